Source: an optimization exercise on an open RTL-to-GDS flow (aim: small area, a short achievable clock period and few clock cycles per item). Production flows keep margins and buffers that such runs may drop. Where RTL was checked, it was by simulation tests only, not by an equivalence proof against the original. Runs are listed by start time; runs that overlapped did not see each other's results, and the first one shown may already differ from the original design. Not every run is shown, and edits may drop behaviour that the tests do not exercise. For runs 3 to 6, only the layout was checked, not whether the RTL still works. Power figures rest on the tool's default switching activity, not on a simulated workload.

--- run.sh ---
#!/bin/bash
# synth_recipe.tcl (not shown) runs the flow's synth.tcl, then flattens the netlist and writes it again
# the make line also repeats each setting of config.mk as NAME=value (left out here)
make -C /OpenROAD-flow-scripts/flow DESIGN_CONFIG=/design/flow/config.mk WORK_HOME=/design/flow/orfs CLKGATE_MAP_FILE= SYNTH_SCRIPT=/design/flow/synth_recipe.tcl finish
--- config.mk ---
export PLATFORM = sky130hd
export DESIGN_NAME = led_serial
export DESIGN_NICKNAME = led_serial
export VERILOG_FILES = /design/flow/design.v
export SDC_FILE = /design/flow/constraint.sdc
export NUM_CORES = 4
export LEC_CHECK = 0
export CAP_MARGIN = 20
export CORE_MARGIN = 2
export CORE_UTILIZATION = 40
export PLACE_DENSITY = 0.6
export SLEW_MARGIN = 20
--- constraint.sdc ---
create_clock -name core_clock -period 6.0 [get_ports {clk}]
set_input_delay 1.2000 -clock core_clock [delete_from_list [all_inputs] [get_ports {clk}]]
set_output_delay 1.2000 -clock core_clock [all_outputs]
set_load 0.01 [all_outputs]
--- design.v ---
module tff(q,t,c,r);
    output q;
    input t,c,r;
    reg q;
    always @ (posedge c, posedge r)
    begin
        if (r) q <= 1'b1;
        else if (t==1'b1) q <= ~q;
    end
endmodule
module tff1(q,t,c,r);
    output q;
    input t,c,r;
    reg q;
    always @ (posedge c, posedge r)
    begin
        if (r) q <= 1'b0;
        else if (t==1'b1) q <= ~q;
    end
endmodule
module random(o,clk,reset);
    output [3:0]o;      input clk; input reset;
    wire t0,t1,t2,t3;
    xor (t0,o[3],o[2]);
    assign t1=o[0];
    assign t2=o[1];
    assign t3=o[2];
    tff u1(o[0],t0,clk,reset);
    tff1 u2(o[1],t1,clk,reset);
    tff1 u3(o[2],t2,clk,reset);
    tff1 u4(o[3],t3,clk,reset);
endmodule
module sbox
	(
    clk,
    reset,
    nibblesi_8,
	mask,
	start,
    nibblesq_8,
	done
	);
   input clk;
   input reset;
   input [7:0] nibblesi_8;
   input [7:0] mask;
   input 	  start;
   output [7:0]  nibblesq_8;
   output done;
   reg [ 11:0] nibblesq_12;
   reg [ 11:0] nibblesq_12_next;
   reg [3:0] y1;
   reg [3:0] y2;
   reg [3:0] y3;
   reg [3:0] y1_next;
   reg [3:0] y2_next;
   reg [3:0] y3_next;
   wire [3:0] n1;
   wire [3:0] n2;
   wire [3:0] n3;
   assign n1[3:0] = mask[3:0] ^ mask[7:4];  
   assign n2[3:0] = nibblesi_8[7:4] ^ mask[7:4];
   assign n3[3:0] = nibblesi_8[3:0] ^ mask[3:0];
   assign done = (ctlstate == STATE_FINISH);
   assign nibblesq_8[7:4] = nibblesq_12[11:8];
   assign nibblesq_8[3:0] = nibblesq_12[7:4] ^ nibblesq_12[3:0];
	parameter STATE_IDLE = 4'h0;
	parameter STATE_SBOXG = 4'h1;
	parameter STATE_SBOXF = 4'h2;
	parameter STATE_FINISH = 4'h3;
	reg [3:0] 	 ctlstate, ctlstate_next;
	function [3:0] G1;  
	input [7:0] G1input;
	begin
		G1[3] = G1input[6]^G1input[5]^G1input[4];  
		G1[2] = 1'b1^G1input[6]^G1input[5];  
		G1[1] = 1'b1^G1input[7]^G1input[5]^(G1input[6]&G1input[4])^(G1input[6]&G1input[0])^(G1input[2]&G1input[4])^(G1input[5]&G1input[4])^(G1input[5]&G1input[0])^(G1input[1]&G1input[4]);  
		G1[0] = 1'b1^G1input[4]^(G1input[7]&G1input[6])^(G1input[7]&G1input[2])^(G1input[3]&G1input[6])^(G1input[7]&G1input[5])^(G1input[7]&G1input[1])^(G1input[3]&G1input[5])^(G1input[6]&G1input[5])^(G1input[6]&G1input[1])^(G1input[2]&G1input[5]);  
	end
	endfunction
	function [3:0] G2;   
	input [7:0] G2input;
	begin
		G2[3] = G2input[2]^G2input[1]^G2input[0];  
		G2[2] = G2input[2]^G2input[1];  
		G2[1] = G2input[3]^G2input[1]^(G2input[2]&G2input[0])^(G2input[2]&G2input[4])^(G2input[6]&G2input[0])^(G2input[1]&G2input[0])^(G2input[1]&G2input[4])^(G2input[5]&G2input[0]);  
		G2[0] = G2input[0]^(G2input[3]&G2input[2])^(G2input[3]&G2input[6])^(G2input[7]&G2input[2])^(G2input[3]&G2input[1])^(G2input[3]&G2input[5])^(G2input[7]&G2input[1])^(G2input[2]&G2input[1])^(G2input[2]&G2input[5])^(G2input[6]&G2input[1]);  
	end
	endfunction
	function [3:0] G3;   
	input [7:0] G3input;
	begin
		G3[3] = G3input[6]^G3input[5]^G3input[4];  
		G3[2] = G3input[6]^G3input[5];  
		G3[1] = G3input[7]^G3input[5]^(G3input[6]&G3input[4])^(G3input[6]&G3input[0])^(G3input[2]&G3input[4])^(G3input[5]&G3input[4])^(G3input[5]&G3input[0])^(G3input[1]&G3input[4]);  
		G3[0] = G3input[4]^(G3input[7]&G3input[6])^(G3input[7]&G3input[2])^(G3input[3]&G3input[6])^(G3input[7]&G3input[5])^(G3input[7]&G3input[1])^(G3input[3]&G3input[5])^(G3input[6]&G3input[5])^(G3input[6]&G3input[1])^(G3input[2]&G3input[5]);  
	end
	endfunction
	function [3:0] F1;   
	input [7:0] F1input;
	begin
		F1[3] = F1input[6]^F1input[5]^F1input[4]^(F1input[7]&F1input[4])^(F1input[7]&F1input[0])^(F1input[3]&F1input[4]);	 
		F1[2] = F1input[7]^(F1input[5]&F1input[4])^(F1input[5]&F1input[0])^(F1input[1]&F1input[4]);	 
		F1[1] = F1input[6]^F1input[5]^(F1input[7]&F1input[4])^(F1input[7]&F1input[0])^(F1input[3]&F1input[4]);	 
		F1[0] = F1input[5]^(F1input[6]&F1input[4])^(F1input[6]&F1input[0])^(F1input[2]&F1input[4]);	 
	end
	endfunction
	function [3:0] F2;   
	input [7:0] F2input;
	begin
		F2[3] = F2input[2]^F2input[1]^F2input[0]^(F2input[3]&F2input[0])^(F2input[3]&F2input[4])^(F2input[7]&F2input[0]);	 
		F2[2] = F2input[3]^(F2input[1]&F2input[0])^(F2input[1]&F2input[4])^(F2input[5]&F2input[0]);	 
		F2[1] = F2input[2]^F2input[1]^(F2input[3]&F2input[0])^(F2input[3]&F2input[4])^(F2input[7]&F2input[0]);	 
		F2[0] = F2input[1]^(F2input[2]&F2input[0])^(F2input[6]&F2input[0])^(F2input[2]&F2input[4]);	 
	end
	endfunction
	function [3:0] F3;   
	input [7:0] F3input;
	begin	
		F3[3] = F3input[6]^F3input[5]^F3input[4]^(F3input[7]&F3input[4])^(F3input[7]&F3input[0])^(F3input[3]&F3input[4]);	 
		F3[2] = F3input[7]^(F3input[5]&F3input[4])^(F3input[5]&F3input[0])^(F3input[1]&F3input[4]);	 
		F3[1] = F3input[6]^F3input[5]^(F3input[7]&F3input[4])^(F3input[7]&F3input[0])^(F3input[3]&F3input[4]);	 
		F3[0] = F3input[5]^(F3input[6]&F3input[4])^(F3input[6]&F3input[0])^(F3input[2]&F3input[4]);	 
	end
	endfunction
	always @(posedge clk, posedge reset)
	if (reset)
	begin
		ctlstate <= STATE_IDLE;
		nibblesq_12 <= 12'h0;
		y1 <= 4'h0;
		y2 <= 4'h0;
		y3 <= 4'h0;
	end
	else
	begin
		ctlstate <= ctlstate_next;
		nibblesq_12 <= nibblesq_12_next;
		y1 <= y1_next;
		y2 <= y2_next;
		y3 <= y3_next; 
	end
	always @(*)
	begin
	y1_next   = y1;
	y2_next   = y2;
	y3_next   = y3;
	ctlstate_next = ctlstate;
	nibblesq_12_next = nibblesq_12;
	case (ctlstate)
		STATE_IDLE:
		begin
			ctlstate_next = start ? STATE_SBOXG : STATE_IDLE;
		end
		STATE_SBOXG:
		begin
			y1_next = G1({n2[3:0],n3[3:0]});
			y2_next = G2({n1[3:0],n3[3:0]});
			y3_next = G3({n1[3:0],n2[3:0]});
			ctlstate_next = STATE_SBOXF;
		end
		STATE_SBOXF:
		begin
			nibblesq_12_next[3:0] = F1({y2[3:0],y1[3:0]});	 
			nibblesq_12_next[7:4] = F2({y3[3:0],y1[3:0]});  
			nibblesq_12_next[11:8] = F3({y3[3:0],y2[3:0]});  
			ctlstate_next = STATE_FINISH;
		end
		STATE_FINISH:
		begin
			ctlstate_next = STATE_IDLE;
		end
	endcase
	end
endmodule
module led_serial
   (
    clk,
    reset,
    keyi,  
    datai,  
    dataq,  
    start,
    done);
   input clk;
   input reset;
   input  [127:0] keyi;
   input  [ 63:0] datai;
   output [ 63:0] dataq;
   input 	  start;
   output 	  done;
   reg  [7:0]  mask;
   wire [7:0]  mask_wire;
    random core_0 (.clk (clk),.reset (reset),.o (mask_wire[3:0]));
    random core_1 (.clk (clk),.reset (reset),.o (mask_wire[7:4]));
	always @(posedge clk)
	begin
		mask <= mask_wire;
	end
   reg [ 63:0] 	 state, state_next;
   reg [127:0] 	 key, key_next;
   reg [  5:0] 	 rc, rc_next;
   reg [127:0]   state_shared, state_shared_next;
   reg [255:0] 	 key_shared, key_shared_next;
   reg [7:0] 	temp_reg1;
   reg [7:0] 	temp_reg2;
   reg [7:0] 	temp_reg3;
   reg [7:0] 	temp_reg4;
   reg [7:0] 	temp_reg5;
   parameter CMD_IDLE = 4'h0;
   parameter CMD_LOAD = 4'h1;
   parameter CMD_ADDSHARE_NIBBLE = 4'h2;
   parameter CMD_ADDSHARE_KEY = 4'h3;
   parameter CMD_ADDCONSTANT = 4'h4;
   parameter CMD_SBOX_CAL = 4'h5;
   parameter CMD_SBOX_SHIFT = 4'h6;
   parameter CMD_SHIFTROW = 4'h7;
   parameter CMD_MIXCOLCOMPUTE = 4'h8;
   parameter CMD_MIXCOLROTATE = 4'h9;
   parameter CMD_ADDKEY = 4'hA;
    parameter CMD_BACK_SHARE = 4'hb;
   reg [3:0] 	 cmd;
   parameter STATE_IDLE = 4'h0;
   parameter STATE_LOAD = 4'h1;
   parameter STATE_ADDSHARE_NIBBLE = 4'h2;
   parameter STATE_ADDSHARE_KEY = 4'h3;
   parameter STATE_INIT = 4'h4;
   parameter STATE_ADDCONSTANT= 4'h5;
   parameter STATE_SBOX_CAL= 4'h6;
   parameter STATE_SBOX_SHIFT= 4'h7;
   parameter STATE_SHIFTROW = 5'h8;
   parameter STATE_MIXCOL0 = 5'h9;
   parameter STATE_MIXCOL1 = 5'hA;
   parameter STATE_MIXCOL2 = 5'hB;
   parameter STATE_MIXCOL3 = 5'hC;
   parameter STATE_MIXCOL4 = 5'hD;
   parameter STATE_NEXTROUND = 5'hE;
   parameter STATE_ADDKEY = 5'hF;
   parameter STATE_NEXTSTEP = 5'h10;
   parameter STATE_BACK_SHARE = 5'h11;
   reg [4:0] 	 ctlstate, ctlstate_next;
   reg [3:0] 	 bcount, bcount_next;   
   reg [3:0] 	 rcount, rcount_next;   
   reg [3:0] 	 scount, scount_next;   
   reg [4:0] 	 keycount, keycount_next;  
   wire sbox_start;
   assign sbox_start = (ctlstate == STATE_SBOX_CAL);
   wire sbox_done;
   wire [7:0] sbox_out;
   sbox s( .clk(clk), .reset(reset), .nibblesi_8(state_shared[(15-(0 + 4*0))*8+7:(15-(0 + 4*0))*8]), .mask(mask), .start(sbox_start), .nibblesq_8(sbox_out), .done(sbox_done));   
   function [7:0] logic_round;
      input [7:0] d;
      input [7:0] k;
	  begin
	  logic_round = d ^ k;
	  end
   endfunction  
   function [7:0] logic_addconst_decode; 
      input [3:0] d;
      case (d)	
    	4'h0: logic_addconst_decode = {4'h8 ^ mask[3:0],mask[3:0]};
	4'h1: logic_addconst_decode = {{1'b0,rc[5:3]}^mask[3:0],mask[3:0]};
	4'h2: logic_addconst_decode = {4'h0 ^ mask[3:0],mask[3:0]};
	4'h3: logic_addconst_decode = {4'h0 ^ mask[3:0],mask[3:0]};
	4'h4: logic_addconst_decode = {4'h9 ^ mask[3:0],mask[3:0]};
	4'h5: logic_addconst_decode = {{1'b0,rc[2:0]}^mask[3:0],mask[3:0]};
	4'h6: logic_addconst_decode = {4'h0 ^ mask[3:0],mask[3:0]};
	4'h7: logic_addconst_decode = {4'h0 ^ mask[3:0],mask[3:0]};
	4'h8: logic_addconst_decode = {4'h2 ^ mask[3:0],mask[3:0]};
	4'h9: logic_addconst_decode = {{1'b0,rc[5:3]}^mask[3:0],mask[3:0]};
	4'ha: logic_addconst_decode = {4'h0 ^ mask[3:0],mask[3:0]};
	4'hb: logic_addconst_decode = {4'h0 ^ mask[3:0],mask[3:0]};
	4'hc: logic_addconst_decode = {4'h3 ^ mask[3:0],mask[3:0]};
	4'hd: logic_addconst_decode = {{1'b0,rc[2:0]}^mask[3:0],mask[3:0]};
	4'he: logic_addconst_decode = {4'h0 ^ mask[3:0],mask[3:0]};
	4'hf: logic_addconst_decode = {4'h0 ^ mask[3:0],mask[3:0]};
      endcase  
   endfunction
   function automatic [3:0] logic_fmul2;
      input [3:0] d;
      logic_fmul2 = {d[2],d[1],d[3]^d[0],d[3]};
   endfunction  
   function [3:0] logic_fmul4;
      input [3:0] d;
      logic_fmul4 = logic_fmul2(logic_fmul2(d));
   endfunction  
   always @(posedge clk, posedge reset)
     if (reset)
       begin
	  ctlstate <= STATE_IDLE;
	  key      <= 128'h0;
	  key_shared <= 256'h0;
	  state    <= 64'h0;
	  state_shared <= 128'h0;
	  rc       <= 6'h1;
	  bcount   <= 4'h0;
	  rcount   <= 4'h0;
	  scount   <= 4'h0;
      keycount <= 5'h0;   
       end
     else
       begin
	  ctlstate <= ctlstate_next;
	  key      <= key_next;
	  key_shared <= key_shared_next;
	  state    <= state_next;
	  state_shared <= state_shared_next;
	  rc       <= rc_next;
	  bcount   <= bcount_next;
	  rcount   <= rcount_next;
	  scount   <= scount_next;	 
      keycount <= keycount_next; 
       end
   always @(*)
     begin
	bcount_next   = bcount;
	rcount_next   = rcount;
	scount_next   = scount;
	keycount_next = keycount;
	ctlstate_next = ctlstate;
	cmd           = CMD_IDLE;
	case (ctlstate)
	  STATE_IDLE:
	    begin
	       cmd = CMD_IDLE;
	       bcount_next = 4'h0;
	       rcount_next = 4'h0;
	       scount_next = 4'h0;
	       ctlstate_next = start ? STATE_LOAD : STATE_IDLE;	       
	    end
	  STATE_LOAD:
	    begin
	       cmd = CMD_LOAD;
	       ctlstate_next = STATE_ADDSHARE_NIBBLE;  
	    end
	   STATE_ADDSHARE_NIBBLE:
	    begin
	       cmd = CMD_ADDSHARE_NIBBLE;
	       bcount_next = (bcount == 4'hf) ? 4'h0 : (bcount + 1);
	       ctlstate_next = (bcount == 4'hf) ? STATE_ADDSHARE_KEY :STATE_ADDSHARE_NIBBLE;	
	    end
	   STATE_ADDSHARE_KEY:
	    begin
	       cmd = CMD_ADDSHARE_KEY;
	       keycount_next   = (keycount == 5'h1f) ? 5'h0 : (keycount + 1);  
	       ctlstate_next = (keycount == 5'h1f) ? STATE_INIT : STATE_ADDSHARE_KEY;	
	    end
	  STATE_INIT:	 
	    begin
	       cmd = CMD_ADDKEY;
	       bcount_next = (bcount == 4'hf) ? 4'h0 : (bcount + 1);
	       ctlstate_next = (bcount == 4'hf) ? STATE_ADDCONSTANT : STATE_INIT;	       
	    end
	 STATE_ADDCONSTANT:
	    begin
	       cmd = CMD_ADDCONSTANT;
	       bcount_next = (bcount == 4'hf) ? 4'h0 : (bcount + 1);
	       ctlstate_next = (bcount == 4'hf) ? STATE_SBOX_CAL: STATE_ADDCONSTANT;	       
	    end
	 STATE_SBOX_CAL:
	     begin
		   cmd = CMD_SBOX_CAL;
		   ctlstate_next = (sbox_done==1)? STATE_SBOX_SHIFT : STATE_SBOX_CAL;
	    end
	 STATE_SBOX_SHIFT:
	     begin
	       cmd = CMD_SBOX_SHIFT;
	       bcount_next = (bcount == 4'hf) ? 4'h0 : (bcount + 1);
	       ctlstate_next = (bcount == 4'hf) ? STATE_SHIFTROW : STATE_SBOX_CAL;	       
	    end
	  STATE_SHIFTROW:
	    begin
	       cmd = CMD_SHIFTROW;
	       ctlstate_next = STATE_MIXCOL0;	       
	    end
	  STATE_MIXCOL0:
	    begin
	       cmd = CMD_MIXCOLCOMPUTE;
	       ctlstate_next = STATE_MIXCOL1;	       
	    end
	  STATE_MIXCOL1:
	    begin
	       cmd = CMD_MIXCOLCOMPUTE;
	       ctlstate_next = STATE_MIXCOL2;	       
	    end
	  STATE_MIXCOL2:
	    begin
	       cmd = CMD_MIXCOLCOMPUTE;
	       ctlstate_next = STATE_MIXCOL3;	       
	    end
	  STATE_MIXCOL3:
	    begin
	       cmd = CMD_MIXCOLCOMPUTE;
	       ctlstate_next = STATE_MIXCOL4;	       
	    end
	  STATE_MIXCOL4:
	    begin
	       cmd = CMD_MIXCOLROTATE;
	       bcount_next = (bcount == 4'h3) ? 4'h0 : (bcount + 1);
	       ctlstate_next = (bcount == 4'h3) ? STATE_NEXTROUND : STATE_MIXCOL0;
	    end
	  STATE_NEXTROUND:
	    begin
	       rcount_next = (rcount == 4'h3) ? 4'h0 : (rcount + 1);
	       ctlstate_next = (rcount == 4'h3) ? STATE_ADDKEY : STATE_ADDCONSTANT;
	    end
	  STATE_ADDKEY:
	    begin
	       cmd = CMD_ADDKEY;
	       bcount_next = (bcount == 4'hf) ? 4'h0 : (bcount + 1);
	       ctlstate_next = (bcount == 4'hf) ? STATE_NEXTSTEP : STATE_ADDKEY;
	    end
	  STATE_NEXTSTEP:
	    begin
	       scount_next = (scount == 4'hb) ? 4'h0 : (scount + 1);
	       ctlstate_next = (scount == 4'hb) ? STATE_BACK_SHARE: STATE_ADDCONSTANT;	       
	    end
	  STATE_BACK_SHARE:
	    begin
		   cmd = CMD_BACK_SHARE;
	       bcount_next = (bcount == 4'hf) ? 4'h0 : (bcount + 1);
		   ctlstate_next = (bcount == 4'hf) ? STATE_IDLE : STATE_BACK_SHARE;
		end
	endcase  
     end
   assign done = (ctlstate == STATE_IDLE);
   assign dataq = state_next;   
   always @(*)
     begin
	temp_reg1 = 8'h0;
	temp_reg2 = 8'h0;
	temp_reg3 = 8'h0;
	temp_reg4 = 8'h0;
	temp_reg5 = 8'h0;
	state_next = state;
	state_shared_next = state_shared;
	key_next      = key;
	key_shared_next = key_shared;
 	rc_next       = rc;
	case (cmd)
	  CMD_IDLE:
	    begin
	    end
	  CMD_LOAD:
	    begin
	       rc_next = 6'h1;
	       key_next = keyi;
	       state_next = datai;	       
	    end
	  CMD_ADDSHARE_NIBBLE:
	      begin
	       state_shared_next[(15-(3 + 4*3))*8+7:(15-(3 + 4*3))*8] = {state[(15-(0 + 4*0))*4+3:(15-(0 + 4*0))*4] ^ mask[3:0],mask[3:0]};
		   state_shared_next[(15-(2 + 4*3))*8+7:(15-(2 + 4*3))*8] = state_shared[(15-(3 + 4*3))*8+7:(15-(3 + 4*3))*8];
	       state_shared_next[(15-(1 + 4*3))*8+7:(15-(1 + 4*3))*8] = state_shared[(15-(2 + 4*3))*8+7:(15-(2 + 4*3))*8];
	       state_shared_next[(15-(0 + 4*3))*8+7:(15-(0 + 4*3))*8] = state_shared[(15-(1 + 4*3))*8+7:(15-(1 + 4*3))*8];    
	       state_shared_next[(15-(3 + 4*2))*8+7:(15-(3 + 4*2))*8] = state_shared[(15-(0 + 4*3))*8+7:(15-(0 + 4*3))*8];
	       state_shared_next[(15-(2 + 4*2))*8+7:(15-(2 + 4*2))*8] = state_shared[(15-(3 + 4*2))*8+7:(15-(3 + 4*2))*8];
	       state_shared_next[(15-(1 + 4*2))*8+7:(15-(1 + 4*2))*8] = state_shared[(15-(2 + 4*2))*8+7:(15-(2 + 4*2))*8];
	       state_shared_next[(15-(0 + 4*2))*8+7:(15-(0 + 4*2))*8] = state_shared[(15-(1 + 4*2))*8+7:(15-(1 + 4*2))*8];
	       state_shared_next[(15-(3 + 4*1))*8+7:(15-(3 + 4*1))*8] = state_shared[(15-(0 + 4*2))*8+7:(15-(0 + 4*2))*8];
	       state_shared_next[(15-(2 + 4*1))*8+7:(15-(2 + 4*1))*8] = state_shared[(15-(3 + 4*1))*8+7:(15-(3 + 4*1))*8];
	       state_shared_next[(15-(1 + 4*1))*8+7:(15-(1 + 4*1))*8] = state_shared[(15-(2 + 4*1))*8+7:(15-(2 + 4*1))*8];
	       state_shared_next[(15-(0 + 4*1))*8+7:(15-(0 + 4*1))*8] = state_shared[(15-(1 + 4*1))*8+7:(15-(1 + 4*1))*8];
	       state_shared_next[(15-(3 + 4*0))*8+7:(15-(3 + 4*0))*8] = state_shared[(15-(0 + 4*1))*8+7:(15-(0 + 4*1))*8];
	       state_shared_next[(15-(2 + 4*0))*8+7:(15-(2 + 4*0))*8] = state_shared[(15-(3 + 4*0))*8+7:(15-(3 + 4*0))*8];
	       state_shared_next[(15-(1 + 4*0))*8+7:(15-(1 + 4*0))*8] = state_shared[(15-(2 + 4*0))*8+7:(15-(2 + 4*0))*8];
	       state_shared_next[(15-(0 + 4*0))*8+7:(15-(0 + 4*0))*8] = state_shared[(15-(1 + 4*0))*8+7:(15-(1 + 4*0))*8];
	       state_next[(15-(3 + 4*3))*4+3:(15-(3 + 4*3))*4] = 4'b0;
	       state_next[(15-(2 + 4*3))*4+3:(15-(2 + 4*3))*4] = state[(15-(3 + 4*3))*4+3:(15-(3 + 4*3))*4];
	       state_next[(15-(1 + 4*3))*4+3:(15-(1 + 4*3))*4] = state[(15-(2 + 4*3))*4+3:(15-(2 + 4*3))*4];
	       state_next[(15-(0 + 4*3))*4+3:(15-(0 + 4*3))*4] = state[(15-(1 + 4*3))*4+3:(15-(1 + 4*3))*4];    
	       state_next[(15-(3 + 4*2))*4+3:(15-(3 + 4*2))*4] = state[(15-(0 + 4*3))*4+3:(15-(0 + 4*3))*4];
	       state_next[(15-(2 + 4*2))*4+3:(15-(2 + 4*2))*4] = state[(15-(3 + 4*2))*4+3:(15-(3 + 4*2))*4];
	       state_next[(15-(1 + 4*2))*4+3:(15-(1 + 4*2))*4] = state[(15-(2 + 4*2))*4+3:(15-(2 + 4*2))*4];
	       state_next[(15-(0 + 4*2))*4+3:(15-(0 + 4*2))*4] = state[(15-(1 + 4*2))*4+3:(15-(1 + 4*2))*4];
	       state_next[(15-(3 + 4*1))*4+3:(15-(3 + 4*1))*4] = state[(15-(0 + 4*2))*4+3:(15-(0 + 4*2))*4];
	       state_next[(15-(2 + 4*1))*4+3:(15-(2 + 4*1))*4] = state[(15-(3 + 4*1))*4+3:(15-(3 + 4*1))*4];
	       state_next[(15-(1 + 4*1))*4+3:(15-(1 + 4*1))*4] = state[(15-(2 + 4*1))*4+3:(15-(2 + 4*1))*4];
	       state_next[(15-(0 + 4*1))*4+3:(15-(0 + 4*1))*4] = state[(15-(1 + 4*1))*4+3:(15-(1 + 4*1))*4];
	       state_next[(15-(3 + 4*0))*4+3:(15-(3 + 4*0))*4] = state[(15-(0 + 4*1))*4+3:(15-(0 + 4*1))*4];
	       state_next[(15-(2 + 4*0))*4+3:(15-(2 + 4*0))*4] = state[(15-(3 + 4*0))*4+3:(15-(3 + 4*0))*4];
	       state_next[(15-(1 + 4*0))*4+3:(15-(1 + 4*0))*4] = state[(15-(2 + 4*0))*4+3:(15-(2 + 4*0))*4];
	       state_next[(15-(0 + 4*0))*4+3:(15-(0 + 4*0))*4] = state[(15-(1 + 4*0))*4+3:(15-(1 + 4*0))*4];
		end
    CMD_ADDSHARE_KEY:   
		begin
	       key_shared_next[(31-(3 + 4*3 + 16*1))*8+ 7:(31-(3 + 4*3 + 16*1))*8] = {key[(31-(0 + 4*0 + 16*0))*4+3:(31-(0 + 4*0 + 16*0))*4] ^ mask[7:4],mask[7:4]};
	       key_shared_next[(31-(0 + 4*0 + 16*1))*8+ 7:(31-(0 + 4*0 + 16*1))*8] = key_shared[(31-(1 + 4*0 + 16*1))*8 + 7:(31-(1 + 4*0 + 16*1))*8]; 
	       key_shared_next[(31-(1 + 4*0 + 16*1))*8+ 7:(31-(1 + 4*0 + 16*1))*8] = key_shared[(31-(2 + 4*0 + 16*1))*8 + 7:(31-(2 + 4*0 + 16*1))*8]; 
	       key_shared_next[(31-(2 + 4*0 + 16*1))*8+ 7:(31-(2 + 4*0 + 16*1))*8] = key_shared[(31-(3 + 4*0 + 16*1))*8 + 7:(31-(3 + 4*0 + 16*1))*8]; 
	       key_shared_next[(31-(3 + 4*0 + 16*1))*8+ 7:(31-(3 + 4*0 + 16*1))*8] = key_shared[(31-(0 + 4*1 + 16*1))*8 + 7:(31-(0 + 4*1 + 16*1))*8]; 
	       key_shared_next[(31-(0 + 4*1 + 16*1))*8+ 7:(31-(0 + 4*1 + 16*1))*8] = key_shared[(31-(1 + 4*1 + 16*1))*8 + 7:(31-(1 + 4*1 + 16*1))*8]; 
	       key_shared_next[(31-(1 + 4*1 + 16*1))*8+ 7:(31-(1 + 4*1 + 16*1))*8] = key_shared[(31-(2 + 4*1 + 16*1))*8 + 7:(31-(2 + 4*1 + 16*1))*8]; 
	       key_shared_next[(31-(2 + 4*1 + 16*1))*8+ 7:(31-(2 + 4*1 + 16*1))*8] = key_shared[(31-(3 + 4*1 + 16*1))*8 + 7:(31-(3 + 4*1 + 16*1))*8]; 
	       key_shared_next[(31-(3 + 4*1 + 16*1))*8+ 7:(31-(3 + 4*1 + 16*1))*8] = key_shared[(31-(0 + 4*2 + 16*1))*8 + 7:(31-(0 + 4*2 + 16*1))*8]; 
	       key_shared_next[(31-(0 + 4*2 + 16*1))*8+ 7:(31-(0 + 4*2 + 16*1))*8] = key_shared[(31-(1 + 4*2 + 16*1))*8 + 7:(31-(1 + 4*2 + 16*1))*8]; 
	       key_shared_next[(31-(1 + 4*2 + 16*1))*8+ 7:(31-(1 + 4*2 + 16*1))*8] = key_shared[(31-(2 + 4*2 + 16*1))*8 + 7:(31-(2 + 4*2 + 16*1))*8]; 
	       key_shared_next[(31-(2 + 4*2 + 16*1))*8+ 7:(31-(2 + 4*2 + 16*1))*8] = key_shared[(31-(3 + 4*2 + 16*1))*8 + 7:(31-(3 + 4*2 + 16*1))*8]; 
	       key_shared_next[(31-(3 + 4*2 + 16*1))*8+ 7:(31-(3 + 4*2 + 16*1))*8] = key_shared[(31-(0 + 4*3 + 16*1))*8 + 7:(31-(0 + 4*3 + 16*1))*8]; 
	       key_shared_next[(31-(0 + 4*3 + 16*1))*8+ 7:(31-(0 + 4*3 + 16*1))*8] = key_shared[(31-(1 + 4*3 + 16*1))*8 + 7:(31-(1 + 4*3 + 16*1))*8]; 
	       key_shared_next[(31-(1 + 4*3 + 16*1))*8+ 7:(31-(1 + 4*3 + 16*1))*8] = key_shared[(31-(2 + 4*3 + 16*1))*8 + 7:(31-(2 + 4*3 + 16*1))*8]; 
	       key_shared_next[(31-(2 + 4*3 + 16*1))*8+ 7:(31-(2 + 4*3 + 16*1))*8] = key_shared[(31-(3 + 4*3 + 16*1))*8 + 7:(31-(3 + 4*3 + 16*1))*8]; 
	       key_shared_next[(31-(0 + 4*0 + 16*0))*8+ 7:(31-(0 + 4*0 + 16*0))*8] = key_shared[(31-(1 + 4*0 + 16*0))*8 + 7:(31-(1 + 4*0 + 16*0))*8]; 
	       key_shared_next[(31-(1 + 4*0 + 16*0))*8+ 7:(31-(1 + 4*0 + 16*0))*8] = key_shared[(31-(2 + 4*0 + 16*0))*8 + 7:(31-(2 + 4*0 + 16*0))*8]; 
	       key_shared_next[(31-(2 + 4*0 + 16*0))*8+ 7:(31-(2 + 4*0 + 16*0))*8] = key_shared[(31-(3 + 4*0 + 16*0))*8 + 7:(31-(3 + 4*0 + 16*0))*8]; 
	       key_shared_next[(31-(3 + 4*0 + 16*0))*8+ 7:(31-(3 + 4*0 + 16*0))*8] = key_shared[(31-(0 + 4*1 + 16*0))*8 + 7:(31-(0 + 4*1 + 16*0))*8]; 
	       key_shared_next[(31-(0 + 4*1 + 16*0))*8+ 7:(31-(0 + 4*1 + 16*0))*8] = key_shared[(31-(1 + 4*1 + 16*0))*8 + 7:(31-(1 + 4*1 + 16*0))*8]; 
	       key_shared_next[(31-(1 + 4*1 + 16*0))*8+ 7:(31-(1 + 4*1 + 16*0))*8] = key_shared[(31-(2 + 4*1 + 16*0))*8 + 7:(31-(2 + 4*1 + 16*0))*8]; 
	       key_shared_next[(31-(2 + 4*1 + 16*0))*8+ 7:(31-(2 + 4*1 + 16*0))*8] = key_shared[(31-(3 + 4*1 + 16*0))*8 + 7:(31-(3 + 4*1 + 16*0))*8]; 
	       key_shared_next[(31-(3 + 4*1 + 16*0))*8+ 7:(31-(3 + 4*1 + 16*0))*8] = key_shared[(31-(0 + 4*2 + 16*0))*8 + 7:(31-(0 + 4*2 + 16*0))*8]; 
	       key_shared_next[(31-(0 + 4*2 + 16*0))*8+ 7:(31-(0 + 4*2 + 16*0))*8] = key_shared[(31-(1 + 4*2 + 16*0))*8 + 7:(31-(1 + 4*2 + 16*0))*8]; 
	       key_shared_next[(31-(1 + 4*2 + 16*0))*8+ 7:(31-(1 + 4*2 + 16*0))*8] = key_shared[(31-(2 + 4*2 + 16*0))*8 + 7:(31-(2 + 4*2 + 16*0))*8]; 
	       key_shared_next[(31-(2 + 4*2 + 16*0))*8+ 7:(31-(2 + 4*2 + 16*0))*8] = key_shared[(31-(3 + 4*2 + 16*0))*8 + 7:(31-(3 + 4*2 + 16*0))*8]; 
	       key_shared_next[(31-(3 + 4*2 + 16*0))*8+ 7:(31-(3 + 4*2 + 16*0))*8] = key_shared[(31-(0 + 4*3 + 16*0))*8 + 7:(31-(0 + 4*3 + 16*0))*8]; 
	       key_shared_next[(31-(0 + 4*3 + 16*0))*8+ 7:(31-(0 + 4*3 + 16*0))*8] = key_shared[(31-(1 + 4*3 + 16*0))*8 + 7:(31-(1 + 4*3 + 16*0))*8]; 
	       key_shared_next[(31-(1 + 4*3 + 16*0))*8+ 7:(31-(1 + 4*3 + 16*0))*8] = key_shared[(31-(2 + 4*3 + 16*0))*8 + 7:(31-(2 + 4*3 + 16*0))*8]; 
	       key_shared_next[(31-(2 + 4*3 + 16*0))*8+ 7:(31-(2 + 4*3 + 16*0))*8] = key_shared[(31-(3 + 4*3 + 16*0))*8 + 7:(31-(3 + 4*3 + 16*0))*8]; 
	       key_shared_next[(31-(3 + 4*3 + 16*0))*8+ 7:(31-(3 + 4*3 + 16*0))*8] = key_shared[(31-(0 + 4*0 + 16*1))*8 + 7:(31-(0 + 4*0 + 16*1))*8]; 
	       key_next[(31-(0 + 4*0 + 16*0))*4+3:(31-(0 + 4*0 + 16*0))*4] = key[(31-(1 + 4*0 + 16*0))*4+3:(31-(1 + 4*0 + 16*0))*4]; 
	       key_next[(31-(1 + 4*0 + 16*0))*4+3:(31-(1 + 4*0 + 16*0))*4] = key[(31-(2 + 4*0 + 16*0))*4+3:(31-(2 + 4*0 + 16*0))*4]; 
	       key_next[(31-(2 + 4*0 + 16*0))*4+3:(31-(2 + 4*0 + 16*0))*4] = key[(31-(3 + 4*0 + 16*0))*4+3:(31-(3 + 4*0 + 16*0))*4]; 
	       key_next[(31-(3 + 4*0 + 16*0))*4+3:(31-(3 + 4*0 + 16*0))*4] = key[(31-(0 + 4*1 + 16*0))*4+3:(31-(0 + 4*1 + 16*0))*4]; 
	       key_next[(31-(0 + 4*1 + 16*0))*4+3:(31-(0 + 4*1 + 16*0))*4] = key[(31-(1 + 4*1 + 16*0))*4+3:(31-(1 + 4*1 + 16*0))*4]; 
	       key_next[(31-(1 + 4*1 + 16*0))*4+3:(31-(1 + 4*1 + 16*0))*4] = key[(31-(2 + 4*1 + 16*0))*4+3:(31-(2 + 4*1 + 16*0))*4]; 
	       key_next[(31-(2 + 4*1 + 16*0))*4+3:(31-(2 + 4*1 + 16*0))*4] = key[(31-(3 + 4*1 + 16*0))*4+3:(31-(3 + 4*1 + 16*0))*4]; 
	       key_next[(31-(3 + 4*1 + 16*0))*4+3:(31-(3 + 4*1 + 16*0))*4] = key[(31-(0 + 4*2 + 16*0))*4+3:(31-(0 + 4*2 + 16*0))*4]; 
	       key_next[(31-(0 + 4*2 + 16*0))*4+3:(31-(0 + 4*2 + 16*0))*4] = key[(31-(1 + 4*2 + 16*0))*4+3:(31-(1 + 4*2 + 16*0))*4]; 
	       key_next[(31-(1 + 4*2 + 16*0))*4+3:(31-(1 + 4*2 + 16*0))*4] = key[(31-(2 + 4*2 + 16*0))*4+3:(31-(2 + 4*2 + 16*0))*4]; 
	       key_next[(31-(2 + 4*2 + 16*0))*4+3:(31-(2 + 4*2 + 16*0))*4] = key[(31-(3 + 4*2 + 16*0))*4+3:(31-(3 + 4*2 + 16*0))*4]; 
	       key_next[(31-(3 + 4*2 + 16*0))*4+3:(31-(3 + 4*2 + 16*0))*4] = key[(31-(0 + 4*3 + 16*0))*4+3:(31-(0 + 4*3 + 16*0))*4]; 
	       key_next[(31-(0 + 4*3 + 16*0))*4+3:(31-(0 + 4*3 + 16*0))*4] = key[(31-(1 + 4*3 + 16*0))*4+3:(31-(1 + 4*3 + 16*0))*4]; 
	       key_next[(31-(1 + 4*3 + 16*0))*4+3:(31-(1 + 4*3 + 16*0))*4] = key[(31-(2 + 4*3 + 16*0))*4+3:(31-(2 + 4*3 + 16*0))*4]; 
	       key_next[(31-(2 + 4*3 + 16*0))*4+3:(31-(2 + 4*3 + 16*0))*4] = key[(31-(3 + 4*3 + 16*0))*4+3:(31-(3 + 4*3 + 16*0))*4]; 
	       key_next[(31-(3 + 4*3 + 16*0))*4+3:(31-(3 + 4*3 + 16*0))*4] = key[(31-(0 + 4*0 + 16*1))*4+3:(31-(0 + 4*0 + 16*1))*4]; 
	       key_next[(31-(0 + 4*0 + 16*1))*4+3:(31-(0 + 4*0 + 16*1))*4] = key[(31-(1 + 4*0 + 16*1))*4+3:(31-(1 + 4*0 + 16*1))*4]; 
	       key_next[(31-(1 + 4*0 + 16*1))*4+3:(31-(1 + 4*0 + 16*1))*4] = key[(31-(2 + 4*0 + 16*1))*4+3:(31-(2 + 4*0 + 16*1))*4]; 
	       key_next[(31-(2 + 4*0 + 16*1))*4+3:(31-(2 + 4*0 + 16*1))*4] = key[(31-(3 + 4*0 + 16*1))*4+3:(31-(3 + 4*0 + 16*1))*4]; 
	       key_next[(31-(3 + 4*0 + 16*1))*4+3:(31-(3 + 4*0 + 16*1))*4] = key[(31-(0 + 4*1 + 16*1))*4+3:(31-(0 + 4*1 + 16*1))*4]; 
	       key_next[(31-(0 + 4*1 + 16*1))*4+3:(31-(0 + 4*1 + 16*1))*4] = key[(31-(1 + 4*1 + 16*1))*4+3:(31-(1 + 4*1 + 16*1))*4]; 
	       key_next[(31-(1 + 4*1 + 16*1))*4+3:(31-(1 + 4*1 + 16*1))*4] = key[(31-(2 + 4*1 + 16*1))*4+3:(31-(2 + 4*1 + 16*1))*4]; 
	       key_next[(31-(2 + 4*1 + 16*1))*4+3:(31-(2 + 4*1 + 16*1))*4] = key[(31-(3 + 4*1 + 16*1))*4+3:(31-(3 + 4*1 + 16*1))*4]; 
	       key_next[(31-(3 + 4*1 + 16*1))*4+3:(31-(3 + 4*1 + 16*1))*4] = key[(31-(0 + 4*2 + 16*1))*4+3:(31-(0 + 4*2 + 16*1))*4]; 
	       key_next[(31-(0 + 4*2 + 16*1))*4+3:(31-(0 + 4*2 + 16*1))*4] = key[(31-(1 + 4*2 + 16*1))*4+3:(31-(1 + 4*2 + 16*1))*4]; 
	       key_next[(31-(1 + 4*2 + 16*1))*4+3:(31-(1 + 4*2 + 16*1))*4] = key[(31-(2 + 4*2 + 16*1))*4+3:(31-(2 + 4*2 + 16*1))*4]; 
	       key_next[(31-(2 + 4*2 + 16*1))*4+3:(31-(2 + 4*2 + 16*1))*4] = key[(31-(3 + 4*2 + 16*1))*4+3:(31-(3 + 4*2 + 16*1))*4]; 
	       key_next[(31-(3 + 4*2 + 16*1))*4+3:(31-(3 + 4*2 + 16*1))*4] = key[(31-(0 + 4*3 + 16*1))*4+3:(31-(0 + 4*3 + 16*1))*4]; 
	       key_next[(31-(0 + 4*3 + 16*1))*4+3:(31-(0 + 4*3 + 16*1))*4] = key[(31-(1 + 4*3 + 16*1))*4+3:(31-(1 + 4*3 + 16*1))*4]; 
	       key_next[(31-(1 + 4*3 + 16*1))*4+3:(31-(1 + 4*3 + 16*1))*4] = key[(31-(2 + 4*3 + 16*1))*4+3:(31-(2 + 4*3 + 16*1))*4]; 
	       key_next[(31-(2 + 4*3 + 16*1))*4+3:(31-(2 + 4*3 + 16*1))*4] = key[(31-(3 + 4*3 + 16*1))*4+3:(31-(3 + 4*3 + 16*1))*4]; 
	       key_next[(31-(3 + 4*3 + 16*1))*4+3:(31-(3 + 4*3 + 16*1))*4] = 4'b0;
	    end   
	  CMD_ADDKEY:
	    begin
	       state_shared_next[(15-(3 + 4*3))*8+7:(15-(3 + 4*3))*8] = state_shared[(15-(0 + 4*0))*8+7:(15-(0 + 4*0))*8] ^ key_shared[(31-(0 + 4*0 + 16*0))*8 + 7:(31-(0 + 4*0 + 16*0))*8];
	       state_shared_next[(15-(2 + 4*3))*8+7:(15-(2 + 4*3))*8] = state_shared[(15-(3 + 4*3))*8+7:(15-(3 + 4*3))*8];
	       state_shared_next[(15-(1 + 4*3))*8+7:(15-(1 + 4*3))*8] = state_shared[(15-(2 + 4*3))*8+7:(15-(2 + 4*3))*8];
	       state_shared_next[(15-(0 + 4*3))*8+7:(15-(0 + 4*3))*8] = state_shared[(15-(1 + 4*3))*8+7:(15-(1 + 4*3))*8];    
	       state_shared_next[(15-(3 + 4*2))*8+7:(15-(3 + 4*2))*8] = state_shared[(15-(0 + 4*3))*8+7:(15-(0 + 4*3))*8];
	       state_shared_next[(15-(2 + 4*2))*8+7:(15-(2 + 4*2))*8] = state_shared[(15-(3 + 4*2))*8+7:(15-(3 + 4*2))*8];
	       state_shared_next[(15-(1 + 4*2))*8+7:(15-(1 + 4*2))*8] = state_shared[(15-(2 + 4*2))*8+7:(15-(2 + 4*2))*8];
	       state_shared_next[(15-(0 + 4*2))*8+7:(15-(0 + 4*2))*8] = state_shared[(15-(1 + 4*2))*8+7:(15-(1 + 4*2))*8];
	       state_shared_next[(15-(3 + 4*1))*8+7:(15-(3 + 4*1))*8] = state_shared[(15-(0 + 4*2))*8+7:(15-(0 + 4*2))*8];
	       state_shared_next[(15-(2 + 4*1))*8+7:(15-(2 + 4*1))*8] = state_shared[(15-(3 + 4*1))*8+7:(15-(3 + 4*1))*8];
	       state_shared_next[(15-(1 + 4*1))*8+7:(15-(1 + 4*1))*8] = state_shared[(15-(2 + 4*1))*8+7:(15-(2 + 4*1))*8];
	       state_shared_next[(15-(0 + 4*1))*8+7:(15-(0 + 4*1))*8] = state_shared[(15-(1 + 4*1))*8+7:(15-(1 + 4*1))*8];
	       state_shared_next[(15-(3 + 4*0))*8+7:(15-(3 + 4*0))*8] = state_shared[(15-(0 + 4*1))*8+7:(15-(0 + 4*1))*8];
	       state_shared_next[(15-(2 + 4*0))*8+7:(15-(2 + 4*0))*8] = state_shared[(15-(3 + 4*0))*8+7:(15-(3 + 4*0))*8];
	       state_shared_next[(15-(1 + 4*0))*8+7:(15-(1 + 4*0))*8] = state_shared[(15-(2 + 4*0))*8+7:(15-(2 + 4*0))*8];
	       state_shared_next[(15-(0 + 4*0))*8+7:(15-(0 + 4*0))*8] = state_shared[(15-(1 + 4*0))*8+7:(15-(1 + 4*0))*8];
	       key_shared_next[(31-(0 + 4*0 + 16*0))*8+ 7:(31-(0 + 4*0 + 16*0))*8] = key_shared[(31-(1 + 4*0 + 16*0))*8 + 7:(31-(1 + 4*0 + 16*0))*8]; 
	       key_shared_next[(31-(1 + 4*0 + 16*0))*8+ 7:(31-(1 + 4*0 + 16*0))*8] = key_shared[(31-(2 + 4*0 + 16*0))*8 + 7:(31-(2 + 4*0 + 16*0))*8]; 
	       key_shared_next[(31-(2 + 4*0 + 16*0))*8+ 7:(31-(2 + 4*0 + 16*0))*8] = key_shared[(31-(3 + 4*0 + 16*0))*8 + 7:(31-(3 + 4*0 + 16*0))*8]; 
	       key_shared_next[(31-(3 + 4*0 + 16*0))*8+ 7:(31-(3 + 4*0 + 16*0))*8] = key_shared[(31-(0 + 4*1 + 16*0))*8 + 7:(31-(0 + 4*1 + 16*0))*8]; 
	       key_shared_next[(31-(0 + 4*1 + 16*0))*8+ 7:(31-(0 + 4*1 + 16*0))*8] = key_shared[(31-(1 + 4*1 + 16*0))*8 + 7:(31-(1 + 4*1 + 16*0))*8]; 
	       key_shared_next[(31-(1 + 4*1 + 16*0))*8+ 7:(31-(1 + 4*1 + 16*0))*8] = key_shared[(31-(2 + 4*1 + 16*0))*8 + 7:(31-(2 + 4*1 + 16*0))*8]; 
	       key_shared_next[(31-(2 + 4*1 + 16*0))*8+ 7:(31-(2 + 4*1 + 16*0))*8] = key_shared[(31-(3 + 4*1 + 16*0))*8 + 7:(31-(3 + 4*1 + 16*0))*8]; 
	       key_shared_next[(31-(3 + 4*1 + 16*0))*8+ 7:(31-(3 + 4*1 + 16*0))*8] = key_shared[(31-(0 + 4*2 + 16*0))*8 + 7:(31-(0 + 4*2 + 16*0))*8]; 
	       key_shared_next[(31-(0 + 4*2 + 16*0))*8+ 7:(31-(0 + 4*2 + 16*0))*8] = key_shared[(31-(1 + 4*2 + 16*0))*8 + 7:(31-(1 + 4*2 + 16*0))*8]; 
	       key_shared_next[(31-(1 + 4*2 + 16*0))*8+ 7:(31-(1 + 4*2 + 16*0))*8] = key_shared[(31-(2 + 4*2 + 16*0))*8 + 7:(31-(2 + 4*2 + 16*0))*8]; 
	       key_shared_next[(31-(2 + 4*2 + 16*0))*8+ 7:(31-(2 + 4*2 + 16*0))*8] = key_shared[(31-(3 + 4*2 + 16*0))*8 + 7:(31-(3 + 4*2 + 16*0))*8]; 
	       key_shared_next[(31-(3 + 4*2 + 16*0))*8+ 7:(31-(3 + 4*2 + 16*0))*8] = key_shared[(31-(0 + 4*3 + 16*0))*8 + 7:(31-(0 + 4*3 + 16*0))*8]; 
	       key_shared_next[(31-(0 + 4*3 + 16*0))*8+ 7:(31-(0 + 4*3 + 16*0))*8] = key_shared[(31-(1 + 4*3 + 16*0))*8 + 7:(31-(1 + 4*3 + 16*0))*8]; 
	       key_shared_next[(31-(1 + 4*3 + 16*0))*8+ 7:(31-(1 + 4*3 + 16*0))*8] = key_shared[(31-(2 + 4*3 + 16*0))*8 + 7:(31-(2 + 4*3 + 16*0))*8]; 
	       key_shared_next[(31-(2 + 4*3 + 16*0))*8+ 7:(31-(2 + 4*3 + 16*0))*8] = key_shared[(31-(3 + 4*3 + 16*0))*8 + 7:(31-(3 + 4*3 + 16*0))*8]; 
	       key_shared_next[(31-(3 + 4*3 + 16*0))*8+ 7:(31-(3 + 4*3 + 16*0))*8] = key_shared[(31-(0 + 4*0 + 16*1))*8 + 7:(31-(0 + 4*0 + 16*1))*8];
	       key_shared_next[(31-(0 + 4*0 + 16*1))*8+ 7:(31-(0 + 4*0 + 16*1))*8] = key_shared[(31-(1 + 4*0 + 16*1))*8 + 7:(31-(1 + 4*0 + 16*1))*8]; 
	       key_shared_next[(31-(1 + 4*0 + 16*1))*8+ 7:(31-(1 + 4*0 + 16*1))*8] = key_shared[(31-(2 + 4*0 + 16*1))*8 + 7:(31-(2 + 4*0 + 16*1))*8]; 
	       key_shared_next[(31-(2 + 4*0 + 16*1))*8+ 7:(31-(2 + 4*0 + 16*1))*8] = key_shared[(31-(3 + 4*0 + 16*1))*8 + 7:(31-(3 + 4*0 + 16*1))*8]; 
	       key_shared_next[(31-(3 + 4*0 + 16*1))*8+ 7:(31-(3 + 4*0 + 16*1))*8] = key_shared[(31-(0 + 4*1 + 16*1))*8 + 7:(31-(0 + 4*1 + 16*1))*8]; 
	       key_shared_next[(31-(0 + 4*1 + 16*1))*8+ 7:(31-(0 + 4*1 + 16*1))*8] = key_shared[(31-(1 + 4*1 + 16*1))*8 + 7:(31-(1 + 4*1 + 16*1))*8]; 
	       key_shared_next[(31-(1 + 4*1 + 16*1))*8+ 7:(31-(1 + 4*1 + 16*1))*8] = key_shared[(31-(2 + 4*1 + 16*1))*8 + 7:(31-(2 + 4*1 + 16*1))*8]; 
	       key_shared_next[(31-(2 + 4*1 + 16*1))*8+ 7:(31-(2 + 4*1 + 16*1))*8] = key_shared[(31-(3 + 4*1 + 16*1))*8 + 7:(31-(3 + 4*1 + 16*1))*8]; 
	       key_shared_next[(31-(3 + 4*1 + 16*1))*8+ 7:(31-(3 + 4*1 + 16*1))*8] = key_shared[(31-(0 + 4*2 + 16*1))*8 + 7:(31-(0 + 4*2 + 16*1))*8]; 
	       key_shared_next[(31-(0 + 4*2 + 16*1))*8+ 7:(31-(0 + 4*2 + 16*1))*8] = key_shared[(31-(1 + 4*2 + 16*1))*8 + 7:(31-(1 + 4*2 + 16*1))*8]; 
	       key_shared_next[(31-(1 + 4*2 + 16*1))*8+ 7:(31-(1 + 4*2 + 16*1))*8] = key_shared[(31-(2 + 4*2 + 16*1))*8 + 7:(31-(2 + 4*2 + 16*1))*8]; 
	       key_shared_next[(31-(2 + 4*2 + 16*1))*8+ 7:(31-(2 + 4*2 + 16*1))*8] = key_shared[(31-(3 + 4*2 + 16*1))*8 + 7:(31-(3 + 4*2 + 16*1))*8]; 
	       key_shared_next[(31-(3 + 4*2 + 16*1))*8+ 7:(31-(3 + 4*2 + 16*1))*8] = key_shared[(31-(0 + 4*3 + 16*1))*8 + 7:(31-(0 + 4*3 + 16*1))*8]; 
	       key_shared_next[(31-(0 + 4*3 + 16*1))*8+ 7:(31-(0 + 4*3 + 16*1))*8] = key_shared[(31-(1 + 4*3 + 16*1))*8 + 7:(31-(1 + 4*3 + 16*1))*8]; 
	       key_shared_next[(31-(1 + 4*3 + 16*1))*8+ 7:(31-(1 + 4*3 + 16*1))*8] = key_shared[(31-(2 + 4*3 + 16*1))*8 + 7:(31-(2 + 4*3 + 16*1))*8]; 
	       key_shared_next[(31-(2 + 4*3 + 16*1))*8+ 7:(31-(2 + 4*3 + 16*1))*8] = key_shared[(31-(3 + 4*3 + 16*1))*8 + 7:(31-(3 + 4*3 + 16*1))*8]; 
	       key_shared_next[(31-(3 + 4*3 + 16*1))*8+ 7:(31-(3 + 4*3 + 16*1))*8] = key_shared[(31-(0 + 4*0 + 16*0))*8 + 7:(31-(0 + 4*0 + 16*0))*8];
	    end
	  CMD_ADDCONSTANT:	 
	    begin
	       state_shared_next[(15-(3 + 4*3))*8+7:(15-(3 + 4*3))*8] = logic_round(state_shared[(15-(0 + 4*0))*8+7:(15-(0 + 4*0))*8], logic_addconst_decode(bcount));  
	       state_shared_next[(15-(2 + 4*3))*8+7:(15-(2 + 4*3))*8] = state_shared[(15-(3 + 4*3))*8+7:(15-(3 + 4*3))*8];
	       state_shared_next[(15-(1 + 4*3))*8+7:(15-(1 + 4*3))*8] = state_shared[(15-(2 + 4*3))*8+7:(15-(2 + 4*3))*8];
	       state_shared_next[(15-(0 + 4*3))*8+7:(15-(0 + 4*3))*8] = state_shared[(15-(1 + 4*3))*8+7:(15-(1 + 4*3))*8];    
	       state_shared_next[(15-(3 + 4*2))*8+7:(15-(3 + 4*2))*8] = state_shared[(15-(0 + 4*3))*8+7:(15-(0 + 4*3))*8];
	       state_shared_next[(15-(2 + 4*2))*8+7:(15-(2 + 4*2))*8] = state_shared[(15-(3 + 4*2))*8+7:(15-(3 + 4*2))*8];
	       state_shared_next[(15-(1 + 4*2))*8+7:(15-(1 + 4*2))*8] = state_shared[(15-(2 + 4*2))*8+7:(15-(2 + 4*2))*8];
	       state_shared_next[(15-(0 + 4*2))*8+7:(15-(0 + 4*2))*8] = state_shared[(15-(1 + 4*2))*8+7:(15-(1 + 4*2))*8];
	       state_shared_next[(15-(3 + 4*1))*8+7:(15-(3 + 4*1))*8] = state_shared[(15-(0 + 4*2))*8+7:(15-(0 + 4*2))*8];
	       state_shared_next[(15-(2 + 4*1))*8+7:(15-(2 + 4*1))*8] = state_shared[(15-(3 + 4*1))*8+7:(15-(3 + 4*1))*8];
	       state_shared_next[(15-(1 + 4*1))*8+7:(15-(1 + 4*1))*8] = state_shared[(15-(2 + 4*1))*8+7:(15-(2 + 4*1))*8];
	       state_shared_next[(15-(0 + 4*1))*8+7:(15-(0 + 4*1))*8] = state_shared[(15-(1 + 4*1))*8+7:(15-(1 + 4*1))*8];
	       state_shared_next[(15-(3 + 4*0))*8+7:(15-(3 + 4*0))*8] = state_shared[(15-(0 + 4*1))*8+7:(15-(0 + 4*1))*8];
	       state_shared_next[(15-(2 + 4*0))*8+7:(15-(2 + 4*0))*8] = state_shared[(15-(3 + 4*0))*8+7:(15-(3 + 4*0))*8];
	       state_shared_next[(15-(1 + 4*0))*8+7:(15-(1 + 4*0))*8] = state_shared[(15-(2 + 4*0))*8+7:(15-(2 + 4*0))*8];
	       state_shared_next[(15-(0 + 4*0))*8+7:(15-(0 + 4*0))*8] = state_shared[(15-(1 + 4*0))*8+7:(15-(1 + 4*0))*8];
	    end
	 CMD_SBOX_CAL:
		begin  
		end
	 CMD_SBOX_SHIFT:
		begin 
		   state_shared_next[(15-(3 + 4*3))*8+7:(15-(3 + 4*3))*8] = sbox_out;
	       state_shared_next[(15-(2 + 4*3))*8+7:(15-(2 + 4*3))*8] = state_shared[(15-(3 + 4*3))*8+7:(15-(3 + 4*3))*8];
	       state_shared_next[(15-(1 + 4*3))*8+7:(15-(1 + 4*3))*8] = state_shared[(15-(2 + 4*3))*8+7:(15-(2 + 4*3))*8];
	       state_shared_next[(15-(0 + 4*3))*8+7:(15-(0 + 4*3))*8] = state_shared[(15-(1 + 4*3))*8+7:(15-(1 + 4*3))*8];    
	       state_shared_next[(15-(3 + 4*2))*8+7:(15-(3 + 4*2))*8] = state_shared[(15-(0 + 4*3))*8+7:(15-(0 + 4*3))*8];
	       state_shared_next[(15-(2 + 4*2))*8+7:(15-(2 + 4*2))*8] = state_shared[(15-(3 + 4*2))*8+7:(15-(3 + 4*2))*8];
	       state_shared_next[(15-(1 + 4*2))*8+7:(15-(1 + 4*2))*8] = state_shared[(15-(2 + 4*2))*8+7:(15-(2 + 4*2))*8];
	       state_shared_next[(15-(0 + 4*2))*8+7:(15-(0 + 4*2))*8] = state_shared[(15-(1 + 4*2))*8+7:(15-(1 + 4*2))*8];
	       state_shared_next[(15-(3 + 4*1))*8+7:(15-(3 + 4*1))*8] = state_shared[(15-(0 + 4*2))*8+7:(15-(0 + 4*2))*8];
	       state_shared_next[(15-(2 + 4*1))*8+7:(15-(2 + 4*1))*8] = state_shared[(15-(3 + 4*1))*8+7:(15-(3 + 4*1))*8];
	       state_shared_next[(15-(1 + 4*1))*8+7:(15-(1 + 4*1))*8] = state_shared[(15-(2 + 4*1))*8+7:(15-(2 + 4*1))*8];
	       state_shared_next[(15-(0 + 4*1))*8+7:(15-(0 + 4*1))*8] = state_shared[(15-(1 + 4*1))*8+7:(15-(1 + 4*1))*8];
	       state_shared_next[(15-(3 + 4*0))*8+7:(15-(3 + 4*0))*8] = state_shared[(15-(0 + 4*1))*8+7:(15-(0 + 4*1))*8];
	       state_shared_next[(15-(2 + 4*0))*8+7:(15-(2 + 4*0))*8] = state_shared[(15-(3 + 4*0))*8+7:(15-(3 + 4*0))*8];
	       state_shared_next[(15-(1 + 4*0))*8+7:(15-(1 + 4*0))*8] = state_shared[(15-(2 + 4*0))*8+7:(15-(2 + 4*0))*8];
	       state_shared_next[(15-(0 + 4*0))*8+7:(15-(0 + 4*0))*8] = state_shared[(15-(1 + 4*0))*8+7:(15-(1 + 4*0))*8];	  
		end
	  CMD_SHIFTROW:
	    begin
	       rc_next = {rc[4:0], (1'b1 ^ rc[4] ^ rc[5])};  
	       state_shared_next[(15-(0 + 4*0))*8+7:(15-(0 + 4*0))*8] = state_shared[(15-(0 + 4*0))*8+7:(15-(0 + 4*0))*8];
	       state_shared_next[(15-(1 + 4*0))*8+7:(15-(1 + 4*0))*8] = state_shared[(15-(1 + 4*0))*8+7:(15-(1 + 4*0))*8];
	       state_shared_next[(15-(2 + 4*0))*8+7:(15-(2 + 4*0))*8] = state_shared[(15-(2 + 4*0))*8+7:(15-(2 + 4*0))*8];
	       state_shared_next[(15-(3 + 4*0))*8+7:(15-(3 + 4*0))*8] = state_shared[(15-(3 + 4*0))*8+7:(15-(3 + 4*0))*8];
	       state_shared_next[(15-(0 + 4*1))*8+7:(15-(0 + 4*1))*8] = state_shared[(15-(1 + 4*1))*8+7:(15-(1 + 4*1))*8];
	       state_shared_next[(15-(1 + 4*1))*8+7:(15-(1 + 4*1))*8] = state_shared[(15-(2 + 4*1))*8+7:(15-(2 + 4*1))*8];
	       state_shared_next[(15-(2 + 4*1))*8+7:(15-(2 + 4*1))*8] = state_shared[(15-(3 + 4*1))*8+7:(15-(3 + 4*1))*8];
	       state_shared_next[(15-(3 + 4*1))*8+7:(15-(3 + 4*1))*8] = state_shared[(15-(0 + 4*1))*8+7:(15-(0 + 4*1))*8];
	       state_shared_next[(15-(0 + 4*2))*8+7:(15-(0 + 4*2))*8] = state_shared[(15-(2 + 4*2))*8+7:(15-(2 + 4*2))*8];
	       state_shared_next[(15-(1 + 4*2))*8+7:(15-(1 + 4*2))*8] = state_shared[(15-(3 + 4*2))*8+7:(15-(3 + 4*2))*8];
	       state_shared_next[(15-(2 + 4*2))*8+7:(15-(2 + 4*2))*8] = state_shared[(15-(0 + 4*2))*8+7:(15-(0 + 4*2))*8];
	       state_shared_next[(15-(3 + 4*2))*8+7:(15-(3 + 4*2))*8] = state_shared[(15-(1 + 4*2))*8+7:(15-(1 + 4*2))*8];
	       state_shared_next[(15-(0 + 4*3))*8+7:(15-(0 + 4*3))*8] = state_shared[(15-(3 + 4*3))*8+7:(15-(3 + 4*3))*8];
	       state_shared_next[(15-(1 + 4*3))*8+7:(15-(1 + 4*3))*8] = state_shared[(15-(0 + 4*3))*8+7:(15-(0 + 4*3))*8];
	       state_shared_next[(15-(2 + 4*3))*8+7:(15-(2 + 4*3))*8] = state_shared[(15-(1 + 4*3))*8+7:(15-(1 + 4*3))*8];
	       state_shared_next[(15-(3 + 4*3))*8+7:(15-(3 + 4*3))*8] = state_shared[(15-(2 + 4*3))*8+7:(15-(2 + 4*3))*8];	       
	    end
	  CMD_MIXCOLCOMPUTE:
	    begin
	       state_shared_next[(15-(0 + 4*0))*8+7:(15-(0 + 4*0))*8] = state_shared[(15-(0 + 4*1))*8+7:(15-(0 + 4*1))*8];
	       state_shared_next[(15-(0 + 4*1))*8+7:(15-(0 + 4*1))*8] = state_shared[(15-(0 + 4*2))*8+7:(15-(0 + 4*2))*8];
	       state_shared_next[(15-(0 + 4*2))*8+7:(15-(0 + 4*2))*8] = state_shared[(15-(0 + 4*3))*8+7:(15-(0 + 4*3))*8];
		   temp_reg1 = state_shared[(15-(0 + 4*0))*8+7:(15-(0 + 4*0))*8];
		   temp_reg2 = state_shared[(15-(0 + 4*1))*8+7:(15-(0 + 4*1))*8];
		   temp_reg3 = state_shared[(15-(0 + 4*2))*8+7:(15-(0 + 4*2))*8];
		   temp_reg4 = state_shared[(15-(0 + 4*3))*8+7:(15-(0 + 4*3))*8];
	       temp_reg5[7:4] = logic_fmul4(temp_reg1[7:4]) ^
				   temp_reg2[7:4] ^
				   logic_fmul2(temp_reg3[7:4]) ^
				   logic_fmul2(temp_reg4[7:4]);
			temp_reg5[3:0] = logic_fmul4(temp_reg1[3:0]) ^
				   temp_reg2[3:0] ^
				   logic_fmul2(temp_reg3[3:0]) ^
				   logic_fmul2(temp_reg4[3:0]);
			state_shared_next[(15-(0 + 4*3))*8+7:(15-(0 + 4*3))*8] = temp_reg5;
	    end
	  CMD_MIXCOLROTATE:
	    begin
	       state_shared_next[(15-(0 + 4*0))*8+7:(15-(0 + 4*0))*8] = state_shared[(15-(1 + 4*0))*8+7:(15-(1 + 4*0))*8];
	       state_shared_next[(15-(1 + 4*0))*8+7:(15-(1 + 4*0))*8] = state_shared[(15-(2 + 4*0))*8+7:(15-(2 + 4*0))*8];
	       state_shared_next[(15-(2 + 4*0))*8+7:(15-(2 + 4*0))*8] = state_shared[(15-(3 + 4*0))*8+7:(15-(3 + 4*0))*8];
	       state_shared_next[(15-(3 + 4*0))*8+7:(15-(3 + 4*0))*8] = state_shared[(15-(0 + 4*0))*8+7:(15-(0 + 4*0))*8];
	       state_shared_next[(15-(0 + 4*1))*8+7:(15-(0 + 4*1))*8] = state_shared[(15-(1 + 4*1))*8+7:(15-(1 + 4*1))*8];
	       state_shared_next[(15-(1 + 4*1))*8+7:(15-(1 + 4*1))*8] = state_shared[(15-(2 + 4*1))*8+7:(15-(2 + 4*1))*8];
	       state_shared_next[(15-(2 + 4*1))*8+7:(15-(2 + 4*1))*8] = state_shared[(15-(3 + 4*1))*8+7:(15-(3 + 4*1))*8];
	       state_shared_next[(15-(3 + 4*1))*8+7:(15-(3 + 4*1))*8] = state_shared[(15-(0 + 4*1))*8+7:(15-(0 + 4*1))*8];
	       state_shared_next[(15-(0 + 4*2))*8+7:(15-(0 + 4*2))*8] = state_shared[(15-(1 + 4*2))*8+7:(15-(1 + 4*2))*8];
	       state_shared_next[(15-(1 + 4*2))*8+7:(15-(1 + 4*2))*8] = state_shared[(15-(2 + 4*2))*8+7:(15-(2 + 4*2))*8];
	       state_shared_next[(15-(2 + 4*2))*8+7:(15-(2 + 4*2))*8] = state_shared[(15-(3 + 4*2))*8+7:(15-(3 + 4*2))*8];
	       state_shared_next[(15-(3 + 4*2))*8+7:(15-(3 + 4*2))*8] = state_shared[(15-(0 + 4*2))*8+7:(15-(0 + 4*2))*8];
	       state_shared_next[(15-(0 + 4*3))*8+7:(15-(0 + 4*3))*8] = state_shared[(15-(1 + 4*3))*8+7:(15-(1 + 4*3))*8];
	       state_shared_next[(15-(1 + 4*3))*8+7:(15-(1 + 4*3))*8] = state_shared[(15-(2 + 4*3))*8+7:(15-(2 + 4*3))*8];
	       state_shared_next[(15-(2 + 4*3))*8+7:(15-(2 + 4*3))*8] = state_shared[(15-(3 + 4*3))*8+7:(15-(3 + 4*3))*8];
	       state_shared_next[(15-(3 + 4*3))*8+7:(15-(3 + 4*3))*8] = state_shared[(15-(0 + 4*3))*8+7:(15-(0 + 4*3))*8];
	    end
		CMD_BACK_SHARE:
	    begin
		   temp_reg1 = state_shared[(15-(0 + 4*0))*8+7:(15-(0 + 4*0))*8];
	      state_next[(15-(3 + 4*3))*4+3:(15-(3 + 4*3))*4] = temp_reg1[7:4]^temp_reg1[3:0];
	       state_next[(15-(2 + 4*3))*4+3:(15-(2 + 4*3))*4] = state[(15-(3 + 4*3))*4+3:(15-(3 + 4*3))*4];
	       state_next[(15-(1 + 4*3))*4+3:(15-(1 + 4*3))*4] = state[(15-(2 + 4*3))*4+3:(15-(2 + 4*3))*4];
	       state_next[(15-(0 + 4*3))*4+3:(15-(0 + 4*3))*4] = state[(15-(1 + 4*3))*4+3:(15-(1 + 4*3))*4];    
	       state_next[(15-(3 + 4*2))*4+3:(15-(3 + 4*2))*4] = state[(15-(0 + 4*3))*4+3:(15-(0 + 4*3))*4];
	       state_next[(15-(2 + 4*2))*4+3:(15-(2 + 4*2))*4] = state[(15-(3 + 4*2))*4+3:(15-(3 + 4*2))*4];
	       state_next[(15-(1 + 4*2))*4+3:(15-(1 + 4*2))*4] = state[(15-(2 + 4*2))*4+3:(15-(2 + 4*2))*4];
	       state_next[(15-(0 + 4*2))*4+3:(15-(0 + 4*2))*4] = state[(15-(1 + 4*2))*4+3:(15-(1 + 4*2))*4];
	       state_next[(15-(3 + 4*1))*4+3:(15-(3 + 4*1))*4] = state[(15-(0 + 4*2))*4+3:(15-(0 + 4*2))*4];
	       state_next[(15-(2 + 4*1))*4+3:(15-(2 + 4*1))*4] = state[(15-(3 + 4*1))*4+3:(15-(3 + 4*1))*4];
	       state_next[(15-(1 + 4*1))*4+3:(15-(1 + 4*1))*4] = state[(15-(2 + 4*1))*4+3:(15-(2 + 4*1))*4];
	       state_next[(15-(0 + 4*1))*4+3:(15-(0 + 4*1))*4] = state[(15-(1 + 4*1))*4+3:(15-(1 + 4*1))*4];
	       state_next[(15-(3 + 4*0))*4+3:(15-(3 + 4*0))*4] = state[(15-(0 + 4*1))*4+3:(15-(0 + 4*1))*4];
	       state_next[(15-(2 + 4*0))*4+3:(15-(2 + 4*0))*4] = state[(15-(3 + 4*0))*4+3:(15-(3 + 4*0))*4];
	       state_next[(15-(1 + 4*0))*4+3:(15-(1 + 4*0))*4] = state[(15-(2 + 4*0))*4+3:(15-(2 + 4*0))*4];
	       state_next[(15-(0 + 4*0))*4+3:(15-(0 + 4*0))*4] = state[(15-(1 + 4*0))*4+3:(15-(1 + 4*0))*4];
		   state_shared_next[(15-(3 + 4*3))*8+7:(15-(3 + 4*3))*8] = 8'h0;
		   state_shared_next[(15-(2 + 4*3))*8+7:(15-(2 + 4*3))*8] = state_shared[(15-(3 + 4*3))*8+7:(15-(3 + 4*3))*8];
	       state_shared_next[(15-(1 + 4*3))*8+7:(15-(1 + 4*3))*8] = state_shared[(15-(2 + 4*3))*8+7:(15-(2 + 4*3))*8];
	       state_shared_next[(15-(0 + 4*3))*8+7:(15-(0 + 4*3))*8] = state_shared[(15-(1 + 4*3))*8+7:(15-(1 + 4*3))*8];    
	       state_shared_next[(15-(3 + 4*2))*8+7:(15-(3 + 4*2))*8] = state_shared[(15-(0 + 4*3))*8+7:(15-(0 + 4*3))*8];
	       state_shared_next[(15-(2 + 4*2))*8+7:(15-(2 + 4*2))*8] = state_shared[(15-(3 + 4*2))*8+7:(15-(3 + 4*2))*8];
	       state_shared_next[(15-(1 + 4*2))*8+7:(15-(1 + 4*2))*8] = state_shared[(15-(2 + 4*2))*8+7:(15-(2 + 4*2))*8];
	       state_shared_next[(15-(0 + 4*2))*8+7:(15-(0 + 4*2))*8] = state_shared[(15-(1 + 4*2))*8+7:(15-(1 + 4*2))*8];
	       state_shared_next[(15-(3 + 4*1))*8+7:(15-(3 + 4*1))*8] = state_shared[(15-(0 + 4*2))*8+7:(15-(0 + 4*2))*8];
	       state_shared_next[(15-(2 + 4*1))*8+7:(15-(2 + 4*1))*8] = state_shared[(15-(3 + 4*1))*8+7:(15-(3 + 4*1))*8];
	       state_shared_next[(15-(1 + 4*1))*8+7:(15-(1 + 4*1))*8] = state_shared[(15-(2 + 4*1))*8+7:(15-(2 + 4*1))*8];
	       state_shared_next[(15-(0 + 4*1))*8+7:(15-(0 + 4*1))*8] = state_shared[(15-(1 + 4*1))*8+7:(15-(1 + 4*1))*8];
	       state_shared_next[(15-(3 + 4*0))*8+7:(15-(3 + 4*0))*8] = state_shared[(15-(0 + 4*1))*8+7:(15-(0 + 4*1))*8];
	       state_shared_next[(15-(2 + 4*0))*8+7:(15-(2 + 4*0))*8] = state_shared[(15-(3 + 4*0))*8+7:(15-(3 + 4*0))*8];
	       state_shared_next[(15-(1 + 4*0))*8+7:(15-(1 + 4*0))*8] = state_shared[(15-(2 + 4*0))*8+7:(15-(2 + 4*0))*8];
	       state_shared_next[(15-(0 + 4*0))*8+7:(15-(0 + 4*0))*8] = state_shared[(15-(1 + 4*0))*8+7:(15-(1 + 4*0))*8];
	    end
	endcase
     end
endmodule
==> impl_metrics.tcl, run 1 <==
set metrics [dict create \
    syn_area_um2 28760 \
    fin_crit_ps 5078 \
    critical_path_peak_fanout 194 \
    crit_slowest_cell "dfrtp_1" \
    area_growth_pct 19.59 \
    dpl.hpwl_um 46170 \
    layout_worst_path_cycle_share_pct 84.63 \
    drt_wl_total_um 71950 \
    fmax_ghz 0.1969 \
    rows 98 \
    crit_path_max_incr_delay_ps 890 \
    cts_buffers 73 \
    clock_tree.root_cell "clkbuf_16" \
    setup_ws_ps 922.4 \
    htreeDepth 3 \
    grt_max_degree 195 \
    io_buffers 259 \
    tritoncts "built" \
    start_util_pct 40.30 \
    post_drt_via_cell_ratio 5.504 \
    outcome "complete, no violations" \
    hold_path_class "reg2reg" \
    fin_tns_setup_ps 0 \
    syn_inst 2466 \
    final_area_um2 34390 \
    clock_tree.buffer_depth 3 \
    synth_top_area_share_pct 55.26 \
    synth_edf_count 0 \
    regArea_um2 16130 \
    endpoint_kind "output pin" \
    grt_pass1_wl_um 114300 \
    clk_pin_slew_ps 60 \
    critPathBufInv 2 \
    yosysTopAreaCell "dfrtp_1" \
    avgSynthCellArea_um2 11.66 \
    clkLatencyLatePin_ps 620 \
    async_flop_share_pct 98.76 \
    place.gp.congestion 0.8528 \
    cts_hold_buf 0 \
    dieArea_um2 74050 \
    die_y_um 272.1 \
    nNetsFinal 2847 \
    critPathKind "reg2out" \
    synth_seq_cells 646 \
    peakVddDrop_mv 0.3815 \
    slew-limit-headroom_pct 28.88 \
    cts_setup_buffers 0 \
    cp-start-kind "register" \
    cp_top_family "buffers and inverters" \
    skew_ps 26.84 \
    max_cap_viol_count 0 \
    ctsResizeCount 0 \
    synth_most_common_cell "dfrtp_1" \
    io_pins 260 \
    drc 0 \
    rsz0062_at_grt "no" \
    fill_cells 6406 \
    worst_slew_pin_slew_ps 1067 \
    cts_num_sinks 646 \
    hold_viol 0 \
    ys_seq_area_share_pct 56.09 \
    synth_common_cells "dfrtp_1 (635), nand2_1 (354), mux2_2 (269), and3_1 (131), a221o_1 (128)" \
    synth.area.top_cells "dfrtp_1 (55%), mux2_2 (11%), nand2_1 (4.6%)" \
    antenna_found_initial 11 \
    post_dp_cell_area_um2 32010 \
    ys.flop_type "dfrtp_1" \
    cp.arrival_ps 3880 \
    num_vias 20050 \
    yosys_warnings 4 \
    drive_above_1_share_pct 16.21 \
    slew_violations 0 \
    crit_chain "nand2b_1 -> nor2_4 -> buf_12 -> a22oi_1 -> o21ai_0 -> clkdlybuf4s50_1" \
    worst-endpoint-required_ps 4800 \
    core_um2 71360 \
    finalSetupViolations 0 \
    die_w_um 272.1 \
    p_per_area_nw_per_um2 529.7 \
    ys_types 70 \
    drtIter0Drc 1836 \
    antenna_left 0 \
    p_total_mw 18.22 \
    wl_per_cell_um 19.76 \
    grt_pass1_vias 20240 \
    multi_input_area_um2 11580 \
    firstDrtPassIters 8 \
    p_leak_nw 16.41 \
    grt_overflow 0 \
    dpl_worst_slack_ps 1554 \
    gr-usage-all-layers_pct 19.24 \
]
[final timing paths]
kind	end	slack, ps	depth (start not counted)	startpoint
max	dataq[1]	920	6	ctlstate[0]$_DFFE_PP0P_
min	mask[3]$_DFF_P_	390	0	core_0.u4.q$_DFFE_PP0P_
max reg2reg	state_shared[5]$_DFFE_PP0N_	2640	7	ctlstate[4]$_DFFE_PP0P_
min reg2reg	mask[3]$_DFF_P_	390	0	core_0.u4.q$_DFFE_PP0P_
max in group asynchronous	key_shared[104]$_DFFE_PP0P_	3720	3	reset
min in group asynchronous	state_shared[55]$_DFFE_PP0P_	940	2	reset
[cell usage in the layout (no fill, tap or decap), drive strengths merged, types with 5 or more instances in the layout]
| cell type | instances |
|---|---|
| nor3 | 17 |
| clkbuf | 106 |
| a22o | 12 |
| mux2 | 270 |
| buf | 28 |
| nand3 | 23 |
| a221oi | 6 |
| o22ai | 5 |
| clkdlybuf4s50 | 259 |
| o21ai | 78 |
| dfrtp | 635 |
| dfxtp | 8 |
| nor2 | 65 |
| a221o | 128 |
| nand2b | 13 |
| a21oi | 52 |
| a22oi | 81 |
| o221ai | 9 |
| a31oi | 20 |
| clkinv | 12 |
| and3 | 131 |
| nor2b | 8 |
| nand2 | 354 |
| xnor2 | 80 |
| mux2i | 28 |
| diode | 8 |
| inv | 68 |
| o31ai | 5 |
| ha | 18 |
| xor2 | 48 |
| a222oi | 53 |
[metrics by stage]
| step | hold slack, ps | instances | utilization (%) |
|---|---|---|---|
| final | 391.5 | 3642 | 48.19 |
| after detailed placement | 378.1 | 3508 | 44.86 |
| after CTS | 392.2 | 3633 | 48.10 |
| after global placement | 372.7 | 3508 | 44.86 |
| after global routing | 391.9 | 3642 | 48.19 |
| after floorplan | 365.0 | 2466 | - |
[flip-flops by register name (all words and copies together), names as in the netlist, 5 cells and up]
| name | flops |
|---|---|
| state | 64 |
| key | 128 |
| s.nibblesq_12 | 12 |
| ctlstate | 5 |
| state_shared | 128 |
| mask | 8 |
| keycount | 5 |
| rc | 6 |
| key_shared | 256 |
[routing by layer]
metal	vias up	GRT usage (%)	share of wire, %
li1	9235	-	-
met1	10100	26.32	44
met2	581	30.15	47
met3	122	3.579	5.6
met4	6	7.996	3.0
met5	-	0	0.049
[report_power, final]
group          total, mW  internal (mW)  leakage (nW)  switching (mW)
clock               4.34           2.58          1.14            1.77
sequential          6.88           5.75          8.41            1.13
combinational       6.99           3.21          6.86            3.78
total               18.2           11.5          16.4            6.69
[cell type report]
type,count,area share (%)
sequential,646,46.91
tap,950,3.456
clock inverter,19,0.6985
inverter,66,0.7313
timing repair buffer,287,8.437
clock buffer,106,6.028
antenna,8,0.05821
multi-input combinational,1560,33.68
[cells by family (layout without fill, tap and decap cells)]
group                      Yosys count  after routing  share of synthesized area (%)
other                                0              8                              0
xor gates and xnor gates           132            132                          4.525
DFF                                646            646                          56.09
adders and majority gates           18             18                         0.7832
buffers and inverters              260            478                          3.929
and+or+nand+nor                    637            637                          10.16
muxes                              298            298                          11.55
AOI/OAI and AO/OA                  475            475                          12.97
[worst register-to-register path: cells and delay by family, from the launching register on]
family | cells | cell delay [ps]
AOI/OAI and AO/OA | 2 | 1140
buffers and inverters | 2 | 940
DFF | 1 | 680
and+or+nand+nor | 3 | 490
==> inputs of run 2 (changes only) <==
==> design.v (replaced) <==
module rng(clk, reset, o);
   input clk;
   input reset;
   output [127:0] o;
   localparam [127:0] RULE150 = 128'b00001010000011000000000000000000000000000000000100110000010000000000001000000000000000000000000100000000000100000100000001000000;
   localparam [127:0] SEED    = 128'h9e3779b97f4a7c15f39cc0605cedc835;
   reg  [127:0] s;
   wire [127:0] l = {s[126:0], 1'b0};
   wire [127:0] r = {1'b0, s[127:1]};
   always @(posedge clk, posedge reset)
     if (reset) s <= SEED;
     else       s <= l ^ r ^ (s & RULE150);
   assign o = s;
endmodule
module sbox_g(a, b, mask, y1, y2, y3);
   input  [3:0] a;       
   input  [3:0] b;       
   input  [7:0] mask;
   output [3:0] y1, y2, y3;
   wire [3:0] n1 = mask[3:0] ^ mask[7:4];
   wire [3:0] n2 = a ^ mask[7:4];
   wire [3:0] n3 = b ^ mask[3:0];
	function [3:0] G1;  
	input [7:0] G1input;
	begin
		G1[3] = G1input[6]^G1input[5]^G1input[4];  
		G1[2] = 1'b1^G1input[6]^G1input[5];  
		G1[1] = 1'b1^G1input[7]^G1input[5]^(G1input[6]&G1input[4])^(G1input[6]&G1input[0])^(G1input[2]&G1input[4])^(G1input[5]&G1input[4])^(G1input[5]&G1input[0])^(G1input[1]&G1input[4]);  
		G1[0] = 1'b1^G1input[4]^(G1input[7]&G1input[6])^(G1input[7]&G1input[2])^(G1input[3]&G1input[6])^(G1input[7]&G1input[5])^(G1input[7]&G1input[1])^(G1input[3]&G1input[5])^(G1input[6]&G1input[5])^(G1input[6]&G1input[1])^(G1input[2]&G1input[5]);  
	end
	endfunction
	function [3:0] G2;   
	input [7:0] G2input;
	begin
		G2[3] = G2input[2]^G2input[1]^G2input[0];  
		G2[2] = G2input[2]^G2input[1];  
		G2[1] = G2input[3]^G2input[1]^(G2input[2]&G2input[0])^(G2input[2]&G2input[4])^(G2input[6]&G2input[0])^(G2input[1]&G2input[0])^(G2input[1]&G2input[4])^(G2input[5]&G2input[0]);  
		G2[0] = G2input[0]^(G2input[3]&G2input[2])^(G2input[3]&G2input[6])^(G2input[7]&G2input[2])^(G2input[3]&G2input[1])^(G2input[3]&G2input[5])^(G2input[7]&G2input[1])^(G2input[2]&G2input[1])^(G2input[2]&G2input[5])^(G2input[6]&G2input[1]);  
	end
	endfunction
	function [3:0] G3;   
	input [7:0] G3input;
	begin
		G3[3] = G3input[6]^G3input[5]^G3input[4];  
		G3[2] = G3input[6]^G3input[5];  
		G3[1] = G3input[7]^G3input[5]^(G3input[6]&G3input[4])^(G3input[6]&G3input[0])^(G3input[2]&G3input[4])^(G3input[5]&G3input[4])^(G3input[5]&G3input[0])^(G3input[1]&G3input[4]);  
		G3[0] = G3input[4]^(G3input[7]&G3input[6])^(G3input[7]&G3input[2])^(G3input[3]&G3input[6])^(G3input[7]&G3input[5])^(G3input[7]&G3input[1])^(G3input[3]&G3input[5])^(G3input[6]&G3input[5])^(G3input[6]&G3input[1])^(G3input[2]&G3input[5]);  
	end
	endfunction
   assign y1 = G1({n2, n3});
   assign y2 = G2({n1, n3});
   assign y3 = G3({n1, n2});
endmodule
module sbox_f(y1, y2, y3, a, b);
   input  [3:0] y1, y2, y3;
   output [3:0] a, b;
	function [3:0] F1;   
	input [7:0] F1input;
	begin
		F1[3] = F1input[6]^F1input[5]^F1input[4]^(F1input[7]&F1input[4])^(F1input[7]&F1input[0])^(F1input[3]&F1input[4]);	 
		F1[2] = F1input[7]^(F1input[5]&F1input[4])^(F1input[5]&F1input[0])^(F1input[1]&F1input[4]);	 
		F1[1] = F1input[6]^F1input[5]^(F1input[7]&F1input[4])^(F1input[7]&F1input[0])^(F1input[3]&F1input[4]);	 
		F1[0] = F1input[5]^(F1input[6]&F1input[4])^(F1input[6]&F1input[0])^(F1input[2]&F1input[4]);	 
	end
	endfunction
	function [3:0] F2;   
	input [7:0] F2input;
	begin
		F2[3] = F2input[2]^F2input[1]^F2input[0]^(F2input[3]&F2input[0])^(F2input[3]&F2input[4])^(F2input[7]&F2input[0]);	 
		F2[2] = F2input[3]^(F2input[1]&F2input[0])^(F2input[1]&F2input[4])^(F2input[5]&F2input[0]);	 
		F2[1] = F2input[2]^F2input[1]^(F2input[3]&F2input[0])^(F2input[3]&F2input[4])^(F2input[7]&F2input[0]);	 
		F2[0] = F2input[1]^(F2input[2]&F2input[0])^(F2input[6]&F2input[0])^(F2input[2]&F2input[4]);	 
	end
	endfunction
	function [3:0] F3;   
	input [7:0] F3input;
	begin	
		F3[3] = F3input[6]^F3input[5]^F3input[4]^(F3input[7]&F3input[4])^(F3input[7]&F3input[0])^(F3input[3]&F3input[4]);	 
		F3[2] = F3input[7]^(F3input[5]&F3input[4])^(F3input[5]&F3input[0])^(F3input[1]&F3input[4]);	 
		F3[1] = F3input[6]^F3input[5]^(F3input[7]&F3input[4])^(F3input[7]&F3input[0])^(F3input[3]&F3input[4]);	 
		F3[0] = F3input[5]^(F3input[6]&F3input[4])^(F3input[6]&F3input[0])^(F3input[2]&F3input[4]);	 
	end
	endfunction
   assign a = F3({y3, y2});
   assign b = F2({y3, y1}) ^ F1({y2, y1});
endmodule
module led_serial
   (
    clk,
    reset,
    keyi,
    datai,
    dataq,
    start,
    done);
   input          clk;
   input          reset;
   input  [127:0] keyi;
   input  [ 63:0] datai;
   output [ 63:0] dataq;
   input          start;
   output         done;
   wire [127:0] g;
   rng u_rng (.clk(clk), .reset(reset), .o(g));
   reg        done_r;    
   reg        lk2;       
   reg        gph;       
   reg        fph;       
   reg        fin;       
   reg  [5:0] rc;        
   reg  [1:0] rs;        
   reg        kp;        
   wire go   = done_r & start;
   wire last = (rc == 6'h04);       
   always @(posedge clk, posedge reset)
     if (reset) begin
        done_r <= 1'b1;
        lk2    <= 1'b0;
        gph    <= 1'b0;
        fph    <= 1'b0;
        fin    <= 1'b0;
        rc     <= 6'h0;
        rs     <= 2'h0;
        kp     <= 1'b0;
     end else begin
        done_r <= (done_r & ~start) | fin;
        lk2    <= go;
        gph    <= lk2 | (fph & ~last);
        fph    <= gph;
        fin    <= fph & last;
        if (lk2) begin
           rc <= 6'h1;
           rs <= 2'h0;
           kp <= 1'b0;
        end else if (fph) begin
           rc <= {rc[4:0], ~(rc[5] ^ rc[4])};
           rs <= rs + 2'h1;
           if (rs == 2'h3) kp <= ~kp;
        end
     end
   assign done = done_r;
   reg  [63:0] ka0, ka1, kb0, kb1;
   wire        kload = go | lk2;
   wire [63:0] kin   = lk2 ? keyi[63:0] : keyi[127:64];
   always @(posedge clk) begin
      ka0 <= kload ? (kin ^ g[127:64]) : kb0;
      ka1 <= kload ? g[127:64]         : kb1;
      kb0 <= ka0;
      kb1 <= ka1;
   end
   reg  [63:0] s0, s1;
   wire        ak  = (gph & (rs == 2'h0)) | fin;
   wire [63:0] k0  = ak ? (kp ? ka0 : kb0) : 64'h0;
   wire [63:0] k1  = ak ? (kp ? ka1 : kb1) : 64'h0;
   wire [5:0]  rcg = gph ? rc : 6'h0;
   reg  [63:0] ac;
   always @(*) begin
      ac = 64'h0;
      ac[63-4*(0) -: 4]  = {gph, 3'b000};
      ac[63-4*(1) -: 4]  = {1'b0, rcg[5:3]};
      ac[63-4*(4) -: 4]  = {gph, 2'b00, gph};
      ac[63-4*(5) -: 4]  = {1'b0, rcg[2:0]};
      ac[63-4*(8) -: 4]  = {2'b00, gph, 1'b0};
      ac[63-4*(9) -: 4]  = {1'b0, rcg[5:3]};
      ac[63-4*(12) -: 4] = {2'b00, gph, gph};
      ac[63-4*(13) -: 4] = {1'b0, rcg[2:0]};
   end
   wire [63:0] t0  = s0 ^ k0 ^ ac;
   wire [63:0] t1  = s1 ^ k1;
   reg  [63:0] y1, y2, y3;
   wire [63:0] y1n, y2n, y3n;
   wire [63:0] f0, f1;
   genvar i;
   generate
      for (i = 0; i < 16; i = i + 1) begin : sb
         sbox_g ug (.a(t0[63-4*(i) -: 4]), .b(t1[63-4*(i) -: 4]), .mask(g[8*i+7:8*i]),
                    .y1(y1n[63-4*(i) -: 4]), .y2(y2n[63-4*(i) -: 4]), .y3(y3n[63-4*(i) -: 4]));
         sbox_f uf (.y1(y1[63-4*(i) -: 4]), .y2(y2[63-4*(i) -: 4]), .y3(y3[63-4*(i) -: 4]),
                    .a(f0[63-4*(i) -: 4]), .b(f1[63-4*(i) -: 4]));
      end
   endgenerate
   always @(posedge clk) begin
      y1 <= y1n;
      y2 <= y2n;
      y3 <= y3n;
   end
   function [3:0] gm2;
      input [3:0] d;
      gm2 = {d[2], d[1], d[3] ^ d[0], d[3]};
   endfunction
   function [63:0] srmc;
      input [63:0] x;
      reg [3:0] c0, c1, c2, c3, n;
      integer j, k;
      begin
         srmc = 64'h0;
         for (j = 0; j < 4; j = j + 1) begin
            c0 = x[63-4*(j) -: 4];
            c1 = x[63-4*(4 + ((j + 1) % 4)) -: 4];
            c2 = x[63-4*(8 + ((j + 2) % 4)) -: 4];
            c3 = x[63-4*(12 + ((j + 3) % 4)) -: 4];
            for (k = 0; k < 4; k = k + 1) begin
               n = gm2(gm2(c0)) ^ c1 ^ gm2(c2) ^ gm2(c3);
               c0 = c1; c1 = c2; c2 = c3; c3 = n;
            end
            srmc[63-4*(j) -: 4]      = c0;
            srmc[63-4*(4 + j) -: 4]  = c1;
            srmc[63-4*(8 + j) -: 4]  = c2;
            srmc[63-4*(12 + j) -: 4] = c3;
         end
      end
   endfunction
   wire [63:0] m0 = srmc(f0);
   wire [63:0] m1 = srmc(f1);
   always @(posedge clk) begin
      s0 <= lk2 ? (datai ^ g[63:0]) : m0;
      s1 <= lk2 ? g[63:0]           : m1;
   end
   reg [63:0] dq;
   always @(posedge clk)
     if (fin) dq <= t0 ^ t1;
   assign dataq = dq;
endmodule
==> run 2 against run 1 <==
Against the previous run: via count grew 89%; sequential share of layout area decreased by 17 points; area after synthesis rose by 78%.
==> impl_metrics.tcl, run 2 <==
set metrics [dict create \
    critPathBufInv 0 \
    ys.flop_type "dfxtp_1" \
    async_flop_share_pct 18.16 \
    clkLatencyLatePin_ps 730 \
    drtIter0Drc 2843 \
    dpl_worst_slack_ps 1920 \
    slew-limit-headroom_pct 26.95 \
    syn_area_um2 51140 \
    final_common_cell "xnor2_1" \
    cts_buffers 88 \
    fill_cells 12140 \
    synth.area.top_cells "dfxtp_1 (23%), xnor2_1 (21%), xor2_1 (11%)" \
    drt_wl_total_um 158800 \
    clock_tree.buffer_depth 3 \
    final_area_um2 58010 \
    cts_num_sinks 782 \
    worstHoldPathCells 0 \
    worst-endpoint-required_ps 6600 \
    endpoint_kind "register" \
    cp.arrival_ps 4750 \
    finalNonFillerCells 7325 \
    fmax_ghz 0.2410 \
    grt_pass1_vias 35770 \
    wl_per_cell_um 21.68 \
    reg2reg_from "kp$_DFFE_PP0P_" \
    slew_violations 0 \
    htreeDepth 3 \
    ys_seq_area_share_pct 33.42 \
    tritoncts "built" \
    dp.cells 7157 \
    gr-usage-all-layers_pct 23.78 \
    yosysTopAreaCell "dfxtp_1" \
    multi_input_area_um2 32200 \
    setup_ws_ps 1851 \
    cts_hold_buf 0 \
    hold_viol 0 \
    avgSynthCellArea_um2 9.255 \
    dieArea_um2 130700 \
    antenna_found_initial 6 \
    critPathKind "reg2reg" \
    clk_pin_slew_ps 60 \
    cp_top_family "XOR/XNOR gates" \
    antenna_left 0 \
    outcome "complete, no violations" \
    synth_common_cells "xnor2_1 (1233), xor2_1 (640), dfxtp_1 (576), nor2_1 (378), nand2_1 (365)" \
    synth_most_common_cell "xnor2_1" \
    yosys_warnings 4 \
    grt_pass1_wl_um 234100 \
    crit_slowest_cell "dfrtp_4" \
    ys_types 74 \
    largest_reg_flops 128 \
    num_vias 37930 \
    crit_chain "mux2i_1 -> nor2_1 -> xnor2_1 -> xor2_1 -> ha_1 -> xor2_1 -> xnor2_1 -> xnor2_1 -> xnor2_1" \
    critical_path_peak_fanout 39 \
    synth_edf_count 64 \
    worst_slew_pin_slew_ps 1088 \
    r2r-end "y1[56]$_DFF_P_" \
    drc 0 \
    nNetsFinal 5879 \
    regArea_um2 17110 \
    die_y_um 361.6 \
    post_drt_via_cell_ratio 5.178 \
    regMostFlops "u_rng.s" \
    fin_crit_ps 4149 \
    dpl.hpwl_um 122800 \
    cp-start-kind "register" \
    min-delay-start "ka1[34]$_DFF_P_" \
    rows 131 \
    worstHoldEndpoint "kb1[34]$_DFF_P_" \
    syn_inst 5526 \
    post_dp_cell_area_um2 54850 \
    place.gp.congestion 0.9209 \
    rrSetupSlack_ps 1850 \
    synth_seq_cells 782 \
    grt_overflow 0 \
    final_cell_mix "xnor2_1 (1231), xor2_1 (639), dfxtp_1 (576)" \
    clock_tree.root_cell "clkbuf_16" \
    area_growth_pct 13.42 \
    finalSetupViolations 0 \
    start_util_pct 40.21 \
    die_w_um 361.6 \
    crit_path_max_incr_delay_ps 960 \
    synth_top_area_share_pct 22.55 \
    io_buffers 259 \
    grt_max_degree 197 \
    drive_above_1_share_pct 6.749 \
    rsz0062_at_grt "no" \
    core_um2 127200 \
    cts_setup_buffers 0 \
    fin_tns_setup_ps 0 \
    io_pins 260 \
    firstDrtPassIters 5 \
    crit_path_frequent_cell "xnor2_1" \
    hold_path_class "reg2reg" \
    rr_worst_depth 9 \
    layout_worst_path_cycle_share_pct 69.16 \
    skew_ps 45.41 \
    ctsResizeCount 0 \
    max_cap_viol_count 0 \
]
## run 2: cell types whose count changed after synthesis, moves of 95 or more
cell	previous run	this run
inv_1	63	158
dfxtp_1	8	576
xor2_1	43	640
a21oi_1	52	242
clkbuf_1	105	230
and3_1	131	14
o21ai_0	70	333
mux2_2	269	92
a221o_1	128	2
xnor2_1	76	1233
mux2i_1	28	194
dfrtp_1	635	72
nand2b_1	13	113
nor2_1	65	378
## run 2: worst max-delay path by stage
stage	endpoint	from	slack, ps	cells after the start
after floorplan	fin$_DFF_PP0_	reset	1110	1
after global placement	y3[29]$_DFF_P_	kp$_DFFE_PP0P_	1960	11
after detailed placement	y3[29]$_DFF_P_	kp$_DFFE_PP0P_	1920	11
after CTS	y3[32]$_DFF_P_	kp$_DFFE_PP0P_	1870	10
after global routing	y1[33]$_DFF_P_	kp$_DFFE_PP0P_	1580	10
final	y1[56]$_DFF_P_	kp$_DFFE_PP0P_	1850	9
## run 2: layout make-up
type,instances,share of cell area [%]
diodes,3,0.01294
flip-flops and latches,782,29.49
inverters,173,1.128
clock inverters,38,0.8305
repair buffers,282,4.881
well taps,1662,3.585
multi-input cells,4258,55.52
clock buffers,127,4.558
## run 2: metrics by stage
stage          util [%]  hold WS (ps)
3_3_place_gp      43.12         333.7
4_1_cts           45.58         329.7
2_1_floorplan         -         330.5
3_5_place_dp      43.12         336.0
6_report          45.60         316.9
5_1_grt           45.60         343.7
## run 2: cells by family after synthesis
| logic type | after synthesis | synth area share (%) |
|---|---|---|
| XOR/XNOR | 1954 | 35.42 |
| flip-flops | 782 | 33.42 |
| adder cells (fa/ha/maj) | 100 | 2.442 |
| multiplexers | 286 | 5.823 |
| buffers and inverters | 486 | 3.706 |
| AND/OR/NAND/NOR | 1066 | 9.314 |
| AO/OA/AOI/OAI | 852 | 9.872 |
## run 2: routing by layer
metal / vias to the layer above / track usage (%) / wire [µm]
li1: 18350 / - / -
met1: 18380 / 33.67 / 74280
met2: 1026 / 36.99 / 70230
met3: 177 / 3.602 / 9405
met4: 2 / 7.696 / 4864
met5: - / 0 / 20
Testbench counts for the RTL of run 2, summed over its fixed seeds: cycles 4,752, items 48.
Power of run 2 is not shown: the default activity estimate is doubtful for this run.
==> inputs of run 3 (changes only) <==
==> design.v (replaced) <==
module rng(clk, reset, o, x);
   input clk;
   input reset;
   output [127:0] o;
   output [127:0] x;
   localparam [127:0] RULE150 = 128'b00000000000000000001000000000000000000000000000000000000000000000000000000000000000000000000000100000000100000000000000000000000;
   localparam [127:0] SEED    = 128'h9e3779b97f4a7c15f39cc0605cedc835;
   reg  [127:0] s;
   assign x = {s[126:0], 1'b0} ^ {1'b0, s[127:1]};
   always @(posedge clk, posedge reset)
     if (reset) s <= SEED;
     else       s <= x ^ (s & RULE150);
   assign o = s;
endmodule
module sbox_g(a, b, m3, m4, n1, y1, y2, y3);
   input  [3:0] a;       
   input  [3:0] b;       
   input  [3:0] m3, m4;  
   input  [3:0] n1;      
   output [3:0] y1, y2, y3;
   wire [3:0] n2 = a ^ m4;
   wire [3:0] n3 = b ^ m3;
   function [3:0] H;
      input [3:0] p;
      input [3:0] q;
      reg ap, aq;
      begin
         ap = p[2] ^ p[1];
         aq = q[2] ^ q[1];
         H[3] = ap ^ p[0];
         H[2] = ap;
         H[1] = p[3] ^ p[1] ^ (ap & (p[0] ^ q[0])) ^ (aq & p[0]);
         H[0] = p[0] ^ (p[3] & (ap ^ aq)) ^ (q[3] & ap) ^
                (p[2] & (p[1] ^ q[1])) ^ (q[2] & p[1]);
      end
   endfunction
   assign y1 = H(n2, n3) ^ 4'b0111;
   assign y2 = H(n3, n1);
   assign y3 = H(n1, n2);
endmodule
module sbox_f(y1, y2, y3, a, b);
   input  [3:0] y1, y2, y3;
   output [3:0] a, b;
   function [3:0] K;
      input [3:0] p;
      input [3:0] q;
      reg t, u;
      begin
         t = p[0] ^ q[0];
         u = (p[3] & t) ^ (q[3] & p[0]);
         K[1] = p[2] ^ p[1] ^ u;
         K[3] = p[2] ^ p[1] ^ p[0] ^ u;
         K[2] = p[3] ^ (p[1] & t) ^ (q[1] & p[0]);
         K[0] = p[1] ^ (p[2] & t) ^ (q[2] & p[0]);
      end
   endfunction
   assign a = K(y3, y2);
   assign b = K(y1, y3) ^ K(y2, y1);
endmodule
module led_serial
   (
    clk,
    reset,
    keyi,
    datai,
    dataq,
    start,
    done);
   input          clk;
   input          reset;
   input  [127:0] keyi;
   input  [ 63:0] datai;
   output [ 63:0] dataq;
   input          start;
   output         done;
   wire [127:0] g, gx;
   rng u_rng (.clk(clk), .reset(reset), .o(g), .x(gx));
   reg        done_r;    
   reg        lk2;       
   reg        gph;       
   reg        fph;       
   reg        fin;       
   reg  [5:0] rc;        
   reg  [1:0] rs;        
   reg        kp;        
   wire go   = done_r & start;
   wire last = (rc == 6'h04);       
   always @(posedge clk, posedge reset)
     if (reset) begin
        done_r <= 1'b1;
        lk2    <= 1'b0;
        gph    <= 1'b0;
        fph    <= 1'b0;
        fin    <= 1'b0;
        rc     <= 6'h0;
        rs     <= 2'h0;
        kp     <= 1'b0;
     end else begin
        done_r <= (done_r & ~start) | fin;
        lk2    <= go;
        gph    <= lk2 | (fph & ~last);
        fph    <= gph;
        fin    <= fph & last;
        if (lk2) begin
           rc <= 6'h1;
           rs <= 2'h0;
           kp <= 1'b0;
        end else if (fph) begin
           rc <= {rc[4:0], ~(rc[5] ^ rc[4])};
           rs <= rs + 2'h1;
           if (rs == 2'h3) kp <= ~kp;
        end
     end
   assign done = done_r;
   reg  [63:0] ka0, ka1, kb0, kb1;
   wire        kload = go | lk2;
   wire [63:0] kin   = lk2 ? keyi[63:0] : keyi[127:64];
   always @(posedge clk) begin
      ka0 <= kload ? (kin ^ g[127:64]) : kb0;
      ka1 <= kload ? g[127:64]         : kb1;
      kb0 <= ka0;
      kb1 <= ka1;
   end
   reg  [63:0] s0, s1;
   wire        ak  = (gph & (rs == 2'h0)) | fin;
   wire [63:0] k0  = ak ? (kp ? ka0 : kb0) : 64'h0;
   wire [63:0] k1  = ak ? (kp ? ka1 : kb1) : 64'h0;
   wire [5:0]  rcg = gph ? rc : 6'h0;
   reg  [63:0] ac;
   always @(*) begin
      ac = 64'h0;
      ac[63-4*(0) -: 4]  = {gph, 3'b000};
      ac[63-4*(1) -: 4]  = {1'b0, rcg[5:3]};
      ac[63-4*(4) -: 4]  = {gph, 2'b00, gph};
      ac[63-4*(5) -: 4]  = {1'b0, rcg[2:0]};
      ac[63-4*(8) -: 4]  = {2'b00, gph, 1'b0};
      ac[63-4*(9) -: 4]  = {1'b0, rcg[5:3]};
      ac[63-4*(12) -: 4] = {2'b00, gph, gph};
      ac[63-4*(13) -: 4] = {1'b0, rcg[2:0]};
   end
   wire [63:0] t0  = s0 ^ k0 ^ ac;
   wire [63:0] t1  = s1 ^ k1;
   reg  [63:0] y1, y2, y3;
   wire [63:0] y1n, y2n, y3n;
   wire [63:0] f0, f1;
   genvar i;
   generate
      for (i = 0; i < 16; i = i + 1) begin : sb
         sbox_g ug (.a(t0[63-4*(i) -: 4]), .b(t1[63-4*(i) -: 4]),
                    .m4({g[8*i+0], g[8*i+1], g[8*i+4], g[8*i+5]}),
                    .m3({g[8*i+2], g[8*i+3], g[8*i+6], g[8*i+7]}),
                    .n1({gx[8*i+1], gx[8*i+2], gx[8*i+5], gx[8*i+6]}),
                    .y1(y1n[63-4*(i) -: 4]), .y2(y2n[63-4*(i) -: 4]), .y3(y3n[63-4*(i) -: 4]));
         sbox_f uf (.y1(y1[63-4*(i) -: 4]), .y2(y2[63-4*(i) -: 4]), .y3(y3[63-4*(i) -: 4]),
                    .a(f0[63-4*(i) -: 4]), .b(f1[63-4*(i) -: 4]));
      end
   endgenerate
   always @(posedge clk) begin
      y1 <= y1n;
      y2 <= y2n;
      y3 <= y3n;
   end
   function [3:0] gm2;
      input [3:0] d;
      gm2 = {d[2], d[1], d[3] ^ d[0], d[3]};
   endfunction
   function [63:0] srmc;
      input [63:0] x;
      reg [3:0] c0, c1, c2, c3, n;
      integer j, k;
      begin
         srmc = 64'h0;
         for (j = 0; j < 4; j = j + 1) begin
            c0 = x[63-4*(j) -: 4];
            c1 = x[63-4*(4 + ((j + 1) % 4)) -: 4];
            c2 = x[63-4*(8 + ((j + 2) % 4)) -: 4];
            c3 = x[63-4*(12 + ((j + 3) % 4)) -: 4];
            for (k = 0; k < 4; k = k + 1) begin
               n = gm2(gm2(c0)) ^ c1 ^ gm2(c2) ^ gm2(c3);
               c0 = c1; c1 = c2; c2 = c3; c3 = n;
            end
            srmc[63-4*(j) -: 4]      = c0;
            srmc[63-4*(4 + j) -: 4]  = c1;
            srmc[63-4*(8 + j) -: 4]  = c2;
            srmc[63-4*(12 + j) -: 4] = c3;
         end
      end
   endfunction
   wire [63:0] m0 = srmc(f0);
   wire [63:0] m1 = srmc(f1);
   always @(posedge clk) begin
      s0 <= lk2 ? (datai ^ g[63:0]) : m0;
      s1 <= lk2 ? g[63:0]           : m1;
   end
   reg [63:0] dq;
   always @(posedge clk)
     if (fin) dq <= t0 ^ t1;
   assign dataq = dq;
endmodule
--- a/config.mk
+++ b/config.mk
@@ -10,3 +10,4 @@
 export CORE_UTILIZATION = 40
 export PLACE_DENSITY = 0.6
+export SETUP_SLACK_MARGIN = 2.5
 export SLEW_MARGIN = 20
==> run 3 against run 2 <==
Against the previous run: critical path depth stayed put; synthesized cell count is 5.1% lower; cell count is 3.7% lower; setup slack better by 690 ps; count of clock-buffer cells in the layout is 9 higher; die area is 6.3% lower; global-route usage is 0.94 points higher; first-iteration DRC count is 12% higher; flip-flop and latch count stayed put; core utilization is 2.6 points higher; area after synthesis is 6.4% lower; sequential share of layout area is 0.61 points higher; highest routed layer unchanged.
==> impl_metrics.tcl, run 3 <==
set metrics [dict create \
    worst_slew_pin_slew_ps 1080 \
    num_vias 36360 \
    grt_overflow 0 \
    slew-limit-headroom_pct 27.50 \
    critPathKind "reg2reg" \
    grt_pass1_wl_um 225800 \
    post_drt_via_cell_ratio 5.157 \
    syn_inst 5244 \
    ys_seq_area_share_pct 35.70 \
    regMostFlops "u_rng.s" \
    fin_crit_ps 3464 \
    max_cap_viol_count 0 \
    largest_reg_flops 128 \
    htreeDepth 3 \
    outcome "complete, no violations" \
    cts_hold_buf 0 \
    clkLatencyLatePin_ps 680 \
    nNetsFinal 5568 \
    synth_edf_count 64 \
    fill_cells 11050 \
    yosysTopAreaCell "dfxtp_1" \
    drt_wl_total_um 155600 \
    syn_area_um2 47880 \
    yosys_warnings 4 \
    crit_path_max_incr_delay_ps 580 \
    hold_path_class "reg2reg" \
    tritoncts "built" \
    synth.area.top_cells "dfxtp_1 (24%), xnor2_1 (18%), xor2_1 (11%)" \
    crit_chain "buf_12 -> mux2i_1 -> nor2_1 -> xnor2_1 -> xor2_2 -> xor2_2 -> mux2_2 -> o32ai_1 -> xnor2_1" \
    drtIter0Drc 3196 \
    drc 0 \
    avgSynthCellArea_um2 9.130 \
    critPathBufInv 1 \
    cts_num_sinks 782 \
    setup_ws_ps 2536 \
    dpl.hpwl_um 117100 \
    utilization_pct 48.22 \
    crit_slowest_cell "dfrtp_4" \
    place.gp.congestion 0.9445 \
    firstDrtPassIters 6 \
    endpoint_kind "register" \
    final_common_cell "xnor2_1" \
    gr-usage-all-layers_pct 24.72 \
    cp_top_family "XOR/XNOR gates" \
    grt_max_degree 136 \
    async_flop_share_pct 18.16 \
    die_w_um 350.0 \
    critical_path_peak_fanout 8 \
    die_y_um 350.0 \
    wl_per_cell_um 22.06 \
    cp-start-kind "register" \
    antenna_found_initial 3 \
    worst-endpoint-required_ps 6540 \
    synth_seq_cells 782 \
    start_util_pct 40.44 \
    drive_above_1_share_pct 12.54 \
    ys.flop_type "dfxtp_1" \
    slew_violations 0 \
    io_pins 260 \
    clk_pin_slew_ps 60 \
    rows 126 \
    cts_buffers 91 \
    finalSetupViolations 0 \
    synth_most_common_cell "xnor2_1" \
    hold_viol 0 \
    synth_top_area_share_pct 24.08 \
    io_buffers 259 \
    dieArea_um2 122500 \
    fmax_ghz 0.2887 \
    final_cell_mix "xnor2_1 (854), nand2_1 (599), dfxtp_1 (527)" \
    area_growth_pct 19.23 \
    layout_worst_path_cycle_share_pct 57.73 \
    fin_tns_setup_ps 0 \
    clock_tree.root_cell "clkbuf_16" \
    synth_common_cells "xnor2_1 (958), nand2_1 (600), xor2_1 (595), dfxtp_1 (576), nor2_1 (336)" \
    ys_types 82 \
    grt_pass1_vias 34330 \
    cp.arrival_ps 4010 \
    antenna_left 0 \
    dpl_worst_slack_ps 1873 \
    core_um2 118400 \
    rsz0062_at_grt "yes" \
    skew_ps 30.10 \
    clock_tree.buffer_depth 3 \
]
run 3: area by class of cell:
cell class                      instances  area (µm²)  area share, %
Antenna cell                            3       7.507        0.01315
Clock buffer                          136        2711          4.750
Clock inverter                         35       464.2         0.8132
Inverter                              176       668.1          1.170
Multi-Input combinational cell       3968       30600          53.61
Sequential cell                       782       17180          30.10
Tap cell                             1600        2002          3.507
Timing Repair Buffer                  351        3446          6.036
run 3: through the flow:
stage               std cells  instance area (µm²)  hold slack, ps
floorplan                5244                47880           330.5
global placement         6808                51490           332.8
detailed placement       6808                51490           336.0
CTS                      6999                55600           344.1
global route             7048                57080           347.3
finish                   7051                57090           338.7
run 3: what timing repair did:
item                       4_1_cts  5_1_grt
setup endpoints to repair      131      108
pin swaps                       11       23
gates resized for setup        126      182
buffers inserted                20       48
run 3: final timing paths:
check / endpoint / slack (ps) / cells after the start / start
worst min register to register: kb0[35]$_DFF_P_ / 340 / 0 / ka0[35]$_DFF_P_
worst max-delay path: y3[40]$_DFF_P_ / 2540 / 9 / kp$_DFFE_PP0P_
min in group asynchronous: u_rng.s[84]$_DFF_PP0_ / 850 / 2 / reset
worst min-delay path: kb0[35]$_DFF_P_ / 340 / 0 / ka0[35]$_DFF_P_
max in group asynchronous: fin$_DFF_PP0_ / 4060 / 3 / reset
worst max register to register: y3[40]$_DFF_P_ / 2540 / 9 / kp$_DFFE_PP0P_
run 3: per-layer routing:
layer / global-route usage (%) / routed length [µm]
met1: 34.83 / 70250
met2: 39.17 / 70210
met3: 3.599 / 10660
met4: 7.152 / 4419
met5: 0 / 14
run 3: worst register-to-register path, delay by kind of cell, from the launching register on:
family | cells | cell delay [ps]
flip-flops | 1 | 580
XOR/XNOR | 4 | 1370
multiplexers | 2 | 930
buffers and inverters | 1 | 180
AO/OA/AOI/OAI | 1 | 170
AND/OR/NAND/NOR | 1 | 120
run 3: cell families (layout without fill, tap and decap cells):
logic type	after synthesis	after routing	synth area share, %
compound gates	829	829	10.30
xor+xnor	1669	1669	33.64
fa+ha+maj	3	3	0.07841
buf+inv	494	698	4.045
flops	782	782	35.70
mux	248	248	5.323
other cells	0	3	0
simple gates	1219	1219	10.91
Power of run 3 is not shown: the default activity estimate is doubtful for this run.
==> inputs of run 4 (changes only) <==
--- a/design.v
+++ b/design.v
@@ -84,6 +84,9 @@
    reg  [1:0] rs;        
    reg        kp;        
+   reg        aka;       
+   reg        akb;       
    wire go   = done_r & start;
    wire last = (rc == 6'h04);       
+   wire stp  = fph & ~last & (rs == 2'h3);    
    always @(posedge clk, posedge reset)
      if (reset) begin
@@ -96,4 +99,6 @@
         rs     <= 2'h0;
         kp     <= 1'b0;
+        aka    <= 1'b0;
+        akb    <= 1'b0;
      end else begin
         done_r <= (done_r & ~start) | fin;
@@ -102,4 +107,6 @@
         fph    <= gph;
         fin    <= fph & last;
+        aka    <= stp & ~kp;
+        akb    <= lk2 | (stp & kp) | (fph & last);
         if (lk2) begin
            rc <= 6'h1;
@@ -123,7 +130,6 @@
    end
    reg  [63:0] s0, s1;
-   wire        ak  = (gph & (rs == 2'h0)) | fin;
-   wire [63:0] k0  = ak ? (kp ? ka0 : kb0) : 64'h0;
-   wire [63:0] k1  = ak ? (kp ? ka1 : kb1) : 64'h0;
+   wire [63:0] k0  = ({64{aka}} & ka0) | ({64{akb}} & kb0);
+   wire [63:0] k1  = ({64{aka}} & ka1) | ({64{akb}} & kb1);
    wire [5:0]  rcg = gph ? rc : 6'h0;
    reg  [63:0] ac;
--- a/config.mk
+++ b/config.mk
@@ -10,4 +10,4 @@
 export CORE_UTILIZATION = 40
 export PLACE_DENSITY = 0.6
-export SETUP_SLACK_MARGIN = 2.5
+export SETUP_SLACK_MARGIN = 3.5
 export SLEW_MARGIN = 20
==> run 4 against run 3 <==
Against the previous run: global-route usage increased by 3.7 points; via count increased by 14%; core utilization increased by 13 points; maximum frequency increased by 9.3%; setup slack improved by 300 ps; die area decreased by 1.9%; synthesized cell count decreased by 2.3%; critical path depth increased by 4.
==> impl_metrics.tcl, run 4 <==
set metrics [dict create \
    finalSetupViolations 0 \
    grt_overflow 0 \
    grt_pass1_vias 38890 \
    syn_area_um2 46950 \
    io_pins 260 \
    met2_usage_pct 44.21 \
    cp.arrival_ps 3740 \
    gr-usage-all-layers_pct 28.45 \
    fmax_ghz 0.3157 \
    busiest_layer "met2" \
    hold_ws_ps 340.8 \
    drc 0 \
    antenna_left 0 \
    max_cap_viol_count 0 \
    hold_viol 0 \
    fin_crit_ps 3168 \
    drtIter0Drc 4424 \
    regMostFlops "u_rng.s" \
    yosys_warnings 4 \
    cp-start-kind "register" \
    worst-endpoint-required_ps 6570 \
    num_vias 41560 \
    synth_top_area_share_pct 24.56 \
    tritoncts "built" \
    skew_ps 36.13 \
    cts_hold_buf 0 \
    synth_most_common_cell "xnor2_1" \
    r2r-end "s1[17]$_DFF_P_" \
    grt_pass1_wl_um 255500 \
    ys_types 82 \
    hold_path_class "reg2reg" \
    syn_inst 5122 \
    grt_use_met1_pct 38.89 \
    final_cell_mix "nand2_1 (626), buf_4 (589), xnor2_1 (559)" \
    rrSetupSlack_ps 2830 \
    startpoint "y1[24]$_DFF_P_" \
    synth.area.top_cells "dfxtp_1 (25%), xnor2_1 (19%), xor2_1 (11%)" \
    io_buffers 259 \
    firstDrtPassIters 6 \
    critPathKind "reg2reg" \
    async_flop_share_pct 18.37 \
    worst_slew_pin_slew_ps 1119 \
    avgSynthCellArea_um2 9.166 \
    clock_tree.buffer_depth 3 \
    cts_num_sinks 784 \
    post_drt_via_cell_ratio 5.444 \
    layout_worst_path_cycle_share_pct 52.80 \
    htreeDepth 3 \
    critical_path_peak_fanout 4 \
    synth_edf_count 64 \
    yosysTopAreaCell "dfxtp_1" \
    use_met3_pct 4.700 \
    drt_wl_total_um 186800 \
    antenna_found_initial 5 \
    area_growth_pct 51.55 \
    cts_buffers 89 \
    final_common_cell "nand2_1" \
    clkLatencyLatePin_ps 690 \
    reg2reg_from "y1[24]$_DFF_P_" \
    slew_violations 0 \
    dieArea_um2 120100 \
    die_y_um 346.6 \
    outcome "complete, no violations" \
    rr_worst_depth 13 \
    crit_end "s1[17]$_DFF_P_" \
    rows 125 \
    place.gp.congestion 0.9505 \
    clk_pin_slew_ps 60 \
    synth_seq_cells 784 \
    ys_seq_area_share_pct 36.52 \
    core_um2 116400 \
    start_util_pct 40.35 \
    grt_max_degree 217 \
    fin_tns_setup_ps 0 \
    dpl.hpwl_um 121200 \
    endpoint_kind "register" \
    rsz0062_at_grt "yes" \
    drive_above_1_share_pct 41.07 \
    largest_reg_flops 128 \
    nNetsFinal 6229 \
    ys.flop_type "dfxtp_1" \
    clock_tree.root_cell "clkbuf_16" \
    slew-limit-headroom_pct 25.42 \
    wl_per_cell_um 24.47 \
    synth_common_cells "xnor2_1 (1030), nand2_1 (650), xor2_1 (586), dfxtp_1 (576), o21ai_0 (272)" \
    die_w_um 346.6 \
]
[run 4: cell count changes in the layout (fill, tap and decap cells not counted), moves of 127 or more]
cell	delta
xnor2_2	+282
xor2_1	-129
a22oi_2	+127
xnor2_1	-295
nor2_1	-203
buf_4	+511
buf_6	+215
[run 4: cells by family after synthesis]
family / Yosys count / synth area share [%]
xor+xnor: 1707 / 33.92
simple gates: 1091 / 10.13
compound gates: 914 / 12.10
flops: 784 / 36.52
buf+inv: 477 / 4.046
mux: 147 / 3.227
fa+ha+maj: 2 / 0.05329
[run 4: metrics by stage]
step / instances / setup WS, ps / util [%] / cell area [µm²]
4_1_cts: 7374 / 2910 / 56.64 / 65910
6_report: 7634 / 2832 / 61.15 / 71150
5_1_grt: 7633 / 2738 / 61.15 / 71150
3_3_place_gp: 6603 / 2168 / 44.46 / 51730
3_5_place_dp: 6603 / 2107 / 44.46 / 51730
2_1_floorplan: 5122 / 3039 / - / 48620
[run 4: worst min path at each step]
| stage | start | to | slack [ps] | cells after the start |
|---|---|---|---|---|
| 3_3_place_gp | ka0[19]$_DFF_P_ | kb0[19]$_DFF_P_ | 330 | 0 |
| 3_5_place_dp | ka0[43]$_DFF_P_ | kb0[43]$_DFF_P_ | 340 | 0 |
| 2_1_floorplan | ka1[5]$_DFF_P_ | kb1[5]$_DFF_P_ | 330 | 0 |
| 5_1_grt | ka0[16]$_DFF_P_ | kb0[16]$_DFF_P_ | 350 | 0 |
| 4_1_cts | ka1[8]$_DFF_P_ | kb1[8]$_DFF_P_ | 340 | 0 |
| 6_report | ka1[18]$_DFF_P_ | kb1[18]$_DFF_P_ | 340 | 0 |
[run 4: routing by layer]
metal  up-vias  part of all wire [%]  routed length (µm)
li1      18670                     -                   -
met2      2005                    45               83420
met1     20470                    41               75680
met5         -                     0                   0
met3       419                   8.7               16210
met4         0                   6.2               11510
[run 4: worst max-delay path: stages (launching register included)]
cell      delay [ps]
dfxtp_4          350
buf_4            140
nand3b_1          90
o211ai_1         150
xnor2_2          220
buf_6            170
xor2_4           300
xnor2_2          130
xnor2_1          230
xnor3_2          460
xnor2_4          170
xnor2_2          170
buf_4            180
mux2_2           280
[run 4: cell type report]
| cell class | count | area [µm²] |
|---|---|---|
| clock inverters | 44 | 476.7 |
| fillers | 8791 | 45210 |
| repair buffers | 1139 | 10760 |
| well taps | 1524 | 1907 |
| clock buffers | 124 | 2618 |
| diodes | 1 | 2.502 |
| flip-flops and latches | 784 | 17500 |
| multi-input cells | 3862 | 37290 |
| inverters | 156 | 601.8 |
[run 4: timing repair]
item                                    in CTS  in global routing
buffers inserted                           596                253
gates cloned                                 7                  6
endpoints found under the setup margin     508                273
pin swaps                                  499                545
hold endpoints to repair                     0                  0
resized for setup                         1375                609
Power of run 4 is not shown: the default activity estimate is doubtful for this run.
==> inputs of run 5 (changes only) <==
--- a/config.mk
+++ b/config.mk
@@ -10,4 +10,4 @@
 export CORE_UTILIZATION = 40
 export PLACE_DENSITY = 0.6
-export SETUP_SLACK_MARGIN = 3.5
+export SETUP_SLACK_MARGIN = 3.0
 export SLEW_MARGIN = 20
==> run 5 against run 4 <==
Against the previous run: first-iteration DRC count down 12%; critical path depth unchanged; setup slack worse by 79 ps; cell count down 6.9%; worst hold slack worse by 3.2 ps; still clean; maximum frequency down 2.4%; clock skew down 0.66 ps; register-to-register slack worse by 80 ps; area after synthesis unchanged; wire length down 11%.
==> impl_metrics.tcl, run 5 <==
set metrics [dict create \
    synth_seq_cells 784 \
    grt_max_degree 228 \
    wl_per_cell_um 23.30 \
    rows 125 \
    ys.flop_type "dfxtp_1" \
    regMostFlops "u_rng.s" \
    worst-endpoint-required_ps 6570 \
    syn_inst 5122 \
    ys_types 82 \
    nNetsFinal 5704 \
    grt_pass1_wl_um 230700 \
    crit_path_max_incr_delay_ps 460 \
    critPathKind "reg2reg" \
    drtIter0Drc 3891 \
    finalSetupViolations 0 \
    firstDrtPassIters 6 \
    skew_ps 35.47 \
    tritoncts "built" \
    synth_top_area_share_pct 24.56 \
    grt_overflow 0 \
    fin_tns_setup_ps 0 \
    rrSetupSlack_ps 2750 \
    rsz0062_at_grt "yes" \
    num_vias 38030 \
    slew_violations 0 \
    grt_pass1_vias 34890 \
    drive_above_1_share_pct 24.59 \
    avgSynthCellArea_um2 9.166 \
    outcome "complete, no violations" \
    antenna_left 0 \
    drt_wl_total_um 165600 \
    htreeDepth 3 \
    ys_seq_area_share_pct 36.52 \
    yosysTopAreaCell "dfxtp_1" \
    drc 0 \
    fill_cells 10160 \
    slew-limit-headroom_pct 27.25 \
    cp.arrival_ps 3820 \
    critical_path_peak_fanout 8 \
    hold_viol 0 \
    crit_slowest_cell "xnor3_2" \
    clk_pin_slew_ps 60 \
    hold_path_class "reg2reg" \
    io_pins 260 \
    cts_hold_buf 0 \
    dieArea_um2 120100 \
    yosys_warnings 4 \
    syn_area_um2 46950 \
    clock_tree.buffer_depth 3 \
    synth_edf_count 64 \
    final_cell_mix "xnor2_1 (730), nand2_1 (649), dfxtp_1 (457)" \
    dpl.hpwl_um 118900 \
    async_flop_share_pct 18.37 \
    start_util_pct 40.35 \
    gr-usage-all-layers_pct 25.75 \
    place.gp.congestion 0.9408 \
    worst_slew_pin_slew_ps 1091 \
    crit_chain "buf_6 -> mux2_2 -> a22o_1 -> xor2_2 -> buf_4 -> buf_6 -> xnor2_2 -> xnor2_1 -> xnor3_2 -> xnor2_4 -> xnor2_2 -> xnor2_2 -> mux2_4" \
    fmax_ghz 0.3080 \
    antenna_found_initial 5 \
    die_y_um 346.6 \
    synth_common_cells "xnor2_1 (1030), nand2_1 (650), xor2_1 (586), dfxtp_1 (576), o21ai_0 (272)" \
    layout_worst_path_cycle_share_pct 54.12 \
    synth_most_common_cell "xnor2_1" \
    crit_path_frequent_cell "xnor2_2" \
    clock_tree.root_cell "clkbuf_16" \
    fin_crit_ps 3247 \
    endpoint_kind "register" \
    area_growth_pct 31.02 \
    synth.area.top_cells "dfxtp_1 (25%), xnor2_1 (19%), xor2_1 (11%)" \
    post_drt_via_cell_ratio 5.350 \
    core_um2 116400 \
    max_cap_viol_count 0 \
    die_w_um 346.6 \
    cp-start-kind "register" \
    cts_buffers 89 \
    largest_reg_flops 128 \
    final_common_cell "xnor2_1" \
    cts_num_sinks 784 \
    clkLatencyLatePin_ps 680 \
    io_buffers 259 \
]
-- run 5: cells by family (layout without fill, tap and decap cells) --
family | after synthesis | after routing | share of synthesized area (%)
XOR/XNOR | 1707 | 1707 | 33.92
AND/OR/NAND/NOR | 1091 | 1092 | 10.13
AO/OA/AOI/OAI | 914 | 914 | 12.10
flip-flops | 784 | 784 | 36.52
buffers and inverters | 477 | 938 | 4.046
multiplexers | 147 | 147 | 3.227
adder cells (fa/ha/maj) | 2 | 2 | 0.05329
other | 0 | 1 | 0
-- run 5: worst paths after layout --
path,end,depth (start not counted),startpoint
worst max register to register,s1[2]$_DFF_P_,13,y1[24]$_DFF_P_
worst min-delay path,kb1[35]$_DFF_P_,0,ka1[35]$_DFF_P_
worst max-delay path,s1[2]$_DFF_P_,13,y1[24]$_DFF_P_
min in group asynchronous,u_rng.s[73]$_DFF_PP0_,2,reset
max in group asynchronous,fin$_DFF_PP0_,3,reset
worst min register to register,kb1[35]$_DFF_P_,0,ka1[35]$_DFF_P_
-- run 5: per-layer routing --
layer / global-route usage (%) / share of wire, %
met1: 36.66 / 44
met3: 3.551 / 7.6
met2: 39.79 / 45
met5: 0 / 0.013
met4: 9.095 / 3.8
-- run 5: final cells by class --
cell class,instances,area [µm²],share of cell area [%]
sequential,784,17470,28.40
multi-input combinational,3862,32910,53.49
antenna,1,2.502,0.004068
clock buffer,132,2625,4.267
clock inverter,36,384.1,0.6244
inverter,156,598.1,0.9723
tap,1524,1907,3.100
timing repair buffer,614,5619,9.135
-- run 5: stage by stage --
step                      util (%)  worst slack (ps)  cell area (µm²)  hold WS [ps]  std cells
after global routing         52.86              2662            61510         346.2       7108
final                        52.86              2753            61510         337.6       7109
after floorplan                  -              3001            47010         331.1       5122
after global placement       43.34              2158            50430         333.3       6599
after CTS                    49.31              2840            57380         340.7       6900
after detailed placement     43.34              2031            50430         336.2       6599
-- run 5: repair_timing --
action / in CTS / in global routing
hold endpoints to repair: 0 / 0
endpoints found under the setup margin: 236 / 162
resized for setup: 504 / 432
setup buffers: 133 / 207
gates cloned: 0 / 1
pin swaps: 129 / 209
-- run 5: worst max-delay path, delay by kind of cell, from the launching register on --
kind | cells | cell delay [ps]
xor gates and xnor gates | 7 | 1570
muxes | 2 | 530
buffers and inverters | 3 | 420
AOI/OAI and AO/OA | 1 | 230
DFF | 1 | 380
Power of run 5 is not shown: the default activity estimate is doubtful for this run.
==> inputs of run 6 (changes only) <==
--- a/config.mk
+++ b/config.mk
@@ -10,4 +10,4 @@
 export CORE_UTILIZATION = 40
 export PLACE_DENSITY = 0.6
-export SETUP_SLACK_MARGIN = 3.0
+export SETUP_SLACK_MARGIN = 2.5
 export SLEW_MARGIN = 20
==> run 6 against run 5 <==
Against the previous run: still clean; global-route usage down 0.74 points; maximum frequency down 6.1%; first-iteration DRC count down 17%; clock skew down 7.1 ps; synthesized cell count unchanged; worst hold slack better by 8.4 ps; core utilization down 5.6 points; count of clock-buffer cells in the layout down 10; cell count down 4.4%; register-to-register slack worse by 210 ps; die area unchanged; highest routed layer is now met4.
==> impl_metrics.tcl, run 6 <==
set metrics [dict create \
    tritoncts "built" \
    finalSetupViolations 0 \
    cts_buffers 89 \
    gr-usage-all-layers_pct 25.01 \
    wl_per_cell_um 22.85 \
    fin_crit_ps 3458 \
    ys_types 82 \
    async_flop_share_pct 18.37 \
    largest_reg_flops 128 \
    final_common_cell "xnor2_1" \
    place.gp.congestion 0.9572 \
    cp.arrival_ps 3960 \
    slew-limit-headroom_pct 19.17 \
    endpoint_kind "register" \
    drive_above_1_share_pct 10.85 \
    post_drt_via_cell_ratio 5.248 \
    io_buffers 259 \
    drtIter0Drc 3213 \
    start_util_pct 40.35 \
    dpl_worst_slack_ps 2095 \
    avgSynthCellArea_um2 9.166 \
    drt_wl_total_um 155300 \
    htreeDepth 3 \
    yosysTopAreaCell "dfxtp_1" \
    slew_violations 0 \
    firstDrtPassIters 6 \
    layout_worst_path_cycle_share_pct 57.63 \
    ys_seq_area_share_pct 36.52 \
    rows 125 \
    regMostFlops "u_rng.s" \
    die_w_um 346.6 \
    grt_pass1_vias 33710 \
    drc 0 \
    final_cell_mix "xnor2_1 (937), nand2_1 (649), xor2_1 (549)" \
    dpl.hpwl_um 117500 \
    area_growth_pct 17.03 \
    diodes 0 \
    critPathKind "reg2reg" \
    hold_viol 0 \
    synth_top_area_share_pct 24.56 \
    io_pins 260 \
    clock_tree.buffer_depth 3 \
    rsz0062_at_grt "yes" \
    core_um2 116400 \
    max_cap_viol_count 0 \
    yosys_warnings 4 \
    worst-endpoint-required_ps 6500 \
    syn_area_um2 46950 \
    synth_seq_cells 784 \
    antenna_found_initial 3 \
    synth_most_common_cell "xnor2_1" \
    fin_tns_setup_ps 0 \
    cts_num_sinks 784 \
    skew_ps 28.33 \
    critical_path_peak_fanout 17 \
    die_y_um 346.6 \
    hold_path_class "reg2reg" \
    antenna_left 0 \
    synth_edf_count 64 \
    synth_common_cells "xnor2_1 (1030), nand2_1 (650), xor2_1 (586), dfxtp_1 (576), o21ai_0 (272)" \
    ys.flop_type "dfxtp_1" \
    fmax_ghz 0.2892 \
    num_vias 35670 \
    clkLatencyLatePin_ps 680 \
    cp-start-kind "register" \
    syn_inst 5122 \
    clock_tree.root_cell "clkbuf_16" \
    grt_pass1_wl_um 223800 \
    dieArea_um2 120100 \
    outcome "complete, no violations" \
    clk_pin_slew_ps 60 \
    synth.area.top_cells "dfxtp_1 (25%), xnor2_1 (19%), xor2_1 (11%)" \
    nNetsFinal 5395 \
    setup_ws_ps 2542 \
    worst_slew_pin_slew_ps 1204 \
    grt_max_degree 212 \
    grt_overflow 0 \
]
-- run 6: worst paths after layout --
check / from / endpoint / slack [ps] / cells past startpoint
setup / recovery: y2[60]$_DFF_P_ / s0[28]$_DFF_P_ / 2540 / 10
hold / removal: ka0[39]$_DFF_P_ / kb0[39]$_DFF_P_ / 350 / 0
setup reg to reg: y2[60]$_DFF_P_ / s0[28]$_DFF_P_ / 2540 / 10
hold reg to reg: ka0[39]$_DFF_P_ / kb0[39]$_DFF_P_ / 350 / 0
max in group asynchronous: reset / u_rng.s[119]$_DFF_PP0_ / 4080 / 3
min in group asynchronous: reset / u_rng.s[85]$_DFF_PP0_ / 820 / 2
-- run 6: cell families after synthesis --
group / count (synthesis) / synth area share (%)
mux: 147 / 3.227
simple gates: 1091 / 10.13
compound gates: 914 / 12.10
fa+ha+maj: 2 / 0.05329
buf+inv: 477 / 4.046
flops: 784 / 36.52
xor+xnor: 1707 / 33.92
-- run 6: stage by stage --
stage	util (%)	hold slack, ps	instances	cell area (µm²)
after floorplan	-	331.1	5122	46950
after global placement	43.27	333.6	6599	50350
after detailed placement	43.27	335.9	6599	50350
after CTS	46.41	342.5	6774	54010
after global routing	47.22	350.9	6798	54950
final	47.22	346.0	6798	54950
-- run 6: repair_timing --
action,4_1_cts,5_1_grt
resized for setup,98,128
setup buffers,8,24
gates cloned,0,0
pin swaps,8,30
hold buffers,0,0
setup endpoints to repair,85,88
-- run 6: cell type report --
type                            instances  area [µm²]
Multi-Input combinational cell       3861       29170
Clock inverter                         45       461.7
Fill cell                           11080       61420
Tap cell                             1524        1907
Timing Repair Buffer                  306        3062
Inverter                              156       589.3
Sequential cell                       784       17230
Clock buffer                          122        2525
-- run 6: critical path, stage by stage, from the launching register on --
cell	delay [ps]
dfxtp_2	530
nand2b_1	200
a21boi_0	250
xnor2_1	150
a21oi_1	130
xnor2_1	390
xor3_1	560
xnor2_1	300
xor2_1	190
nor2_1	60
a21oi_1	520
-- run 6: routing by layer --
| metal | GRT usage, % | vias up | wire, µm |
|---|---|---|---|
| li1 | - | 17070 | - |
| met1 | 36.14 | 17170 | 71250 |
| met2 | 38.30 | 1237 | 68230 |
| met3 | 3.395 | 200 | 10740 |
| met4 | 8.181 | 0 | 5112 |
| met5 | 0 | - | 0 |
Power of run 6 is not shown: the default activity estimate is doubtful for this run.
==> inputs of run 7 (changes only) <==
--- a/design.v
+++ b/design.v
@@ -77,5 +77,5 @@
    rng u_rng (.clk(clk), .reset(reset), .o(g), .x(gx));
    reg        done_r;    
-   reg        lk2;       
+   reg        first;     
    reg        gph;       
    reg        fph;       
@@ -92,5 +92,5 @@
      if (reset) begin
         done_r <= 1'b1;
-        lk2    <= 1'b0;
+        first  <= 1'b0;
         gph    <= 1'b0;
         fph    <= 1'b0;
@@ -103,11 +103,11 @@
      end else begin
         done_r <= (done_r & ~start) | fin;
-        lk2    <= go;
-        gph    <= lk2 | (fph & ~last);
+        first  <= go;
+        gph    <= go | (fph & ~last);
         fph    <= gph;
         fin    <= fph & last;
-        aka    <= stp & ~kp;
-        akb    <= lk2 | (stp & kp) | (fph & last);
-        if (lk2) begin
+        aka    <= go | (stp & kp) | (fph & last);
+        akb    <= stp & ~kp;
+        if (go) begin
            rc <= 6'h1;
            rs <= 2'h0;
@@ -121,13 +121,13 @@
    assign done = done_r;
    reg  [63:0] ka0, ka1, kb0, kb1;
-   wire        kload = go | lk2;
-   wire [63:0] kin   = lk2 ? keyi[63:0] : keyi[127:64];
    always @(posedge clk) begin
-      ka0 <= kload ? (kin ^ g[127:64]) : kb0;
-      ka1 <= kload ? g[127:64]         : kb1;
-      kb0 <= ka0;
-      kb1 <= ka1;
+      ka0 <= done_r ? (keyi[127:64] ^ g[127:64]) : kb0;
+      ka1 <= done_r ? g[127:64]                  : kb1;
+      kb0 <= done_r ? (keyi[63:0] ^ g[63:0])     : ka0;
+      kb1 <= done_r ? g[63:0]                    : ka1;
    end
    reg  [63:0] s0, s1;
+   wire [63:0] u0  = first ? datai : s0;
+   wire [63:0] u1  = s1 & {64{~first}};
    wire [63:0] k0  = ({64{aka}} & ka0) | ({64{akb}} & kb0);
    wire [63:0] k1  = ({64{aka}} & ka1) | ({64{akb}} & kb1);
@@ -145,6 +145,6 @@
       ac[63-4*(13) -: 4] = {1'b0, rcg[2:0]};
    end
-   wire [63:0] t0  = s0 ^ k0 ^ ac;
-   wire [63:0] t1  = s1 ^ k1;
+   wire [63:0] t0  = u0 ^ k0 ^ ac;
+   wire [63:0] t1  = u1 ^ k1;
    reg  [63:0] y1, y2, y3;
    wire [63:0] y1n, y2n, y3n;
@@ -193,9 +193,7 @@
       end
    endfunction
-   wire [63:0] m0 = srmc(f0);
-   wire [63:0] m1 = srmc(f1);
    always @(posedge clk) begin
-      s0 <= lk2 ? (datai ^ g[63:0]) : m0;
-      s1 <= lk2 ? g[63:0]           : m1;
+      s0 <= srmc(f0);
+      s1 <= srmc(f1);
    end
    reg [63:0] dq;
--- a/config.mk
+++ b/config.mk
@@ -9,4 +9,6 @@
 export CORE_MARGIN = 2
 export CORE_UTILIZATION = 40
+export CTS_CLUSTER_DIAMETER = 100
+export CTS_CLUSTER_SIZE = 24
 export PLACE_DENSITY = 0.6
 export SETUP_SLACK_MARGIN = 2.5
==> run 7 against run 6 <==
Against the previous run: worst hold slack gained 130 ps; count of clock-buffer cells in the layout fell by 58; clock skew increased by 25 ps; synthesized cell count down 6.6%; flip-flop and latch count unchanged; largest cell class unchanged.
==> impl_metrics.tcl, run 7 <==
set metrics [dict create \
    fin_tns_setup_ps 0 \
    worst_slew_pin_slew_ps 925.6 \
    grt_overflow 0 \
    synth.area.top_cells "dfxtp_1 (25%), xnor2_1 (23%), xor2_1 (10%)" \
    rows 124 \
    skew_ps 53.62 \
    slew_violations 0 \
    drtIter0Drc 2600 \
    post_drt_via_cell_ratio 5.140 \
    io_buffers 259 \
    yosysTopAreaCell "dfxtp_1" \
    fin_crit_ps 3502 \
    io_pins 260 \
    synth_edf_count 64 \
    crit_path_max_incr_delay_ps 670 \
    critPathBufInv 0 \
    finalSetupViolations 0 \
    utilization_pct 45.50 \
    min-delay-start "kb1[7]$_DFF_P_" \
    r2r-end "y1[45]$_DFF_P_" \
    hold_path_class "reg2reg" \
    gr-usage-all-layers_pct 23.63 \
    rr_worst_depth 9 \
    clkLatencyLatePin_ps 680 \
    grt_pass1_vias 31670 \
    dieArea_um2 118200 \
    grt_pass1_wl_um 207700 \
    die_y_um 343.8 \
    dpl.hpwl_um 109500 \
    critPathKind "reg2reg" \
    area_growth_pct 12.80 \
    start_util_pct 40.34 \
    dp.cells 6287 \
    drive_above_1_share_pct 9.924 \
    finalNonFillerCells 6381 \
    crit_slowest_cell "dfrtp_4" \
    worst-endpoint-required_ps 6590 \
    crit_chain "a22oi_1 -> xnor2_1 -> xnor2_1 -> xor2_2 -> nor3_1 -> a21oi_1 -> o22ai_1 -> a21oi_1 -> xnor2_1" \
    antenna_left 0 \
    critical_path_peak_fanout 15 \
    largest_reg_flops 128 \
    routed.top_layer "met4" \
    synth_most_common_cell "xnor2_1" \
    antenna_found_initial 5 \
    reg2reg_from "aka$_DFF_PP0_" \
    cts_num_sinks 784 \
    syn_area_um2 46190 \
    crit_path_frequent_cell "xnor2_1" \
    met1_length_um 66480 \
    nNetsFinal 5031 \
    setup_ws_ps 2498 \
    avgSynthCellArea_um2 9.652 \
    outcome "complete, no violations" \
    tritoncts "built" \
    cts_buffers 42 \
    cp-start-kind "register" \
    ys.flop_type "dfxtp_1" \
    dpl_worst_slack_ps 1843 \
    place.gp.congestion 0.9238 \
    fmax_ghz 0.2855 \
    layout_worst_path_cycle_share_pct 58.37 \
    worstHoldPathCells 1 \
    cts_hold_buf 0 \
    slew-limit-headroom_pct 37.85 \
    dr_wl_met2_um 65330 \
    synth_common_cells "xnor2_1 (1219), dfxtp_1 (576), xor2_1 (526), nor2_1 (271), a21oi_1 (256)" \
    htreeDepth 2 \
    ys_seq_area_share_pct 37.12 \
    firstDrtPassIters 6 \
    cp_top_family "XOR/XNOR gates" \
    rrSetupSlack_ps 2500 \
    drt_wl_total_um 143000 \
    met3_length_um 7139 \
    final_cell_mix "xnor2_1 (1162), dfxtp_1 (545), xor2_1 (489)" \
    synth_top_area_share_pct 24.97 \
    clk_pin_slew_ps 100 \
    hold_viol 0 \
    syn_inst 4785 \
    drc 0 \
    clock_tree.buffer_depth 3 \
    ys_types 74 \
    regMostFlops "u_rng.s" \
    synth_seq_cells 784 \
    clock_tree.root_cell "clkbuf_16" \
    core_um2 114500 \
    yosys_warnings 4 \
    die_w_um 343.8 \
    worstHoldEndpoint "ka1[7]$_DFF_P_" \
    async_flop_share_pct 18.37 \
    final_common_cell "xnor2_1" \
    wl_per_cell_um 22.41 \
    grt_max_degree 149 \
    max_cap_viol_count 0 \
    cp.arrival_ps 4090 \
    endpoint_kind "register" \
    rsz0062_at_grt "yes" \
    num_vias 32800 \
]
[run 7: worst max path at each step]
stage / start / end / slack (ps) / cells past startpoint
floorplan: datai[13] / y1[12]$_DFF_P_ / 2840 / 10
CTS: done_r$_DFF_PP1_ / done / 2410 / 1
global placement: datai[25] / y3[24]$_DFF_P_ / 1870 / 10
global route: aka$_DFF_PP0_ / y1[45]$_DFF_P_ / 2350 / 9
detailed placement: datai[25] / y3[24]$_DFF_P_ / 1840 / 10
finish: aka$_DFF_PP0_ / y1[45]$_DFF_P_ / 2500 / 9
[run 7: cell families (layout without fill, tap and decap cells)]
| group | after synthesis | count (layout) | synth area share (%) |
|---|---|---|---|
| mux | 256 | 256 | 5.930 |
| flops | 784 | 784 | 37.12 |
| other cells | 0 | 2 | 0 |
| fa+ha+maj | 2 | 2 | 0.05417 |
| xor+xnor | 1791 | 1791 | 35.12 |
| buf+inv | 393 | 475 | 3.419 |
| simple gates | 826 | 826 | 8.409 |
| compound gates | 733 | 733 | 9.945 |
[run 7: worst reg2reg max path: stages (launching register included)]
cell	delay (ps)
dfrtp_4	670
a22oi_1	610
xnor2_1	360
xnor2_1	600
xor2_2	480
nor3_1	120
a21oi_1	170
o22ai_1	100
a21oi_1	180
xnor2_1	130
[run 7: timing repair]
| action | CTS | global route |
|---|---|---|
| pin swaps | 2 | 6 |
| endpoints found under the setup margin | 37 | 67 |
| buffers inserted | 3 | 12 |
| resized for setup | 44 | 103 |
[run 7: through the flow]
| stage | area [µm²] | hold WS [ps] |
|---|---|---|
| 3_3_place_gp | 49720 | 455.2 |
| 4_1_cts | 51370 | 480.3 |
| 2_1_floorplan | 46190 | 392.9 |
| 5_1_grt | 52090 | 484.8 |
| 6_report | 52100 | 479.6 |
| 3_5_place_dp | 49720 | 462.2 |
[run 7: metal layers]
metal	track usage [%]	vias to the layer above
met4	6.168	0
met5	0	-
li1	-	15790
met2	38.42	926
met3	2.443	138
met1	33.40	15940
[run 7: cell type report]
class                   count  area [µm²]
fillers                 10880       62400
multi-input cells        3608       28270
flip-flops and latches    784       17210
repair buffers            291        2980
well taps                1512        1892
clock buffers              64        1175
inverters                 107       405.4
clock inverters            13       155.1
diodes                      2       5.005
Testbench counts for the RTL of run 7, summed over its fixed seeds: cycles 4,704, items 48.
Power of run 7 is not shown: the default activity estimate is doubtful for this run.
==> inputs of run 8 (changes only) <==
--- a/config.mk
+++ b/config.mk
@@ -8,8 +8,8 @@
 export CAP_MARGIN = 20
 export CORE_MARGIN = 2
-export CORE_UTILIZATION = 40
+export CORE_UTILIZATION = 60
 export CTS_CLUSTER_DIAMETER = 100
 export CTS_CLUSTER_SIZE = 24
-export PLACE_DENSITY = 0.6
+export PLACE_DENSITY = 0.75
 export SETUP_SLACK_MARGIN = 2.5
 export SLEW_MARGIN = 20
==> run 8 against run 7 <==
Against the previous run: flip-flop and latch count stayed put; still clean; area after synthesis unchanged; largest cell class unchanged; non-clock buffer count did not move; highest routed layer is now met5; clock skew fell by 25 ps; first-iteration DRC count increased by 24%; via count increased by 1.4%.
==> impl_metrics.tcl, run 8 <==
set metrics [dict create \
    grt_pass1_wl_um 194300 \
    rr_worst_depth 9 \
    cts_buffers 38 \
    synth_edf_count 64 \
    die_w_um 281.5 \
    finalSetupViolations 0 \
    met2_usage_pct 51.98 \
    reg2reg_from "aka$_DFF_PP0_" \
    multi_input_area_um2 28060 \
    post_drt_via_cell_ratio 5.645 \
    crit_chain "a22oi_1 -> xor2_1 -> xnor2_1 -> xor2_1 -> xor2_1 -> xnor2_1 -> nand2_1 -> xnor2_1 -> xnor2_1" \
    drt_wl_total_um 131900 \
    io_buffers 259 \
    hold_path_class "reg2reg" \
    outcome "complete, no violations" \
    worst_slew_pin_slew_ps 1098 \
    synth.area.top_cells "dfxtp_1 (25%), xnor2_1 (23%), xor2_1 (10%)" \
    wl_per_cell_um 22.38 \
    die_y_um 281.5 \
    nNetsFinal 5027 \
    io_pins 260 \
    htreeDepth 2 \
    endpoint_kind "register" \
    rows 101 \
    startpoint "aka$_DFF_PP0_" \
    fmax_ghz 0.2903 \
    final_common_cell "xnor2_1" \
    synth_seq_cells 784 \
    use_met3_pct 4.698 \
    core_um2 76080 \
    syn_inst 4785 \
    start_util_pct 60.71 \
    drc 0 \
    synth_most_common_cell "xnor2_1" \
    grt_overflow 0 \
    max_cap_viol_count 0 \
    rrSetupSlack_ps 2560 \
    ys.flop_type "dfxtp_1" \
    clkLatencyLatePin_ps 620 \
    clock_tree.root_cell "clkbuf_16" \
    cp.arrival_ps 3990 \
    avgSynthCellArea_um2 9.652 \
    yosysTopAreaCell "dfxtp_1" \
    ys_seq_area_share_pct 37.12 \
    rsz0062_at_grt "yes" \
    busiest_layer "met2" \
    worstHoldPathCells 2 \
    area_growth_pct 10.62 \
    firstDrtPassIters 7 \
    ys_types 74 \
    critical_path_peak_fanout 20 \
    grt_max_degree 124 \
    cp-start-kind "register" \
    yosys_warnings 4 \
    synth_common_cells "xnor2_1 (1219), dfxtp_1 (576), xor2_1 (526), nor2_1 (271), a21oi_1 (256)" \
    post_dp_cell_area_um2 49100 \
    async_flop_share_pct 18.37 \
    drive_above_1_share_pct 8.909 \
    final_area_um2 51090 \
    largest_reg_flops 128 \
    layout_worst_path_cycle_share_pct 57.42 \
    min-delay-start "ka0[1]$_DFF_P_" \
    tritoncts "built" \
    dpl_worst_slack_ps 1918 \
    crit_path_frequent_cell "xnor2_1" \
    syn_area_um2 46190 \
    slew_violations 0 \
    grt_use_met1_pct 45.32 \
    fill_cells 6139 \
    cts_num_sinks 784 \
    synth_top_area_share_pct 24.97 \
    setup_ws_ps 2555 \
    crit_path_max_incr_delay_ps 690 \
    fin_crit_ps 3445 \
    crit_slowest_cell "dfrtp_4" \
    finalNonFillerCells 5891 \
    clk_pin_slew_ps 100 \
    gr-usage-all-layers_pct 32.58 \
    hold_viol 0 \
    dpl.hpwl_um 99060 \
    dp.cells 5805 \
    antenna_found_initial 3 \
    skew_ps 28.94 \
    regMostFlops "u_rng.s" \
    num_vias 33260 \
    clock_tree.buffer_depth 3 \
    grt_pass1_vias 31340 \
    place.gp.congestion 0.9582 \
    worst-endpoint-required_ps 6550 \
    final_cell_mix "xnor2_1 (1172), dfxtp_1 (554), xor2_1 (498)" \
    drtIter0Drc 3225 \
    regArea_um2 17200 \
    slew-limit-headroom_pct 26.80 \
    antenna_left 0 \
    worstHoldEndpoint "kb0[1]$_DFF_P_" \
    critPathKind "reg2reg" \
    fin_tns_setup_ps 0 \
    r2r-end "y3[56]$_DFF_P_" \
    dieArea_um2 79210 \
]
-- run 8: cell counts after synthesis --
Identical to the previous run, type by type.
-- run 8: logic make-up (layout without fill, tap and decap cells) --
| family | Yosys count | in the layout | share of synthesized area (%) |
|---|---|---|---|
| compound gates | 733 | 733 | 9.945 |
| xor+xnor | 1791 | 1791 | 35.12 |
| fa+ha+maj | 2 | 2 | 0.05417 |
| buf+inv | 393 | 468 | 3.419 |
| flops | 784 | 784 | 37.12 |
| mux | 256 | 256 | 5.930 |
| other cells | 0 | 1 | 0 |
| simple gates | 826 | 826 | 8.409 |
-- run 8: through the flow --
step	util, %	hold slack [ps]
5_1_grt	67.16	500.1
6_report	67.16	483.7
3_3_place_gp	64.55	456.9
2_1_floorplan	-	392.9
4_1_cts	66.37	482.8
3_5_place_dp	64.55	467.7
-- run 8: area by class of cell --
cell class | instances | share of cell area, %
tap | 1030 | 2.522
clock inverter | 1 | 0.009796
antenna | 1 | 0.004898
clock buffer | 69 | 2.255
multi-input combinational | 3608 | 54.93
inverter | 107 | 0.7934
timing repair buffer | 291 | 5.828
sequential | 784 | 33.66
-- run 8: worst max-delay path, delay by kind of cell, from the launching register on --
family | cells | cell delay, ps
simple gates | 1 | 80
compound gates | 1 | 580
flops | 1 | 690
xor+xnor | 7 | 2000
-- run 8: worst max-delay path by stage --
stage / end / slack, ps
after floorplan: y1[12]$_DFF_P_ / 2840
after global placement: y1[44]$_DFF_P_ / 1950
after detailed placement: y1[44]$_DFF_P_ / 1920
after CTS: y3[16]$_DFF_P_ / 2490
after global routing: y3[56]$_DFF_P_ / 2420
final: y3[56]$_DFF_P_ / 2560
-- run 8: timing repair --
action,CTS,global route
endpoints found under the hold margin,0,0
hold buffers,0,0
endpoints found under the setup margin,53,60
pin swaps,0,7
setup buffers,5,10
gates resized for setup,22,85
-- run 8: routing by layer --
layer  vias up  part of all wire, %
met5         -               0.0099
met4         2                  3.6
met3       186                  7.0
met2      1164                   46
met1     16150                   44
li1      15760                    -
Power of run 8 is not shown: the default activity estimate is doubtful for this run.
==> inputs of run 9 (changes only) <==
--- a/config.mk
+++ b/config.mk
@@ -8,8 +8,8 @@
 export CAP_MARGIN = 20
 export CORE_MARGIN = 2
-export CORE_UTILIZATION = 60
+export CORE_UTILIZATION = 70
 export CTS_CLUSTER_DIAMETER = 100
 export CTS_CLUSTER_SIZE = 24
-export PLACE_DENSITY = 0.75
-export SETUP_SLACK_MARGIN = 2.5
+export PLACE_DENSITY = 0.85
+export SETUP_SLACK_MARGIN = 2.8
 export SLEW_MARGIN = 20
==> run 9 against run 8 <==
Against the previous run: still clean on timing, DRC and antenna; synthesized cell count did not move; die area fell by 14%; core utilization grew 13 points; first-iteration DRC count increased by 19%; register-to-register slack better by 120 ps; worst hold slack worse by 2.1 ps; cell count shrank 1.7%; area after synthesis is the same; maximum frequency rose by 3.6%; critical path depth stayed put; setup slack improved by 120 ps; clock skew shrank 8.9 ps.
==> impl_metrics.tcl, run 9 <==
set metrics [dict create \
    clk_pin_slew_ps 100 \
    nNetsFinal 5092 \
    ys_types 74 \
    grt_pass1_wl_um 196700 \
    cp-start-kind "primary input" \
    io_pins 260 \
    fmax_ghz 0.3006 \
    cts_num_sinks 784 \
    wl_per_cell_um 23.54 \
    reg2reg_from "y2[0]$_DFF_P_" \
    dieArea_um2 68050 \
    clkLatencyLatePin_ps 620 \
    utilization_pct 80.57 \
    slew-limit-headroom_pct 25.74 \
    drt_wl_total_um 136300 \
    r2r-end "s1[29]$_DFF_P_" \
    layout_worst_path_cycle_share_pct 55.44 \
    finalNonFillerCells 5789 \
    worstHoldPathCells 2 \
    rrSetupSlack_ps 2670 \
    syn_area_um2 46190 \
    firstDrtPassIters 6 \
    grt_overflow 0 \
    synth_edf_count 64 \
    drtIter0Drc 3840 \
    crit_end "y3[16]$_DFF_P_" \
    slew_violations 0 \
    antenna_left 0 \
    grt_max_degree 153 \
    largest_reg_flops 128 \
    tritoncts "built" \
    final_cell_mix "xnor2_1 (1086), dfxtp_1 (516), xor2_1 (450)" \
    die_w_um 260.9 \
    clock_tree.buffer_depth 3 \
    ys_seq_area_share_pct 37.12 \
    final_common_cell "xnor2_1" \
    rsz0062_at_grt "yes" \
    avgSynthCellArea_um2 9.652 \
    post_drt_via_cell_ratio 6.070 \
    outcome "complete, no violations" \
    synth.area.top_cells "dfxtp_1 (25%), xnor2_1 (23%), xor2_1 (10%)" \
    synth_seq_cells 784 \
    hold_path_class "reg2reg" \
    htreeDepth 2 \
    startpoint "datai[19]" \
    antenna_found_initial 4 \
    dp.cells 5638 \
    clock_tree.root_cell "clkbuf_16" \
    drc 0 \
    finalSetupViolations 0 \
    place.gp.congestion 0.9691 \
    critical_path_peak_fanout 8 \
    synth_top_area_share_pct 24.97 \
    yosysTopAreaCell "dfxtp_1" \
    grt_pass1_vias 32990 \
    fin_crit_ps 3327 \
    drive_above_1_share_pct 13.95 \
    synth_most_common_cell "xnor2_1" \
    die_y_um 260.9 \
    skew_ps 20.06 \
    fin_tns_setup_ps 0 \
    critPathKind "in2reg" \
    worst_slew_pin_slew_ps 1114 \
    async_flop_share_pct 18.37 \
    cts_buffers 38 \
    worst-endpoint-required_ps 6510 \
    yosys_warnings 4 \
    rows 94 \
    num_vias 35140 \
    syn_inst 4785 \
    cts_hold_buf 0 \
    gr-usage-all-layers_pct 38.12 \
    start_util_pct 70.50 \
    max_cap_viol_count 0 \
    ys.flop_type "dfxtp_1" \
    io_buffers 259 \
    synth_common_cells "xnor2_1 (1219), dfxtp_1 (576), xor2_1 (526), nor2_1 (271), a21oi_1 (256)" \
    hold_viol 0 \
    area_growth_pct 14.28 \
    cp.arrival_ps 3830 \
    endpoint_kind "register" \
    core_um2 65510 \
    regMostFlops "u_rng.s" \
    dpl.hpwl_um 95860 \
    rr_worst_depth 9 \
]
==> run 9: cell counts after synthesis <==
No cell type changed its count.
==> run 9: how the worst min path moves through the flow <==
stage,endpoint,slack (ps),start
floorplan,fph$_DFF_PP0_,390,gph$_DFF_PP0_
global placement,ka0[0]$_DFF_P_,460,kb0[0]$_DFF_P_
detailed placement,kb0[3]$_DFF_P_,470,ka0[3]$_DFF_P_
CTS,ka0[0]$_DFF_P_,480,kb0[0]$_DFF_P_
global route,kb1[60]$_DFF_P_,510,ka1[60]$_DFF_P_
finish,ka0[16]$_DFF_P_,480,kb0[16]$_DFF_P_
==> run 9: cell type report <==
class / count / area [µm²]
multi-input cells: 3608 / 29320
flip-flops and latches: 784 / 17290
fillers: 4024 / 12730
repair buffers: 356 / 3545
clock buffers: 68 / 1127
well taps: 864 / 1081
inverters: 107 / 406.6
clock inverters: 1 / 8.758
diodes: 1 / 2.502
==> run 9: repair_timing <==
| action | in CTS | in global routing |
|---|---|---|
| setup buffers | 38 | 43 |
| endpoints found under the hold margin | 0 | 0 |
| endpoints found under the setup margin | 146 | 89 |
| pin swaps | 31 | 41 |
| gates resized for setup | 161 | 175 |
==> run 9: layer usage <==
| metal | up-vias | wire length [µm] | global-route usage (%) |
|---|---|---|---|
| met2 | 1802 | 61710 | 59.90 |
| li1 | 15880 | - | - |
| met1 | 17070 | 54350 | 50.71 |
| met4 | 0 | 7979 | 19.43 |
| met3 | 389 | 12240 | 6.546 |
| met5 | - | 0 | 0 |
==> run 9: cells by family (layout without fill, tap and decap cells) <==
group / after synthesis / count (layout) / synth area share, %
other: 0 / 1 / 0
multiplexers: 256 / 256 / 5.930
buffers and inverters: 393 / 532 / 3.419
adder cells (fa/ha/maj): 2 / 2 / 0.05417
XOR/XNOR: 1791 / 1791 / 35.12
AND/OR/NAND/NOR: 826 / 826 / 8.409
flip-flops: 784 / 784 / 37.12
AO/OA/AOI/OAI: 733 / 733 / 9.945
==> run 9: metrics by stage <==
step	area (µm²)	hold WS [ps]	setup slack (ps)
finish	52780	481.7	2673
global route	52780	506.0	2618
CTS	51360	484.9	2795
detailed placement	48900	467.1	1745
global placement	48900	458.2	1760
floorplan	46190	392.9	2840
==> run 9: critical path: stages <==
cell and delay (ps):
clkdlybuf4s50_1 430, mux2i_1 580, xnor2_1 250, xor2_1 610
or3_1 210, a21oi_1 60, a31oi_1 160, o211ai_1 160
xnor2_1 170
Power of run 9 is not shown: the default activity estimate is doubtful for this run.
==> inputs of run 10 (changes only) <==
==> config.mk (replaced) <==
export PLATFORM = sky130hd
export DESIGN_NAME = led_serial
export DESIGN_NICKNAME = led_serial
export VERILOG_FILES = /design/flow/design.v
export SDC_FILE = /design/flow/constraint.sdc
export NUM_CORES = 4
export LEC_CHECK = 0
export CAP_MARGIN = 5
export CORE_MARGIN = 2
export CORE_UTILIZATION = 60
export CTS_CLUSTER_DIAMETER = 100
export CTS_CLUSTER_SIZE = 24
export PLACE_DENSITY = 0.75
export SETUP_SLACK_MARGIN = 2.5
export SLEW_MARGIN = 5
==> run 10 against run 9 <==
Against the previous run: cell count rose by 1.8%; flip-flop and latch count did not move; via count fell by 5.4%; worst hold slack improved by 2.1 ps; count of clock-buffer cells in the layout rose by 1; first-iteration DRC count fell by 16%; largest cell class unchanged; highest routed layer is now met5.
==> impl_metrics.tcl, run 10 <==
set metrics [dict create \
    outcome "complete, no violations" \
    synth_top_family_by_area "XOR/XNOR gates" \
    firstDrtPassIters 7 \
    final_cell_mix "xnor2_1 (1172), dfxtp_1 (554), xor2_1 (498)" \
    syn_inst 4785 \
    fin_tns_setup_ps 0 \
    synth_xor_area_share_pct 35.12 \
    rows 101 \
    min-delay-start "ka0[1]$_DFF_P_" \
    rrSetupSlack_ps 2560 \
    htreeDepth 2 \
    slew-limit-headroom_pct 26.80 \
    final_common_cell "xnor2_1" \
    drtIter0Drc 3225 \
    wl_per_cell_um 22.38 \
    grt_max_degree 124 \
    r2r-end "y3[56]$_DFF_P_" \
    antenna_found_initial 3 \
    syn_area_um2 46190 \
    critPathKind "reg2reg" \
    finalSetupViolations 0 \
    cts_buffers 38 \
    fmax_ghz 0.2903 \
    skew_ps 28.94 \
    worst-endpoint-required_ps 6550 \
    worst_slew_pin_slew_ps 1098 \
    place.gp.congestion 0.9582 \
    num_vias 33260 \
    cp.arrival_ps 3990 \
    worstHoldEndpoint "kb0[1]$_DFF_P_" \
    post_drt_via_cell_ratio 5.645 \
    muxShareOfSynthArea_pct 5.930 \
    synth_edf_count 64 \
    ys_seq_area_share_pct 37.12 \
    async_flop_share_pct 18.37 \
    hold_ws_ps 483.7 \
    cp-start-kind "register" \
    cts_hold_buf 0 \
    critical_path_peak_fanout 20 \
    synth.area.top_cells "dfxtp_1 (25%), xnor2_1 (23%), xor2_1 (10%)" \
    rr_worst_depth 9 \
    grt_pass1_wl_um 194300 \
    yosys_warnings 4 \
    clk_pin_slew_ps 100 \
    synthAdderAreaFrac_pct 0.05418 \
    synth_top_area_share_pct 24.97 \
    antenna_left 0 \
    gr-usage-all-layers_pct 32.58 \
    tritoncts "built" \
    worstHoldPathCells 2 \
    start_util_pct 60.71 \
    slew_violations 0 \
    drc 0 \
    synth_common_cells "xnor2_1 (1219), dfxtp_1 (576), xor2_1 (526), nor2_1 (271), a21oi_1 (256)" \
    synth_seq_cells 784 \
    nNetsFinal 5027 \
    ys_types 74 \
    synth_simple_gate_area_share_pct 8.409 \
    synth-compound-area-share_pct 9.945 \
    grt_overflow 0 \
    dieArea_um2 79210 \
    cts_num_sinks 784 \
    drive_above_1_share_pct 8.909 \
    clkLatencyLatePin_ps 620 \
    ys.flop_type "dfxtp_1" \
    reg2reg_from "aka$_DFF_PP0_" \
    rsz0062_at_grt "yes" \
    avgSynthCellArea_um2 9.652 \
    area_growth_pct 10.62 \
    dpl_worst_slack_ps 1918 \
    endpoint_kind "register" \
    die_w_um 281.5 \
    max_cap_viol_count 0 \
    io_buffers 259 \
    setup_ws_ps 2555 \
    die_y_um 281.5 \
    regMostFlops "u_rng.s" \
    yosysTopAreaCell "dfxtp_1" \
    synth_most_common_cell "xnor2_1" \
    fill_cells 6139 \
    largest_reg_flops 128 \
    core_um2 76080 \
    hold_viol 0 \
    grt_pass1_vias 31340 \
    hold_path_class "reg2reg" \
    layout_worst_path_cycle_share_pct 57.42 \
    clock_tree.buffer_depth 3 \
    io_pins 260 \
    clock_tree.root_cell "clkbuf_16" \
    dpl.hpwl_um 99060 \
    fin_crit_ps 3445 \
    drt_wl_total_um 131900 \
]
==> run 10: cell counts after synthesis <==
Identical to the previous run, type by type.
==> run 10: worst max-delay path, stage by stage (launching register included) <==
cell	delay, ps
dfrtp_4	690
a22oi_1	580
xor2_1	150
xnor2_1	350
xor2_1	460
xor2_1	500
xnor2_1	170
nand2_1	80
xnor2_1	230
xnor2_1	140
==> run 10: layout make-up <==
cell class              count  area (µm²)  area share (%)
clock buffers              69        1152           2.255
well taps                1030        1289           2.522
flip-flops and latches    784       17200           33.66
inverters                 107       405.4          0.7934
repair buffers            291        2978           5.828
diodes                      1       2.502        0.004898
clock inverters             1       5.005        0.009796
multi-input cells        3608       28060           54.93
==> run 10: stage by stage <==
step                      instances  cell area, µm²  utilization, %
after global routing           5890           51090           67.16
after global placement         5805           49100           64.55
after floorplan                4785           46190               -
final                          5891           51090           67.16
after detailed placement       5805           49100           64.55
after CTS                      5880           50490           66.37
==> run 10: cells by family (layout without fill, tap and decap cells) <==
family,Yosys count,in the layout
AO/OA/AOI/OAI,733,733
XOR/XNOR,1791,1791
adder cells (fa/ha/maj),2,2
buffers and inverters,393,468
flip-flops,784,784
multiplexers,256,256
other,0,1
AND/OR/NAND/NOR,826,826
==> run 10: metal layers <==
| metal | vias to the layer above | track usage, % | share of wire (%) |
|---|---|---|---|
| met1 | 16150 | 45.32 | 44 |
| met2 | 1164 | 51.98 | 46 |
| met4 | 2 | 11.03 | 3.6 |
| li1 | 15760 | - | - |
| met3 | 186 | 4.698 | 7.0 |
| met5 | - | 0 | 0.0099 |
==> run 10: worst max path at each step <==
| stage | startpoint | slack, ps | endpoint | cells past startpoint |
|---|---|---|---|---|
| after floorplan | datai[13] | 2840 | y1[12]$_DFF_P_ | 10 |
| after global placement | datai[45] | 1950 | y1[44]$_DFF_P_ | 10 |
| after detailed placement | datai[45] | 1920 | y1[44]$_DFF_P_ | 10 |
| after CTS | first$_DFF_PP0_ | 2490 | y3[16]$_DFF_P_ | 10 |
| after global routing | aka$_DFF_PP0_ | 2420 | y3[56]$_DFF_P_ | 9 |
| final | aka$_DFF_PP0_ | 2560 | y3[56]$_DFF_P_ | 9 |
==> run 10: timing repair <==
action                     4_1_cts  5_1_grt
pin swaps                        0        7
setup endpoints to repair       53       60
buffers inserted                 5       10
gates resized for setup         22       85
hold endpoints to repair         0        0
Power of run 10 is not shown: the default activity estimate is doubtful for this run.
==> inputs of run 11 (changes only) <==
--- a/config.mk
+++ b/config.mk
@@ -6,5 +6,5 @@
 export NUM_CORES = 4
 export LEC_CHECK = 0
-export CAP_MARGIN = 5
+export CAP_MARGIN = 20
 export CORE_MARGIN = 2
 export CORE_UTILIZATION = 60
@@ -12,4 +12,4 @@
 export CTS_CLUSTER_SIZE = 24
 export PLACE_DENSITY = 0.75
-export SETUP_SLACK_MARGIN = 2.5
-export SLEW_MARGIN = 5
+export SETUP_SLACK_MARGIN = 2.3
+export SLEW_MARGIN = 20
==> run 11 against run 10 <==
Against the previous run: still clean on timing, DRC and antenna; die area stayed put; synthesized cell count stayed put; area after synthesis stayed put; global-route usage is 0.41 points lower; critical endpoint is now done; highest routed layer unchanged.
==> impl_metrics.tcl, run 11 <==
set metrics [dict create \
    critPathBufInv 1 \
    final_cell_mix "xnor2_1 (1203), dfxtp_1 (569), xor2_1 (520)" \
    rsz0062_at_grt "yes" \
    area_growth_pct 9.411 \
    skew_ps 30.89 \
    drive_above_1_share_pct 7.218 \
    place.gp.congestion 0.9582 \
    grt_pass1_wl_um 192300 \
    slew-limit-headroom_pct 26.37 \
    async_flop_share_pct 18.37 \
    start_util_pct 60.71 \
    critPathKind "reg2out" \
    cp-start-kind "register" \
    reg2reg_from "first$_DFF_PP0_" \
    startpoint "done_r$_DFF_PP1_" \
    dpl.hpwl_um 99060 \
    ys_types 74 \
    outcome "complete, no violations" \
    regMostFlops "u_rng.s" \
    worst_slew_pin_slew_ps 1104 \
    layout_worst_path_cycle_share_pct 59.85 \
    core_um2 76080 \
    fin_tns_setup_ps 0 \
    fill_cells 6224 \
    die_y_um 281.5 \
    wl_per_cell_um 22.34 \
    crit_slowest_cell "dfstp_4" \
    nNetsFinal 5016 \
    largest_reg_flops 128 \
    clk_pin_slew_ps 100 \
    drtIter0Drc 3064 \
    grt_max_degree 124 \
    synth.area.top_cells "dfxtp_1 (25%), xnor2_1 (23%), xor2_1 (10%)" \
    drc 0 \
    yosys_warnings 4 \
    synth_edf_count 64 \
    antenna_left 0 \
    yosysTopAreaCell "dfxtp_1" \
    syn_inst 4785 \
    grt_overflow 0 \
    crit_chain "clkdlybuf4s50_1" \
    fmax_ghz 0.2785 \
    htreeDepth 2 \
    io_buffers 259 \
    cts_num_sinks 784 \
    die_w_um 281.5 \
    clock_tree.root_cell "clkbuf_16" \
    post_drt_via_cell_ratio 5.654 \
    cts_buffers 38 \
    ys.flop_type "dfxtp_1" \
    crit_path_max_incr_delay_ps 1070 \
    antenna_found_initial 3 \
    synth_xor_area_share_pct 35.12 \
    drt_wl_total_um 131400 \
    synth_top_area_share_pct 24.97 \
    synth_most_common_cell "xnor2_1" \
    grt_pass1_vias 31140 \
    max_cap_viol_count 0 \
    final_common_cell "xnor2_1" \
    ys_seq_area_share_pct 37.12 \
    hold_viol 0 \
    cts_hold_buf 0 \
    synthAdderAreaFrac_pct 0.05418 \
    rows 101 \
    diodes 0 \
    hold_path_class "reg2reg" \
    synth-compound-area-share_pct 9.945 \
    synth_common_cells "xnor2_1 (1219), dfxtp_1 (576), xor2_1 (526), nor2_1 (271), a21oi_1 (256)" \
    clock_tree.buffer_depth 3 \
    tritoncts "built" \
    cp_top_family "flip-flops" \
    avgSynthCellArea_um2 9.652 \
    cp.arrival_ps 2390 \
    firstDrtPassIters 5 \
    finalSetupViolations 0 \
    fin_crit_ps 3591 \
    gr-usage-all-layers_pct 32.17 \
    critical_path_peak_fanout 65 \
    worst-endpoint-required_ps 4800 \
    num_vias 33240 \
    muxShareOfSynthArea_pct 5.930 \
    synth_simple_gate_area_share_pct 8.409 \
    min-delay-start "ka0[15]$_DFF_P_" \
    synth_top_family_by_area "XOR/XNOR gates" \
    syn_area_um2 46190 \
    clkLatencyLatePin_ps 630 \
    endpoint_kind "output pin" \
    synth_seq_cells 784 \
    io_pins 260 \
    slew_violations 0 \
    dieArea_um2 79210 \
]
-- run 11: layout make-up --
type | count | area, µm² | share of cell area, %
multi-input cells | 3608 | 27650 | 54.71
well taps | 1030 | 1289 | 2.550
inverters | 107 | 405.4 | 0.8022
repair buffers | 280 | 2863 | 5.665
clock buffers | 69 | 1152 | 2.280
clock inverters | 1 | 5.005 | 0.009904
flip-flops and latches | 784 | 17170 | 33.98
-- run 11: cells by family after synthesis --
logic type,count (synthesis)
AOI/OAI and AO/OA,733
buffers and inverters,393
DFF,784
xor gates and xnor gates,1791
and+or+nand+nor,826
muxes,256
adders and majority gates,2
-- run 11: worst paths after layout --
kind / slack [ps] / endpoint / cells past startpoint
min reg2reg: 480 / kb0[15]$_DFF_P_ / 2
max: 2410 / done / 1
max in group asynchronous: 3610 / first$_DFF_PP0_ / 3
min: 480 / kb0[15]$_DFF_P_ / 2
max reg2reg: 2430 / y3[16]$_DFF_P_ / 10
min in group asynchronous: 1040 / u_rng.s[126]$_DFF_PP0_ / 2
-- run 11: through the flow --
step                      utilization [%]  cells  hold slack, ps  cell area, µm²  setup slack (ps)
final                               66.43   5879           479.1           50530              2409
after global routing                66.43   5879           500.2           50530              2240
after CTS                           66.09   5876           482.8           50280              2303
after detailed placement            64.55   5805           467.7           49100              1918
after global placement              64.55   5805           456.9           49100              1946
after floorplan                         -   4785           392.9           46190              2840
-- run 11: worst min-delay path: stages (launching register included) --
cell and delay (ps):
dfxtp_1 320, nor2_1 90, a21oi_1 40
-- run 11: layer usage --
layer  part of all wire, %  track usage, %
met2                    46           51.66
met5                0.0099               0
met4                   3.2           10.16
met3                   6.8           4.284
met1                    44           44.98
-- run 11: what timing repair did --
| item | CTS | global route |
|---|---|---|
| buffers inserted | 1 | 3 |
| hold endpoints to repair | 0 | 0 |
| setup endpoints to repair | 3 | 40 |
| gates cloned | 0 | 0 |
| resized for setup | 0 | 33 |
Power of run 11 is not shown: the default activity estimate is doubtful for this run.
==> inputs of run 12 (changes only) <==
--- a/design.v
+++ b/design.v
@@ -83,7 +83,5 @@
    reg  [5:0] rc;        
    reg  [1:0] rs;        
-   reg        kp;        
-   reg        aka;       
-   reg        akb;       
+   reg        ak;        
    wire go   = done_r & start;
    wire last = (rc == 6'h04);       
@@ -98,7 +96,5 @@
         rc     <= 6'h0;
         rs     <= 2'h0;
-        kp     <= 1'b0;
-        aka    <= 1'b0;
-        akb    <= 1'b0;
+        ak     <= 1'b0;
      end else begin
         done_r <= (done_r & ~start) | fin;
@@ -107,29 +103,24 @@
         fph    <= gph;
         fin    <= fph & last;
-        aka    <= go | (stp & kp) | (fph & last);
-        akb    <= stp & ~kp;
+        ak     <= go | stp | (fph & last);
         if (go) begin
            rc <= 6'h1;
            rs <= 2'h0;
-           kp <= 1'b0;
         end else if (fph) begin
            rc <= {rc[4:0], ~(rc[5] ^ rc[4])};
            rs <= rs + 2'h1;
-           if (rs == 2'h3) kp <= ~kp;
         end
      end
    assign done = done_r;
-   reg  [63:0] ka0, ka1, kb0, kb1;
+   reg  [127:0] kr0, kr1;
    always @(posedge clk) begin
-      ka0 <= done_r ? (keyi[127:64] ^ g[127:64]) : kb0;
-      ka1 <= done_r ? g[127:64]                  : kb1;
-      kb0 <= done_r ? (keyi[63:0] ^ g[63:0])     : ka0;
-      kb1 <= done_r ? g[63:0]                    : ka1;
+      kr0 <= done_r ? (keyi ^ g) : {kr0[119:0], kr0[127:120]};
+      kr1 <= done_r ? g          : {kr1[119:0], kr1[127:120]};
    end
    reg  [63:0] s0, s1;
    wire [63:0] u0  = first ? datai : s0;
    wire [63:0] u1  = s1 & {64{~first}};
-   wire [63:0] k0  = ({64{aka}} & ka0) | ({64{akb}} & kb0);
-   wire [63:0] k1  = ({64{aka}} & ka1) | ({64{akb}} & kb1);
+   wire [63:0] k0  = {64{ak}} & kr0[127:64];
+   wire [63:0] k1  = {64{ak}} & kr1[127:64];
    wire [5:0]  rcg = gph ? rc : 6'h0;
    reg  [63:0] ac;
--- a/config.mk
+++ b/config.mk
@@ -12,4 +12,4 @@
 export CTS_CLUSTER_SIZE = 24
 export PLACE_DENSITY = 0.75
-export SETUP_SLACK_MARGIN = 2.3
+export SETUP_SLACK_MARGIN = 2.5
 export SLEW_MARGIN = 20
==> run 12 against run 11 <==
Against the previous run: still clean on timing, DRC and antenna; via count rose by 2.6%; synthesized cell count rose by 3.9%; sequential share of layout area decreased by 0.97 points; setup slack better by 180 ps; wire length grew 8.6%; die area up 2.4%; cell count rose by 3.6%; core utilization grew 0.34 points; critical path depth grew 8; area after synthesis up 2.4%; critical path type is now reg2reg; largest cell class unchanged.
==> impl_metrics.tcl, run 12 <==
set metrics [dict create \
    outcome "complete, no violations" \
    synth_edf_count 64 \
    nNetsFinal 5215 \
    synth.area.top_cells "xnor2_1 (26%), dfxtp_1 (24%), xor2_1 (7.7%)" \
    skew_ps 31.29 \
    rr_worst_depth 9 \
    syn_area_um2 47320 \
    grt_max_degree 173 \
    clock_tree.root_cell "clkbuf_16" \
    clk_pin_slew_ps 100 \
    fmax_ghz 0.2928 \
    tritoncts "built" \
    layout_worst_path_cycle_share_pct 56.92 \
    post_drt_via_cell_ratio 5.598 \
    worstHoldPathCells 2 \
    dieArea_um2 81120 \
    hold_viol 0 \
    clkLatencyLatePin_ps 620 \
    endpoint_kind "register" \
    min-delay-start "kr0[9]$_DFF_P_" \
    num_vias 34100 \
    grt_pass1_vias 31970 \
    reg2reg_from "y1[40]$_DFF_P_" \
    regArea_um2 17130 \
    drc 0 \
    r2r-end "s1[15]$_DFF_P_" \
    antenna_found_initial 9 \
    core_um2 77720 \
    cp.arrival_ps 3920 \
    place.gp.congestion 0.9759 \
    final_common_cell "xnor2_1" \
    rsz0062_at_grt "yes" \
    grt_overflow 0 \
    max_cap_viol_count 0 \
    start_util_pct 60.88 \
    slew-limit-headroom_pct 30.12 \
    syn_inst 4974 \
    async_flop_share_pct 18.16 \
    synth_top_area_share_pct 25.54 \
    htreeDepth 2 \
    ys_seq_area_share_pct 36.13 \
    worst_slew_pin_slew_ps 1048 \
    yosysTopAreaCell "xnor2_1" \
    fin_crit_ps 3415 \
    critical_path_peak_fanout 9 \
    wl_per_cell_um 23.42 \
    clock_tree.buffer_depth 3 \
    firstDrtPassIters 6 \
    worst-endpoint-required_ps 6510 \
    synth_seq_cells 782 \
    fin_tns_setup_ps 0 \
    die_w_um 284.8 \
    die_y_um 284.8 \
    area_growth_pct 9.676 \
    synth_most_common_cell "xnor2_1" \
    synth_common_cells "xnor2_1 (1380), dfxtp_1 (576), nand2_1 (431), xor2_1 (416), nor2_1 (274)" \
    final_cell_mix "xnor2_1 (1349), dfxtp_1 (561), nand2_1 (431)" \
    rrSetupSlack_ps 2580 \
    grt_pass1_wl_um 207300 \
    ys_types 79 \
    io_pins 260 \
    drtIter0Drc 3134 \
    drive_above_1_share_pct 7.427 \
    finalSetupViolations 0 \
    multi_input_area_um2 28940 \
    cts_hold_buf 0 \
    drt_wl_total_um 142700 \
    fill_cells 6363 \
    rows 102 \
    io_buffers 259 \
    hold_path_class "reg2reg" \
    critPathKind "reg2reg" \
    worstHoldEndpoint "kr0[17]$_DFF_P_" \
    cts_buffers 39 \
    dpl.hpwl_um 110700 \
    yosys_warnings 4 \
    antenna_left 0 \
    ys.flop_type "dfxtp_1" \
    gr-usage-all-layers_pct 34.24 \
    avgSynthCellArea_um2 9.513 \
    cp-start-kind "register" \
    slew_violations 0 \
    largestRegisters "kr0: 128 flops, kr1: 128 flops, u_rng.s: 128 flops" \
    cts_num_sinks 782 \
]
[run 12: how the worst max path moves through the flow]
stage,startpoint,endpoint
3_3_place_gp,datai[45],y1[44]$_DFF_P_
2_1_floorplan,datai[13],y3[13]$_DFF_P_
3_5_place_dp,datai[45],y1[44]$_DFF_P_
6_report,y1[40]$_DFF_P_,s1[15]$_DFF_P_
4_1_cts,first$_DFF_PP0_,y1[48]$_DFF_P_
5_1_grt,y3[12]$_DFF_P_,s0[11]$_DFF_P_
[run 12: layout make-up]
| class | count | area share [%] |
|---|---|---|
| antenna | 3 | 0.01447 |
| clock buffer | 66 | 2.117 |
| clock inverter | 6 | 0.1278 |
| inverter | 126 | 0.9186 |
| multi-input combinational | 3788 | 55.76 |
| sequential | 782 | 33.01 |
| tap | 1040 | 2.507 |
| timing repair buffer | 281 | 5.545 |
[run 12: metrics by stage]
step                      hold WS, ps  util [%]  std cells  worst slack, ps  instance area, µm²
final                           452.3     66.77       6092             2585               51890
after global routing            464.4     66.76       6089             2485               51890
after CTS                       454.8     66.33       6087             2416               51550
after detailed placement        440.8     64.66       6012             1853               50260
after global placement          437.7     64.66       6012             1904               50260
after floorplan                 352.8         -       4974             2847               47320
[run 12: what timing repair did]
item	in CTS	in global routing
buffers inserted	3	1
endpoints found under the setup margin	40	49
resized for setup	12	49
endpoints found under the hold margin	0	0
pin swaps	1	0
[run 12: layer usage]
metal | share of wire [%] | up-vias | GRT usage [%]
met5 | 0.0091 | - | 0
met4 | 5.5 | 2 | 16.43
met3 | 6.9 | 228 | 3.576
met2 | 45 | 1282 | 53.33
met1 | 43 | 16380 | 47.77
li1 | - | 16210 | -
[run 12: cell families after synthesis]
family	synth area share [%]
buffers and inverters	3.430
AO/OA/AOI/OAI	8.279
flip-flops	36.13
multiplexers	5.984
adder cells (fa/ha/maj)	0.05288
AND/OR/NAND/NOR	9.615
XOR/XNOR	36.51
[run 12: worst max-delay path, cell delays in order, from the launching register on]
cell     delay (ps)
dfxtp_1         570
xnor2_1         230
mux2i_1         140
a22oi_2         300
xnor2_4         210
xnor3_1         590
xnor2_1         180
xnor2_1         300
xnor3_1         440
xnor3_1         340
Testbench counts for the RTL of run 12, summed over its fixed seeds: cycles 4,704, items 48.
Power of run 12 is not shown: the default activity estimate is doubtful for this run.
==> inputs of run 13 (changes only) <==
--- a/design.v
+++ b/design.v
@@ -83,5 +83,7 @@
    reg  [5:0] rc;        
    reg  [1:0] rs;        
-   reg        ak;        
+   reg        kp;        
+   reg        aka;       
+   reg        akb;       
    wire go   = done_r & start;
    wire last = (rc == 6'h04);       
@@ -96,5 +98,7 @@
         rc     <= 6'h0;
         rs     <= 2'h0;
-        ak     <= 1'b0;
+        kp     <= 1'b0;
+        aka    <= 1'b0;
+        akb    <= 1'b0;
      end else begin
         done_r <= (done_r & ~start) | fin;
@@ -103,24 +107,29 @@
         fph    <= gph;
         fin    <= fph & last;
-        ak     <= go | stp | (fph & last);
+        aka    <= go | (stp & kp) | (fph & last);
+        akb    <= stp & ~kp;
         if (go) begin
            rc <= 6'h1;
            rs <= 2'h0;
+           kp <= 1'b0;
         end else if (fph) begin
            rc <= {rc[4:0], ~(rc[5] ^ rc[4])};
            rs <= rs + 2'h1;
+           if (rs == 2'h3) kp <= ~kp;
         end
      end
    assign done = done_r;
-   reg  [127:0] kr0, kr1;
+   reg  [63:0] ka0, ka1, kb0, kb1;
    always @(posedge clk) begin
-      kr0 <= done_r ? (keyi ^ g) : {kr0[119:0], kr0[127:120]};
-      kr1 <= done_r ? g          : {kr1[119:0], kr1[127:120]};
+      ka0 <= done_r ? (keyi[127:64] ^ g[127:64]) : kb0;
+      ka1 <= done_r ? g[127:64]                  : kb1;
+      kb0 <= done_r ? (keyi[63:0] ^ g[63:0])     : ka0;
+      kb1 <= done_r ? g[63:0]                    : ka1;
    end
    reg  [63:0] s0, s1;
    wire [63:0] u0  = first ? datai : s0;
    wire [63:0] u1  = s1 & {64{~first}};
-   wire [63:0] k0  = {64{ak}} & kr0[127:64];
-   wire [63:0] k1  = {64{ak}} & kr1[127:64];
+   wire [63:0] k0  = ({64{aka}} & ka0) | ({64{akb}} & kb0);
+   wire [63:0] k1  = ({64{aka}} & ka1) | ({64{akb}} & kb1);
    wire [5:0]  rcg = gph ? rc : 6'h0;
    reg  [63:0] ac;
==> flow/run.sh (new file) <==
#!/bin/bash
set -euo pipefail
export REMOVE_ABC_BUFFERS=1
bash standard.sh synth > synth.log 2>&1
bash standard.sh > layout.log 2>&1
==> standard.sh (new file) <==
#!/bin/bash
# synth_recipe.tcl (not shown) runs the flow's synth.tcl, then flattens the netlist and writes it again
# the make line also repeats each setting of config.mk as NAME=value (left out here)
make -C /OpenROAD-flow-scripts/flow DESIGN_CONFIG=/design/flow/config.mk WORK_HOME=/design/flow/orfs CLKGATE_MAP_FILE= SYNTH_SCRIPT=/design/flow/synth_recipe.tcl "${@:-finish}"
removed: run.sh
==> run 13 against run 12 <==
Against the previous run: flip-flop and latch count rose by 2; area after synthesis decreased by 2.4%; critical path depth increased by 1; maximum frequency is 1.3% lower; register-to-register slack got worse by 40 ps; synthesized cell count is 3.8% lower; still clean on timing, DRC and antenna.
==> impl_metrics.tcl, run 13 <==
set metrics [dict create \
    place.gp.congestion 0.9597 \
    syn_inst 4785 \
    rsz0062_at_grt "yes" \
    hold_ws_ps 472.1 \
    clkLatencyLatePin_ps 620 \
    grt_max_degree 162 \
    synth_seq_cells 784 \
    max_cap_viol_count 0 \
    cp.arrival_ps 3970 \
    yosysTopAreaCell "dfxtp_1" \
    cts_num_sinks 784 \
    synth.area.top_cells "dfxtp_1 (25%), xnor2_1 (23%), xor2_1 (10%)" \
    worst_slew_pin_slew_ps 1037 \
    area_growth_pct 10.52 \
    slew-limit-headroom_pct 30.89 \
    synth_most_common_cell "xnor2_1" \
    clock_tree.root_cell "clkbuf_16" \
    worst-endpoint-required_ps 6510 \
    dpl.hpwl_um 96450 \
    synth_top_area_share_pct 24.97 \
    htreeDepth 2 \
    clock_tree.buffer_depth 3 \
    antenna_found_initial 6 \
    die_y_um 281.5 \
    rows 101 \
    drtIter0Drc 2627 \
    layout_worst_path_cycle_share_pct 57.65 \
    critical_path_peak_fanout 14 \
    endpoint_kind "register" \
    ys_types 74 \
    rrSetupSlack_ps 2540 \
    regMostFlops "u_rng.s" \
    ys.flop_type "dfxtp_1" \
    skew_ps 27.75 \
    avgSynthCellArea_um2 9.652 \
    regArea_um2 17190 \
    nNetsFinal 5033 \
    cts_hold_buf 0 \
    fin_crit_ps 3459 \
    slew_violations 0 \
    hold_viol 0 \
    cts_buffers 39 \
    fin_tns_setup_ps 0 \
    start_util_pct 60.71 \
    syn_area_um2 46190 \
    wl_per_cell_um 21.70 \
    io_buffers 259 \
    io_pins 260 \
    final_cell_mix "xnor2_1 (1174), dfxtp_1 (558), xor2_1 (506)" \
    yosys_warnings 4 \
    post_dp_cell_area_um2 49140 \
    outcome "complete, no violations" \
    ys_seq_area_share_pct 37.12 \
    synth_edf_count 64 \
    fmax_ghz 0.2891 \
    drt_wl_total_um 128000 \
    antenna_left 0 \
    clk_pin_slew_ps 100 \
    hold_path_class "reg2reg" \
    final_area_um2 51040 \
    critPathKind "reg2reg" \
    num_vias 33030 \
    grt_overflow 0 \
    firstDrtPassIters 5 \
    fill_cells 6132 \
    finalSetupViolations 0 \
    grt_pass1_wl_um 189300 \
    async_flop_share_pct 18.37 \
    die_w_um 281.5 \
    cp-start-kind "register" \
    largest_reg_flops 128 \
    tritoncts "built" \
    grt_pass1_vias 31140 \
    gr-usage-all-layers_pct 31.43 \
    final_common_cell "xnor2_1" \
    multi_input_area_um2 28010 \
    synth_common_cells "xnor2_1 (1219), dfxtp_1 (576), xor2_1 (526), nor2_1 (271), a21oi_1 (256)" \
    core_um2 76080 \
    post_drt_via_cell_ratio 5.601 \
    dieArea_um2 79210 \
    drive_above_1_share_pct 8.755 \
    drc 0 \
]
[run 13: cell types whose count changed in the layout (fill, tap and decap cells not counted), moves of 18 or more]
cell,previous run,this run
nand2_1,431,249
o21ai_0,186,149
inv_1,123,104
xnor3_1,38,18
xnor2_2,43,62
a21oi_1,228,256
nor2b_1,101,80
xor2_1,404,506
xnor2_1,1349,1174
mux2i_1,131,113
nand2b_1,90,121
a22oi_1,39,149
[run 13: final cells by class]
class	count	share of cell area (%)
clock buffers	69	2.236
inverters	107	0.7966
clock inverters	2	0.07599
flip-flops and latches	784	33.67
repair buffers	296	5.812
multi-input cells	3608	54.88
diodes	2	0.009805
well taps	1030	2.525
[run 13: cells by family (layout without fill, tap and decap cells)]
group	after synthesis	count (layout)	synth area share (%)
mux	256	256	5.930
xor+xnor	1791	1791	35.12
simple gates	826	826	8.409
flops	784	784	37.12
other cells	0	2	0
compound gates	733	733	9.945
fa+ha+maj	2	2	0.05417
buf+inv	393	474	3.419
[run 13: what timing repair did]
| item | CTS | global route |
|---|---|---|
| endpoints found under the hold margin | 0 | 0 |
| pin swaps | 0 | 3 |
| buffers inserted | 2 | 10 |
| gates resized for setup | 25 | 69 |
| endpoints found under the setup margin | 36 | 63 |
[run 13: stage by stage]
stage                     cells  util [%]  worst slack, ps
after detailed placement   5813     64.59             1887
after floorplan            4499         -            741.4
after global routing       5896     67.09             2422
final                      5898     67.10             2541
after CTS                  5886     66.36             2502
after global placement     5813     64.59             1860
[run 13: worst paths after layout]
| path | startpoint | endpoint | cells after the start |
|---|---|---|---|
| max | y3[52]$_DFF_P_ | s1[5]$_DFF_P_ | 10 |
| min | kb1[4]$_DFF_P_ | ka1[4]$_DFF_P_ | 1 |
| max reg2reg | y3[52]$_DFF_P_ | s1[5]$_DFF_P_ | 10 |
| min reg2reg | kb1[4]$_DFF_P_ | ka1[4]$_DFF_P_ | 1 |
| max in group asynchronous | reset | u_rng.s[3]$_DFF_PP0_ | 3 |
| min in group asynchronous | reset | u_rng.s[12]$_DFF_PP0_ | 2 |
[run 13: layer usage]
metal  track usage, %  up-vias  routed length [µm]
met3            3.911      196                8084
li1                 -    15810                   -
met1            42.97    15990               55480
met4            10.79        2                4625
met2            51.47     1036               59780
met5                0        -                   7
[run 13: critical path, cell delays in order, from the launching register on]
cell      delay (ps)
dfxtp_2          490
nand2b_1         200
o21ai_0          100
a221o_1          350
a21oi_1          310
xnor2_2          210
xnor2_2          290
xnor3_2          540
xnor2_4          210
xnor3_2          510
xnor2_1          150
Testbench counts for the RTL of run 13, summed over its fixed seeds: cycles 4,704, items 48.
Power of run 13 is not shown: the default activity estimate is doubtful for this run.
==> inputs of run 14 (changes only) <==
==> run.sh (new file) <==
#!/bin/bash
# synth_recipe.tcl (not shown) runs the flow's synth.tcl, then flattens the netlist and writes it again
# the make line also repeats each setting of config.mk as NAME=value (left out here)
make -C /OpenROAD-flow-scripts/flow DESIGN_CONFIG=/design/flow/config.mk WORK_HOME=/design/flow/orfs CLKGATE_MAP_FILE= SYNTH_SCRIPT=/design/flow/synth_recipe.tcl finish
--- a/config.mk
+++ b/config.mk
@@ -8,8 +8,8 @@
 export CAP_MARGIN = 20
 export CORE_MARGIN = 2
-export CORE_UTILIZATION = 60
-export CTS_CLUSTER_DIAMETER = 100
-export CTS_CLUSTER_SIZE = 24
-export PLACE_DENSITY = 0.75
+export CORE_UTILIZATION = 55
+export CTS_CLUSTER_DIAMETER = 90
+export CTS_CLUSTER_SIZE = 20
+export PLACE_DENSITY = 0.7
 export SETUP_SLACK_MARGIN = 2.5
 export SLEW_MARGIN = 20
removed: flow/run.sh
removed: standard.sh
==> run 14 against run 13 <==
Against the previous run: still clean; flip-flop and latch count is the same; worst hold slack improved by 4.2 ps; count of clock-buffer cells in the layout up 8; area after synthesis stayed put; global-route usage decreased by 1.2 points; register-to-register slack better by 80 ps; wire length grew 5.3%; critical path type is now in2reg; critical endpoint is now y3[8]$_DFF_P_; largest cell class unchanged.
==> impl_metrics.tcl, run 14 <==
set metrics [dict create \
    grt_max_degree 134 \
    avgSynthCellArea_um2 9.652 \
    synth_most_common_cell "xnor2_1" \
    cp.arrival_ps 3880 \
    skew_ps 23.95 \
    grt_overflow 0 \
    crit_path_frequent_cell "xnor2_1" \
    fmax_ghz 0.2955 \
    clock_tree.root_cell "clkbuf_16" \
    async_flop_share_pct 18.37 \
    htreeDepth 2 \
    rr_worst_depth 10 \
    worst-endpoint-required_ps 6500 \
    crit_slowest_cell "xor2_1" \
    yosys_warnings 4 \
    dieArea_um2 86310 \
    tritoncts "built" \
    clock_tree.buffer_depth 3 \
    cp-start-kind "primary input" \
    final_cell_mix "xnor2_1 (1173), dfxtp_1 (552), xor2_1 (503)" \
    synth_top_area_share_pct 24.97 \
    num_vias 33370 \
    drive_above_1_share_pct 9.530 \
    largest_reg_flops 128 \
    wl_per_cell_um 22.56 \
    die_w_um 293.8 \
    antenna_found_initial 1 \
    slew-limit-headroom_pct 27.55 \
    start_util_pct 55.36 \
    ys_seq_area_share_pct 37.12 \
    io_pins 260 \
    rrSetupSlack_ps 2620 \
    syn_inst 4785 \
    reg2reg_from "akb$_DFF_PP0_" \
    r2r-end "y3[52]$_DFF_P_" \
    synth.area.top_cells "dfxtp_1 (25%), xnor2_1 (23%), xor2_1 (10%)" \
    cp.depth 10 \
    fin_tns_setup_ps 0 \
    layout_worst_path_cycle_share_pct 56.40 \
    crit_path_max_incr_delay_ps 560 \
    clkLatencyLatePin_ps 640 \
    critical_path_peak_fanout 7 \
    synth_edf_count 64 \
    die_y_um 293.8 \
    final_common_cell "xnor2_1" \
    place.gp.congestion 0.9423 \
    io_buffers 259 \
    min-delay-start "kb0[0]$_DFF_P_" \
    nNetsFinal 5049 \
    cts_num_sinks 784 \
    crit_end "y3[8]$_DFF_P_" \
    synth_seq_cells 784 \
    fin_crit_ps 3384 \
    ys.flop_type "dfxtp_1" \
    critPathBufInv 1 \
    drtIter0Drc 2963 \
    endpoint_kind "register" \
    finalSetupViolations 0 \
    max_cap_viol_count 0 \
    rsz0062_at_grt "yes" \
    area_growth_pct 11.49 \
    grt_pass1_vias 31400 \
    slew_violations 0 \
    synth_common_cells "xnor2_1 (1219), dfxtp_1 (576), xor2_1 (526), nor2_1 (271), a21oi_1 (256)" \
    hold_path_class "reg2reg" \
    drc 0 \
    cts_buffers 47 \
    post_drt_via_cell_ratio 5.588 \
    startpoint "datai[9]" \
    critPathKind "in2reg" \
    multi_input_area_um2 28050 \
    core_um2 83420 \
    regMostFlops "u_rng.s" \
    drt_wl_total_um 134700 \
    outcome "complete, no violations" \
    grt_pass1_wl_um 197000 \
    fill_cells 7048 \
    ys_types 74 \
    clk_pin_slew_ps 90 \
    rows 106 \
    yosysTopAreaCell "dfxtp_1" \
    worst_slew_pin_slew_ps 1087 \
    dpl.hpwl_um 100500 \
    firstDrtPassIters 5 \
    syn_area_um2 46190 \
    cp_top_family "XOR/XNOR gates" \
    antenna_left 0 \
    hold_viol 0 \
    gr-usage-all-layers_pct 30.25 \
    regArea_um2 17200 \
    crit_chain "clkdlybuf4s50_1 -> mux2i_1 -> xor2_1 -> xnor2_1 -> xnor2_1 -> xor2_1 -> xnor2_1 -> nand2_1 -> xnor2_1 -> xnor2_1" \
]
## run 14: changes by cell type in the layout (fill, tap and decap cells not counted), sizes merged
cell | previous run | this run
buf | 37 | 45
clkinvlp | 0 | 3
diode | 2 | 1
clkinv | 4 | 5
inv | 105 | 109
dlymetal6s2s | 1 | 0
clkbuf | 69 | 77
clkdlybuf4s50 | 258 | 259
## run 14: logic make-up (layout without fill, tap and decap cells)
family                   after synthesis  in the layout  synth area share [%]
XOR/XNOR                            1791           1791                 35.12
AND/OR/NAND/NOR                      826            826                 8.409
flip-flops                           784            784                 37.12
AO/OA/AOI/OAI                        733            733                 9.945
buffers and inverters                393            498                 3.419
multiplexers                         256            256                 5.930
adder cells (fa/ha/maj)                2              2               0.05417
other                                  0              1                     0
## run 14: area by class of cell
type	count	area share, %
diodes	1	0.004860
repair buffers	304	5.939
clock inverters	10	0.1774
clock buffers	77	2.581
inverters	107	0.7946
well taps	1080	2.624
multi-input cells	3608	54.48
flip-flops and latches	784	33.40
## run 14: worst register-to-register path: stages, from the launching register on
cell and delay (ps):
dfrtp_4 700, buf_12 300, a22oi_1 290, xnor2_1 570
xor2_1 310, xor2_1 380, inv_1 150, xnor2_1 170
nand2_1 80, xnor2_1 160, xnor2_1 150
## run 14: metrics by stage
stage	hold slack, ps	instances	utilization (%)	area [µm²]	setup slack, ps
6_report	476.3	5971	61.72	51490	2616
3_5_place_dp	464.0	5858	58.93	49160	1833
2_1_floorplan	392.9	4785	-	46190	2840
5_1_grt	487.6	5970	61.72	51490	2460
3_3_place_gp	459.7	5858	58.93	49160	1880
4_1_cts	481.1	5950	60.97	50860	2499
## run 14: worst min-delay path by stage
stage                                end  slack (ps)  depth (start not counted)
after floorplan            fph$_DFF_PP0_         390                          0
after global placement    ka0[0]$_DFF_P_         460                          2
after detailed placement  ka0[6]$_DFF_P_         460                          2
after CTS                 ka0[6]$_DFF_P_         480                          2
after global routing      ka0[0]$_DFF_P_         490                          2
final                     ka0[0]$_DFF_P_         480                          2
## run 14: timing repair
| action | 4_1_cts | 5_1_grt |
|---|---|---|
| gates resized for setup | 32 | 80 |
| pin swaps | 1 | 7 |
| endpoints found under the setup margin | 72 | 67 |
| cloned | 0 | 0 |
| buffers inserted | 5 | 20 |
| hold buffers | 0 | 0 |
## run 14: layer usage
| layer | share of wire [%] | GRT usage (%) | vias to the layer above | routed length (µm) |
|---|---|---|---|---|
| met2 | 46 | 48.88 | 1101 | 61980 |
| met5 | 0 | 0 | - | 0 |
| li1 | - | - | 15840 | - |
| met4 | 2.9 | 8.437 | 0 | 3964 |
| met1 | 45 | 42.83 | 16280 | 60040 |
| met3 | 6.5 | 3.353 | 153 | 8728 |
Power of run 14 is not shown: the default activity estimate is doubtful for this run.
==> inputs of run 15 (changes only) <==
--- a/design.v
+++ b/design.v
@@ -83,7 +83,5 @@
    reg  [5:0] rc;        
    reg  [1:0] rs;        
-   reg        kp;        
-   reg        aka;       
-   reg        akb;       
+   reg        ak;        
    wire go   = done_r & start;
    wire last = (rc == 6'h04);       
@@ -98,7 +96,5 @@
         rc     <= 6'h0;
         rs     <= 2'h0;
-        kp     <= 1'b0;
-        aka    <= 1'b0;
-        akb    <= 1'b0;
+        ak     <= 1'b0;
      end else begin
         done_r <= (done_r & ~start) | fin;
@@ -107,29 +103,24 @@
         fph    <= gph;
         fin    <= fph & last;
-        aka    <= go | (stp & kp) | (fph & last);
-        akb    <= stp & ~kp;
+        ak     <= go | stp | (fph & last);
         if (go) begin
            rc <= 6'h1;
            rs <= 2'h0;
-           kp <= 1'b0;
         end else if (fph) begin
            rc <= {rc[4:0], ~(rc[5] ^ rc[4])};
            rs <= rs + 2'h1;
-           if (rs == 2'h3) kp <= ~kp;
         end
      end
    assign done = done_r;
-   reg  [63:0] ka0, ka1, kb0, kb1;
+   reg  [127:0] kr0, kr1;
    always @(posedge clk) begin
-      ka0 <= done_r ? (keyi[127:64] ^ g[127:64]) : kb0;
-      ka1 <= done_r ? g[127:64]                  : kb1;
-      kb0 <= done_r ? (keyi[63:0] ^ g[63:0])     : ka0;
-      kb1 <= done_r ? g[63:0]                    : ka1;
+      kr0 <= done_r ? (keyi ^ g) : {kr0[119:0], kr0[127:120]};
+      kr1 <= done_r ? g          : {kr1[119:0], kr1[127:120]};
    end
    reg  [63:0] s0, s1;
    wire [63:0] u0  = first ? datai : s0;
    wire [63:0] u1  = s1 & {64{~first}};
-   wire [63:0] k0  = ({64{aka}} & ka0) | ({64{akb}} & kb0);
-   wire [63:0] k1  = ({64{aka}} & ka1) | ({64{akb}} & kb1);
+   wire [63:0] k0  = {64{ak}} & kr0[127:64];
+   wire [63:0] k1  = {64{ak}} & kr1[127:64];
    wire [5:0]  rcg = gph ? rc : 6'h0;
    reg  [63:0] ac;
--- a/config.mk
+++ b/config.mk
@@ -8,8 +8,8 @@
 export CAP_MARGIN = 20
 export CORE_MARGIN = 2
-export CORE_UTILIZATION = 55
-export CTS_CLUSTER_DIAMETER = 90
-export CTS_CLUSTER_SIZE = 20
-export PLACE_DENSITY = 0.7
-export SETUP_SLACK_MARGIN = 2.5
+export CORE_UTILIZATION = 60
+export CTS_CLUSTER_DIAMETER = 100
+export CTS_CLUSTER_SIZE = 24
+export PLACE_DENSITY = 0.75
+export SETUP_SLACK_MARGIN = 2.65
 export SLEW_MARGIN = 20
==> run 15 against run 14 <==
Against the previous run: worst hold slack lost 25 ps; area after synthesis grew 2.4%; via count grew 2.8%; cell area grew 1.7%; global-route usage grew 4.2 points; flip-flop and latch count shrank 2.
==> impl_metrics.tcl, run 15 <==
set metrics [dict create \
    outcome "complete, no violations" \
    utilization_pct 67.37 \
    clock_tree.buffer_depth 3 \
    cts_num_sinks 782 \
    synth_seq_cells 782 \
    grt_overflow 0 \
    fin_tns_setup_ps 0 \
    grt_max_degree 173 \
    cp_top_family "XOR/XNOR gates" \
    yosysTopAreaCell "xnor2_1" \
    nNetsFinal 5225 \
    endpoint_kind "register" \
    gr-usage-all-layers_pct 34.46 \
    largestRegisters "kr0: 128 flops, kr1: 128 flops, u_rng.s: 128 flops" \
    tritoncts "built" \
    clock_tree.root_cell "clkbuf_16" \
    startpoint "y2[60]$_DFF_P_" \
    rsz0062_at_grt "yes" \
    syn_area_um2 47320 \
    ys.flop_type "dfxtp_1" \
    dieArea_um2 81120 \
    die_y_um 284.8 \
    final_common_cell "xnor2_1" \
    clkLatencyLatePin_ps 620 \
    num_vias 34310 \
    fmax_ghz 0.3032 \
    max_cap_viol_count 0 \
    drive_above_1_share_pct 8.757 \
    synth_common_cells "xnor2_1 (1380), dfxtp_1 (576), nand2_1 (431), xor2_1 (416), nor2_1 (274)" \
    ys_types 79 \
    dp.cells 6012 \
    grt_pass1_vias 32170 \
    crit_chain "nand2b_1 -> o31ai_1 -> o31a_1 -> a311oi_4 -> xnor2_2 -> xnor3_2 -> xnor3_2 -> xor2_1 -> xnor2_1" \
    io_pins 260 \
    finalNonFillerCells 6103 \
    finalSetupViolations 0 \
    slew-limit-headroom_pct 28.88 \
    critical_path_peak_fanout 15 \
    rows 102 \
    crit_path_frequent_cell "xnor3_2" \
    antenna_found_initial 7 \
    clk_pin_slew_ps 90 \
    worst_slew_pin_slew_ps 1067 \
    drt_wl_total_um 143600 \
    layout_worst_path_cycle_share_pct 54.98 \
    grt_pass1_wl_um 208300 \
    reg2reg_from "y2[60]$_DFF_P_" \
    cts_buffers 39 \
    io_buffers 259 \
    synth_most_common_cell "xnor2_1" \
    fin_crit_ps 3299 \
    area_growth_pct 10.65 \
    critPathBufInv 0 \
    critPathKind "reg2reg" \
    place.gp.congestion 0.9759 \
    hold_viol 0 \
    antenna_left 0 \
    wl_per_cell_um 23.52 \
    async_flop_share_pct 18.16 \
    slew_violations 0 \
    cp-start-kind "register" \
    worst-endpoint-required_ps 6500 \
    die_w_um 284.8 \
    cp.arrival_ps 3800 \
    crit_slowest_cell "xnor3_2" \
    hold_path_class "reg2reg" \
    avgSynthCellArea_um2 9.513 \
    dpl.hpwl_um 110700 \
    firstDrtPassIters 5 \
    drc 0 \
    synth_edf_count 64 \
    ys_seq_area_share_pct 36.13 \
    yosys_warnings 4 \
    final_cell_mix "xnor2_1 (1316), dfxtp_1 (546), nand2_1 (431)" \
    core_um2 77720 \
    post_drt_via_cell_ratio 5.622 \
    crit_path_max_incr_delay_ps 550 \
    start_util_pct 60.88 \
    drtIter0Drc 2930 \
    synth.area.top_cells "xnor2_1 (26%), dfxtp_1 (24%), xor2_1 (7.7%)" \
    synth_top_area_share_pct 25.54 \
    skew_ps 30.72 \
    min-delay-start "kr0[9]$_DFF_P_" \
    htreeDepth 2 \
    hold_ws_ps 451.6 \
    cts_hold_buf 0 \
    syn_inst 4974 \
]
[run 15: cell count changes after synthesis, moves of 20 or more]
| cell | before | now |
|---|---|---|
| nand2_1 | 249 | 431 |
| xnor2_1 | 1219 | 1380 |
| a22oi_1 | 149 | 39 |
| xor2_1 | 526 | 416 |
| o21ai_0 | 149 | 186 |
| nand2b_1 | 121 | 90 |
| a21oi_1 | 256 | 228 |
| nor2b_1 | 80 | 102 |
| xnor3_1 | 18 | 38 |
[run 15: per-layer routing]
metal	track usage [%]	routed length [µm]	part of all wire, %	up-vias
met5	0	0	0	-
met4	16.64	7896	5.5	0
met1	48.13	62550	44	16610
li1	-	-	-	16230
met3	3.248	8896	6.2	231
met2	53.81	64220	45	1236
[run 15: final timing paths]
check / to / slack, ps / cells past startpoint
max: s1[13]$_DFF_P_ / 2700 / 9
min: kr0[17]$_DFF_P_ / 450 / 2
max reg2reg: s1[13]$_DFF_P_ / 2700 / 9
min reg2reg: kr0[17]$_DFF_P_ / 450 / 2
max in group asynchronous: u_rng.s[82]$_DFF_PP0_ / 4020 / 3
min in group asynchronous: u_rng.s[31]$_DFF_PP0_ / 1090 / 3
[run 15: per-stage QoR]
step                area (µm²)  setup slack, ps
finish                   52360             2701
CTS                      51770             2650
global route             52350             2518
floorplan                47320             2847
global placement         50260             1904
detailed placement       50260             1853
[run 15: kinds of logic (layout without fill, tap and decap cells)]
group	Yosys count	after routing	share of synthesized area (%)
AO/OA/AOI/OAI	644	644	8.279
XOR/XNOR	1868	1868	36.51
adder cells (fa/ha/maj)	2	2	0.05288
buffers and inverters	404	489	3.430
flip-flops	782	782	36.13
multiplexers	266	266	5.984
other	0	4	0
AND/OR/NAND/NOR	1008	1008	9.615
[run 15: area by class of cell]
cell class | instances | area [µm²]
Multi-Input combinational cell | 3788 | 29270
Clock inverter | 6 | 66.31
Sequential cell | 782 | 17160
Antenna cell | 4 | 10.01
Clock buffer | 66 | 1099
Inverter | 126 | 476.7
Timing Repair Buffer | 291 | 2980
Tap cell | 1040 | 1301
Fill cell | 6309 | 25360
[run 15: worst reg2reg max path, delay by kind of cell, from the launching register on]
kind / cells / cell delay (ps)
DFF: 1 / 520
and+or+nand+nor: 1 / 180
xor gates and xnor gates: 5 / 1700
AOI/OAI and AO/OA: 3 / 800
[run 15: what timing repair did]
action | CTS | global route
buffers inserted | 7 | 7
gates cloned | 0 | 0
gates resized for setup | 39 | 87
setup endpoints to repair | 80 | 74
pin swaps | 3 | 6
Testbench counts for the RTL of run 15, summed over its fixed seeds: cycles 4,704, items 48.
Power of run 15 is not shown: the default activity estimate is doubtful for this run.
==> inputs of run 16 (changes only) <==
--- a/config.mk
+++ b/config.mk
@@ -12,4 +12,4 @@
 export CTS_CLUSTER_SIZE = 24
 export PLACE_DENSITY = 0.75
-export SETUP_SLACK_MARGIN = 2.65
+export SETUP_SLACK_MARGIN = 3.2
 export SLEW_MARGIN = 20
==> run 16 against run 15 <==
Against the previous run: still clean; die area unchanged; worst hold slack lost 55 ps; clock skew increased by 6.1 ps; critical path type unchanged; non-clock buffer count up 322; critical path depth is the same; core utilization increased by 8.5 points; largest cell class unchanged; wire length rose by 8.5%; setup slack improved by 270 ps; first-iteration DRC count grew 37%; count of clock-buffer cells in the layout is 1 higher; maximum frequency is 8.8% higher.
==> impl_metrics.tcl, run 16 <==
set metrics [dict create \
    outcome "complete, no violations" \
    ys_types 79 \
    final_common_cell "xnor2_1" \
    synth_top_area_share_pct 25.54 \
    grt_overflow 0 \
    synth_most_common_cell "xnor2_1" \
    io_buffers 259 \
    hold_path_class "reg2reg" \
    layout_worst_path_cycle_share_pct 50.53 \
    ys_seq_area_share_pct 36.13 \
    htreeDepth 2 \
    largestRegisters "kr0: 128 flops, kr1: 128 flops, u_rng.s: 128 flops" \
    rrSetupSlack_ps 2970 \
    synth_common_cells "xnor2_1 (1380), dfxtp_1 (576), nand2_1 (431), xor2_1 (416), nor2_1 (274)" \
    hold_viol 0 \
    crit_chain "xnor2_4 -> mux2i_1 -> a32oi_1 -> xnor2_2 -> xor2_2 -> buf_4 -> xnor3_2 -> xnor3_2 -> xnor3_1" \
    crit_path_max_incr_delay_ps 470 \
    antenna_found_initial 9 \
    drtIter0Drc 4014 \
    synth_seq_cells 782 \
    start_util_pct 60.88 \
    skew_ps 36.78 \
    fmax_ghz 0.3298 \
    synth_edf_count 64 \
    cts_num_sinks 782 \
    final_cell_mix "xnor2_1 (1078), dfxtp_1 (485), nand2_1 (428)" \
    die_w_um 284.8 \
    regArea_um2 17330 \
    rsz0062_at_grt "yes" \
    cp_top_family "XOR/XNOR gates" \
    avgSynthCellArea_um2 9.513 \
    syn_area_um2 47320 \
    yosys_warnings 4 \
    ys.flop_type "dfxtp_1" \
    core_um2 77720 \
    num_vias 37010 \
    cts_hold_buf 0 \
    gr-usage-all-layers_pct 35.40 \
    antenna_left 0 \
    critPathBufInv 1 \
    slew_violations 0 \
    worst-endpoint-required_ps 6490 \
    firstDrtPassIters 6 \
    finalSetupViolations 0 \
    critical_path_peak_fanout 8 \
    clk_pin_slew_ps 100 \
    clkLatencyLatePin_ps 630 \
    place.gp.congestion 1.006 \
    async_flop_share_pct 18.16 \
    slew-limit-headroom_pct 31.59 \
    grt_pass1_vias 33590 \
    synth.area.top_cells "xnor2_1 (26%), dfxtp_1 (24%), xor2_1 (7.7%)" \
    drt_wl_total_um 155800 \
    drive_above_1_share_pct 22.83 \
    worst_slew_pin_slew_ps 1026 \
    crit_slowest_cell "dfxtp_2" \
    area_growth_pct 24.63 \
    fin_tns_setup_ps 0 \
    post_drt_via_cell_ratio 5.763 \
    dpl.hpwl_um 110200 \
    yosysTopAreaCell "xnor2_1" \
    cts_buffers 39 \
    max_cap_viol_count 0 \
    cp-start-kind "register" \
    multi_input_area_um2 32890 \
    cp.arrival_ps 3530 \
    dieArea_um2 81120 \
    wl_per_cell_um 24.26 \
    rows 102 \
    drc 0 \
    fin_crit_ps 3032 \
    syn_inst 4974 \
    fill_cells 5104 \
    clock_tree.root_cell "clkbuf_16" \
    grt_pass1_wl_um 214900 \
    endpoint_kind "register" \
    tritoncts "built" \
    crit_path_frequent_cell "xnor3_2" \
    nNetsFinal 5547 \
    io_pins 260 \
    die_y_um 284.8 \
    clock_tree.buffer_depth 3 \
    grt_max_degree 145 \
    critPathKind "reg2reg" \
]
## run 16: cell count changes in the layout (fill, tap and decap cells not counted), sizes merged
cell           change
buf              +314
clkdlybuf4s50     -13
clkbuf             +9
dlymetal6s2s       +8
dlygate4sd2        +5
diode              -2
clkinv             -1
clkinvlp           -1
## run 16: per-stage QoR
step | cell area, µm² | std cells | hold WS (ps) | util, % | setup WS, ps
finish | 58970 | 6422 | 397.0 | 75.87 | 2968
global route | 58970 | 6420 | 404.6 | 75.87 | 2917
CTS | 55560 | 6236 | 402.2 | 71.48 | 3085
detailed placement | 50640 | 6016 | 386.0 | 65.15 | 2150
global placement | 50640 | 6016 | 361.4 | 65.15 | 2156
floorplan | 47710 | 4974 | 352.8 | - | 3080
## run 16: final timing paths
| check | start | endpoint | depth (start not counted) |
|---|---|---|---|
| max in group asynchronous | reset | u_rng.s[82]$_DFF_PP0_ | 3 |
| min in group asynchronous | reset | u_rng.s[29]$_DFF_PP0_ | 3 |
| min reg2reg | gph$_DFF_PP0_ | fph$_DFF_PP0_ | 0 |
| max | y3[40]$_DFF_P_ | s1[15]$_DFF_P_ | 9 |
| max reg2reg | y3[40]$_DFF_P_ | s1[15]$_DFF_P_ | 9 |
| min | gph$_DFF_PP0_ | fph$_DFF_PP0_ | 0 |
## run 16: routing by layer
metal,up-vias,wire length [µm],track usage [%]
li1,16850,-,-
met1,18030,62440,48.06
met2,1762,70610,55.54
met3,368,13300,5.216
met4,6,9420,17.26
met5,-,38,0
## run 16: logic make-up after synthesis
family	synth area share, %
DFF	36.13
xor gates and xnor gates	36.51
buffers and inverters	3.430
adders and majority gates	0.05288
and+or+nand+nor	9.615
muxes	5.984
AOI/OAI and AO/OA	8.279
## run 16: worst register-to-register path, delay by kind of cell, from the launching register on
family          cells  cell delay [ps]
buf+inv             1              200
compound gates      1              150
mux                 1              250
xor+xnor            6             1850
flops               1              470
## run 16: area by class of cell
class / instances / area share [%]
multi-input combinational: 3788 / 55.78
sequential: 782 / 29.39
timing repair buffer: 613 / 9.815
tap: 1040 / 2.207
clock buffer: 67 / 1.922
inverter: 126 / 0.8084
clock inverter: 4 / 0.06577
antenna: 2 / 0.008487
## run 16: repair_timing
action                     4_1_cts  5_1_grt
gates cloned                     0        4
pin swaps                      109      151
setup buffers                  149      180
gates resized for setup        435      315
setup endpoints to repair      253      133
Power of run 16 is not shown: the default activity estimate is doubtful for this run.
==> inputs of run 17 (changes only) <==
--- a/config.mk
+++ b/config.mk
@@ -12,4 +12,4 @@
 export CTS_CLUSTER_SIZE = 24
 export PLACE_DENSITY = 0.75
-export SETUP_SLACK_MARGIN = 3.2
+export SETUP_SLACK_MARGIN = 3.0
 export SLEW_MARGIN = 20
==> run 17 against run 16 <==
Against the previous run: critical path depth decreased by 1; worst hold slack gained 56 ps; global-route usage decreased by 0.45 points; cell area is 6.0% lower; largest cell class unchanged; setup slack worse by 32 ps; count of clock-buffer cells in the layout fell by 1; register-to-register slack got worse by 30 ps; critical path type unchanged; sequential share of layout area up 1.8 points; wire length is 5.3% lower; critical endpoint is now s1[12]$_DFF_P_.
==> impl_metrics.tcl, run 17 <==
set metrics [dict create \
    cts_buffers 38 \
    htreeDepth 2 \
    endpoint_kind "register" \
    drtIter0Drc 3372 \
    drive_above_1_share_pct 15.89 \
    gr-usage-all-layers_pct 34.96 \
    grt_max_degree 200 \
    fill_cells 5779 \
    cp-start-kind "register" \
    fin_crit_ps 3064 \
    firstDrtPassIters 5 \
    yosysTopAreaCell "xnor2_1" \
    num_vias 35390 \
    avgSynthCellArea_um2 9.513 \
    synth_seq_cells 782 \
    cts_num_sinks 782 \
    antenna_left 0 \
    core_um2 77720 \
    clock_tree.root_cell "clkbuf_16" \
    synth_top_area_share_pct 25.54 \
    drt_wl_total_um 147600 \
    grt_pass1_vias 33120 \
    tritoncts "built" \
    yosys_warnings 4 \
    io_pins 260 \
    setup_ws_ps 2936 \
    clock_tree.buffer_depth 3 \
    fin_tns_setup_ps 0 \
    regArea_um2 17280 \
    place.gp.congestion 0.9988 \
    clkLatencyLatePin_ps 620 \
    rows 102 \
    syn_area_um2 47320 \
    ys.flop_type "dfxtp_1" \
    synth_most_common_cell "xnor2_1" \
    synth_edf_count 64 \
    multi_input_area_um2 31090 \
    cts_hold_buf 0 \
    synth.area.top_cells "xnor2_1 (26%), dfxtp_1 (24%), xor2_1 (7.7%)" \
    die_w_um 284.8 \
    layout_worst_path_cycle_share_pct 51.06 \
    ys_seq_area_share_pct 36.13 \
    critical_path_peak_fanout 8 \
    die_y_um 284.8 \
    post_drt_via_cell_ratio 5.664 \
    dieArea_um2 81120 \
    fmax_ghz 0.3264 \
    critPathKind "reg2reg" \
    wl_per_cell_um 23.62 \
    io_buffers 259 \
    worst-endpoint-required_ps 6490 \
    clk_pin_slew_ps 100 \
    synth_common_cells "xnor2_1 (1380), dfxtp_1 (576), nand2_1 (431), xor2_1 (416), nor2_1 (274)" \
    final_cell_mix "xnor2_1 (1187), dfxtp_1 (508), nand2_1 (430)" \
    nNetsFinal 5373 \
    async_flop_share_pct 18.16 \
    rsz0062_at_grt "yes" \
    outcome "complete, no violations" \
    cp.arrival_ps 3560 \
    syn_inst 4974 \
    start_util_pct 60.88 \
    max_cap_viol_count 0 \
    antenna_found_initial 3 \
    finalSetupViolations 0 \
    dpl.hpwl_um 110700 \
    largestRegisters "kr0: 128 flops, kr1: 128 flops, u_rng.s: 128 flops" \
    ys_types 79 \
    slew_violations 0 \
    hold_viol 0 \
    worst_slew_pin_slew_ps 979.8 \
    dpl_worst_slack_ps 1858 \
    area_growth_pct 17.16 \
    skew_ps 21.39 \
    hold_path_class "reg2reg" \
    slew-limit-headroom_pct 34.21 \
    grt_overflow 0 \
    drc 0 \
    grt_pass1_wl_um 212200 \
    final_common_cell "xnor2_1" \
]
## run 17: cell types whose count changed in the layout (fill, tap and decap cells not counted), sizes merged
cell,change
clkdlybuf4s50,+12
dlymetal6s2s,-7
buf,-170
dlygate4sd2,-4
diode,+1
clkbuf,-5
## run 17: routing by layer
metal / vias to the layer above / part of all wire (%) / GRT usage (%) / routed length [µm]
met1: 17250 / 42 / 48.19 / 61490
met4: 0 / 5.2 / 15.70 / 7645
li1: 16490 / - / - / -
met3: 234 / 7.8 / 4.968 / 11560
met5: - / 0 / 0 / 0
met2: 1413 / 45 / 54.70 / 66880
## run 17: area by class of cell
cell class / count / share of cell area, %
multi-input combinational: 3788 / 56.09
tap: 1040 / 2.347
clock inverter: 4 / 0.07674
sequential: 782 / 31.18
timing repair buffer: 440 / 7.527
inverter: 126 / 0.8599
clock buffer: 66 / 1.905
antenna: 3 / 0.01354
## run 17: repair_timing
item                       CTS  global route
setup endpoints to repair  193           102
buffers inserted            48           117
gates resized for setup    247           200
pin swaps                   40            82
## run 17: worst paths after layout
kind / start / endpoint / slack [ps] / cells after the start
min in group asynchronous: reset / u_rng.s[29]$_DFF_PP0_ / 1000 / 3
worst max-delay path: y2[3]$_DFF_P_ / s1[12]$_DFF_P_ / 2940 / 8
worst min-delay path: kr0[23]$_DFF_P_ / kr0[31]$_DFF_P_ / 450 / 2
worst min register to register: kr0[23]$_DFF_P_ / kr0[31]$_DFF_P_ / 450 / 2
max in group asynchronous: reset / u_rng.s[72]$_DFF_PP0_ / 4160 / 3
worst max register to register: y2[3]$_DFF_P_ / s1[12]$_DFF_P_ / 2940 / 8
## run 17: metrics by stage
stage / cells / cell area (µm²) / utilization (%) / hold WS [ps]
floorplan: 4974 / 47370 / - / 352.8
global placement: 6010 / 50320 / 64.75 / 437.2
detailed placement: 6010 / 50320 / 64.75 / 440.3
CTS: 6128 / 53260 / 68.52 / 456.0
global route: 6246 / 55430 / 71.31 / 463.9
finish: 6249 / 55430 / 71.32 / 452.7
## run 17: cell families after synthesis
family          share of synthesized area, %
xor+xnor                               36.51
simple gates                           9.615
flops                                  36.13
compound gates                         8.279
buf+inv                                3.430
mux                                    5.984
fa+ha+maj                            0.05288
## run 17: worst max-delay path: stages (launching register included)
cell	delay, ps
dfxtp_1	540
xnor2_1	160
xnor2_1	260
xnor2_1	150
xnor2_2	420
xor3_2	590
xnor2_1	330
inv_1	130
xnor3_1	360
Power of run 17 is not shown: the default activity estimate is doubtful for this run.
==> inputs of run 18 (changes only) <==
--- a/config.mk
+++ b/config.mk
@@ -12,4 +12,4 @@
 export CTS_CLUSTER_SIZE = 24
 export PLACE_DENSITY = 0.75
-export SETUP_SLACK_MARGIN = 3.0
+export SETUP_SLACK_MARGIN = 2.8
 export SLEW_MARGIN = 20
==> run 18 against run 17 <==
Against the previous run: flip-flop and latch count unchanged; die area unchanged; clock skew increased by 8.8 ps; cell count decreased by 2.0%; wire length decreased by 2.2%; synthesized cell count unchanged; register-to-register slack got worse by 130 ps; global-route usage decreased by 0.35 points; area after synthesis unchanged; core utilization decreased by 3.1 points; non-clock buffer count decreased by 127; via count decreased by 2.5%.
==> impl_metrics.tcl, run 18 <==
set metrics [dict create \
    ys.flop_type "dfxtp_1" \
    grt_max_degree 173 \
    grt_pass1_vias 32380 \
    tritoncts "built" \
    dp.cells 6012 \
    use_met3_pct 3.400 \
    gr-usage-all-layers_pct 34.60 \
    hold_path_class "reg2reg" \
    worst_slew_pin_slew_ps 1100 \
    rows 102 \
    cp-start-kind "register" \
    drtIter0Drc 3131 \
    firstDrtPassIters 5 \
    synth.area.top_cells "xnor2_1 (26%), dfxtp_1 (24%), xor2_1 (7.7%)" \
    io_buffers 259 \
    clkLatencyLatePin_ps 620 \
    crit_slowest_cell "dfxtp_2" \
    yosysTopAreaCell "xnor2_1" \
    post_drt_via_cell_ratio 5.637 \
    start_util_pct 60.88 \
    htreeDepth 2 \
    fmax_ghz 0.3135 \
    synth_seq_cells 782 \
    drive_above_1_share_pct 10.55 \
    wl_per_cell_um 23.57 \
    synth_most_common_cell "xnor2_1" \
    skew_ps 30.19 \
    clock_tree.root_cell "clkbuf_16" \
    cts_hold_buf 0 \
    endpoint_kind "register" \
    clock_tree.buffer_depth 3 \
    fin_tns_setup_ps 0 \
    worst-endpoint-required_ps 6500 \
    finalNonFillerCells 6123 \
    place.gp.congestion 0.9759 \
    critical_path_peak_fanout 15 \
    dpl.hpwl_um 110700 \
    clk_pin_slew_ps 90 \
    crit_path_max_incr_delay_ps 510 \
    synth_top_area_share_pct 25.54 \
    finalSetupViolations 0 \
    grt_overflow 0 \
    core_um2 77720 \
    ys_seq_area_share_pct 36.13 \
    num_vias 34520 \
    cts_buffers 39 \
    rsz0062_at_grt "yes" \
    grt_use_met1_pct 48.23 \
    avgSynthCellArea_um2 9.513 \
    async_flop_share_pct 18.16 \
    crit_path_frequent_cell "xnor3_1" \
    slew_violations 0 \
    syn_inst 4974 \
    nNetsFinal 5247 \
    fin_crit_ps 3190 \
    slew-limit-headroom_pct 26.65 \
    final_cell_mix "xnor2_1 (1279), dfxtp_1 (533), nand2_1 (431)" \
    io_pins 260 \
    dieArea_um2 81120 \
    hold_viol 0 \
    busiest_layer "met2" \
    synth_common_cells "xnor2_1 (1380), dfxtp_1 (576), nand2_1 (431), xor2_1 (416), nor2_1 (274)" \
    ys_types 79 \
    crit_chain "nand2b_1 -> o31ai_1 -> o31a_1 -> a311oi_4 -> xnor2_2 -> xor3_2 -> xnor2_1 -> xnor3_1 -> xnor3_1" \
    cts_num_sinks 782 \
    outcome "complete, no violations" \
    antenna_found_initial 8 \
    critPathKind "reg2reg" \
    die_w_um 284.8 \
    synth_edf_count 64 \
    die_y_um 284.8 \
    met2_usage_pct 53.99 \
    syn_area_um2 47320 \
    final_common_cell "xnor2_1" \
    area_growth_pct 12.01 \
    fill_cells 6209 \
    grt_pass1_wl_um 209300 \
    antenna_left 0 \
    max_cap_viol_count 0 \
    layout_worst_path_cycle_share_pct 53.16 \
    cp.arrival_ps 3690 \
    drc 0 \
    drt_wl_total_um 144300 \
    yosys_warnings 4 \
    largestRegisters "kr0: 128 flops, kr1: 128 flops, u_rng.s: 128 flops" \
]
-- run 18: changes by cell type in the layout (fill, tap and decap cells not counted), moves of 6 or more --
cell,before,now
xor2_1,369,394
xnor2_2,182,110
xor2_4,14,3
xnor2_1,1187,1279
xnor2_4,26,6
xnor3_2,16,10
dfxtp_4,36,8
xor2_2,37,23
buf_4,156,40
a32oi_1,29,35
xnor3_1,26,32
dfxtp_1,508,533
-- run 18: cell families after synthesis --
| logic type | after synthesis | synth area share [%] |
|---|---|---|
| compound gates | 644 | 8.279 |
| xor+xnor | 1868 | 36.51 |
| fa+ha+maj | 2 | 0.05288 |
| buf+inv | 404 | 3.430 |
| flops | 782 | 36.13 |
| mux | 266 | 5.984 |
| simple gates | 1008 | 9.615 |
-- run 18: timing repair --
| action | in CTS | in global routing |
|---|---|---|
| buffers inserted | 18 | 18 |
| cloned | 0 | 0 |
| hold endpoints to repair | 0 | 0 |
| pin swaps | 10 | 15 |
| resized for setup | 99 | 107 |
| endpoints found under the setup margin | 122 | 88 |
-- run 18: final timing paths --
path | start | to | slack [ps] | cells after the start
worst max register to register | y2[60]$_DFF_P_ | s1[15]$_DFF_P_ | 2810 | 9
min in group asynchronous | reset | u_rng.s[31]$_DFF_PP0_ | 1090 | 3
worst min register to register | kr0[9]$_DFF_P_ | kr0[17]$_DFF_P_ | 450 | 2
worst max-delay path | y2[60]$_DFF_P_ | s1[15]$_DFF_P_ | 2810 | 9
worst min-delay path | kr0[9]$_DFF_P_ | kr0[17]$_DFF_P_ | 450 | 2
max in group asynchronous | reset | u_rng.s[95]$_DFF_PP0_ | 3980 | 3
-- run 18: worst max-delay path, delay by kind of cell (launching register included) --
kind	cells	cell delay [ps]
compound gates	3	790
xor+xnor	5	1610
flops	1	510
simple gates	1	180
-- run 18: per-stage QoR --
step	instance area [µm²]	worst slack, ps	hold slack (ps)	util, %
detailed placement	50260	1853	440.8	64.66
global placement	50260	1904	437.7	64.66
floorplan	47320	2847	352.8	-
finish	53000	2810	451.4	68.19
global route	52990	2635	464.4	68.18
CTS	52240	2767	454.8	67.21
-- run 18: area by class of cell --
type / count / area (µm²) / share of cell area (%)
inverters: 126 / 476.7 / 0.8995
flip-flops and latches: 782 / 17180 / 32.42
repair buffers: 313 / 3171 / 5.982
diodes: 2 / 5.005 / 0.009443
clock inverters: 6 / 66.31 / 0.1251
multi-input cells: 3788 / 29700 / 56.03
clock buffers: 66 / 1099 / 2.073
well taps: 1040 / 1301 / 2.455
-- run 18: metal layers --
metal  up-vias  share of wire, %
met5         -             0.012
met4         2               5.6
met3       243               6.7
met2      1301                45
met1     16710                43
li1      16260                 -
Power of run 18 is not shown: the default activity estimate is doubtful for this run.
==> inputs of run 19 (changes only) <==
--- a/config.mk
+++ b/config.mk
@@ -8,8 +8,8 @@
 export CAP_MARGIN = 20
 export CORE_MARGIN = 2
-export CORE_UTILIZATION = 60
+export CORE_UTILIZATION = 70
 export CTS_CLUSTER_DIAMETER = 100
 export CTS_CLUSTER_SIZE = 24
-export PLACE_DENSITY = 0.75
+export PLACE_DENSITY = 0.85
 export SETUP_SLACK_MARGIN = 2.8
 export SLEW_MARGIN = 20
==> run 19 against run 18 <==
Against the previous run: first-iteration DRC count up 17%; maximum frequency down 1.1%; cell count shrank 2.5%; wire length is 0.84% lower; global-route usage up 5.3 points; count of clock-buffer cells in the layout shrank 1; cell area hardly changed; core utilization grew 11 points; sequential share of layout area about the same; register-to-register slack worse by 40 ps; non-clock buffer count increased by 13.
==> impl_metrics.tcl, run 19 <==
set metrics [dict create \
    synth.area.top_cells "xnor2_1 (26%), dfxtp_1 (24%), xor2_1 (7.7%)" \
    dieArea_um2 69690 \
    firstDrtPassIters 6 \
    wl_per_cell_um 23.97 \
    layout_worst_path_cycle_share_pct 53.77 \
    yosysTopAreaCell "xnor2_1" \
    avgSynthCellArea_um2 9.513 \
    final_area_um2 52980 \
    worstHoldPathCells 1 \
    ys_types 79 \
    critPathKind "reg2reg" \
    htreeDepth 2 \
    cts_num_sinks 782 \
    final_common_cell "xnor2_1" \
    dp.cells 5842 \
    cp.arrival_ps 3710 \
    worst_slew_pin_slew_ps 1095 \
    rows 95 \
    area_growth_pct 11.97 \
    tritoncts "built" \
    critPathBufInv 0 \
    rsz0062_at_grt "yes" \
    cp-start-kind "register" \
    syn_inst 4974 \
    crit_chain "nand2b_1 -> o21ai_0 -> a32oi_1 -> xnor2_2 -> xnor2_1 -> xnor3_1 -> xnor3_1 -> xnor2_2 -> xnor2_2" \
    worstHoldEndpoint "kr1[47]$_DFF_P_" \
    r2r-end "s0[22]$_DFF_P_" \
    slew-limit-headroom_pct 27.01 \
    grt_pass1_vias 33720 \
    critical_path_peak_fanout 12 \
    synth_common_cells "xnor2_1 (1380), dfxtp_1 (576), nand2_1 (431), xor2_1 (416), nor2_1 (274)" \
    clkLatencyLatePin_ps 630 \
    grt_pass1_wl_um 208200 \
    rr_worst_depth 9 \
    cp_top_family "XOR/XNOR gates" \
    hold_viol 0 \
    fmax_ghz 0.3100 \
    syn_area_um2 47320 \
    finalSetupViolations 0 \
    skew_ps 33.51 \
    ys_seq_area_share_pct 36.13 \
    async_flop_share_pct 18.16 \
    startpoint "y2[8]$_DFF_P_" \
    place.gp.congestion 0.9930 \
    ys.flop_type "dfxtp_1" \
    fin_tns_setup_ps 0 \
    cts_hold_buf 0 \
    crit_path_max_incr_delay_ps 550 \
    worst-endpoint-required_ps 6480 \
    die_y_um 264.0 \
    drt_wl_total_um 143100 \
    die_w_um 264.0 \
    clock_tree.buffer_depth 3 \
    antenna_left 0 \
    clk_pin_slew_ps 100 \
    drive_above_1_share_pct 11.15 \
    endpoint_kind "register" \
    max_cap_viol_count 0 \
    rrSetupSlack_ps 2770 \
    crit_slowest_cell "dfxtp_1" \
    crit_path_frequent_cell "xnor2_2" \
    grt_overflow 0 \
    fill_cells 4497 \
    post_drt_via_cell_ratio 5.941 \
    slew_violations 0 \
    hold_path_class "reg2reg" \
    drtIter0Drc 3675 \
    grt_max_degree 143 \
    io_buffers 259 \
    drc 0 \
    synth_top_area_share_pct 25.54 \
    cts_buffers 39 \
    post_dp_cell_area_um2 50010 \
    synth_most_common_cell "xnor2_1" \
    dpl.hpwl_um 108500 \
    antenna_found_initial 7 \
    yosys_warnings 4 \
    fin_crit_ps 3226 \
    io_pins 260 \
    core_um2 67040 \
    nNetsFinal 5261 \
    min-delay-start "kr1[39]$_DFF_P_" \
    cp.depth 9 \
    finalNonFillerCells 5971 \
    largestRegisters "kr0: 128 flops, kr1: 128 flops, u_rng.s: 128 flops" \
    gr-usage-all-layers_pct 39.89 \
    outcome "complete, no violations" \
    num_vias 35480 \
    synth_seq_cells 782 \
    clock_tree.root_cell "clkbuf_16" \
    final_cell_mix "xnor2_1 (1279), dfxtp_1 (527), nand2_1 (431)" \
    synth_edf_count 64 \
    reg2reg_from "y2[8]$_DFF_P_" \
    start_util_pct 70.58 \
]
-- run 19: final cells by class --
| type | count | area (µm²) | share of cell area, % |
|---|---|---|---|
| antenna | 3 | 7.507 | 0.01417 |
| clock buffer | 65 | 1074 | 2.026 |
| clock inverter | 7 | 68.82 | 0.1299 |
| inverter | 126 | 476.7 | 0.8998 |
| multi-input combinational | 3789 | 29850 | 56.35 |
| sequential | 782 | 17200 | 32.47 |
| tap | 873 | 1092 | 2.062 |
| timing repair buffer | 326 | 3206 | 6.051 |
-- run 19: metal layers --
layer  track usage [%]  share of wire [%]
met3             6.050                8.6
met5                 0                  0
met2             62.27                 45
met4             23.53                7.0
met1             52.78                 40
-- run 19: cells by family after synthesis --
group / Yosys count / share of synthesized area, %
AOI/OAI and AO/OA: 644 / 8.279
adders and majority gates: 2 / 0.05288
xor gates and xnor gates: 1868 / 36.51
DFF: 782 / 36.13
buffers and inverters: 404 / 3.430
muxes: 266 / 5.984
and+or+nand+nor: 1008 / 9.615
-- run 19: what timing repair did --
item                                    4_1_cts  5_1_grt
pin swaps                                    10       24
gates resized for setup                     111      124
endpoints found under the setup margin      116       74
cloned                                        0        1
buffers inserted                             18       34
-- run 19: metrics by stage --
step           setup WS [ps]  hold slack [ps]  utilization, %
3_5_place_dp            1788            440.4           74.60
6_report                2774            453.8           79.03
4_1_cts                 2777            458.6           77.52
5_1_grt                 2702            472.8           79.02
3_3_place_gp            1843            437.3           74.60
2_1_floorplan           2847            352.8               -
-- run 19: worst max-delay path by stage --
stage                                end  slack [ps]
final                     s0[22]$_DFF_P_        2770
after global placement    y1[16]$_DFF_P_        1840
after CTS                 s1[13]$_DFF_P_        2780
after detailed placement  y1[16]$_DFF_P_        1790
after global routing      s0[22]$_DFF_P_        2700
after floorplan           y3[13]$_DFF_P_        2850
-- run 19: worst reg2reg max path: stages (launching register included) --
cell,delay [ps]
dfxtp_1,550
nand2b_1,240
o21ai_0,90
a32oi_1,300
xnor2_2,170
xnor2_1,320
xnor3_1,440
xnor3_1,450
xnor2_2,210
xnor2_2,330
Power of run 19 is not shown: the default activity estimate is doubtful for this run.
==> inputs of run 20 (changes only) <==
--- a/config.mk
+++ b/config.mk
@@ -8,8 +8,9 @@
 export CAP_MARGIN = 20
 export CORE_MARGIN = 2
-export CORE_UTILIZATION = 70
-export CTS_CLUSTER_DIAMETER = 100
-export CTS_CLUSTER_SIZE = 24
-export PLACE_DENSITY = 0.85
+export CORE_UTILIZATION = 60
+export CTS_CLUSTER_DIAMETER = 80
+export CTS_CLUSTER_SIZE = 20
+export GPL_ROUTABILITY_DRIVEN = 0
+export PLACE_DENSITY = 0.75
 export SETUP_SLACK_MARGIN = 2.8
 export SLEW_MARGIN = 20
==> run 20 against run 19 <==
Against the previous run: synthesized cell count stayed put; maximum frequency grew 2.0%; wire length grew 0.16%; first-iteration DRC count decreased by 0.60%; count of clock-buffer cells in the layout rose by 12; die area rose by 16%; area after synthesis stayed put; clock skew is 5.9 ps lower.
==> impl_metrics.tcl, run 20 <==
set metrics [dict create \
    drive_above_1_share_pct 11.19 \
    setup_ws_ps 2838 \
    slew-limit-headroom_pct 31.48 \
    clock_tree.buffer_depth 3 \
    synth_most_common_cell "xnor2_1" \
    cp.arrival_ps 3670 \
    ys.flop_type "dfxtp_1" \
    worst_slew_pin_slew_ps 1021 \
    ys_seq_area_share_pct 36.13 \
    endpoint_kind "register" \
    nNetsFinal 5254 \
    rsz0062_at_grt "yes" \
    cts_num_sinks 782 \
    dpl.hpwl_um 109200 \
    start_util_pct 60.88 \
    critPathKind "reg2reg" \
    grt_pass1_wl_um 207700 \
    gr-usage-all-layers_pct 34.14 \
    synth.area.top_cells "xnor2_1 (26%), dfxtp_1 (24%), xor2_1 (7.7%)" \
    finalSetupViolations 0 \
    hold_viol 0 \
    htreeDepth 2 \
    clkLatencyLatePin_ps 640 \
    layout_worst_path_cycle_share_pct 52.70 \
    ys_types 79 \
    yosys_warnings 4 \
    dpl_worst_slack_ps 1876 \
    antenna_found_initial 7 \
    antenna_left 0 \
    syn_area_um2 47320 \
    io_buffers 259 \
    rows 102 \
    num_vias 34880 \
    worst-endpoint-required_ps 6510 \
    hold_path_class "reg2reg" \
    final_area_um2 53470 \
    die_w_um 284.8 \
    synth_top_area_share_pct 25.54 \
    rrSetupSlack_ps 2840 \
    synth_common_cells "xnor2_1 (1380), dfxtp_1 (576), nand2_1 (431), xor2_1 (416), nor2_1 (274)" \
    max_cap_viol_count 0 \
    area_growth_pct 13.01 \
    grt_pass1_vias 32880 \
    synth_edf_count 64 \
    final_cell_mix "xnor2_1 (1262), dfxtp_1 (527), nand2_1 (431)" \
    rr_worst_depth 8 \
    drc 0 \
    synth_seq_cells 782 \
    avgSynthCellArea_um2 9.513 \
    async_flop_share_pct 18.16 \
    dieArea_um2 81120 \
    grt_overflow 0 \
    outcome "complete, no violations" \
    syn_inst 4974 \
    crit_end "s1[15]$_DFF_P_" \
    drt_wl_total_um 143300 \
    post_drt_via_cell_ratio 5.684 \
    core_um2 77720 \
    largestRegisters "kr0: 128 flops, kr1: 128 flops, u_rng.s: 128 flops" \
    cts_buffers 47 \
    clock_tree.root_cell "clkbuf_16" \
    yosysTopAreaCell "xnor2_1" \
    clk_pin_slew_ps 90 \
    firstDrtPassIters 6 \
    die_y_um 284.8 \
    fin_tns_setup_ps 0 \
    slew_violations 0 \
    critical_path_peak_fanout 4 \
    drtIter0Drc 3653 \
    fill_cells 6010 \
    tritoncts "built" \
    cp-start-kind "register" \
    fin_crit_ps 3162 \
    cts_hold_buf 0 \
    wl_per_cell_um 23.36 \
    r2r-end "s1[15]$_DFF_P_" \
    post_dp_cell_area_um2 50260 \
    skew_ps 27.66 \
    startpoint "y1[1]$_DFF_P_" \
    io_pins 260 \
    final_common_cell "xnor2_1" \
    grt_max_degree 93 \
    fmax_ghz 0.3162 \
    reg2reg_from "y1[1]$_DFF_P_" \
]
==> run 20: kinds of logic after synthesis <==
family                     synth area share (%)
buffers and inverters                     3.430
adders and majority gates               0.05288
DFF                                       36.13
muxes                                     5.984
xor gates and xnor gates                  36.51
AOI/OAI and AO/OA                         8.279
and+or+nand+nor                           9.615
==> run 20: per-stage QoR <==
step	utilization, %	instances	hold slack [ps]
after CTS	67.57	6122	389.0
after detailed placement	64.67	6014	367.0
after global placement	64.67	6014	355.1
final	68.80	6137	389.0
after floorplan	-	4974	352.8
after global routing	68.80	6136	394.0
==> run 20: cell type report <==
cell class / instances / area [µm²] / share of cell area (%)
Antenna cell: 1 / 2.502 / 0.004680
Clock buffer: 77 / 1320 / 2.469
Clock inverter: 11 / 143.9 / 0.2691
Inverter: 126 / 476.7 / 0.8915
Multi-Input combinational cell: 3788 / 29870 / 55.86
Sequential cell: 782 / 17200 / 32.16
Tap cell: 1040 / 1301 / 2.433
Timing Repair Buffer: 312 / 3163 / 5.915
==> run 20: layer usage <==
layer | GRT usage [%] | up-vias | part of all wire (%)
met2 | 53.59 | 1496 | 45
met3 | 4.704 | 291 | 8.1
met1 | 46.22 | 16810 | 41
li1 | - | 16290 | -
met4 | 17.26 | 0 | 6.0
met5 | 0 | - | 0
==> run 20: worst min-delay path by stage <==
| stage | endpoint | cells after the start | slack, ps | startpoint |
|---|---|---|---|---|
| after floorplan | u_rng.s[127]$_DFF_PP1_ | 0 | 350 | u_rng.s[126]$_DFF_PP0_ |
| after global placement | fph$_DFF_PP0_ | 0 | 360 | gph$_DFF_PP0_ |
| after detailed placement | fph$_DFF_PP0_ | 0 | 370 | gph$_DFF_PP0_ |
| after CTS | fph$_DFF_PP0_ | 0 | 390 | gph$_DFF_PP0_ |
| after global routing | fph$_DFF_PP0_ | 0 | 390 | gph$_DFF_PP0_ |
| final | fph$_DFF_PP0_ | 0 | 390 | gph$_DFF_PP0_ |
==> run 20: repair_timing <==
item,in CTS,in global routing
pin swaps,8,21
buffers inserted,20,13
endpoints found under the setup margin,131,88
resized for setup,106,129
==> run 20: critical path: stages (launching register included) <==
cell and delay (ps):
dfxtp_1 370, xnor2_1 330, xnor2_1 180, xnor2_2 360
xnor2_4 180, xnor3_1 430, xnor3_2 420, xnor3_2 350
xnor3_1 430
Power of run 20 is not shown: the default activity estimate is doubtful for this run.
==> inputs of run 21 (changes only) <==
--- a/design.v
+++ b/design.v
@@ -83,8 +83,7 @@
    reg  [5:0] rc;        
    reg  [1:0] rs;        
-   reg        ak;        
+   reg        akf;       
    wire go   = done_r & start;
    wire last = (rc == 6'h04);       
-   wire stp  = fph & ~last & (rs == 2'h3);    
    always @(posedge clk, posedge reset)
      if (reset) begin
@@ -96,5 +95,5 @@
         rc     <= 6'h0;
         rs     <= 2'h0;
-        ak     <= 1'b0;
+        akf    <= 1'b0;
      end else begin
         done_r <= (done_r & ~start) | fin;
@@ -103,5 +102,5 @@
         fph    <= gph;
         fin    <= fph & last;
-        ak     <= go | stp | (fph & last);
+        akf    <= gph & (rs == 2'h3);
         if (go) begin
            rc <= 6'h1;
@@ -119,23 +118,20 @@
    end
    reg  [63:0] s0, s1;
-   wire [63:0] u0  = first ? datai : s0;
-   wire [63:0] u1  = s1 & {64{~first}};
-   wire [63:0] k0  = {64{ak}} & kr0[127:64];
-   wire [63:0] k1  = {64{ak}} & kr1[127:64];
-   wire [5:0]  rcg = gph ? rc : 6'h0;
+   wire [63:0] u0  = first ? (datai ^ kr0[127:64]) : s0;
+   wire [63:0] u1  = first ? kr1[127:64]           : s1;
    reg  [63:0] ac;
    always @(*) begin
       ac = 64'h0;
-      ac[63-4*(0) -: 4]  = {gph, 3'b000};
-      ac[63-4*(1) -: 4]  = {1'b0, rcg[5:3]};
-      ac[63-4*(4) -: 4]  = {gph, 2'b00, gph};
-      ac[63-4*(5) -: 4]  = {1'b0, rcg[2:0]};
-      ac[63-4*(8) -: 4]  = {2'b00, gph, 1'b0};
-      ac[63-4*(9) -: 4]  = {1'b0, rcg[5:3]};
-      ac[63-4*(12) -: 4] = {2'b00, gph, gph};
-      ac[63-4*(13) -: 4] = {1'b0, rcg[2:0]};
+      ac[63-4*(0) -: 4]  = 4'h8;
+      ac[63-4*(1) -: 4]  = {1'b0, rc[5:3]};
+      ac[63-4*(4) -: 4]  = 4'h9;
+      ac[63-4*(5) -: 4]  = {1'b0, rc[2:0]};
+      ac[63-4*(8) -: 4]  = 4'h2;
+      ac[63-4*(9) -: 4]  = {1'b0, rc[5:3]};
+      ac[63-4*(12) -: 4] = 4'h3;
+      ac[63-4*(13) -: 4] = {1'b0, rc[2:0]};
    end
-   wire [63:0] t0  = u0 ^ k0 ^ ac;
-   wire [63:0] t1  = u1 ^ k1;
+   wire [63:0] t0  = u0 ^ ac;
+   wire [63:0] t1  = u1;
    reg  [63:0] y1, y2, y3;
    wire [63:0] y1n, y2n, y3n;
@@ -184,11 +180,13 @@
       end
    endfunction
+   wire [63:0] kf0 = {64{akf}} & kr0[119:56];
+   wire [63:0] kf1 = {64{akf}} & kr1[119:56];
    always @(posedge clk) begin
-      s0 <= srmc(f0);
-      s1 <= srmc(f1);
+      s0 <= srmc(f0) ^ kf0;
+      s1 <= srmc(f1) ^ kf1;
    end
    reg [63:0] dq;
    always @(posedge clk)
-     if (fin) dq <= t0 ^ t1;
+     if (fin) dq <= s0 ^ s1;
    assign dataq = dq;
 endmodule
--- a/config.mk
+++ b/config.mk
@@ -9,8 +9,7 @@
 export CORE_MARGIN = 2
 export CORE_UTILIZATION = 60
-export CTS_CLUSTER_DIAMETER = 80
-export CTS_CLUSTER_SIZE = 20
-export GPL_ROUTABILITY_DRIVEN = 0
+export CTS_CLUSTER_DIAMETER = 100
+export CTS_CLUSTER_SIZE = 24
 export PLACE_DENSITY = 0.75
-export SETUP_SLACK_MARGIN = 2.8
+export SETUP_SLACK_MARGIN = 2.5
 export SLEW_MARGIN = 20
==> run 21 against run 20 <==
Against the previous run: still clean on timing, DRC and antenna; area after synthesis decreased by 0.71%; critical path depth is the same; non-clock buffer count shrank 19; count of clock-buffer cells in the layout down 12; critical endpoint is now s1[6]$_DFF_P_.
==> impl_metrics.tcl, run 21 <==
set metrics [dict create \
    outcome "complete, no violations" \
    final_common_cell "xnor2_1" \
    r2r-end "s1[6]$_DFF_P_" \
    synth_top_area_share_pct 24.55 \
    endpoint_kind "register" \
    rows 102 \
    place.gp.congestion 1.048 \
    grt_max_degree 194 \
    start_util_pct 60.64 \
    worst_slew_pin_slew_ps 1107 \
    synth_seq_cells 782 \
    crit_path_frequent_cell "xnor3_1" \
    slew_violations 0 \
    yosys_warnings 4 \
    crit_slowest_cell "xnor3_1" \
    syn_inst 4858 \
    rsz0062_at_grt "no" \
    clkLatencyLatePin_ps 630 \
    synth_most_common_cell "xnor2_1" \
    fmax_ghz 0.2935 \
    rrSetupSlack_ps 2590 \
    grt_overflow 0 \
    layout_worst_path_cycle_share_pct 56.79 \
    hold_path_class "reg2reg" \
    reg2reg_from "y1[31]$_DFF_P_" \
    largestRegisters "kr0: 128 flops, kr1: 128 flops, u_rng.s: 128 flops" \
    critPathKind "reg2reg" \
    fill_cells 6253 \
    nNetsFinal 5094 \
    num_vias 34570 \
    cts_num_sinks 782 \
    htreeDepth 2 \
    drive_above_1_share_pct 9.253 \
    utilization_pct 66.95 \
    syn_area_um2 46980 \
    yosysTopAreaCell "dfxtp_1" \
    startpoint "y1[31]$_DFF_P_" \
    critical_path_peak_fanout 6 \
    hold_viol 0 \
    slew-limit-headroom_pct 26.18 \
    clock_tree.root_cell "clkbuf_16" \
    crit_chain "mux2_2 -> a32o_1 -> xnor3_1 -> xor2_1 -> xnor3_2 -> xor2_4 -> xnor3_1 -> xnor2_1" \
    max_cap_viol_count 0 \
    gr-usage-all-layers_pct 35.99 \
    cp.arrival_ps 3910 \
    final_cell_mix "xnor2_1 (1096), dfxtp_1 (547), xor2_1 (486)" \
    antenna_found_initial 4 \
    rr_worst_depth 8 \
    synth.area.top_cells "dfxtp_1 (25%), xnor2_1 (21%), xor2_1 (9.3%)" \
    cp.depth 8 \
    grt_pass1_vias 32270 \
    drtIter0Drc 3589 \
    area_growth_pct 10.41 \
    die_w_um 283.8 \
    skew_ps 31.23 \
    wl_per_cell_um 25.08 \
    dieArea_um2 80550 \
    ys_seq_area_share_pct 36.39 \
    worst-endpoint-required_ps 6500 \
    clock_tree.buffer_depth 3 \
    core_um2 77470 \
    fin_tns_setup_ps 0 \
    die_y_um 283.8 \
    critPathBufInv 0 \
    avgSynthCellArea_um2 9.670 \
    drc 0 \
    async_flop_share_pct 18.16 \
    clk_pin_slew_ps 100 \
    post_drt_via_cell_ratio 5.790 \
    ys_types 83 \
    ys.flop_type "dfxtp_1" \
    crit_end "s1[6]$_DFF_P_" \
    synth_edf_count 64 \
    cts_hold_buf 0 \
    grt_pass1_wl_um 215400 \
    dpl.hpwl_um 116700 \
    antenna_left 0 \
    synth_common_cells "xnor2_1 (1138), dfxtp_1 (576), xor2_1 (498), nand2_1 (423), nor2_1 (274)" \
    io_buffers 259 \
    finalSetupViolations 0 \
    firstDrtPassIters 6 \
    drt_wl_total_um 149700 \
    crit_path_max_incr_delay_ps 520 \
    cp-start-kind "register" \
    cts_buffers 39 \
    cp_top_family "XOR/XNOR gates" \
    tritoncts "built" \
    fin_crit_ps 3407 \
    io_pins 260 \
]
## run 21: kinds of logic (layout without fill, tap and decap cells)
| family | after synthesis | in the layout | synth area share (%) |
|---|---|---|---|
| buffers and inverters | 396 | 466 | 3.332 |
| adders and majority gates | 2 | 2 | 0.05326 |
| other | 0 | 2 | 0 |
| muxes | 304 | 304 | 6.874 |
| DFF | 782 | 782 | 36.39 |
| and+or+nand+nor | 937 | 937 | 8.869 |
| xor gates and xnor gates | 1745 | 1745 | 35.44 |
| AOI/OAI and AO/OA | 692 | 692 | 9.047 |
## run 21: worst min-delay path by stage
stage | from | to | cells past startpoint
floorplan | gph$_DFF_PP0_ | fph$_DFF_PP0_ | 0
detailed placement | gph$_DFF_PP0_ | fph$_DFF_PP0_ | 0
finish | gph$_DFF_PP0_ | fph$_DFF_PP0_ | 0
global placement | gph$_DFF_PP0_ | fph$_DFF_PP0_ | 0
CTS | gph$_DFF_PP0_ | fph$_DFF_PP0_ | 0
global route | gph$_DFF_PP0_ | fph$_DFF_PP0_ | 0
## run 21: worst register-to-register path, cell delays in order (launching register included)
cell and delay [ps]:
dfxtp_1 460, mux2_2 360, a32o_1 220, xnor3_1 480, xor2_1 360, xnor3_2 440, xor2_4 300, xnor3_1 520
xnor2_1 160
## run 21: timing repair
action                                  CTS  global route
endpoints found under the setup margin   61            64
buffers inserted                          4            15
resized for setup                        48            59
pin swaps                                 3            14
## run 21: layout make-up
cell class / count / area (µm²) / area share [%]
antenna: 2 / 5.005 / 0.009649
clock buffer: 65 / 1115 / 2.149
sequential: 782 / 17150 / 33.07
multi-input combinational: 3680 / 28850 / 55.63
tap: 1040 / 1301 / 2.509
timing repair buffer: 293 / 2968 / 5.722
clock inverter: 7 / 91.34 / 0.1761
inverter: 101 / 382.9 / 0.7382
## run 21: layer usage
layer	wire length [µm]	share of wire (%)	global-route usage, %	up-vias
met1	63510	42	50.12	16700
met4	8810	5.9	17.80	4
met3	12910	8.6	5.579	251
met2	64450	43	54.47	1560
li1	-	-	-	16050
met5	27	0.018	0	-
## run 21: metrics by stage
| stage | hold slack (ps) | setup slack [ps] | area (µm²) | instances |
|---|---|---|---|---|
| after floorplan | 346.1 | 2882 | 46980 | 4858 |
| after global placement | 351.0 | 1985 | 49870 | 5877 |
| after detailed placement | 361.4 | 1979 | 49870 | 5877 |
| after CTS | 382.2 | 2442 | 51390 | 5953 |
| after global routing | 399.8 | 2480 | 51860 | 5968 |
| final | 381.6 | 2593 | 51870 | 5970 |
Testbench counts for the RTL of run 21, summed over its fixed seeds: cycles 4,704, items 48.
Power of run 21 is not shown: the default activity estimate is doubtful for this run.
==> inputs of run 22 (changes only) <==
--- a/config.mk
+++ b/config.mk
@@ -12,4 +12,4 @@
 export CTS_CLUSTER_SIZE = 24
 export PLACE_DENSITY = 0.75
-export SETUP_SLACK_MARGIN = 2.5
+export SETUP_SLACK_MARGIN = 2.8
 export SLEW_MARGIN = 20
==> run 22 against run 21 <==
Against the previous run: register-to-register slack better by 220 ps; global-route usage is 0.48 points higher; non-clock buffer count rose by 67; flip-flop and latch count unchanged; worst hold slack worse by 0.70 ps; die area stayed put; count of clock-buffer cells in the layout did not move; via count up 1.4%; clock skew grew 5.9 ps; maximum frequency grew 5.6%; critical endpoint is now y1[8]$_DFF_P_.
==> impl_metrics.tcl, run 22 <==
set metrics [dict create \
    clock_tree.root_cell "clkbuf_16" \
    antenna_left 0 \
    slew_violations 0 \
    syn_inst 4858 \
    rsz0062_at_grt "yes" \
    fin_crit_ps 3225 \
    io_buffers 259 \
    largestRegisters "kr0: 128 flops, kr1: 128 flops, u_rng.s: 128 flops" \
    cp-start-kind "primary input" \
    synth_most_common_cell "xnor2_1" \
    critical_path_peak_fanout 7 \
    clkLatencyLatePin_ps 630 \
    ys.flop_type "dfxtp_1" \
    fmax_ghz 0.3101 \
    drive_above_1_share_pct 13.97 \
    layout_worst_path_cycle_share_pct 53.75 \
    post_dp_cell_area_um2 49870 \
    utilization_pct 69.12 \
    tritoncts "built" \
    fill_cells 5998 \
    synth.area.top_cells "dfxtp_1 (25%), xnor2_1 (21%), xor2_1 (9.3%)" \
    drc 0 \
    area_growth_pct 13.97 \
    hold_path_class "reg2reg" \
    grt_max_degree 194 \
    ys_seq_area_share_pct 36.39 \
    skew_ps 37.17 \
    final_common_cell "xnor2_1" \
    yosys_warnings 4 \
    num_vias 35050 \
    critPathKind "in2reg" \
    clock_tree.buffer_depth 3 \
    die_y_um 283.8 \
    rows 102 \
    synth_edf_count 64 \
    final_cell_mix "xnor2_1 (1027), dfxtp_1 (513), xor2_1 (446)" \
    cts_num_sinks 782 \
    worst_slew_pin_slew_ps 1111 \
    cp.arrival_ps 3720 \
    synth_seq_cells 782 \
    drt_wl_total_um 152700 \
    grt_pass1_wl_um 218100 \
    fin_tns_setup_ps 0 \
    wl_per_cell_um 25.29 \
    nNetsFinal 5161 \
    avgSynthCellArea_um2 9.670 \
    worstHoldPathCells 0 \
    yosysTopAreaCell "dfxtp_1" \
    firstDrtPassIters 6 \
    async_flop_share_pct 18.16 \
    post_drt_via_cell_ratio 5.807 \
    finalNonFillerCells 6036 \
    drtIter0Drc 3749 \
    synth_top_area_share_pct 24.55 \
    die_w_um 283.8 \
    io_pins 260 \
    ys_types 83 \
    cts_buffers 39 \
    endpoint_kind "register" \
    outcome "complete, no violations" \
    syn_area_um2 46980 \
    slew-limit-headroom_pct 25.97 \
    grt_pass1_vias 32590 \
    worst-endpoint-required_ps 6500 \
    core_um2 77470 \
    dp.cells 5877 \
    grt_overflow 0 \
    synth_common_cells "xnor2_1 (1138), dfxtp_1 (576), xor2_1 (498), nand2_1 (423), nor2_1 (274)" \
    gr-usage-all-layers_pct 36.47 \
    finalSetupViolations 0 \
    final_area_um2 53540 \
    dieArea_um2 80550 \
    htreeDepth 2 \
    rr_worst_depth 7 \
    place.gp.congestion 1.048 \
    clk_pin_slew_ps 100 \
    hold_viol 0 \
    antenna_found_initial 5 \
    max_cap_viol_count 0 \
    start_util_pct 60.64 \
    dpl.hpwl_um 116700 \
]
## run 22: changes by cell type in the layout (fill, tap and decap cells not counted), moves of 21 or more
cell     before   now
xnor2_2      57   115
xor2_2       16    54
dfxtp_1     547   513
dfxtp_2      26    49
xor2_1      486   446
xnor3_1      54    33
xnor3_2      10    31
buf_4        25    89
xnor2_1    1096  1027
## run 22: cell families after synthesis
logic type / after synthesis / synth area share (%)
AOI/OAI and AO/OA: 692 / 9.047
xor gates and xnor gates: 1745 / 35.44
adders and majority gates: 2 / 0.05326
buffers and inverters: 396 / 3.332
DFF: 782 / 36.39
muxes: 304 / 6.874
and+or+nand+nor: 937 / 8.869
## run 22: area by class of cell
type,instances,area [µm²],area share (%)
antenna,1,2.502,0.004674
clock buffer,65,1115,2.082
clock inverter,7,91.34,0.1706
inverter,101,382.9,0.7151
multi-input combinational,3680,29920,55.89
sequential,782,17220,32.17
tap,1040,1301,2.430
timing repair buffer,360,3503,6.543
## run 22: worst paths after layout
check	startpoint	end	slack, ps
min	gph$_DFF_PP0_	fph$_DFF_PP0_	380
max in group asynchronous	reset	u_rng.s[82]$_DFF_PP0_	3990
max reg2reg	y3[21]$_DFF_P_	s0[29]$_DFF_P_	2810
min in group asynchronous	reset	u_rng.s[6]$_DFF_PP0_	1070
max	datai[9]	y1[8]$_DFF_P_	2770
min reg2reg	gph$_DFF_PP0_	fph$_DFF_PP0_	380
## run 22: what timing repair did
item,4_1_cts,5_1_grt
buffers inserted,45,41
pin swaps,36,34
hold buffers,0,0
gates resized for setup,163,152
setup endpoints to repair,136,104
## run 22: metrics by stage
step,setup slack (ps),hold WS [ps]
global route,2686,399.8
CTS,2772,382.2
floorplan,2882,346.1
global placement,1985,351.0
detailed placement,1979,361.4
finish,2775,380.9
## run 22: layer usage
layer,up-vias,global-route usage (%),wire length (µm)
li1,16130,-,-
met1,17030,50.80,64200
met2,1620,55.38,66330
met3,269,5.563,13070
met4,6,17.84,9030
met5,-,0,39
## run 22: worst max-delay path: stages
cell,delay (ps)
clkdlybuf4s50_1,510
xnor2_1,290
a21oi_1,150
xnor2_2,220
xnor2_1,730
xnor2_1,200
nand2_1,80
xor2_1,170
xnor2_1,170
Power of run 22 is not shown: the default activity estimate is doubtful for this run.
==> inputs of run 23 (changes only) <==
--- a/config.mk
+++ b/config.mk
@@ -12,4 +12,4 @@
 export CTS_CLUSTER_SIZE = 24
 export PLACE_DENSITY = 0.75
-export SETUP_SLACK_MARGIN = 2.8
+export SETUP_SLACK_MARGIN = 3.0
 export SLEW_MARGIN = 20
==> run 23 against run 22 <==
Against the previous run: still clean; area after synthesis stayed put; count of clock-buffer cells in the layout increased by 3; worst hold slack lost 13 ps; non-clock buffer count grew 160; wire length grew 3.5%; cell count increased by 2.7%; critical endpoint is now s1[6]$_DFF_P_; largest cell class unchanged; highest routed layer is now met4.
==> impl_metrics.tcl, run 23 <==
set metrics [dict create \
    endpoint_kind "register" \
    hold_path_class "reg2reg" \
    yosys_warnings 4 \
    met1_length_um 64630 \
    layout_worst_path_cycle_share_pct 52.05 \
    critPathBufInv 0 \
    met3_length_um 16090 \
    place.gp.congestion 1.030 \
    drtIter0Drc 4084 \
    drive_above_1_share_pct 20.92 \
    r2r-end "s1[6]$_DFF_P_" \
    slew-limit-headroom_pct 31.23 \
    crit_path_max_incr_delay_ps 600 \
    syn_area_um2 46980 \
    fmax_ghz 0.3202 \
    outcome "complete, no violations" \
    crit_chain "xor2_4 -> xnor2_2 -> xnor3_2 -> xor2_4 -> xnor3_2 -> xor2_4 -> xnor3_2 -> xnor2_1" \
    die_w_um 283.8 \
    crit_end "s1[6]$_DFF_P_" \
    final_common_cell "xnor2_1" \
    clkLatencyLatePin_ps 620 \
    dpl.hpwl_um 115900 \
    fin_crit_ps 3123 \
    final_cell_mix "xnor2_1 (941), dfxtp_1 (482), xor2_1 (424)" \
    synth.area.top_cells "dfxtp_1 (25%), xnor2_1 (21%), xor2_1 (9.3%)" \
    firstDrtPassIters 6 \
    clock_tree.buffer_depth 3 \
    dieArea_um2 80550 \
    wl_per_cell_um 25.50 \
    avgSynthCellArea_um2 9.670 \
    num_vias 36390 \
    grt_max_degree 159 \
    antenna_found_initial 0 \
    rsz0062_at_grt "yes" \
    grt_pass1_wl_um 220300 \
    grt_overflow 0 \
    synth_top_area_share_pct 24.55 \
    critPathKind "reg2reg" \
    clock_tree.root_cell "clkbuf_16" \
    gr-usage-all-layers_pct 36.93 \
    startpoint "y2[29]$_DFF_P_" \
    die_y_um 283.8 \
    start_util_pct 60.64 \
    cp.depth 8 \
    hold_viol 0 \
    routed.top_layer "met4" \
    hold_ws_ps 367.5 \
    drt_wl_total_um 158000 \
    critical_path_peak_fanout 7 \
    cts_hold_buf 0 \
    ys.flop_type "dfxtp_1" \
    nNetsFinal 5321 \
    io_pins 260 \
    core_um2 77470 \
    min-delay-start "gph$_DFF_PP0_" \
    cts_num_sinks 782 \
    cp_top_family "XOR/XNOR gates" \
    post_drt_via_cell_ratio 5.872 \
    yosysTopAreaCell "dfxtp_1" \
    rows 102 \
    drc 0 \
    finalSetupViolations 0 \
    synth_edf_count 64 \
    ys_types 83 \
    worst-endpoint-required_ps 6510 \
    syn_inst 4858 \
    dr_wl_met2_um 67300 \
    synth_most_common_cell "xnor2_1" \
    cts_buffers 39 \
    area_growth_pct 20.17 \
    cp-start-kind "register" \
    reg2reg_from "y2[29]$_DFF_P_" \
    ys_seq_area_share_pct 36.39 \
    worst_slew_pin_slew_ps 1021 \
    antenna_left 0 \
    async_flop_share_pct 18.16 \
    rrSetupSlack_ps 2880 \
    synth_seq_cells 782 \
    fin_tns_setup_ps 0 \
    synth_common_cells "xnor2_1 (1138), dfxtp_1 (576), xor2_1 (498), nand2_1 (423), nor2_1 (274)" \
    cp.arrival_ps 3630 \
    max_cap_viol_count 0 \
    tritoncts "built" \
    grt_pass1_vias 32850 \
    crit_slowest_cell "xnor3_2" \
    io_buffers 259 \
    skew_ps 32.30 \
    rr_worst_depth 8 \
    htreeDepth 2 \
    clk_pin_slew_ps 110 \
    slew_violations 0 \
    largestRegisters "kr0: 128 flops, kr1: 128 flops, u_rng.s: 128 flops" \
]
run 23: cell count changes in the layout (fill, tap and decap cells not counted), sizes merged:
cell	delta
clkinvlp	+1
buf	+156
clkbuf	+7
inv	-1
diode	+3
bufinv	-1
clkinv	-3
run 23: through the flow:
step / setup WS, ps / instance area, µm² / cells / util [%]
2_1_floorplan: 3006 / 47000 / 4858 / -
3_5_place_dp: 1996 / 49910 / 5880 / 64.43
5_1_grt: 2846 / 56450 / 6194 / 72.86
3_3_place_gp: 2020 / 49910 / 5880 / 64.43
4_1_cts: 2976 / 53930 / 6049 / 69.61
6_report: 2877 / 56460 / 6198 / 72.88
run 23: logic make-up after synthesis:
| family | share of synthesized area [%] |
|---|---|
| buffers and inverters | 3.332 |
| DFF | 36.39 |
| adders and majority gates | 0.05326 |
| AOI/OAI and AO/OA | 9.047 |
| and+or+nand+nor | 8.869 |
| xor gates and xnor gates | 35.44 |
| muxes | 6.874 |
run 23: worst reg2reg max path, cell delays in order, from the launching register on:
cell,delay (ps)
dfxtp_2,440
xor2_4,210
xnor2_2,170
xnor3_2,600
xor2_4,210
xnor3_2,470
xor2_4,220
xnor3_2,510
xnor2_1,170
run 23: worst min path at each step:
| stage | to | slack [ps] | cells after the start |
|---|---|---|---|
| global route | fph$_DFF_PP0_ | 380 | 0 |
| global placement | fph$_DFF_PP0_ | 360 | 0 |
| CTS | fph$_DFF_PP0_ | 370 | 0 |
| finish | fph$_DFF_PP0_ | 370 | 0 |
| detailed placement | fph$_DFF_PP0_ | 360 | 0 |
| floorplan | fph$_DFF_PP0_ | 350 | 0 |
run 23: area by class of cell:
type                            count  area [µm²]
Tap cell                         1040        1301
Clock buffer                       68        1167
Inverter                          101       382.9
Clock inverter                      3       32.53
Sequential cell                   782       17340
Antenna cell                        4       10.01
Timing Repair Buffer              520        4758
Fill cell                        5644       21010
Multi-Input combinational cell   3680       31460
run 23: what timing repair did:
action | CTS | global route
pin swaps | 86 | 111
resized for setup | 361 | 272
buffers inserted | 98 | 145
endpoints found under the setup margin | 219 | 116
run 23: routing by layer:
layer	global-route usage [%]	up-vias
li1	-	16480
met1	52.28	17610
met2	54.32	1945
met3	6.624	359
met4	18.29	0
met5	0	-
Power of run 23 is not shown: the default activity estimate is doubtful for this run.

[what the ideal ports hide]
How much do the figures lean on ideal ports? The routed layouts below were timed once more, with nothing changed but the port constraints.
Step 1 (the two cells are an assumption about what drives the block):
set clk [get_ports {clk}]
set_driving_cell -lib_cell sky130_fd_sc_hd__clkbuf_16 $clk
set_driving_cell -lib_cell sky130_fd_sc_hd__buf_2 [delete_from_list [all_inputs] $clk]
Step 2, shift: input delay + t, output delay - t, t = (earliest + latest rising clock arrival at the registers) / 2. This alone moves slack from input paths to output paths.
Slacks: ideal / step 1 / step 2; pairs: ideal / step 1.
| run | t (ns) | setup slack, ns | worst setup path after step 2 | worst data-port slew with drivers (ns) |
|---|---|---|---|---|
| run 1 | 0.672 | 0.922 / 0.854 / 1.526 | register to output | 0.13 |
| run 2 | 0.781 | 1.851 / 1.851 / 1.851 | register to register | 0.07 |
| run 3 | 0.738 | 2.536 / 2.536 / 2.063 | input to register | 0.07 |
| run 4 | 0.744 | 2.832 / 2.832 / 2.832 | register to register | 0.06 |
| run 5 | 0.744 | 2.753 / 2.753 / 2.282 | input to register | 0.07 |
| run 6 | 0.739 | 2.542 / 2.542 / 2.057 | input to register | 0.05 |
| run 7 | 0.720 | 2.498 / 2.498 / 2.054 | input to register | 0.07 |
| run 8 | 0.681 | 2.555 / 2.515 / 2.078 | input to register | 0.06 |
| run 9 | 0.673 | 2.673 / 2.675 / 2.041 | input to register | 0.06 |
| run 10 | 0.681 | 2.555 / 2.515 / 2.078 | input to register | 0.06 |
| run 11 | 0.677 | 2.409 / 2.342 / 1.826 | input to register | 0.06 |
| run 12 | 0.677 | 2.585 / 2.585 / 1.933 | input to register | 0.08 |
| run 13 | 0.674 | 2.541 / 2.541 / 2.031 | input to register | 0.05 |
| run 14 | 0.689 | 2.616 / 2.618 / 1.968 | input to register | 0.07 |
| run 15 | 0.679 | 2.701 / 2.701 / 2.089 | input to register | 0.07 |
| run 16 | 0.685 | 2.968 / 2.968 / 2.584 | input to register | 0.08 |
| run 17 | 0.678 | 2.936 / 2.936 / 2.402 | input to register | 0.06 |
| run 18 | 0.673 | 2.810 / 2.810 / 2.231 | input to register | 0.07 |
| run 19 | 0.681 | 2.774 / 2.774 / 2.260 | input to register | 0.07 |
| run 20 | 0.694 | 2.838 / 2.838 / 2.200 | input to register | 0.08 |
| run 21 | 0.684 | 2.593 / 2.593 / 2.010 | input to register | 0.06 |
| run 22 | 0.683 | 2.775 / 2.807 / 2.140 | input to register | 0.06 |
| run 23 | 0.681 | 2.877 / 2.877 / 2.354 | input to register | 0.05 |
After both steps every run listed still meets setup and hold. For run 12, which loses most, drivers alone change the setup slack by 0.000 ns; drivers and shift together by -0.652 ns.
